Context: an optimization exercise on an open-source flow, tuned for small area, a short achievable clock period and few clock cycles per item. The choices shown serve that exercise and are no tape-out recipe.
RTL that was checked went through simulation tests only; none was proved equivalent to the original.
The runs stand in the order in which they began. Some may have run side by side, so a run need not build on the results above it, and the first need not be the original design.
Some runs may be left out. An edit can pass the tests and still lose a function that they never use.
Only the layout flow was run in runs 1 to 9; the RTL was not checked for function there.
Power and IR drop assume default switching activity.

==> design/flow/design.v <==
`timescale 1ns / 1ps
module axi_stream_insert_header#(
    parameter DATA_WD = 32,
    parameter DATA_BYTE_WD = DATA_WD / 8,
    parameter BYTE_CNT_WD = $clog2(DATA_BYTE_WD)
    )(
    input                       clk,
    input                       rst_n,
    input                       valid_in,
    input [DATA_WD-1 : 0]       data_in,
    input [DATA_BYTE_WD-1 : 0]  keep_in,
    input                       last_in,
    output                      ready_in,
    output                      valid_out,
    output [DATA_WD-1 : 0]      data_out,
    output [DATA_BYTE_WD-1 : 0] keep_out,
    output                      last_out,
    input                       ready_out,
    input                       valid_insert,
    input [DATA_WD-1 : 0]       header_insert,
    input [DATA_BYTE_WD-1 : 0]  keep_insert,
    input [BYTE_CNT_WD : 0]     byte_insert_cnt,
    output                      ready_insert
);
localparam NB = DATA_BYTE_WD;
localparam BW = BYTE_CNT_WD;
localparam S_HDR  = 2'd0;    
localparam S_DATA = 2'd1;    
localparam S_TAIL = 2'd2;    
reg [1:0]           state;
reg [BW-1:0]        hcnt;    
reg [BW-1:0]        tcnt;    
reg [DATA_WD-9:0]   carry;   
wire in_hdr  = (state == S_HDR);
wire in_data = (state == S_DATA);
wire in_tail = (state == S_TAIL);
wire hdr_full = keep_insert[NB-1];
reg [BW-1:0] kin;
integer i;
always @(*) begin
    kin = 0;
    for (i = 0; i < NB - 1; i = i + 1)
        kin = kin + keep_in[i];
end
wire [BW:0] tot = hcnt + kin;
wire        ovf = tot[BW];
wire [2*DATA_WD-9:0] joined = {carry, data_in} << (8 * (NB - 1 - hcnt));
wire [DATA_WD-1:0]   window = joined[2*DATA_WD-9 -: DATA_WD];
function [NB-1:0] hmask(input [BW-1:0] n);
    hmask = ~({NB{1'b1}} >> (n + 1));
endfunction
wire end_pkt = in_data & valid_in & last_in & ~ovf;    
assign valid_out    = in_tail | (in_data & valid_in) | (in_hdr & valid_insert & hdr_full);
assign ready_in     = in_data & ready_out;
assign ready_insert = in_hdr ? (~hdr_full | ready_out)
                             : (~hdr_full & ready_out & (in_tail | end_pkt));
assign data_out = in_hdr ? header_insert : window;
assign last_out = in_tail | (in_data & last_in & ~ovf);
assign keep_out = in_tail ? hmask(tcnt) :
                  (in_data & last_in & ~ovf) ? hmask(tot[BW-1:0]) : {NB{1'b1}};
wire take_in  = ready_in & valid_in;
wire take_hdr = ready_insert & valid_insert;
always @(posedge clk or negedge rst_n) begin
    if (!rst_n) begin
        state <= S_HDR;
    end else begin
        case (state)
        S_HDR:
            if (take_hdr)
                state <= S_DATA;
        S_DATA:
            if (take_in && last_in)
                state <= ovf ? S_TAIL : take_hdr ? S_DATA : S_HDR;
        S_TAIL:
            if (ready_out)
                state <= take_hdr ? S_DATA : S_HDR;
        default:
            state <= S_HDR;
        endcase
    end
end
always @(posedge clk) begin
    if (take_hdr) begin
        carry <= header_insert[DATA_WD-9:0];
        hcnt  <= byte_insert_cnt[BW-1:0];
    end else if (take_in) begin
        carry <= data_in[DATA_WD-9:0];
        tcnt  <= tot[BW-1:0];
    end
end
endmodule
==> design/flow/constraint.sdc <==
create_clock -name core_clock -period 4.5 [get_ports {clk}]
set_input_delay 0.9000 -clock core_clock [delete_from_list [all_inputs] [get_ports {clk}]]
set_output_delay 0.9000 -clock core_clock [all_outputs]
set_load 0.01 [all_outputs]
==> design/flow/config.mk <==
export PLATFORM = sky130hd
export DESIGN_NAME = axi_stream_insert_header
export DESIGN_NICKNAME = axi_stream_insert_header
export VERILOG_FILES = /design/flow/design.v
export SDC_FILE = /design/flow/constraint.sdc
export NUM_CORES = 4
export LEC_CHECK = 0
export CAP_MARGIN = 20
export CORE_MARGIN = 2
export CORE_UTILIZATION = 40
export PLACE_DENSITY = 0.6
export SLEW_MARGIN = 20
==> design/flow/run.sh <==
#!/bin/bash
# synth_recipe.tcl (not shown) runs the flow's synth.tcl, then flattens the netlist and writes it again
# the make line also repeats each setting of config.mk as NAME=value (left out here)
make -C /OpenROAD-flow-scripts/flow DESIGN_CONFIG=/design/flow/config.mk WORK_HOME=/design/flow/orfs CLKGATE_MAP_FILE= SYNTH_SCRIPT=/design/flow/synth_recipe.tcl finish
==> results of run 1 <==
-- worst register-to-register path: cells and delay by family, from the launching register on --
family	cells	cell delay (ns)
AO/OA/AOI/OAI	1	0.09
adder cells (fa/ha/maj)	3	1.05
buffers and inverters	2	0.37
flip-flops	1	0.41
multiplexers	1	0.31
AND/OR/NAND/NOR	2	0.42
-- layout make-up --
cell class              instances  area (µm²)  share of cell area
clock buffers                   7       86.33             0.02207
clock inverters                 1       5.005            0.001279
repair buffers                125        1226              0.3134
flip-flops and latches         30       890.9              0.2277
well taps                      77       96.34             0.02462
inverters                       2       7.507            0.001919
multi-input cells             195        1600              0.4090
-- cell families (layout without fill, tap and decap cells) --
group / count (synthesis) / in the layout / share of synthesized area
muxes: 96 / 96 / 0.4101
AOI/OAI and AO/OA: 40 / 40 / 0.08580
other: 1 / 1 / 0.001453
buffers and inverters: 20 / 135 / 0.03781
and+or+nand+nor: 55 / 55 / 0.09937
DFF: 30 / 30 / 0.3451
adders and majority gates: 3 / 3 / 0.02036
-- synthesized netlist by cell type, types with 2 or more instances --
master / instances
buf_2: 3
mux2i_1: 48
mux2_4: 10
buf_1: 2
buf_6: 2
mux2_2: 31
dfrtp_1: 2
nor2_1: 12
mux2_1: 7
nand2_1: 33
a21oi_1: 12
edfxtp_1: 28
clkbuf_1: 10
nand3_1: 2
o21ai_0: 25
fa_1: 2
nor3_1: 3
-- final timing paths --
path / endpoint / slack (ns) / cells after the start
min: state[0] / 0.74 / 3
max: keep_out[2] / 0.10 / 9
max in group asynchronous: state[1] / 3.60 / 1
min in group asynchronous: state[0] / 0.77 / 1
max reg2reg: carry[7] / 1.58 / 9
min reg2reg: state[0] / 0.74 / 3
-- timing repair --
| action | in CTS | in global routing |
|---|---|---|
| setup endpoints to repair | 0 | 1 |
| setup buffers | 0 | 0 |
| endpoints found under the hold margin | 0 | 0 |
| hold buffers | 0 | 0 |
| gates resized for setup | 0 | 1 |
-- metrics by stage --
| step | total power [mW] | setup WS (ns) | hold WS, ns | utilization | cells |
|---|---|---|---|---|---|
| final | 1.723 | 0.1045 | 0.7424 | 0.6233 | 437 |
| after global routing | 1.850 | 0.009325 | 0.7675 | 0.6233 | 437 |
| after CTS | 1.750 | 0.06884 | 0.7407 | 0.6229 | 437 |
| after detailed placement | 1.513 | 0.08617 | 0.7371 | 0.6083 | 429 |
| after global placement | 1.508 | 0.09420 | 0.7321 | 0.6083 | 429 |
| after floorplan | 1.015 | 0.8397 | 0.6044 | - | 245 |
-- flip-flops by register name, summed over array words and instances, names as in the netlist --
| name | count |
|---|---|
| state | 2 |
| tcnt | 2 |
| carry | 24 |
| hcnt | 2 |
-- power by group --
part	total, mW	internal (mW)	switching, mW	leakage (nW)
sequential	0.431	0.396	0.0346	0.289
combinational	1.06	0.596	0.467	1.25
clock	0.228	0.123	0.105	0.0482
-- metal layers --
metal,global-route usage,vias up
li1,-,1134
met5,0,-
met3,0.05310,6
met2,0.3283,69
met4,0.04762,0
met1,0.2237,1010
==> results by group, run 1 <==
Floorplanning
  – Initial core utilization: 0.4112
  – Die area: approximately 7000 µm²
  – Die height: 84.33 µm
  – # rows: 29
  – Core Region: roughly 6300 µm²
  – Die Wd: ~84 µm
  – IO Pins: around 120

Flow run
  – Max-cap violations: 0

Synthesis
  – Cells after Synth: roughly 250
  – Synth top area share: 0.3257
  – Post-Syn Area: roughly 2600 µm²
  – Synthesized area per cell: around 11 µm²
  – Synth Net Count: ~330
  – Yosys warns: 1
  – Register area share after synthesis: 0.3451
  – EDFF count, synth: 28
  – Post-synth top area cell: edfxtp_1
  – Yosys cell types: 30
  – Top FF cell, synth: edfxtp_1
  – Flops & latches, synth: 30
  – Async SR Flop Fraction: 0.06667
  – Area contributors post-synth: edfxtp_1, mux2i_1, mux2_2, mux2_4, o21ai_0

Timing
  – Final Setup Violations: 0
  – Post-layout min period: ~4.4 ns
  – Slew HR: 0.5718
  – Skew final: roughly 0.009 ns
  – Final worst path period share: 0.9768
  – Setup TNS: 0 ns
  – Peak Freq: 0.2275 GHz
  – Slew Limit Fails: 0
  – Slew @ Worst Pin: between 0.6 and 0.7 ns
  – Hold Vio Cnt, Final: 0
  – RSZ-0062 raised after global routing: false

Route
  – ANT nets after route: 0
  – Met1 wire length: 2.805 mm
  – Initial drt markers: 124
  – WL final: approximately 6.4 mm
  – Drt pass-1 iters: 4
  – Uppermost layer routed: met4
  – Vias: 2219
  – Post-DR vias/cell: just over 5
  – Routed wl met2: between 3 and 4 mm
  – DRC Markers: 0
  – Wire per inst: around 15 µm
  – WL met3: ~450 µm

Clock tree
  – TritonCTS clock tree: yes
  – Maximum clock path buffer count: 2
  – Clock Latency Late Sink: approximately 0.28 ns
  – Htree depth: 2
  – Clk pin slew, worst setup/hold paths: ~0.07 ns
  – Root buf cell: clkbuf_8
  – Num CTS Buffers: 5
  – Clock sink count: 30

Power and ir drop
  – Lkg Pwr: roughly 1.6 nW
  – Pwr dens: about 440 nW/µm²
  – VDD IR max: 0.2802 mV

Setup path
  – Worst Path Class, Setup: input pin to output port
  – CP Launch Point: keep_in[1]
  – Required time worst endpoint: roughly 3.6 ns
  – CP endpoint kind: output port
  – Largest fanout on the critical path: 4
  – Worst r2r src: hcnt[0]
  – Crit path DAT: ~3.5 ns
  – Crit-path slowest cell: clkdlybuf4s50_1
  – Worst path bufs/invs: 3
  – Cell chain of the critical path: clkdlybuf4s50_1 -> fa_1 -> ha_1 -> fa_1 -> nand4bb_4 -> buf_4 -> nor3_1 -> nor2_1 -> clkdlybuf4s50_1
  – CP peak stage delay: a little under 0.5 ns
  – CP top delay family: buffers and inverters
  – Critical path launch point type: input pin

Worst hold path
  – Min-delay worst type: register to register
  – Hold Startpoint: state[1]

Cells and area
  – Fillcell total: between 500 and 600
  – Fraction of layout cells with a size suffix above 1: 0.1833
  – Final Cell Area: between 3000 and 4000 µm²
  – Syn-to-layout area delta: 51.58%
  – Commonest non-fill, non-tap cell in the layout: clkdlybuf4s50_1
  – N_diodes: 0
  – Final #Nets: 443
  – Most frequent cells in the layout: clkdlybuf4s50_1, mux2i_1, nand2_1

Placement
  – Placement Cell Area: around 3800 µm²
  – RD Place Congestion: just under 0.8
  – Dpl hpwl: roughly 5 mm
  – I/O Buffers: about 110

Global routing
  – Grt total ovfl: 0
  – Initial antenna violation count: 0
  – Largest net degree at the start of global routing: a little under 50
  – GRT Overall Usage: 0.1861
  – First-pass GRT wire length: 10.68 mm
  – Number of global-route vias before repair: ~2.3k

Status
  – Outcome: complete, no violations
==> run 2: changes to the inputs <==
--- a/design/flow/design.v
+++ b/design/flow/design.v
@@ -30,5 +30,5 @@
 reg [1:0]           state;
 reg [BW-1:0]        hcnt;    
-reg [BW-1:0]        tcnt;    
+reg [1:0]           tkeep;   
 reg [DATA_WD-9:0]   carry;   
 wire in_hdr  = (state == S_HDR);
@@ -36,19 +36,19 @@
 wire in_tail = (state == S_TAIL);
 wire hdr_full = keep_insert[NB-1];
-reg [BW-1:0] kin;
-integer i;
-always @(*) begin
-    kin = 0;
-    for (i = 0; i < NB - 1; i = i + 1)
-        kin = kin + keep_in[i];
-end
-wire [BW:0] tot = hcnt + kin;
-wire        ovf = tot[BW];
+wire h1 = (hcnt == 2'd1);
+wire h2 = (hcnt == 2'd2);
+wire h3 = (hcnt == 2'd3);
+wire k2 = keep_in[2];
+wire k1 = keep_in[1];
+wire k0 = keep_in[0];
+wire ovf = (h1 & k0) | (h2 & k1) | (h3 & k2);
+wire [NB-2:0] lkeep = {h1 | h2 | h3 | k2,
+                       h2 | h3 | (h1 & k2) | k1,
+                       h3 | (h2 & k2) | (h1 & k1) | k0};
+wire [1:0] nkeep = {(h3 & k1) | (h2 & k0), h3 & k0};
 wire [2*DATA_WD-9:0] joined = {carry, data_in} << (8 * (NB - 1 - hcnt));
 wire [DATA_WD-1:0]   window = joined[2*DATA_WD-9 -: DATA_WD];
-function [NB-1:0] hmask(input [BW-1:0] n);
-    hmask = ~({NB{1'b1}} >> (n + 1));
-endfunction
-wire end_pkt = in_data & valid_in & last_in & ~ovf;    
+wire last_beat = in_data & last_in & ~ovf;      
+wire end_pkt   = last_beat & valid_in;
 assign valid_out    = in_tail | (in_data & valid_in) | (in_hdr & valid_insert & hdr_full);
 assign ready_in     = in_data & ready_out;
@@ -56,7 +56,7 @@
                              : (~hdr_full & ready_out & (in_tail | end_pkt));
 assign data_out = in_hdr ? header_insert : window;
-assign last_out = in_tail | (in_data & last_in & ~ovf);
-assign keep_out = in_tail ? hmask(tcnt) :
-                  (in_data & last_in & ~ovf) ? hmask(tot[BW-1:0]) : {NB{1'b1}};
+assign last_out = in_tail | last_beat;
+assign keep_out = in_tail   ? {1'b1, tkeep, 1'b0} :
+                  last_beat ? {1'b1, lkeep} : {NB{1'b1}};
 wire take_in  = ready_in & valid_in;
 wire take_hdr = ready_insert & valid_insert;
@@ -86,5 +86,5 @@
     end else if (take_in) begin
         carry <= data_in[DATA_WD-9:0];
-        tcnt  <= tot[BW-1:0];
+        tkeep <= nkeep;
     end
 end
==> run 2 against run 1 <==
Count of clock-buffer cells in the layout unchanged. Combinational power decreased by 6%. Via count is 9.2% higher. Core utilization fell by 2.6 points. Critical path depth is 3 lower. Flip-flop and latch count is the same. Synthesized cell count grew 8.2%. Critical endpoint is now keep_out[1]. Critical path type unchanged. Still clean. Total power decreased by 2.7%. First-iteration DRC count shrank 35%. Global-route usage rose by 1.1 points.
==> results by group, run 2 <==
Status
  – Outcome: complete, no violations

Route
  – Initial drt markers: 81
  – WL final: between 7 and 8 mm
  – Vias: between 2k and 2.5k
  – Wire per inst: between 15 and 20 µm
  – Drt pass-1 iters: 6
  – Post-DR vias/cell: roughly 5.3
  – ANT nets after route: 0
  – DRC Markers: 0

Timing
  – Final Setup Violations: 0
  – RSZ-0062 raised after global routing: false
  – Peak Freq: between 0.2 and 0.3 GHz
  – Skew final: 0.009522 ns
  – Final worst path period share: 0.8292
  – Hold Vio Cnt, Final: 0
  – Setup TNS: 0 ns
  – Post-layout min period: around 3.7 ns
  – Slew Limit Fails: 0

Synthesis
  – Post-synth top area cell: edfxtp_1
  – Area contributors post-synth: edfxtp_1, mux2_2, mux2_4, mux2i_1, o21ai_0
  – Async SR Flop Fraction: 0.06667
  – EDFF count, synth: 28
  – Post-Syn Area: around 2800 µm²
  – Yosys cell types: 43
  – Synth Net Count: between 300 and 400
  – Cells after Synth: approximately 270
  – Synth top area share: 0.3034
  – Synth cell count leaders: nand2_1, mux2_2, edfxtp_1
  – Yosys warns: 1
  – Flops & latches, synth: 30
  – Synthesized area per cell: 10.46 µm²
  – Top FF cell, synth: edfxtp_1
  – Most frequent cell after synthesis: nand2_1
  – Register area share after synthesis: 0.3214

Floorplanning
  – Die area: 7610 µm²
  – IO Pins: roughly 120
  – Die Wd: about 87 µm
  – # rows: 30
  – Initial core utilization: 0.4102
  – Die height: 87.24 µm
  – Core Region: roughly 6800 µm²

Setup path
  – CP Launch Point: keep_in[2]
  – Largest fanout on the critical path: 6
  – FF-to-FF setup slack: 1.95 ns
  – Crit path DAT: about 2.8 ns
  – Critical path launch point type: input pin
  – CP endpoint kind: output port
  – Crit path to: keep_out[1]
  – Reg2Reg Depth: 6
  – Worst r2r src: hcnt[1]
  – Worst Path Class, Setup: input pin to output port
  – RR Endpoint: carry[9]
  – Required time worst endpoint: 3.60 ns

Clock tree
  – Num CTS Buffers: 5
  – Root buf cell: clkbuf_8
  – Clk pin slew, worst setup/hold paths: about 0.070 ns
  – Clock Latency Late Sink: ~0.28 ns
  – Post-CTS Setup Repair Bufs: 0
  – Maximum clock path buffer count: 2
  – Htree depth: 2
  – CTS resizes: 0
  – Clock sink count: 30
  – TritonCTS clock tree: yes
  – CTS Hold Bufs: 0

Cells and area
  – Layout Utilization: 0.5978
  – N_diodes: 0
  – Max reg flops: 24
  – Final Cell Area: approximately 4000 µm²
  – Final #Nets: 454
  – Most frequent cells in the layout: clkdlybuf4s50_1, nand2_1, mux2_2
  – Top reg by flops: carry
  – Syn-to-layout area delta: 45.73%
  – Fillcell total: 600
  – Commonest non-fill, non-tap cell in the layout: clkdlybuf4s50_1
  – Fraction of layout cells with a size suffix above 1: 0.2032

Power and ir drop
  – Lkg Pwr: ~1.6 nW
  – Final Power: roughly 1.7 mW
  – Pwr dens: about 420 nW/µm²
  – VDD IR max: ~0.17 mV

Placement
  – Placement Cell Area: 3933 µm²
  – I/O Buffers: 114
  – Dpl hpwl: 5.633 mm
  – RD Place Congestion: 0.7834

Global routing
  – Grt total ovfl: 0
  – First-pass GRT wire length: approximately 12 mm
  – GRT Overall Usage: 0.1970
  – Initial antenna violation count: 0
  – Number of global-route vias before repair: 2302
  – Largest net degree at the start of global routing: 37

Flow run
  – Max-cap violations: 0

Worst hold path
  – Min-delay worst type: input pin to asynchronous set/reset pin
## run 2: worst max-delay path, stage by stage
cell and delay (ns):
clkdlybuf4s50_1 0.48, mux2i_2 0.29, o2111ai_4 0.19, a2111oi_0 0.41, nor2_1 0.07, clkdlybuf4s50_1 0.49
## run 2: worst min path at each step
stage                  start       end  cells after the start
floorplan              rst_n  state[0]                      0
finish                 rst_n  state[0]                      1
global route           rst_n  state[0]                      1
CTS                    rst_n  state[0]                      1
detailed placement  state[1]  state[1]                      2
global placement    state[1]  state[1]                      2
## run 2: routing by layer
| layer | up-vias | track usage | part of all wire |
|---|---|---|---|
| met2 | 87 | 0.3248 | 0.49 |
| met5 | - | 0 | 0 |
| met1 | 1118 | 0.2588 | 0.44 |
| li1 | 1211 | - | - |
| met4 | 0 | 0.06154 | 0.017 |
| met3 | 8 | 0.04265 | 0.058 |
## run 2: through the flow
step	std cells	setup slack [ns]	hold WS, ns
after floorplan	265	1.617	0.6044
after global placement	446	0.7764	0.8267
after detailed placement	446	0.7910	0.8095
after CTS	454	0.7836	0.7687
after global routing	454	0.6827	0.7753
final	454	0.7685	0.7736
## run 2: layout make-up
class,instances,area [µm²],share of cell area
multi-input combinational,209,1718,0.4253
timing repair buffer,123,1209,0.2993
sequential,30,890.9,0.2206
tap,80,100.1,0.02478
clock buffer,7,76.32,0.01890
clock inverter,1,30.03,0.007435
inverter,4,15.01,0.003717
## run 2: cell families (layout without fill, tap and decap cells)
logic type | count (synthesis) | count (layout) | synth area share
muxes | 74 | 74 | 0.3562
buffers and inverters | 26 | 135 | 0.06185
other | 1 | 1 | 0.001353
AOI/OAI and AO/OA | 65 | 65 | 0.1427
DFF | 30 | 30 | 0.3214
and+or+nand+nor | 69 | 69 | 0.1165
## run 2: where the power goes
part	switching, mW	total, mW	leakage [nW]	internal (mW)
logic	0.439	0.992	1.22	0.553
registers	0.0302	0.414	0.286	0.384
clock network	0.105	0.271	0.0524	0.166
==> run 3: changes to the inputs <==
==> design/flow/flow/run.sh (new file) <==
#!/bin/bash
# Standard layout, with each port buffered by a small buffer instead of
# the delay cell that buffer_ports picks by default.
set -euo pipefail
export BUFFER_PORTS_ARGS="-buffer_cell sky130_fd_sc_hd__buf_1"
bash standard.sh > standard.log 2>&1
==> design/flow/standard.sh (new file) <==
#!/bin/bash
# synth_recipe.tcl (not shown) runs the flow's synth.tcl, then flattens the netlist and writes it again
# the make line also repeats each setting of config.mk as NAME=value (left out here)
make -C /OpenROAD-flow-scripts/flow DESIGN_CONFIG=/design/flow/config.mk WORK_HOME=/design/flow/orfs CLKGATE_MAP_FILE= SYNTH_SCRIPT=/design/flow/synth_recipe.tcl "${@:-finish}"
removed: design/flow/run.sh
==> run 3 against run 2 <==
Clock power fell by 25%. Die area did not move. Sequential power barely moved. Highest routed layer unchanged. First-iteration DRC count rose by 16%. Largest power group unchanged. Count of clock-buffer cells in the layout rose by 1. Combinational power fell by 23%. Still clean. Routed wire length fell by 11%. Register-to-register slack got worse by 0.31 ns.
==> results by group, run 3 <==
Status
  – Outcome: complete, no violations

Synthesis
  – Register area share after synthesis: 0.3214
  – Async SR Flop Fraction: 0.06667
  – Top FF cell, synth: edfxtp_1
  – Synth top area share: 0.3034
  – Yosys warns: 1
  – Most frequent cell after synthesis: nand2_1
  – Synth cell count leaders: nand2_1, mux2_2, edfxtp_1
  – EDFF count, synth: 28
  – Flops & latches, synth: 30
  – Synth Net Count: about 350
  – Yosys cell types: between 40 and 50
  – Synthesized area per cell: between 10 and 15 µm²
  – Cells after Synth: ~270
  – Post-Syn Area: roughly 2800 µm²
  – Area contributors post-synth: edfxtp_1, mux2_2, mux2_4, mux2i_1, o21ai_0
  – Post-synth top area cell: edfxtp_1

Route
  – Post-DR vias/cell: between 5 and 6
  – Drt pass-1 iters: 4
  – Initial drt markers: 94
  – ANT nets after route: 0
  – WL final: ~6.6 mm
  – Wire per inst: ~15 µm
  – Vias: ~2.4k
  – DRC Markers: 0

Clock tree
  – CTS resizes: 0
  – Maximum clock path buffer count: 2
  – TritonCTS clock tree: yes
  – Clock sink count: 30
  – Post-CTS Setup Repair Bufs: 0
  – Clock Latency Late Sink: around 0.27 ns
  – Root buf cell: clkbuf_8
  – CTS Hold Bufs: 0
  – Clk pin slew, worst setup/hold paths: 0.06 ns
  – Htree depth: 2
  – Num CTS Buffers: 5

Timing
  – RSZ-0062 raised after global routing: false
  – Skew final: about 0.0066 ns
  – Peak Freq: 0.3243 GHz
  – Slew Limit Fails: 0
  – Worst setup margin: around 1.4 ns
  – Setup TNS: 0 ns
  – Slew HR: 0.5478
  – Hold Vio Cnt, Final: 0
  – Final worst path period share: 0.6851
  – Final Setup Violations: 0
  – Slew @ Worst Pin: between 0.6 and 0.7 ns
  – Post-layout min period: 3.083 ns

Cells and area
  – Fillcell total: 693
  – Final Cell Area: about 3300 µm²
  – Syn-to-layout area delta: 18.51%
  – Most frequent cells in the layout: buf_1, nand2_1, mux2_2
  – Max reg flops: 24
  – Fraction of layout cells with a size suffix above 1: 0.1941
  – Final #Nets: about 450
  – N_diodes: 0
  – Top reg by flops: carry
  – Commonest non-fill, non-tap cell in the layout: buf_1
  – Finished Layout Cells: 451

Setup path
  – Critical path launch point type: register
  – Worst Path Class, Setup: register to output port
  – CP endpoint kind: output port
  – Crit path DAT: 2.18 ns
  – Required time worst endpoint: 3.60 ns
  – Largest fanout on the critical path: 46

Worst hold path
  – Min-delay worst type: input pin to asynchronous set/reset pin

Placement
  – I/O Buffers: about 110
  – Post-Place Setup Slack: 1.418 ns
  – Placement Cell Area: ~3200 µm²
  – RD Place Congestion: roughly 0.79
  – Dpl hpwl: between 4 and 5 mm
  – Placed cell count: approximately 440

Power and ir drop
  – Net Sw Frac: 0.3997
  – Pwr dens: roughly 420 nW/µm²
  – Final Power: about 1.4 mW
  – Comb power frac: 0.554
  – Sequential share of power: 0.299
  – Lkg Pwr: about 1.2 nW
  – Internal power: 0.8303 mW
  – Clock power share: 0.147
  – VDD IR max: roughly 0.15 mV
  – Net switching power figure: 0.5528 mW

Flow run
  – Max-cap violations: 0

Floorplanning
  – Initial core utilization: 0.4102
  – IO Pins: between 100 and 150
  – Die Wd: ~87 µm
  – # rows: 30
  – Core Region: 6756 µm²
  – Die area: about 7600 µm²
  – Die height: about 87 µm

Global routing
  – GRT Overall Usage: 0.1685
  – First-pass GRT wire length: between 10 and 15 mm
  – Initial antenna violation count: 0
  – Grt total ovfl: 0
  – Largest net degree at the start of global routing: approximately 50
  – Number of global-route vias before repair: 2114
==> run 3: worst paths after layout <==
kind                                    start          end  slack (ns)  cells past startpoint
hold / removal                          rst_n     state[1]        0.41                      1
setup reg to reg                      hcnt[0]    carry[21]        1.64                      5
max in group asynchronous               rst_n     state[0]        3.96                      1
min in group core_clock    byte_insert_cnt[0]      hcnt[0]        0.80                      1
hold reg to reg                      state[1]     state[1]        0.81                      2
setup / recovery                      hcnt[0]  keep_out[1]        1.42                      6
==> run 3: area by class of cell <==
class | instances | area [µm²] | share of cell area
clock buffer | 8 | 80.08 | 0.02438
timing repair buffer | 120 | 480.5 | 0.1463
inverter | 4 | 15.01 | 0.004571
multi-input combinational | 209 | 1718 | 0.5230
tap | 80 | 100.1 | 0.03048
sequential | 30 | 890.9 | 0.2712
==> run 3: per-layer routing <==
metal / track usage / wire length, µm / up-vias / share of wire
met5: 0 / 0 / - / 0
met4: 0.03217 / 50 / 0 / 0.0076
met3: 0.03507 / 329 / 4 / 0.050
met2: 0.2748 / 3123 / 75 / 0.47
met1: 0.2336 / 3102 / 1078 / 0.47
li1: - / - / 1198 / -
==> run 3: power groups by stage <==
stage / Clock (mW) / Sequential (mW) / Combinational [mW]
after floorplan: 0 / 0.407 / 0.581
after global placement: 0 / 0.416 / 0.752
after detailed placement: 0 / 0.419 / 0.760
after CTS: 0.212 / 0.414 / 0.764
after global routing: 0.222 / 0.420 / 0.846
final: 0.204 / 0.414 / 0.766
==> run 3: critical path, cell delays in order (launching register included) <==
cell and delay [ns]:
edfxtp_1 0.34, buf_4 0.44, nand3b_2 0.26, o2111ai_4 0.17, a2111oi_0 0.47, nor2_1 0.07
buf_1 0.14
==> run 3: kinds of logic (layout without fill, tap and decap cells) <==
logic type / Yosys count / after routing / synth area share
AO/OA/AOI/OAI: 65 / 65 / 0.1427
other: 1 / 1 / 0.001353
multiplexers: 74 / 74 / 0.3562
AND/OR/NAND/NOR: 69 / 69 / 0.1165
buffers and inverters: 26 / 132 / 0.06185
flip-flops: 30 / 30 / 0.3214
==> run 3: metrics by stage <==
step	hold slack, ns	utilization
after detailed placement	0.6984	0.4720
after global placement	0.6935	0.4720
after global routing	0.4028	0.4861
final	0.4081	0.4861
after CTS	0.3994	0.4839
after floorplan	0.6044	-
==> run 4: changes to the inputs <==
--- a/design/flow/config.mk
+++ b/design/flow/config.mk
@@ -10,3 +10,4 @@
 export CORE_UTILIZATION = 40
 export PLACE_DENSITY = 0.6
+export SETUP_SLACK_MARGIN = 2.4
 export SLEW_MARGIN = 20
==> run 4 against run 3 <==
Hold slack worse by 0.017 ns. Non-clock buffer count grew 43. Die area unchanged. First-iteration DRC count down 22%. Sequential share of layout area decreased by 7.5 points. Core utilization is 19 points higher. Maximum frequency is 11% higher. Sequential power up 1%. Final area rose by 39%. Critical endpoint is now data_out[31].
==> results by group, run 4 <==
Setup path
  – Cell chain of the critical path: buf_12 -> mux4_2 -> mux2_4 -> buf_6
  – CP Launch Point: hcnt[0]
  – CP peak stage delay: 0.52 ns
  – Required time worst endpoint: roughly 3.6 ns
  – Worst r2r src: hcnt[1]
  – RR Endpoint: carry[15]
  – Largest fanout on the critical path: 12
  – FF-to-FF setup slack: approximately 1.9 ns
  – CP top delay family: multiplexers
  – Crit path DAT: approximately 1.9 ns
  – Worst path bufs/invs: 2
  – Reg2Reg Depth: 11
  – Worst Path Class, Setup: register to output port
  – CP endpoint kind: output port
  – Crit-path slowest cell: mux4_2
  – Critical path launch point type: register

Synthesis
  – Cells after Synth: around 270
  – Register area share after synthesis: 0.3214
  – EDFF count, synth: 28
  – Post-Syn Area: about 2800 µm²
  – Async SR Flop Fraction: 0.06667
  – Post-synth top area cell: edfxtp_1
  – Synth Net Count: between 300 and 400
  – Yosys cell types: 43
  – Yosys warns: 1
  – Top FF cell, synth: edfxtp_1
  – Flops & latches, synth: 30
  – Area contributors post-synth: edfxtp_1, mux2_2, mux2_4, mux2i_1, o21ai_0
  – Synth cell count leaders: nand2_1, mux2_2, edfxtp_1
  – Most frequent cell after synthesis: nand2_1
  – Synth top area share: 0.3034
  – Synthesized area per cell: 10.46 µm²

Placement
  – I/O Buffers: approximately 110
  – RD Place Congestion: approximately 0.76
  – Post-Place Setup Slack: roughly 1.3 ns
  – Dpl hpwl: roughly 4.9 mm

Global routing
  – GRT Overall Usage: 0.2290
  – Initial antenna violation count: 0
  – Largest net degree at the start of global routing: 47
  – Grt total ovfl: 0
  – First-pass GRT wire length: 13.18 mm
  – Number of global-route vias before repair: around 2.7k

Cells and area
  – Syn-to-layout area delta: 64.42%
  – Max reg flops: 24
  – N_diodes: 0
  – Layout Utilization: 0.6744
  – Commonest non-fill, non-tap cell in the layout: buf_1
  – Most frequent cells in the layout: buf_1, mux2_4, buf_6
  – Fillcell total: between 500 and 600
  – Final #Nets: about 500
  – Top reg by flops: carry
  – Fraction of layout cells with a size suffix above 1: 0.5394

Worst hold path
  – Min-delay worst type: input pin to asynchronous set/reset pin

Clock tree
  – Htree depth: 2
  – TritonCTS clock tree: yes
  – CTS Hold Bufs: 0
  – Num CTS Buffers: 5
  – Clk pin slew, worst setup/hold paths: roughly 0.060 ns
  – Clock Latency Late Sink: 0.28 ns
  – Root buf cell: clkbuf_8
  – Maximum clock path buffer count: 2
  – Clock sink count: 30

Power and ir drop
  – Pwr dens: 423.4 nW/µm²
  – Net switching power figure: between 0.7 and 0.8 mW
  – Lkg Pwr: approximately 1.9 nW
  – Net Sw Frac: 0.3860
  – VDD IR max: between 0.15 and 0.2 mV
  – Clock power share: 0.119
  – Internal power: 1.185 mW
  – Comb power frac: 0.664
  – Sequential share of power: 0.218

Timing
  – Final Setup Violations: 0
  – Hold Vio Cnt, Final: 0
  – Worst Hold Slack: roughly 0.39 ns
  – Slew Limit Fails: 0
  – Final worst path period share: 0.6155
  – Worst setup margin: between 1.5 and 2 ns
  – Skew final: around 0.0028 ns
  – Setup TNS: 0 ns
  – RSZ-0062 raised after global routing: true
  – Post-layout min period: between 2 and 3 ns
  – Peak Freq: approximately 0.36 GHz

Route
  – Vias: around 2.7k
  – Post-DR vias/cell: about 5.4
  – WL final: approximately 9.3 mm
  – Wire per inst: between 15 and 20 µm
  – Initial drt markers: 73
  – ANT nets after route: 0
  – DRC Markers: 0
  – Drt pass-1 iters: 4

Floorplanning
  – Die Wd: 87.24 µm
  – Die area: ~7600 µm²
  – IO Pins: between 100 and 150
  – Core Region: a little under 7000 µm²
  – # rows: 30
  – Initial core utilization: 0.4102
  – Die height: between 80 and 90 µm

Status
  – Outcome: complete, no violations

Flow run
  – Max-cap violations: 0
run 4: cell counts after synthesis:
Identical to the previous run, type by type.
run 4: timing repair:
item / in CTS / in global routing
cloned: 10 / 4
buffers inserted: 28 / 7
gates resized for setup: 109 / 47
pin swaps: 9 / 5
setup endpoints to repair: 89 / 91
run 4: cells by family (layout without fill, tap and decap cells):
kind of cell           count (synthesis)  count (layout)  synth area share
AO/OA/AOI/OAI                         65              67            0.1427
AND/OR/NAND/NOR                       69              72            0.1165
flip-flops                            30              30            0.3214
other                                  1               1          0.001353
buffers and inverters                 26             175           0.06185
multiplexers                          74              74            0.3562
run 4: how the worst max path moves through the flow:
stage | depth (start not counted) | endpoint | slack, ns
final | 4 | data_out[31] | 1.73
after global routing | 4 | data_out[27] | 1.68
after CTS | 4 | data_out[29] | 1.74
after detailed placement | 5 | carry[21] | 1.31
after global placement | 5 | carry[19] | 1.35
after floorplan | 3 | keep_out[0] | 1.97
run 4: final cells by class:
type	instances	area, µm²	share of cell area
Multi-Input combinational cell	214	2150	0.4717
Clock buffer	7	86.33	0.01895
Inverter	4	20.02	0.004393
Sequential cell	30	893.4	0.1960
Timing Repair Buffer	163	1303	0.2858
Tap cell	80	100.1	0.02197
Clock inverter	1	5.005	0.001098
run 4: stage by stage:
stage	cell area (µm²)	cells	power (mW)
6_report	4557	499	1.930
3_3_place_gp	3348	442	1.287
5_1_grt	4557	499	2.035
4_1_cts	4258	488	1.835
2_1_floorplan	2978	265	1.109
3_5_place_dp	3348	442	1.297
run 4: layer usage:
layer,vias to the layer above,track usage,part of all wire
met2,87,0.4060,0.52
li1,1312,-,-
met5,-,0,0
met3,13,0.03223,0.046
met1,1293,0.2857,0.41
met4,0,0.07552,0.017
run 4: power groups by stage:
stage	sequential [mW]	clock (mW)	combinational, mW
2_1_floorplan	0.407	0	0.702
3_3_place_gp	0.417	0	0.869
3_5_place_dp	0.421	0	0.876
4_1_cts	0.416	0.232	1.19
5_1_grt	0.425	0.241	1.37
6_report	0.420	0.229	1.28
==> run 5: changes to the inputs <==
--- a/design/flow/config.mk
+++ b/design/flow/config.mk
@@ -8,6 +8,6 @@
 export CAP_MARGIN = 20
 export CORE_MARGIN = 2
-export CORE_UTILIZATION = 40
-export PLACE_DENSITY = 0.6
+export CORE_UTILIZATION = 70
+export PLACE_DENSITY = 0.8
 export SETUP_SLACK_MARGIN = 2.4
 export SLEW_MARGIN = 20
==> run 5 against run 4 <==
The flow now stops in clock tree synthesis. Synthesized area did not move. Synthesized cell count did not move.
==> results by group, run 5 <==
Status
  – Outcome: aborted with a tool error
  – Failed at: clock tree synthesis
  – Stop err: [ERROR DPL-0038] Utilization greater than 100%, impossible to legalize

Synthesis
  – Yosys warns: 1
  – Post-Syn Area: between 2000 and 3000 µm²
  – Most frequent cell after synthesis: nand2_1
  – Flops & latches, synth: 30
  – Yosys cell types: 43
  – Synth cell count leaders: nand2_1, mux2_2, edfxtp_1
  – Post-synth top area cell: edfxtp_1
  – Async SR Flop Fraction: 0.06667
  – Cells after Synth: around 270
  – Synthesized area per cell: approximately 10 µm²
  – Synth Net Count: 346
  – Synth top area share: 0.3034
  – EDFF count, synth: 28
  – Top FF cell, synth: edfxtp_1
  – Register area share after synthesis: 0.3214
  – Area contributors post-synth: edfxtp_1, mux2_2, mux2_4, mux2i_1, o21ai_0

Clock tree
  – Clock sink count: 30
  – Post-CTS Setup Repair Bufs: 23
  – Root buf cell: clkbuf_8
  – Num CTS Buffers: 5
  – CTS Hold Bufs: 0
  – Htree depth: 2
  – CTS resizes: 120
  – Maximum clock path buffer count: 2

Floorplanning
  – IO Pins: ~120
  – Initial core utilization: 0.7403
  – Die Wd: 66.92 µm
  – Die height: between 60 and 70 µm
  – # rows: 22

Placement
  – Dpl hpwl: around 5.4 mm
  – RD Place Congestion: 0.7833
  – I/O Buffers: around 110
  – Placed cell count: ~410
==> run 5: cell counts after synthesis <==
Identical to the previous run, type by type.
==> run 5: how the worst max path moves through the flow <==
stage	endpoint	slack (ns)	cells past startpoint
2_1_floorplan	keep_out[0]	1.97	3
3_5_place_dp	carry[18]	1.30	5
3_3_place_gp	carry[21]	1.40	5
==> run 5: kinds of logic after synthesis <==
| kind of cell | synth area share |
|---|---|
| flip-flops | 0.3214 |
| AO/OA/AOI/OAI | 0.1427 |
| AND/OR/NAND/NOR | 0.1165 |
| multiplexers | 0.3562 |
| buffers and inverters | 0.06185 |
| other | 0.001353 |
==> run 5: power groups by stage <==
stage               registers, mW  clock network [mW]  logic, mW
detailed placement          0.428                   0      0.910
global placement            0.422                   0      0.851
floorplan                   0.407                   0      0.702
==> run 5: stage by stage <==
step / hold slack, ns / area (µm²) / worst slack (ns) / power, mW / util
after detailed placement: 0.6953 / 3336 / 1.300 / 1.337 / 0.8910
after global placement: 0.6834 / 3308 / 1.402 / 1.273 / 0.8837
after floorplan: 0.6044 / 2978 / 1.974 / 1.109 / -
==> run 6: changes to the inputs <==
==> design/flow/design.v (replaced) <==
`timescale 1ns / 1ps
module axi_stream_insert_header#(
    parameter DATA_WD = 32,
    parameter DATA_BYTE_WD = DATA_WD / 8,
    parameter BYTE_CNT_WD = $clog2(DATA_BYTE_WD)
    )(
    input                       clk,
    input                       rst_n,
    input                       valid_in,
    input [DATA_WD-1 : 0]       data_in,
    input [DATA_BYTE_WD-1 : 0]  keep_in,
    input                       last_in,
    output                      ready_in,
    output                      valid_out,
    output [DATA_WD-1 : 0]      data_out,
    output [DATA_BYTE_WD-1 : 0] keep_out,
    output                      last_out,
    input                       ready_out,
    input                       valid_insert,
    input [DATA_WD-1 : 0]       header_insert,
    input [DATA_BYTE_WD-1 : 0]  keep_insert,
    input [BYTE_CNT_WD : 0]     byte_insert_cnt,
    output                      ready_insert
);
localparam NB = DATA_BYTE_WD;
localparam BW = BYTE_CNT_WD;
reg                 in_hdr;
reg                 in_data;
reg                 in_tail;
reg [NB-1:0]        hsel;    
reg [1:0]           tkeep;   
reg [DATA_WD-9:0]   carry;   
wire hdr_full = keep_insert[NB-1];
wire h1 = hsel[1];
wire h2 = hsel[2];
wire h3 = hsel[3];
wire k2 = keep_in[2];
wire k1 = keep_in[1];
wire k0 = keep_in[0];
wire ovf = (h1 & k0) | (h2 & k1) | (h3 & k2);
wire [NB-2:0] lkeep = {h1 | h2 | h3 | k2,
                       h2 | h3 | (h1 & k2) | k1,
                       h3 | (h2 & k2) | (h1 & k1) | k0};
wire [1:0] nkeep = {(h3 & k1) | (h2 & k0), h3 & k0};
reg [DATA_WD-1:0] window;
integer j, k;
always @(*) begin
    window = in_hdr ? header_insert : {DATA_WD{1'b0}};
    for (k = 0; k < NB; k = k + 1)
        if (hsel[k])
            window = window | ({carry, data_in} >> (8 * k));
end
wire last_beat = in_data & last_in & ~ovf;      
wire end_pkt   = last_beat & valid_in;
assign valid_out    = in_tail | (in_data & valid_in) | (in_hdr & valid_insert & hdr_full);
assign ready_in     = in_data & ready_out;
assign ready_insert = (in_hdr & (~hdr_full | ready_out)) |
                      (~hdr_full & ready_out & (in_tail | end_pkt));
assign data_out = window;
assign last_out = in_tail | last_beat;
assign keep_out = in_tail   ? {1'b1, tkeep, 1'b0} :
                  last_beat ? {1'b1, lkeep} : {NB{1'b1}};
wire take_in  = ready_in & valid_in;
wire take_hdr = ready_insert & valid_insert;
wire to_hdr   = ((take_in & last_in & ~ovf) | (in_tail & ready_out)) & ~take_hdr;
wire to_tail  = take_in & last_in & ovf;
always @(posedge clk or negedge rst_n) begin
    if (!rst_n) begin
        in_hdr  <= 1'b1;
        in_data <= 1'b0;
        in_tail <= 1'b0;
    end else begin
        if (take_hdr | to_hdr | to_tail) begin
            in_hdr  <= to_hdr;
            in_data <= take_hdr;
            in_tail <= to_tail;
        end
    end
end
always @(posedge clk or negedge rst_n) begin
    if (!rst_n)
        hsel <= {NB{1'b0}};
    else if (take_hdr)
        hsel <= {NB{1'b0}} | (1 << byte_insert_cnt[BW-1:0]);
    else if (to_hdr)
        hsel <= {NB{1'b0}};
end
always @(posedge clk) begin
    if (take_hdr) begin
        carry <= header_insert[DATA_WD-9:0];
    end else if (take_in) begin
        carry <= data_in[DATA_WD-9:0];
        tkeep <= nkeep;
    end
end
endmodule
--- a/design/flow/config.mk
+++ b/design/flow/config.mk
@@ -8,6 +8,5 @@
 export CAP_MARGIN = 20
 export CORE_MARGIN = 2
-export CORE_UTILIZATION = 70
-export PLACE_DENSITY = 0.8
-export SETUP_SLACK_MARGIN = 2.4
+export CORE_UTILIZATION = 40
+export PLACE_DENSITY = 0.6
 export SLEW_MARGIN = 20
==> run 6 against run 5 <==
The run now finishes clean. Synthesized cell count shrank 12%. Synthesized area shrank 12%.
==> results by group, run 6 <==
Clock tree
  – Root buf cell: clkbuf_8
  – Htree depth: 2
  – CTS Hold Bufs: 0
  – Clock Latency Late Sink: 0.28 ns
  – Clk pin slew, worst setup/hold paths: roughly 0.07 ns
  – Maximum clock path buffer count: 2
  – Post-CTS Setup Repair Bufs: 0
  – CTS resizes: 0
  – Num CTS Buffers: 5
  – Clock sink count: 33
  – TritonCTS clock tree: yes

Setup path
  – Critical path launch point type: input pin
  – Required time worst endpoint: 3.60 ns
  – CP endpoint kind: output port
  – Worst Path Class, Setup: input pin to output port
  – FF-to-FF setup slack: around 1.5 ns
  – Crit path DAT: approximately 2.3 ns
  – Largest fanout on the critical path: 4

Timing
  – Slew Limit Fails: 0
  – Skew final: slightly below 0.006 ns
  – Final worst path period share: 0.7097
  – Peak Freq: 0.3131 GHz
  – Slew @ Worst Pin: roughly 1.0 ns
  – RSZ-0062 raised after global routing: false
  – Post-layout min period: about 3.2 ns
  – Hold Vio Cnt, Final: 0
  – Setup TNS: 0 ns
  – Slew HR: 0.3269
  – Final Setup Violations: 0

Route
  – Drt pass-1 iters: 6
  – Vias: around 2.4k
  – ANT nets after route: 0
  – Initial drt markers: approximately 240
  – WL met3: between 600 and 700 µm
  – WL final: between 6 and 7 mm
  – DRC Markers: 0
  – Uppermost layer routed: met4
  – Wire per inst: around 17 µm
  – Routed wl met2: around 3.1 mm
  – Met1 wire length: a little over 3 mm
  – Post-DR vias/cell: between 5 and 6

Cells and area
  – Final #Nets: between 400 and 500
  – Most frequent cells in the layout: buf_1, nand2_1, a222oi_1
  – Syn-to-layout area delta: 20.94%
  – Finished Layout Cells: 409
  – Largest registers: carry (24), hsel (4), tkeep (2)
  – Fraction of layout cells with a size suffix above 1: 0.1138
  – Top reg by flops: carry
  – Fillcell total: between 600 and 700
  – N_diodes: 0
  – Commonest non-fill, non-tap cell in the layout: buf_1
  – Max reg flops: 24

Synthesis
  – Post-synth top area cell: edfxtp_1
  – Post-Syn Area: about 2400 µm²
  – Synth cell count leaders: nand2_1, a222oi_1, a22oi_1
  – Cells after Synth: 232
  – Most frequent cell after synthesis: nand2_1
  – Area contributors post-synth: edfxtp_1, a222oi_1, mux2_4, a22oi_1, nand2_1
  – Synth top area share: 0.3203
  – Synth Net Count: around 310
  – Register area share after synthesis: 0.3927
  – EDFF count, synth: 26
  – Yosys cell types: 33
  – Synthesized area per cell: roughly 11 µm²
  – Top FF cell, synth: edfxtp_1
  – Yosys warns: 1
  – Async SR Flop Fraction: 0.2121
  – Flops & latches, synth: 33

Global routing
  – Number of global-route vias before repair: 2007
  – First-pass GRT wire length: between 9 and 10 mm
  – Grt total ovfl: 0
  – Largest net degree at the start of global routing: 38
  – Initial antenna violation count: 0
  – GRT Overall Usage: 0.1966

Placement
  – Placed cell count: 401
  – I/O Buffers: between 100 and 150
  – RD Place Congestion: roughly 0.80
  – Dpl hpwl: 4.507 mm

Power and ir drop
  – Lkg Pwr: approximately 1.2 nW
  – VDD IR max: about 0.25 mV
  – Pwr dens: 583.1 nW/µm²

Worst hold path
  – Min-delay worst type: input pin to asynchronous set/reset pin

Floorplanning
  – Core Region: about 6000 µm²
  – Die height: 82.06 µm
  – Die Wd: between 80 and 90 µm
  – # rows: 28
  – Initial core utilization: 0.4117
  – Die area: slightly below 7000 µm²
  – IO Pins: 121

Flow run
  – Max-cap violations: 0

Status
  – Outcome: complete, no violations
run 6: cell count changes after synthesis, moves of 6 or more:
cell,change
a222oi_1,+33
a22oi_1,+32
mux2_2,-28
o21ai_0,-25
a21oi_1,-17
nand2_1,+15
nor2_1,-14
mux2i_1,-13
nor2b_1,-11
a211oi_1,-8
clkbuf_1,+6
run 6: final timing paths:
kind / end / from / depth (start not counted)
worst min-delay path: in_data / rst_n / 1
worst min register to register: in_data / in_data / 2
max in group asynchronous: in_hdr / rst_n / 1
worst max-delay path: keep_out[2] / keep_in[0] / 6
min in group core_clock: in_data / in_data / 2
worst max register to register: carry[4] / hsel[1] / 6
run 6: kinds of logic (layout without fill, tap and decap cells):
kind of cell           after synthesis  in the layout  share of synthesized area
flip-flops                          33             33                     0.3927
buffers and inverters               29            131                    0.06005
AO/OA/AOI/OAI                       79             79                     0.2762
AND/OR/NAND/NOR                     62             62                     0.1083
multiplexers                        28             28                     0.1612
other                                1              1                   0.001539
run 6: report_power, final:
group / switching [mW] / total [mW] / leakage, nW / internal [mW]
combinational: 0.573 / 0.970 / 0.802 / 0.398
clock: 0.108 / 0.216 / 0.0422 / 0.109
sequential: 0.113 / 0.532 / 0.330 / 0.419
total: 0.793 / 1.72 / 1.17 / 0.925
run 6: stage by stage:
step	util	hold slack, ns	worst slack (ns)	power, mW	cell area [µm²]
2_1_floorplan	-	0.5292	1.493	1.190	2437
3_3_place_gp	0.4842	0.5744	1.155	1.506	2867
3_5_place_dp	0.4842	0.5828	1.122	1.507	2867
4_1_cts	0.4979	0.5048	1.326	1.725	2948
5_1_grt	0.4979	0.5221	1.166	1.860	2948
6_report	0.4979	0.4959	1.306	1.719	2948
run 6: cell type report:
class / instances / area [µm²] / area share
multi-input combinational: 170 / 1335 / 0.4529
sequential: 33 / 957.2 / 0.3247
timing repair buffer: 119 / 465.4 / 0.1579
tap: 75 / 93.84 / 0.03183
clock buffer: 7 / 76.32 / 0.02589
inverter: 4 / 15.01 / 0.005093
clock inverter: 1 / 5.005 / 0.001698
run 6: worst max-delay path, stage by stage:
cell	delay, ns
buf_1	0.11
a222oi_1	0.54
nand3_1	0.20
nor4_1	0.27
a2bb2oi_1	0.13
buf_1	0.14
run 6: per-layer routing:
layer	GRT usage	up-vias
li1	-	1155
met1	0.2664	1155
met2	0.3065	131
met3	0.04945	6
met4	0.06333	0
met5	0	-
==> run 7: changes to the inputs <==
--- a/design/flow/config.mk
+++ b/design/flow/config.mk
@@ -6,4 +6,5 @@
 export NUM_CORES = 4
 export LEC_CHECK = 0
+export ABC_CLOCK_PERIOD_IN_PS = 1500
 export CAP_MARGIN = 20
 export CORE_MARGIN = 2
==> run 7 against run 6 <==
Maximum frequency did not move. Clock power barely moved. Final area did not move. First-iteration DRC count did not move. Flip-flop and latch count did not move. Non-clock buffer count did not move. Synthesized cell count did not move. Synthesized area did not move. Combinational power barely moved. Total power did not move. Die area did not move.
==> results by group, run 7 <==
Cells and area
  – Fraction of layout cells with a size suffix above 1: 0.1138
  – N_diodes: 0
  – Finished Layout Cells: roughly 410
  – Final Cell Area: between 2000 and 3000 µm²
  – Layout Utilization: 0.4979
  – Syn-to-layout area delta: 20.94%
  – Max reg flops: 24
  – Final #Nets: between 400 and 500
  – Fillcell total: roughly 600
  – Commonest non-fill, non-tap cell in the layout: buf_1
  – Most frequent cells in the layout: buf_1, nand2_1, a222oi_1
  – Top reg by flops: carry
  – Largest registers: carry (24), hsel (4), tkeep (2)

Floorplanning
  – Die area: 6734 µm²
  – IO Pins: approximately 120
  – Initial core utilization: 0.4117
  – Die height: 82.06 µm
  – Core Region: between 5000 and 6000 µm²
  – # rows: 28
  – Die Wd: 82.06 µm

Synthesis
  – EDFF count, synth: 26
  – Area contributors post-synth: edfxtp_1, a222oi_1, mux2_4, a22oi_1, nand2_1
  – Async SR Flop Fraction: 0.2121
  – Post-synth top area cell: edfxtp_1
  – Post-Syn Area: between 2000 and 2500 µm²
  – Synth top area share: 0.3203
  – Synth cell count leaders: nand2_1, a222oi_1, a22oi_1
  – Synth Net Count: 313
  – Flops & latches, synth: 33
  – Yosys cell types: 33
  – Synthesized area per cell: about 11 µm²
  – Register area share after synthesis: 0.3927
  – Cells after Synth: roughly 230
  – Most frequent cell after synthesis: nand2_1
  – Top FF cell, synth: edfxtp_1
  – Yosys warns: 1

Placement
  – Dpl hpwl: approximately 4.5 mm
  – RD Place Congestion: roughly 0.8
  – Placement Cell Area: around 2900 µm²
  – Placed cell count: between 400 and 500
  – I/O Buffers: 114

Global routing
  – First-pass GRT wire length: 9.991 mm
  – Initial antenna violation count: 0
  – Largest net degree at the start of global routing: 38
  – Number of global-route vias before repair: 2007
  – Grt total ovfl: 0
  – GRT Overall Usage: 0.1966

Power and ir drop
  – Pwr dens: 583.1 nW/µm²
  – Lkg Pwr: 1.174 nW
  – Sequential share of power: 0.310
  – Clock power share: 0.126
  – VDD IR max: 0.2479 mV
  – Internal power: just over 0.9 mW
  – Net switching power figure: between 0.7 and 0.8 mW
  – Net Sw Frac: 0.4616
  – Comb power frac: 0.565

Clock tree
  – CTS Hold Bufs: 0
  – Clk pin slew, worst setup/hold paths: about 0.070 ns
  – CTS resizes: 0
  – Post-CTS Setup Repair Bufs: 0
  – Htree depth: 2
  – Clock Latency Late Sink: approximately 0.28 ns
  – Clock sink count: 33
  – Root buf cell: clkbuf_8
  – Num CTS Buffers: 5
  – TritonCTS clock tree: yes
  – Maximum clock path buffer count: 2

Route
  – Uppermost layer routed: met4
  – DRC Markers: 0
  – Post-DR vias/cell: around 6
  – Vias: about 2.4k
  – Wire per inst: 17.06 µm
  – Routed wl met2: 3.133 mm
  – ANT nets after route: 0
  – WL met3: approximately 660 µm
  – Initial drt markers: 235
  – WL final: approximately 7 mm
  – Drt pass-1 iters: 6
  – Met1 wire length: 3.108 mm

Setup path
  – Worst Path Class, Setup: input pin to output port
  – Crit path DAT: about 2.3 ns
  – Critical path launch point type: input pin
  – CP endpoint kind: output port
  – Largest fanout on the critical path: 4
  – Required time worst endpoint: between 3 and 4 ns

Timing
  – Setup TNS: 0 ns
  – Final Setup Violations: 0
  – Skew final: ~0.006 ns
  – Final worst path period share: 0.7097
  – Hold Vio Cnt, Final: 0
  – Slew @ Worst Pin: 1.010 ns
  – Slew Limit Fails: 0
  – Slew HR: 0.3269
  – Peak Freq: ~0.31 GHz
  – RSZ-0062 raised after global routing: false
  – Post-layout min period: around 3.2 ns

Flow run
  – Max-cap violations: 0

Worst hold path
  – Min-delay worst type: input pin to asynchronous set/reset pin

Status
  – Outcome: complete, no violations
-- run 7: cell counts after synthesis --
No cell type changed its count.
-- run 7: per-layer routing --
metal / vias to the layer above / global-route usage
met5: - / 0
met3: 6 / 0.04945
met4: 0 / 0.06333
li1: 1155 / -
met1: 1155 / 0.2664
met2: 131 / 0.3065
-- run 7: cells by family after synthesis --
kind of cell           synth area share
AO/OA/AOI/OAI                    0.2762
buffers and inverters           0.06005
flip-flops                       0.3927
multiplexers                     0.1612
other                          0.001539
AND/OR/NAND/NOR                  0.1083
-- run 7: through the flow --
stage               hold WS (ns)  total power, mW  setup slack [ns]
finish                    0.4959            1.719             1.306
global route              0.5221            1.860             1.166
detailed placement        0.5828            1.507             1.122
global placement          0.5744            1.506             1.155
CTS                       0.5048            1.725             1.326
floorplan                 0.5292            1.190             1.493
-- run 7: path summary, 6_finish.rpt --
path,slack (ns),from,depth (start not counted),endpoint
setup / recovery,1.31,keep_in[0],6,keep_out[2]
hold / removal,0.50,rst_n,1,in_data
setup reg to reg,1.52,hsel[1],6,carry[4]
hold reg to reg,0.60,in_data,2,in_data
max in group asynchronous,3.69,rst_n,1,in_hdr
min in group core_clock,0.60,in_data,2,in_data
-- run 7: cell type report --
class / instances / area (µm²) / area share
inverter: 4 / 15.01 / 0.005093
clock buffer: 7 / 76.32 / 0.02589
multi-input combinational: 170 / 1335 / 0.4529
timing repair buffer: 119 / 465.4 / 0.1579
tap: 75 / 93.84 / 0.03183
clock inverter: 1 / 5.005 / 0.001698
sequential: 33 / 957.2 / 0.3247
-- run 7: power by group through the flow --
| stage | Clock [mW] | Combinational (mW) | Sequential [mW] |
|---|---|---|---|
| CTS | 0.221 | 0.975 | 0.529 |
| detailed placement | 0 | 0.971 | 0.535 |
| floorplan | 0 | 0.743 | 0.447 |
| finish | 0.216 | 0.970 | 0.532 |
| global route | 0.234 | 1.09 | 0.541 |
| global placement | 0 | 0.971 | 0.534 |
-- run 7: worst max-delay path, stage by stage --
cell	delay [ns]
buf_1	0.11
a222oi_1	0.54
nand3_1	0.20
nor4_1	0.27
a2bb2oi_1	0.13
buf_1	0.14
==> run 8: changes to the inputs <==
--- a/design/flow/config.mk
+++ b/design/flow/config.mk
@@ -6,8 +6,8 @@
 export NUM_CORES = 4
 export LEC_CHECK = 0
-export ABC_CLOCK_PERIOD_IN_PS = 1500
 export CAP_MARGIN = 20
 export CORE_MARGIN = 2
 export CORE_UTILIZATION = 40
 export PLACE_DENSITY = 0.6
+export SETUP_SLACK_MARGIN = 1.8
 export SLEW_MARGIN = 20
==> run 8 against run 7 <==
Hold slack improved by 0.0011 ns. Clock power grew 26%. Count of clock-buffer cells in the layout decreased by 1. Die area unchanged. Core utilization is 1.9 points higher. Still clean on timing, DRC and antenna.
==> results by group, run 8 <==
Timing
  – Peak Freq: about 0.33 GHz
  – Final Setup Violations: 0
  – Worst Hold Slack: around 0.50 ns
  – Setup TNS: 0 ns
  – RSZ-0062 raised after global routing: true
  – Slew @ Worst Pin: 1.028 ns
  – Post-layout min period: ~3.1 ns
  – Slew HR: 0.3150
  – Hold Vio Cnt, Final: 0
  – Slew Limit Fails: 0
  – Skew final: 0.006119 ns
  – Final worst path period share: 0.6799

Synthesis
  – Register area share after synthesis: 0.3927
  – Synth cell count leaders: nand2_1, a222oi_1, a22oi_1
  – Yosys cell types: 33
  – Area contributors post-synth: edfxtp_1, a222oi_1, mux2_4, a22oi_1, nand2_1
  – Most frequent cell after synthesis: nand2_1
  – EDFF count, synth: 26
  – Post-synth top area cell: edfxtp_1
  – Top FF cell, synth: edfxtp_1
  – Cells after Synth: approximately 230
  – Synthesized area per cell: between 10 and 15 µm²
  – Yosys warns: 1
  – Post-Syn Area: approximately 2400 µm²
  – Synth Net Count: around 310
  – Synth top area share: 0.3203
  – Flops & latches, synth: 33
  – Async SR Flop Fraction: 0.2121

Power and ir drop
  – Sequential share of power: 0.297
  – Net switching power figure: between 0.8 and 0.9 mW
  – Clock power share: 0.150
  – Internal power: between 1 and 1.5 mW
  – VDD IR max: between 0.2 and 0.3 mV
  – Net Sw Frac: 0.4436
  – Lkg Pwr: between 1 and 1.5 nW
  – Pwr dens: approximately 590 nW/µm²
  – Comb power frac: 0.553

Route
  – Initial drt markers: 288
  – Post-DR vias/cell: between 5 and 6
  – WL final: slightly below 7 mm
  – Vias: about 2.5k
  – ANT nets after route: 0
  – Wire per inst: 16.89 µm
  – Drt pass-1 iters: 5
  – DRC Markers: 0

Global routing
  – Largest net degree at the start of global routing: 39
  – Initial antenna violation count: 0
  – GRT Overall Usage: 0.2015
  – Grt total ovfl: 0
  – Number of global-route vias before repair: roughly 2.1k
  – First-pass GRT wire length: between 10 and 15 mm

Floorplanning
  – IO Pins: between 100 and 150
  – Die Wd: roughly 80 µm
  – # rows: 28
  – Core Region: about 5900 µm²
  – Die height: a little over 80 µm
  – Die area: 6734 µm²
  – Initial core utilization: 0.4117

Setup path
  – Crit-path slowest cell: a222oi_1
  – CP top delay family: compound AO/OA/AOI/OAI gates
  – CP peak stage delay: between 0.4 and 0.5 ns
  – FF-to-FF setup slack: 1.62 ns
  – Worst Path Class, Setup: input pin to output port
  – Critical path launch point type: input pin
  – Crit path DAT: between 2 and 2.5 ns
  – Worst path bufs/invs: 4
  – Cell chain of the critical path: buf_8 -> a222oi_1 -> buf_4 -> buf_6 -> and3_4 -> nor2_4 -> o21ai_2 -> buf_2
  – CP endpoint kind: output port
  – Largest fanout on the critical path: 2
  – Required time worst endpoint: approximately 3.6 ns

Clock tree
  – Num CTS Buffers: 5
  – Root buf cell: clkbuf_8
  – TritonCTS clock tree: yes
  – Clock sink count: 33
  – CTS Hold Bufs: 0
  – Maximum clock path buffer count: 2
  – Clk pin slew, worst setup/hold paths: 0.07 ns
  – Clock Latency Late Sink: ~0.29 ns
  – Htree depth: 2

Cells and area
  – Fraction of layout cells with a size suffix above 1: 0.1518
  – Commonest non-fill, non-tap cell in the layout: buf_1
  – Max reg flops: 24
  – Largest registers: carry (24), hsel (4), tkeep (2)
  – Most frequent cells in the layout: buf_1, nand2_1, a222oi_1
  – Finished Layout Cells: 411
  – Top reg by flops: carry
  – Final #Nets: 416
  – N_diodes: 0
  – Fillcell total: around 600
  – Syn-to-layout area delta: 25.62%

Placement
  – I/O Buffers: ~110
  – RD Place Congestion: about 0.79
  – Placed cell count: 399
  – Dpl hpwl: about 4.5 mm

Status
  – Outcome: complete, no violations

Worst hold path
  – Min-delay worst type: input pin to asynchronous set/reset pin

Flow run
  – Max-cap violations: 0
-- run 8: changes by cell type in the layout (fill, tap and decap cells not counted), sizes merged --
cell / previous run / this run
buf: 119 / 120
bufinv: 0 / 1
-- run 8: power groups by stage --
stage | combinational, mW | sequential [mW] | clock [mW]
6_report | 1.01 | 0.541 | 0.273
4_1_cts | 0.995 | 0.535 | 0.279
3_5_place_dp | 0.970 | 0.540 | 0
3_3_place_gp | 0.966 | 0.540 | 0
2_1_floorplan | 0.752 | 0.446 | 0
5_1_grt | 1.12 | 0.552 | 0.294
-- run 8: cell type report --
class                      instances  area, µm²  share of cell area
clock buffer                       6      72.57             0.02370
clock inverter                     2      33.78             0.01103
inverter                           4      15.01            0.004904
multi-input combinational        170       1374              0.4487
sequential                        33      962.2              0.3143
tap                               75      93.84             0.03065
timing repair buffer             121      510.5              0.1667
-- run 8: worst reg2reg max path, cell delays in order (launching register included) --
cell and delay [ns]:
dfrtp_1 0.37, buf_6 0.20, a222oi_1 0.48, nand3_1 0.23
a221o_2 0.78, nand2_4 0.47
-- run 8: layer usage --
layer	track usage	wire, µm	share of wire	vias up
met4	0.05667	72	0.010	0
met2	0.3268	3182	0.46	118
li1	-	-	-	1162
met5	0	0	0	-
met3	0.05275	626	0.090	6
met1	0.2647	3058	0.44	1165
-- run 8: kinds of logic after synthesis --
kind of cell,count (synthesis),share of synthesized area
buffers and inverters,29,0.06005
other,1,0.001539
DFF,33,0.3927
and+or+nand+nor,62,0.1083
AOI/OAI and AO/OA,79,0.2762
muxes,28,0.1612
-- run 8: final timing paths --
check,from,endpoint,cells past startpoint
setup reg to reg,hsel[1],carry[0],5
setup / recovery,keep_in[0],ready_insert,8
min in group core_clock,in_data,in_data,2
hold / removal,rst_n,in_data,1
max in group asynchronous,rst_n,in_hdr,1
hold reg to reg,in_data,in_data,2
-- run 8: repair_timing --
action,in CTS,in global routing
buffers inserted,3,1
pin swaps,4,5
endpoints found under the setup margin,87,86
hold endpoints to repair,0,0
resized for setup,10,9
-- run 8: metrics by stage --
| step | util | setup slack (ns) | total power [mW] | area, µm² |
|---|---|---|---|---|
| 2_1_floorplan | - | 1.791 | 1.198 | 2455 |
| 3_3_place_gp | 0.4846 | 1.129 | 1.507 | 2869 |
| 3_5_place_dp | 0.4846 | 1.138 | 1.509 | 2869 |
| 4_1_cts | 0.5110 | 1.551 | 1.809 | 3025 |
| 5_1_grt | 0.5171 | 1.330 | 1.966 | 3062 |
| 6_report | 0.5171 | 1.441 | 1.821 | 3062 |
==> run 9: changes to the inputs <==
--- a/design/flow/config.mk
+++ b/design/flow/config.mk
@@ -10,4 +10,4 @@
 export CORE_UTILIZATION = 40
 export PLACE_DENSITY = 0.6
-export SETUP_SLACK_MARGIN = 1.8
+export SETUP_SLACK_MARGIN = 2.1
 export SLEW_MARGIN = 20
==> run 9 against run 8 <==
First-iteration DRC count grew 53%. Largest power group unchanged. Synthesized cell count is the same. Still clean on timing, DRC and antenna. Non-clock buffer count grew 30. Via count grew 14%. Core utilization grew 12 points. Combinational power grew 42%.
==> results by group, run 9 <==
Status
  – Outcome: complete, no violations

Synthesis
  – Synth Net Count: approximately 310
  – Post-Syn Area: between 2000 and 2500 µm²
  – Area contributors post-synth: edfxtp_1, a222oi_1, mux2_4, a22oi_1, nand2_1
  – Yosys warns: 1
  – Synthesized area per cell: 10.51 µm²
  – Synth cell count leaders: nand2_1, a222oi_1, a22oi_1
  – Register area share after synthesis: 0.3927
  – Yosys cell types: 33
  – Post-synth top area cell: edfxtp_1
  – Top FF cell, synth: edfxtp_1
  – EDFF count, synth: 26
  – Most frequent cell after synthesis: nand2_1
  – Cells after Synth: 232
  – Async SR Flop Fraction: 0.2121
  – Synth top area share: 0.3203
  – Flops & latches, synth: 33

Cells and area
  – Commonest non-fill, non-tap cell in the layout: buf_1
  – Top reg by flops: carry
  – Syn-to-layout area delta: 54.52%
  – Most frequent cells in the layout: buf_1, nand2_1, a222oi_1
  – Max reg flops: 24
  – Layout Utilization: 0.6361
  – Finished Layout Cells: roughly 450
  – Final #Nets: 453
  – Largest registers: carry (24), hsel (4), tkeep (2)
  – Fraction of layout cells with a size suffix above 1: 0.3914
  – N_diodes: 0

Placement
  – Placed cell count: 400
  – I/O Buffers: between 100 and 150
  – RD Place Congestion: 0.8250
  – Dpl hpwl: about 4.6 mm
  – Post-Place Setup Slack: approximately 1.3 ns

Global routing
  – GRT Overall Usage: 0.2310
  – Number of global-route vias before repair: between 2k and 2.5k
  – Initial antenna violation count: 0
  – First-pass GRT wire length: roughly 12 mm
  – Grt total ovfl: 0
  – Largest net degree at the start of global routing: 39

Clock tree
  – Clk pin slew, worst setup/hold paths: 0.08 ns
  – Clock Latency Late Sink: 0.29 ns
  – Htree depth: 2
  – Maximum clock path buffer count: 2
  – CTS Hold Bufs: 0
  – TritonCTS clock tree: yes
  – Clock sink count: 33
  – Num CTS Buffers: 5
  – Root buf cell: clkbuf_8

Timing
  – Peak Freq: roughly 0.34 GHz
  – Final worst path period share: 0.6595
  – Slew Limit Fails: 0
  – Setup TNS: 0 ns
  – Slew @ Worst Pin: 0.7790 ns
  – Worst Hold Slack: 0.4885 ns
  – Skew final: ~0.011 ns
  – Slew HR: 0.4784
  – Final Setup Violations: 0
  – RSZ-0062 raised after global routing: true
  – Worst setup margin: 1.532 ns
  – Hold Vio Cnt, Final: 0
  – Post-layout min period: a little under 3 ns

Power and ir drop
  – Net switching power figure: ~0.95 mW
  – Internal power: between 1 and 1.5 mW
  – Pwr dens: just under 600 nW/µm²
  – Comb power frac: 0.655
  – VDD IR max: between 0.2 and 0.3 mV
  – Sequential share of power: 0.222
  – Clock power share: 0.123
  – Net Sw Frac: 0.4348
  – Lkg Pwr: 1.671 nW

Route
  – Vias: approximately 2.8k
  – Met1 wire length: about 3.6 mm
  – Drt pass-1 iters: 8
  – WL met3: around 900 µm
  – ANT nets after route: 0
  – Wire per inst: roughly 20 µm
  – Post-DR vias/cell: roughly 6.2
  – Initial drt markers: 440
  – Routed wl met2: around 4.2 mm
  – Uppermost layer routed: met4
  – DRC Markers: 0
  – WL final: 8.941 mm

Setup path
  – CP Launch Point: keep_in[0]
  – Required time worst endpoint: 3.60 ns
  – Crit path to: keep_out[2]
  – FF-to-FF setup slack: 2.03 ns
  – Reg2Reg Depth: 5
  – CP endpoint kind: output port
  – RR Endpoint: carry[18]
  – Crit path DAT: 2.07 ns
  – Largest fanout on the critical path: 3
  – Worst r2r src: in_hdr
  – Worst Path Class, Setup: input pin to output port
  – Critical path launch point type: input pin

Floorplanning
  – Die Wd: approximately 82 µm
  – # rows: 28
  – IO Pins: 121
  – Initial core utilization: 0.4117
  – Die area: 6734 µm²
  – Core Region: about 5900 µm²
  – Die height: between 80 and 90 µm

Worst hold path
  – Min-delay worst type: input pin to asynchronous set/reset pin

Flow run
  – Max-cap violations: 0
-- run 9: repair_timing --
action / 4_1_cts / 5_1_grt
setup endpoints to repair: 94 / 90
endpoints found under the hold margin: 0 / 0
pin swaps: 30 / 43
buffers inserted: 13 / 17
gates cloned: 2 / 8
gates resized for setup: 65 / 68
-- run 9: cells by family after synthesis --
logic type | Yosys count | share of synthesized area
AOI/OAI and AO/OA | 79 | 0.2762
buffers and inverters | 29 | 0.06005
DFF | 33 | 0.3927
muxes | 28 | 0.1612
other | 1 | 0.001539
and+or+nand+nor | 62 | 0.1083
-- run 9: final cells by class --
cell class,count,area [µm²]
clock inverter,2,15.01
inverter,4,15.01
timing repair buffer,151,1070
fill,498,2155
multi-input combinational,177,1516
clock buffer,6,93.84
tap,75,93.84
sequential,33,962.2
-- run 9: how the worst min path moves through the flow --
stage | start | endpoint | slack (ns) | depth (start not counted)
finish | rst_n | hsel[3] | 0.49 | 1
global route | rst_n | hsel[3] | 0.51 | 1
CTS | rst_n | hsel[3] | 0.50 | 1
detailed placement | in_data | in_data | 0.58 | 2
global placement | in_data | in_data | 0.58 | 2
floorplan | in_data | in_data | 0.53 | 2
-- run 9: routing by layer --
layer	GRT usage	vias to the layer above
li1	-	1257
met1	0.2935	1329
met2	0.3789	186
met3	0.06264	23
met4	0.07667	0
met5	0	-
-- run 9: critical path, stage by stage --
cell,delay [ns]
buf_8,0.09
a222oi_1,0.36
buf_4,0.20
nand3_4,0.10
nor4_4,0.17
a2bb2oi_1,0.11
buf_1,0.13
-- run 9: power groups by stage --
stage               clock network (mW)  registers, mW  logic, mW
floorplan                            0          0.446      0.757
global placement                     0          0.518      0.998
detailed placement                   0          0.517       1.00
CTS                              0.270          0.470       1.19
global route                     0.283          0.490       1.54
finish                           0.269          0.484       1.43
-- run 9: through the flow --
step                      total power, mW  cell area [µm²]
after floorplan                     1.203             2466
after global placement              1.516             2888
after detailed placement            1.519             2888
after CTS                           1.931             3298
after global routing                2.310             3766
final                               2.181             3766
==> run 10: changes to the inputs <==
==> design/flow/design.v (replaced) <==
`timescale 1ns / 1ps
module axi_stream_insert_header#(
    parameter DATA_WD = 32,
    parameter DATA_BYTE_WD = DATA_WD / 8,
    parameter BYTE_CNT_WD = $clog2(DATA_BYTE_WD)
    )(
    input                       clk,
    input                       rst_n,
    input                       valid_in,
    input [DATA_WD-1 : 0]       data_in,
    input [DATA_BYTE_WD-1 : 0]  keep_in,
    input                       last_in,
    output                      ready_in,
    output                      valid_out,
    output [DATA_WD-1 : 0]      data_out,
    output [DATA_BYTE_WD-1 : 0] keep_out,
    output                      last_out,
    input                       ready_out,
    input                       valid_insert,
    input [DATA_WD-1 : 0]       header_insert,
    input [DATA_BYTE_WD-1 : 0]  keep_insert,
    input [BYTE_CNT_WD : 0]     byte_insert_cnt,
    output                      ready_insert
);
localparam NB = DATA_BYTE_WD;
localparam BW = BYTE_CNT_WD;
reg                 in_hdr;
reg                 in_data;
reg                 in_tail;
reg [NB-1:0]        hsel;
reg [NB-2:0]        kfix;
reg [DATA_WD-9:0]   carry;   
wire hdr_full = keep_insert[NB-1];
wire k2 = keep_in[2];
wire k1 = keep_in[1];
wire k0 = keep_in[0];
wire fits = hsel[0] | (hsel[1] & ~k0) | (hsel[2] & ~k1) | (hsel[3] & ~k2);
reg [DATA_WD-1:0] window;
integer k;
always @(*) begin
    window = {DATA_WD{in_hdr}} & header_insert;
    for (k = 0; k < NB; k = k + 1)
        window = window | ({DATA_WD{hsel[k]}} & ({carry, data_in} >> (8 * k)));
end
wire db = in_data & ~last_in;    
assign data_out  = window;
assign last_out  = in_tail | (last_in & fits);
assign keep_out  = {1'b1,
                    kfix[2] | db | (in_data & k2),
                    kfix[1] | db | (in_data & k1) | (in_data & hsel[1] & k2),
                    kfix[0] | db | (in_data & k0) | (in_data & hsel[1] & k1) |
                                                    (in_data & hsel[2] & k2)};
assign valid_out    = in_tail | (in_data & valid_in) | (in_hdr & valid_insert & hdr_full);
assign ready_in     = in_data & ready_out;
assign ready_insert = (in_hdr & ~hdr_full) | (in_hdr & ready_out) |
                      (~hdr_full & ready_out & in_tail) |
                      (~hdr_full & ready_out & valid_in & last_in & fits);
wire take_in  = ready_in & valid_in;
wire take_hdr = ready_insert & valid_insert;
wire end_pkt  = take_in & last_in & fits;
wire to_tail  = take_in & last_in & ~fits;
wire          n_data = take_hdr | (in_data & ~end_pkt & ~to_tail);
wire          n_tail = to_tail | (in_tail & ~ready_out);
wire          n_hdr  = ~n_data & ~n_tail;
wire [NB-1:0] n_hsel = take_hdr ? ({{(NB-1){1'b0}}, 1'b1} << byte_insert_cnt[BW-1:0]) :
                       n_hdr    ? {NB{1'b0}} : hsel;
wire [1:0]    tkeep  = {(hsel[3] & k1) | (hsel[2] & k0), hsel[3] & k0};
wire [NB-2:0] n_kfix = {n_hdr | (n_tail & (to_tail ? tkeep[1] : kfix[2])) |
                            (n_data & ~n_hsel[0]),
                        n_hdr | (n_tail & (to_tail ? tkeep[0] : kfix[1])) |
                            (n_data & (n_hsel[2] | n_hsel[3])),
                        n_hdr | (n_data & n_hsel[3])};
always @(posedge clk or negedge rst_n) begin
    if (!rst_n) begin
        in_hdr  <= 1'b1;
        in_data <= 1'b0;
        in_tail <= 1'b0;
        hsel    <= {NB{1'b0}};
        kfix    <= {(NB-1){1'b1}};
    end else begin
        in_hdr  <= n_hdr;
        in_data <= n_data;
        in_tail <= n_tail;
        hsel    <= n_hsel;
        kfix    <= n_kfix;
    end
end
wire hold = ~take_hdr & ~take_in;
always @(posedge clk)
    carry <= ({(DATA_WD-8){take_hdr}} & header_insert[DATA_WD-9:0]) |
             ({(DATA_WD-8){~take_hdr & take_in}} & data_in[DATA_WD-9:0]) |
             ({(DATA_WD-8){hold}} & carry);
endmodule
--- a/design/flow/config.mk
+++ b/design/flow/config.mk
@@ -10,4 +10,4 @@
 export CORE_UTILIZATION = 40
 export PLACE_DENSITY = 0.6
-export SETUP_SLACK_MARGIN = 2.1
+export SETUP_SLACK_MARGIN = 2.0
 export SLEW_MARGIN = 20
==> run 10 against run 9 <==
Still clean on timing, DRC and antenna. Critical path depth fell by 1. Non-clock buffer count fell by 21. Clock power decreased by 3%. Hold slack improved by 0.028 ns. Register-to-register slack improved by 0.22 ns. Sequential share of layout area is 2.2 points lower. Core utilization is 8.9 points lower. Cell count is 6.9% higher. Critical endpoint is now ready_insert. Highest routed layer unchanged.
==> results by group, run 10 <==
Status
  – Outcome: complete, no violations

Floorplanning
  – Die Wd: between 80 and 90 µm
  – IO Pins: approximately 120
  – Initial core utilization: 0.4108
  – Core Region: approximately 5900 µm²
  – Die height: between 80 and 90 µm
  – Die area: 6645 µm²
  – # rows: 28

Timing
  – Peak Freq: between 0.3 and 0.4 GHz
  – Post-layout min period: about 2.7 ns
  – Slew @ Worst Pin: 0.5894 ns
  – Slew Limit Fails: 0
  – Final worst path period share: 0.6006
  – Hold Vio Cnt, Final: 0
  – Setup TNS: 0 ns
  – RSZ-0062 raised after global routing: true
  – Slew HR: 0.6057
  – Skew final: 0.006545 ns
  – Worst Hold Slack: between 0.5 and 0.6 ns
  – Final Setup Violations: 0

Cells and area
  – N_diodes: 0
  – Fraction of layout cells with a size suffix above 1: 0.1658
  – Top reg by flops: carry
  – Fillcell total: 569
  – Commonest non-fill, non-tap cell in the layout: buf_1
  – Syn-to-layout area delta: 33.26%
  – Most frequent cells in the layout: buf_1, nand2_1, a222oi_1, a22oi_1
  – Largest registers: carry (24), hsel (4), kfix (3)
  – Final #Nets: a little under 500
  – Max reg flops: 24

Route
  – Drt pass-1 iters: 9
  – WL final: approximately 8.2 mm
  – Wire per inst: about 17 µm
  – ANT nets after route: 0
  – DRC Markers: 0
  – Vias: 2907
  – Post-DR vias/cell: around 6
  – Initial drt markers: 422

Setup path
  – Worst Path Class, Setup: input pin to output port
  – Critical path launch point type: input pin
  – Crit path to: ready_insert
  – FF-to-FF setup slack: approximately 2.3 ns
  – CP endpoint kind: output port
  – Crit path DAT: approximately 1.8 ns
  – CP Launch Point: keep_in[0]
  – Required time worst endpoint: 3.60 ns
  – Reg2Reg Depth: 6
  – RR Endpoint: carry[6]
  – Largest fanout on the critical path: 3
  – Worst r2r src: in_hdr

Synthesis
  – Yosys cell types: 45
  – Register area share after synthesis: 0.3061
  – Post-Syn Area: ~2400 µm²
  – Synth Net Count: 376
  – Top FF cell, synth: dfxtp_1
  – Flops & latches, synth: 34
  – Async SR Flop Fraction: 0.2941
  – Synth cell count leaders: nand2_1, a22oi_1, a222oi_1
  – Most frequent cell after synthesis: nand2_1
  – Post-synth top area cell: dfxtp_1
  – Area contributors post-synth: dfxtp_1, a222oi_1, a22oi_1, mux2i_1, nand2_1
  – Cells after Synth: between 200 and 300
  – Synth top area share: 0.1999
  – Synthesized area per cell: slightly above 8 µm²
  – Yosys warns: 1
  – EDFF count, synth: 0

Clock tree
  – Num CTS Buffers: 5
  – Maximum clock path buffer count: 2
  – Htree depth: 2
  – Clock sink count: 34
  – TritonCTS clock tree: yes
  – Root buf cell: clkbuf_8
  – Clk pin slew, worst setup/hold paths: 0.07 ns
  – Clock Latency Late Sink: around 0.28 ns

Global routing
  – Number of global-route vias before repair: approximately 2.7k
  – First-pass GRT wire length: approximately 12 mm
  – Largest net degree at the start of global routing: 39
  – Initial antenna violation count: 0
  – Grt total ovfl: 0
  – GRT Overall Usage: 0.2272

Power and ir drop
  – VDD IR max: ~0.29 mV
  – Pwr dens: between 500 and 600 nW/µm²
  – Lkg Pwr: 1.403 nW

Placement
  – RD Place Congestion: about 0.81
  – I/O Buffers: 114
  – Dpl hpwl: around 5.1 mm

Flow run
  – Max-cap violations: 0

Worst hold path
  – Min-delay worst type: register to register
-- run 10: cell types whose count changed after synthesis, moves of 3 or more --
cell      delta
a21o_1       +4
buf_2        +5
clkbuf_1     +3
dfstp_2      +3
dfxtp_1     +24
edfxtp_1    -26
mux2_4      -22
mux2i_1     +20
nand2_1     +16
nor2b_1      +4
o21ai_0     +23
o21ai_1      +5
-- run 10: kinds of logic after synthesis --
kind of cell | Yosys count | synth area share
compound gates | 113 | 0.3634
buf+inv | 36 | 0.06663
flops | 34 | 0.3061
mux | 24 | 0.09995
other cells | 1 | 0.001560
simple gates | 87 | 0.1624
-- run 10: per-stage QoR --
stage	cells	area (µm²)	util	power (mW)	setup slack, ns
after floorplan	295	2404	-	1.232	2.003
after global placement	459	2825	0.4829	1.511	1.599
after detailed placement	459	2826	0.4831	1.518	1.576
after CTS	474	3068	0.5244	1.834	1.774
after global routing	479	3203	0.5475	2.059	1.750
final	479	3203	0.5475	1.896	1.797
-- run 10: where the power goes --
group          leakage (nW)  internal, mW  switching (mW)
clock network        0.0575         0.155           0.107
registers             0.320         0.466           0.139
logic                  1.02         0.449           0.581
total                  1.40          1.07           0.827
-- run 10: critical path: stages --
cell and delay, ns:
buf_8 0.08, nor2b_4 0.03, o41a_1 0.43, o21ai_1 0.15
o21ai_1 0.07, buf_2 0.13
-- run 10: final cells by class --
cell class / instances / area, µm² / area share
clock buffers: 8 / 110.1 / 0.03438
inverters: 6 / 22.52 / 0.007031
multi-input cells: 226 / 1545 / 0.4824
flip-flops and latches: 34 / 747.0 / 0.2332
well taps: 75 / 93.84 / 0.02930
repair buffers: 130 / 684.4 / 0.2137
-- run 10: per-layer routing --
metal  track usage  part of all wire  vias to the layer above
met5             0                 0                        -
met4       0.05932            0.0082                        0
met3       0.04396              0.10                        6
met2        0.3746              0.45                      159
met1        0.3036              0.44                     1363
li1              -                 -                     1379
-- run 10: what timing repair did --
action / in CTS / in global routing
gates resized for setup: 28 / 40
hold buffers: 0 / 0
pin swaps: 10 / 19
endpoints found under the setup margin: 56 / 45
cloned: 0 / 1
buffers inserted: 7 / 4
endpoints found under the hold margin: 0 / 0
-- run 10: worst min path at each step --
| stage | startpoint | cells after the start | endpoint | slack, ns |
|---|---|---|---|---|
| 5_1_grt | kfix[2] | 2 | kfix[2] | 0.54 |
| 3_5_place_dp | kfix[2] | 2 | kfix[2] | 0.51 |
| 2_1_floorplan | kfix[2] | 2 | kfix[2] | 0.49 |
| 6_report | kfix[2] | 2 | kfix[2] | 0.52 |
| 4_1_cts | kfix[2] | 2 | kfix[2] | 0.52 |
| 3_3_place_gp | kfix[2] | 2 | kfix[2] | 0.51 |
Testbench counts for the RTL of run 10, summed over its fixed seeds: cycles 8,282, bytes 30,700.
==> run 11: changes to the inputs <==
--- a/design/flow/config.mk
+++ b/design/flow/config.mk
@@ -10,4 +10,3 @@
 export CORE_UTILIZATION = 40
 export PLACE_DENSITY = 0.6
-export SETUP_SLACK_MARGIN = 2.0
 export SLEW_MARGIN = 20
==> run 11 against run 10 <==
Sequential power is 3.6% higher. Flip-flop and latch count unchanged. Final area fell by 8.6%. Largest cell class unchanged. First-iteration DRC count is 35% lower. Still clean on timing, DRC and antenna. Combinational power decreased by 13%. Synthesized area unchanged. Hold slack improved by 0.0024 ns. Count of clock-buffer cells in the layout is 2 lower. Total power is 7.2% lower. Core utilization decreased by 4.7 points. Critical path type unchanged. Register-to-register slack lost 0.37 ns. Critical endpoint unchanged.
==> results by group, run 11 <==
Status
  – Outcome: complete, no violations

Cells and area
  – Final #Nets: around 470
  – Top reg by flops: carry
  – Most frequent cells in the layout: buf_1, nand2_1, a22oi_1
  – Syn-to-layout area delta: 21.81%
  – Largest registers: carry (24), hsel (4), kfix (3)
  – Commonest non-fill, non-tap cell in the layout: buf_1
  – Fillcell total: around 630
  – Fraction of layout cells with a size suffix above 1: 0.06361
  – Max reg flops: 24
  – N_diodes: 0

Global routing
  – Largest net degree at the start of global routing: 38
  – First-pass GRT wire length: between 10 and 15 mm
  – Initial antenna violation count: 0
  – Grt total ovfl: 0
  – Number of global-route vias before repair: about 2.4k
  – GRT Overall Usage: 0.2183

Clock tree
  – Clock sink count: 34
  – Htree depth: 2
  – CTS resizes: 0
  – TritonCTS clock tree: yes
  – Root buf cell: clkbuf_8
  – Maximum clock path buffer count: 2
  – Clock Latency Late Sink: roughly 0.29 ns
  – Clk pin slew, worst setup/hold paths: 0.08 ns
  – CTS Hold Bufs: 0
  – Num CTS Buffers: 5
  – Post-CTS Setup Repair Bufs: 0

Timing
  – Hold Vio Cnt, Final: 0
  – Final worst path period share: 0.6509
  – Skew final: roughly 0.0084 ns
  – Post-layout min period: 2.929 ns
  – Slew HR: 0.5261
  – Worst Hold Slack: slightly above 0.5 ns
  – Setup TNS: 0 ns
  – Final Setup Violations: 0
  – Slew @ Worst Pin: just over 0.7 ns
  – RSZ-0062 raised after global routing: false
  – Peak Freq: 0.3414 GHz
  – Slew Limit Fails: 0

Synthesis
  – Synthesized area per cell: between 8 and 9 µm²
  – Post-Syn Area: between 2000 and 2500 µm²
  – Post-synth top area cell: dfxtp_1
  – Yosys warns: 1
  – Async SR Flop Fraction: 0.2941
  – Most frequent cell after synthesis: nand2_1
  – Area contributors post-synth: dfxtp_1, a222oi_1, a22oi_1, mux2i_1, nand2_1
  – Yosys cell types: 45
  – Top FF cell, synth: dfxtp_1
  – Synth top area share: 0.1999
  – EDFF count, synth: 0
  – Cells after Synth: 295
  – Register area share after synthesis: 0.3061
  – Synth cell count leaders: nand2_1, a22oi_1, a222oi_1
  – Synth Net Count: 376
  – Flops & latches, synth: 34

Setup path
  – Critical path launch point type: input pin
  – Largest fanout on the critical path: 4
  – CP endpoint kind: output port
  – Worst Path Class, Setup: input pin to output port
  – Crit path DAT: 2.03 ns
  – Required time worst endpoint: between 3 and 4 ns

Route
  – Post-DR vias/cell: roughly 6
  – Drt pass-1 iters: 7
  – WL final: about 7.4 mm
  – Vias: approximately 2.8k
  – DRC Markers: 0
  – Wire per inst: between 15 and 20 µm
  – Initial drt markers: 273
  – ANT nets after route: 0

Floorplanning
  – IO Pins: roughly 120
  – Core Region: about 6000 µm²
  – Initial core utilization: 0.4108
  – Die height: about 82 µm
  – Die Wd: ~82 µm
  – Die area: roughly 6600 µm²
  – # rows: 28

Power and ir drop
  – VDD IR max: 0.2795 mV
  – Pwr dens: around 600 nW/µm²
  – Lkg Pwr: between 1 and 1.5 nW

Placement
  – I/O Buffers: roughly 110
  – RD Place Congestion: 0.7989
  – Dpl hpwl: roughly 5.1 mm

Worst hold path
  – Min-delay worst type: register to register

Flow run
  – Max-cap violations: 0
run 11: cell counts after synthesis:
No cell type changed its count.
run 11: where the power goes:
| part | internal (mW) | total, mW | switching (mW) |
|---|---|---|---|
| logic | 0.377 | 0.892 | 0.514 |
| clock network | 0.123 | 0.240 | 0.117 |
| registers | 0.461 | 0.627 | 0.167 |
run 11: logic make-up (layout without fill, tap and decap cells):
family | after synthesis | count (layout) | synth area share
muxes | 24 | 24 | 0.09995
AOI/OAI and AO/OA | 113 | 113 | 0.3634
other | 1 | 1 | 0.001560
and+or+nand+nor | 87 | 87 | 0.1624
buffers and inverters | 36 | 134 | 0.06663
DFF | 34 | 34 | 0.3061
run 11: worst paths after layout:
check | from | to | slack [ns] | cells after the start
min in group asynchronous | rst_n | in_tail | 0.56 | 1
min | kfix[2] | kfix[2] | 0.52 | 2
max in group asynchronous | rst_n | hsel[3] | 3.57 | 1
max | keep_in[1] | ready_insert | 1.57 | 6
min reg2reg | kfix[2] | kfix[2] | 0.52 | 2
max reg2reg | in_hdr | carry[3] | 1.88 | 5
run 11: critical path, stage by stage:
cell and delay [ns]:
buf_1 0.21, nor2b_4 0.06, o41a_1 0.46, o21ai_0 0.16, o21ai_0 0.11, buf_1 0.13
run 11: per-stage QoR:
stage               std cells  setup slack [ns]  instance area (µm²)  power [mW]    util
finish                    468             1.571                 2928       1.759  0.5004
global route              468             1.476                 2928       1.917  0.5004
CTS                       468             1.575                 2928       1.766  0.5004
detailed placement        460             1.583                 2833       1.523  0.4842
global placement          460             1.580                 2833       1.511  0.4842
floorplan                 295             1.974                 2404       1.232       -
run 11: layout make-up:
class	instances	area, µm²	share of cell area
inverters	6	22.52	0.007692
repair buffers	120	473.0	0.1615
well taps	75	93.84	0.03205
multi-input cells	225	1508	0.5150
clock inverters	2	12.51	0.004274
clock buffers	6	82.58	0.02821
flip-flops and latches	34	735.7	0.2513
run 11: layer usage:
| metal | GRT usage | share of wire | vias up |
|---|---|---|---|
| li1 | - | - | 1344 |
| met1 | 0.3076 | 0.46 | 1305 |
| met2 | 0.3385 | 0.45 | 141 |
| met3 | 0.03736 | 0.081 | 7 |
| met4 | 0.06949 | 0.010 | 0 |
| met5 | 0 | 0 | - |
==> run 12: changes to the inputs <==
==> design/flow/flow/run.sh (replaced) <==
#!/bin/bash
# Standard layout, with each port buffered by a small buffer instead of
# the delay cell that buffer_ports picks by default, and a clock tree of
# one sink cluster without dummy loads.
set -euo pipefail
export BUFFER_PORTS_ARGS="-buffer_cell sky130_fd_sc_hd__buf_1"
export CTS_ARGS="-sink_clustering_enable -repair_clock_nets -dont_use_dummy_load -sink_clustering_size 50 -sink_clustering_max_diameter 200 -buf_list sky130_fd_sc_hd__clkbuf_8"
bash standard.sh > standard.log 2>&1
--- a/design/flow/config.mk
+++ b/design/flow/config.mk
@@ -8,5 +8,5 @@
 export CAP_MARGIN = 20
 export CORE_MARGIN = 2
-export CORE_UTILIZATION = 40
-export PLACE_DENSITY = 0.6
+export CORE_UTILIZATION = 70
+export PLACE_DENSITY = 0.8
 export SLEW_MARGIN = 20
==> run 12 against run 11 <==
Setup slack worse by 0.088 ns. Total power shrank 1.3%. Sequential share of layout area increased by 0.72 points. Clock skew is 0.0032 ns higher. Maximum frequency shrank 2.9%. Via count increased by 7.4%. Register-to-register slack lost 0.18 ns. Critical path type unchanged.
==> results by group, run 12 <==
Status
  – Outcome: complete, no violations

Cells and area
  – Fraction of layout cells with a size suffix above 1: 0.05412
  – Syn-to-layout area delta: 18.64%
  – Largest registers: carry (24), hsel (4), kfix (3)
  – N_diodes: 0
  – Area of the multi-input gates: roughly 1500 µm²
  – Top reg by flops: carry
  – Max reg flops: 24
  – Final Cell Area: about 2900 µm²
  – Fillcell total: between 200 and 250
  – Finished Layout Cells: 434
  – Most frequent cells in the layout: buf_1, nand2_1, a22oi_1
  – Reg area: roughly 740 µm²
  – Commonest non-fill, non-tap cell in the layout: buf_1
  – Final #Nets: ~470

Synthesis
  – Synth Area in Simple Gates: 0.1624
  – Post-synth top area cell: dfxtp_1
  – Synth cell count leaders: nand2_1, a22oi_1, a222oi_1
  – Largest family of logic cells by synthesized area: compound AO/OA/AOI/OAI gates
  – Register area share after synthesis: 0.3061
  – Multiplexer share of the synthesized area: 0.09995
  – Yosys warns: 1
  – Cells after Synth: between 200 and 300
  – Most frequent cell after synthesis: nand2_1
  – Synth top area share: 0.1999
  – Synth Net Count: approximately 380
  – Post-Syn Area: about 2400 µm²
  – Area contributors post-synth: dfxtp_1, a222oi_1, a22oi_1, mux2i_1, nand2_1
  – Post-synthesis adder-cell area fraction: 0
  – Yosys cell types: 45
  – Flops & latches, synth: 34
  – EDFF count, synth: 0
  – Synthesized area per cell: 8.148 µm²
  – Async SR Flop Fraction: 0.2941
  – XOR/XNOR Fraction of Synth Area: 0
  – Synth Area in Compound Gates: 0.3634
  – Top FF cell, synth: dfxtp_1

Clock tree
  – Num CTS Buffers: 5
  – Clock Latency Late Sink: approximately 0.29 ns
  – Root buf cell: clkbuf_8
  – Clock sink count: 34
  – TritonCTS clock tree: yes
  – Maximum clock path buffer count: 2
  – Htree depth: 2
  – Clk pin slew, worst setup/hold paths: around 0.070 ns
  – CTS resizes: 0
  – CTS Hold Bufs: 0
  – Post-CTS Setup Repair Bufs: 0

Flow run
  – Max-cap violations: 0

Setup path
  – Required time worst endpoint: roughly 3.6 ns
  – Largest fanout on the critical path: 4
  – CP endpoint kind: output port
  – Crit path DAT: ~2.1 ns
  – Worst Path Class, Setup: input pin to output port
  – Critical path launch point type: input pin
  – FF-to-FF setup slack: 1.70 ns

Placement
  – Post-Place Setup Slack: between 1.5 and 2 ns
  – RD Place Congestion: ~0.88
  – I/O Buffers: about 110
  – Dpl hpwl: 5.042 mm
  – Placed cell count: 429
  – Placement Cell Area: roughly 2800 µm²

Power and ir drop
  – Sequential share of power: 0.378
  – Comb power frac: 0.508
  – Pwr dens: 608.8 nW/µm²
  – Clock power share: 0.114
  – Net Sw Frac: 0.4621
  – Net switching power figure: 0.8022 mW
  – VDD IR max: around 0.42 mV
  – Lkg Pwr: 1.212 nW
  – Internal power: ~0.93 mW

Route
  – DRC Markers: 0
  – Vias: ~3.0k
  – ANT nets after route: 0
  – WL final: between 7 and 8 mm
  – Initial drt markers: 565
  – Post-DR vias/cell: 6.922
  – Drt pass-1 iters: 10
  – Wire per inst: approximately 17 µm

Floorplanning
  – Die area: about 3900 µm²
  – Core Region: about 3300 µm²
  – # rows: 21
  – Die Wd: around 63 µm
  – IO Pins: approximately 120
  – Initial core utilization: 0.7260
  – Die height: ~63 µm

Timing
  – Worst Hold Slack: 0.5201 ns
  – Worst setup margin: about 1.5 ns
  – Slew HR: 0.3271
  – Peak Freq: roughly 0.33 GHz
  – Final worst path period share: 0.6703
  – Slew Limit Fails: 0
  – Post-layout min period: ~3 ns
  – Final Setup Violations: 0
  – RSZ-0062 raised after global routing: false
  – Skew final: ~0.012 ns
  – Hold Vio Cnt, Final: 0
  – Slew @ Worst Pin: 1.009 ns
  – Setup TNS: 0 ns

Global routing
  – Number of global-route vias before repair: roughly 2.8k
  – Largest net degree at the start of global routing: 58
  – GRT Overall Usage: 0.3833
  – Initial antenna violation count: 0
  – First-pass GRT wire length: between 10 and 15 mm
  – Grt total ovfl: 0

Worst hold path
  – Min-delay worst type: register to register
run 12: changes by cell type in the layout (fill, tap and decap cells not counted):
| cell | delta |
|---|---|
| clkinvlp_4 | -1 |
| buf_4 | -2 |
| dfrtp_2 | +1 |
| clkinv_2 | -1 |
| dfrtp_1 | -1 |
| clkbuf_8 | -1 |
run 12: cell type report:
type | count | share of cell area
clock buffers | 5 | 0.02413
well taps | 46 | 0.02018
multi-input cells | 225 | 0.5287
flip-flops and latches | 34 | 0.2584
inverters | 6 | 0.007898
repair buffers | 118 | 0.1606
run 12: kinds of logic after synthesis:
kind of cell,count (synthesis)
buffers and inverters,36
other,1
multiplexers,24
AND/OR/NAND/NOR,87
flip-flops,34
AO/OA/AOI/OAI,113
run 12: stage by stage:
step	power, mW	util
floorplan	1.232	-
global placement	1.479	0.8401
detailed placement	1.520	0.8401
CTS	1.720	0.8609
global route	1.869	0.8613
finish	1.736	0.8613
run 12: power by group through the flow:
stage / Clock (mW) / Combinational, mW / Sequential, mW
6_report: 0.198 / 0.882 / 0.656
3_3_place_gp: 0 / 0.839 / 0.640
2_1_floorplan: 0 / 0.698 / 0.533
5_1_grt: 0.213 / 0.976 / 0.679
4_1_cts: 0.199 / 0.873 / 0.648
3_5_place_dp: 0 / 0.868 / 0.651
run 12: metal layers:
| metal | global-route usage | vias up | routed length [µm] | part of all wire |
|---|---|---|---|---|
| met4 | 0.1639 | 0 | 131 | 0.018 |
| met1 | 0.4674 | 1392 | 2808 | 0.38 |
| met2 | 0.6573 | 254 | 3540 | 0.48 |
| met3 | 0.07568 | 18 | 845 | 0.12 |
| li1 | - | 1340 | - | - |
| met5 | 0 | - | 0 | 0 |
run 12: final timing paths:
| check | cells past startpoint | from | endpoint |
|---|---|---|---|
| worst max-delay path | 6 | keep_in[1] | ready_insert |
| worst min-delay path | 2 | kfix[1] | kfix[1] |
| worst max register to register | 5 | in_hdr | hsel[2] |
| worst min register to register | 2 | kfix[1] | kfix[1] |
| max in group asynchronous | 1 | rst_n | hsel[1] |
| min in group asynchronous | 1 | rst_n | hsel[3] |
run 12: worst max-delay path, stage by stage:
cell and delay [ns]:
buf_1 0.24, nor2b_4 0.07, o41a_1 0.47, o21ai_0 0.18, o21ai_0 0.11, buf_1 0.14
==> run 13: changes to the inputs <==
==> design/flow/flow/run.sh (replaced) <==
#!/bin/bash
# Standard layout, with each port buffered by a small buffer instead of
# the delay cell that buffer_ports picks by default.
set -euo pipefail
export BUFFER_PORTS_ARGS="-buffer_cell sky130_fd_sc_hd__buf_1"
bash standard.sh > standard.log 2>&1
--- a/design/flow/config.mk
+++ b/design/flow/config.mk
@@ -6,7 +6,8 @@
 export NUM_CORES = 4
 export LEC_CHECK = 0
+export ABC_CLOCK_PERIOD_IN_PS = 300
 export CAP_MARGIN = 20
 export CORE_MARGIN = 2
-export CORE_UTILIZATION = 70
-export PLACE_DENSITY = 0.8
+export CORE_UTILIZATION = 40
+export PLACE_DENSITY = 0.6
 export SLEW_MARGIN = 20
==> run 13 against run 12 <==
Still clean. Global-route usage is 16 points lower. Sequential share of layout area is 0.72 points lower. Synthesized area stayed put. Non-clock buffer count increased by 2. Maximum frequency grew 3.0%. Combinational power grew 1%. Die area grew 70%. Critical path type unchanged. Critical endpoint unchanged. Largest power group unchanged.
==> results by group, run 13 <==
Status
  – Outcome: complete, no violations

Route
  – Wire per inst: between 15 and 20 µm
  – Initial drt markers: between 200 and 300
  – DRC Markers: 0
  – ANT nets after route: 0
  – Post-DR vias/cell: around 6
  – Drt pass-1 iters: 7
  – Vias: 2797
  – WL final: ~7.4 mm

Cells and area
  – Top reg by flops: carry
  – Max reg flops: 24
  – Fraction of layout cells with a size suffix above 1: 0.06361
  – Finished Layout Cells: 468
  – Layout Utilization: 0.5004
  – Final #Nets: 473
  – Largest registers: carry (24), hsel (4), kfix (3)
  – Most frequent cells in the layout: buf_1, nand2_1, a22oi_1
  – Syn-to-layout area delta: 21.81%
  – Final Cell Area: 2928 µm²
  – Commonest non-fill, non-tap cell in the layout: buf_1
  – N_diodes: 0

Power and ir drop
  – Lkg Pwr: 1.236 nW
  – Clock power share: 0.137
  – Net switching power figure: ~0.80 mW
  – Internal power: 0.9609 mW
  – Net Sw Frac: 0.4538
  – VDD IR max: approximately 0.28 mV
  – Sequential share of power: 0.357
  – Comb power frac: 0.507
  – Final Power: about 1.8 mW
  – Pwr dens: approximately 600 nW/µm²

Placement
  – I/O Buffers: between 100 and 150
  – Post-Place Setup Slack: between 1.5 and 2 ns
  – Dpl hpwl: 5.090 mm
  – RD Place Congestion: roughly 0.8
  – Placed cell count: 460
  – Placement Cell Area: ~2800 µm²

Clock tree
  – Htree depth: 2
  – CTS Hold Bufs: 0
  – Num CTS Buffers: 5
  – CTS resizes: 0
  – Maximum clock path buffer count: 2
  – Root buf cell: clkbuf_8
  – Post-CTS Setup Repair Bufs: 0
  – Clock sink count: 34
  – Clk pin slew, worst setup/hold paths: approximately 0.08 ns
  – TritonCTS clock tree: yes
  – Clock Latency Late Sink: 0.29 ns

Synthesis
  – EDFF count, synth: 0
  – Yosys warns: 1
  – Cells after Synth: 295
  – Area contributors post-synth: dfxtp_1, a222oi_1, a22oi_1, mux2i_1, nand2_1
  – Synth top area share: 0.1999
  – Yosys cell types: 45
  – Async SR Flop Fraction: 0.2941
  – Register area share after synthesis: 0.3061
  – Flops & latches, synth: 34
  – Most frequent cell after synthesis: nand2_1
  – Synthesized area per cell: 8.148 µm²
  – Post-synth top area cell: dfxtp_1
  – Synth cell count leaders: nand2_1, a22oi_1, a222oi_1
  – Top FF cell, synth: dfxtp_1
  – Post-Syn Area: around 2400 µm²
  – Synth Net Count: 376

Global routing
  – Number of global-route vias before repair: 2447
  – Met1 Resource Use GR: 0.3076
  – Grt total ovfl: 0
  – Initial antenna violation count: 0
  – Met2 GRT Util: 0.3385
  – GRT busiest layer: met2
  – GRT Overall Usage: 0.2183
  – First-pass GRT wire length: about 11 mm
  – Met3 Usage GRT: 0.03736
  – Largest net degree at the start of global routing: 38

Floorplanning
  – # rows: 28
  – Initial core utilization: 0.4108
  – IO Pins: 121
  – Die height: just over 80 µm
  – Die area: about 6600 µm²
  – Core Region: around 5900 µm²
  – Die Wd: 81.52 µm

Timing
  – Slew @ Worst Pin: 0.7108 ns
  – Skew final: between 0.008 and 0.009 ns
  – Setup TNS: 0 ns
  – Worst setup margin: roughly 1.6 ns
  – Slew Limit Fails: 0
  – Final Setup Violations: 0
  – Post-layout min period: approximately 3 ns
  – Hold Vio Cnt, Final: 0
  – RSZ-0062 raised after global routing: false
  – Slew HR: 0.5261
  – Final worst path period share: 0.6509
  – Peak Freq: between 0.3 and 0.4 GHz
  – Worst Hold Slack: between 0.5 and 0.6 ns

Setup path
  – Worst r2r src: in_hdr
  – FF-to-FF setup slack: roughly 1.9 ns
  – CP Launch Point: keep_in[1]
  – Largest fanout on the critical path: 4
  – Required time worst endpoint: around 3.6 ns
  – Worst Path Class, Setup: input pin to output port
  – CP endpoint kind: output port
  – Crit path DAT: around 2 ns
  – Critical path launch point type: input pin
  – RR Endpoint: carry[3]
  – Reg2Reg Depth: 5
  – Crit path to: ready_insert

Worst hold path
  – Min-delay worst type: register to register

Flow run
  – Max-cap violations: 0
-- run 13: cell counts after synthesis --
Identical to the previous run, type by type.
-- run 13: logic make-up after synthesis --
logic type      count (synthesis)  synth area share
other cells                     1          0.001560
compound gates                113            0.3634
mux                            24           0.09995
flops                          34            0.3061
simple gates                   87            0.1624
buf+inv                        36           0.06663
-- run 13: how the worst min path moves through the flow --
| stage | from | end | cells past startpoint |
|---|---|---|---|
| floorplan | kfix[2] | kfix[2] | 2 |
| global placement | kfix[2] | kfix[2] | 2 |
| detailed placement | kfix[2] | kfix[2] | 2 |
| CTS | kfix[2] | kfix[2] | 2 |
| global route | kfix[2] | kfix[2] | 2 |
| finish | kfix[2] | kfix[2] | 2 |
-- run 13: area by class of cell --
cell class	count	area, µm²
clock buffer	6	82.58
multi-input combinational	225	1508
tap	75	93.84
fill	632	2923
inverter	6	22.52
clock inverter	2	12.51
sequential	34	735.7
timing repair buffer	120	473.0
-- run 13: metal layers --
layer  vias to the layer above  share of wire
li1                       1344              -
met1                      1305           0.46
met2                       141           0.45
met3                         7          0.081
met4                         0          0.010
met5                         -              0
-- run 13: power by group through the flow --
stage	Sequential, mW	Combinational, mW	Clock, mW
global placement	0.627	0.884	0
finish	0.627	0.892	0.240
global route	0.650	1.01	0.259
floorplan	0.533	0.698	0
detailed placement	0.629	0.894	0
CTS	0.624	0.895	0.246
-- run 13: worst max-delay path: stages --
cell and delay, ns:
buf_1 0.21, nor2b_4 0.06, o41a_1 0.46, o21ai_0 0.16, o21ai_0 0.11, buf_1 0.13
==> run 14: changes to the inputs <==
==> design/flow/flow/run.sh (replaced) <==
#!/bin/bash
# Standard layout, with each port buffered by a small buffer instead of
# the delay cell that buffer_ports picks by default, and a clock tree
# without dummy loads.
set -euo pipefail
export BUFFER_PORTS_ARGS="-buffer_cell sky130_fd_sc_hd__buf_1"
export CTS_ARGS="-sink_clustering_enable -repair_clock_nets -dont_use_dummy_load"
bash standard.sh > standard.log 2>&1
--- a/design/flow/config.mk
+++ b/design/flow/config.mk
@@ -6,8 +6,8 @@
 export NUM_CORES = 4
 export LEC_CHECK = 0
-export ABC_CLOCK_PERIOD_IN_PS = 300
 export CAP_MARGIN = 20
 export CORE_MARGIN = 2
 export CORE_UTILIZATION = 40
 export PLACE_DENSITY = 0.6
+export SETUP_SLACK_MARGIN = 1.6
 export SLEW_MARGIN = 20
==> run 14 against run 13 <==
First-iteration DRC count rose by 12%. Still clean on timing, DRC and antenna. Highest routed layer unchanged. Register-to-register slack improved by 0.22 ns. Final area fell by 0.47%. Critical path type unchanged. Sequential share of layout area rose by 0.12 points.
==> results by group, run 14 <==
Placement
  – Placement Cell Area: between 2000 and 3000 µm²
  – RD Place Congestion: approximately 0.8
  – I/O Buffers: approximately 110
  – Dpl hpwl: roughly 5.1 mm

Setup path
  – Worst path bufs/invs: 2
  – Cell chain of the critical path: buf_2 -> nor2b_4 -> o41a_1 -> o21ai_1 -> o21ai_0 -> buf_1
  – Worst Path Class, Setup: input pin to output port
  – CP peak stage delay: ~0.46 ns
  – CP endpoint kind: output port
  – CP top delay family: compound AO/OA/AOI/OAI gates
  – Crit-path slowest cell: o41a_1
  – Largest fanout on the critical path: 4
  – Critical path launch point type: input pin
  – Crit path DAT: 1.92 ns
  – Required time worst endpoint: around 3.6 ns

Route
  – WL final: 7.427 mm
  – Vias: approximately 2.8k
  – ANT nets after route: 0
  – Wire per inst: ~16 µm
  – Post-DR vias/cell: 6.019
  – DRC Markers: 0
  – Initial drt markers: about 300
  – Drt pass-1 iters: 9

Global routing
  – First-pass GRT wire length: around 11 mm
  – Number of global-route vias before repair: about 2.4k
  – Initial antenna violation count: 0
  – Grt total ovfl: 0
  – Largest net degree at the start of global routing: 38
  – GRT Overall Usage: 0.2183

Synthesis
  – Synthesized area per cell: just over 8 µm²
  – Most frequent cell after synthesis: nand2_1
  – Synth Net Count: ~380
  – Top FF cell, synth: dfxtp_1
  – Async SR Flop Fraction: 0.2941
  – Synth cell count leaders: nand2_1, a22oi_1, a222oi_1
  – Synth top area share: 0.1999
  – Post-synth top area cell: dfxtp_1
  – Yosys warns: 1
  – Cells after Synth: just under 300
  – Yosys cell types: 45
  – Flops & latches, synth: 34
  – EDFF count, synth: 0
  – Post-Syn Area: about 2400 µm²
  – Register area share after synthesis: 0.3061
  – Area contributors post-synth: dfxtp_1, a222oi_1, a22oi_1, mux2i_1, nand2_1

Cells and area
  – Largest registers: carry (24), hsel (4), kfix (3)
  – Final Cell Area: approximately 3000 µm²
  – Commonest non-fill, non-tap cell in the layout: buf_1
  – Final #Nets: between 400 and 500
  – Top reg by flops: carry
  – N_diodes: 0
  – Max reg flops: 24
  – Syn-to-layout area delta: 21.24%
  – Most frequent cells in the layout: buf_1, nand2_1, a22oi_1
  – Fraction of layout cells with a size suffix above 1: 0.06410

Timing
  – Slew @ Worst Pin: between 0.7 and 0.8 ns
  – Peak Freq: around 0.35 GHz
  – Final worst path period share: 0.6267
  – Setup TNS: 0 ns
  – Slew HR: 0.5326
  – Hold Vio Cnt, Final: 0
  – Post-layout min period: 2.820 ns
  – Slew Limit Fails: 0
  – Final Setup Violations: 0
  – Skew final: 0.02161 ns
  – RSZ-0062 raised after global routing: false

Clock tree
  – Htree depth: 2
  – Root buf cell: clkbuf_8
  – Clk pin slew, worst setup/hold paths: 0.08 ns
  – Post-CTS Setup Repair Bufs: 0
  – CTS Hold Bufs: 0
  – Maximum clock path buffer count: 2
  – Clock Latency Late Sink: about 0.28 ns
  – Clock sink count: 34
  – Num CTS Buffers: 5
  – TritonCTS clock tree: yes

Floorplanning
  – # rows: 28
  – Die area: between 6000 and 7000 µm²
  – Die height: just over 80 µm
  – Die Wd: 81.52 µm
  – Initial core utilization: 0.4108
  – Core Region: a little under 6000 µm²
  – IO Pins: approximately 120

Power and ir drop
  – Internal power: between 0.9 and 1 mW
  – Pwr dens: about 590 nW/µm²
  – Net Sw Frac: 0.4555
  – Clock power share: 0.117
  – VDD IR max: approximately 0.28 mV
  – Lkg Pwr: about 1.2 nW
  – Net switching power figure: 0.7863 mW
  – Sequential share of power: 0.364
  – Comb power frac: 0.519

Status
  – Outcome: complete, no violations

Flow run
  – Max-cap violations: 0

Worst hold path
  – Min-delay worst type: register to register
==> run 14: cell counts after synthesis <==
Identical to the previous run, type by type.
==> run 14: cell families (layout without fill, tap and decap cells) <==
family                 Yosys count  in the layout  share of synthesized area
AO/OA/AOI/OAI                  113            113                     0.3634
buffers and inverters           36            131                    0.06663
flip-flops                      34             34                     0.3061
multiplexers                    24             24                    0.09995
other                            1              1                   0.001560
AND/OR/NAND/NOR                 87             87                     0.1624
==> run 14: tightest hold or removal path, stage by stage, from the launching register on <==
cell and delay [ns]:
dfstp_2 0.37, nand2_1 0.06, o221ai_2 0.08
==> run 14: path summary, 6_finish.rpt <==
kind	start	endpoint	slack (ns)	depth (start not counted)
worst max register to register	in_hdr	carry[8]	2.10	5
min in group asynchronous	rst_n	in_tail	0.56	1
worst max-delay path	keep_in[1]	ready_insert	1.68	6
worst min register to register	kfix[2]	kfix[2]	0.52	2
max in group asynchronous	rst_n	hsel[3]	3.56	1
worst min-delay path	kfix[2]	kfix[2]	0.52	2
==> run 14: repair_timing <==
| action | CTS | global route |
|---|---|---|
| gates resized for setup | 1 | 4 |
| endpoints found under the setup margin | 1 | 2 |
| gates cloned | 0 | 0 |
| pin swaps | 0 | 0 |
==> run 14: metal layers <==
layer  vias to the layer above  global-route usage  part of all wire
met5                         -                   0                 0
met4                         0             0.06949            0.0096
met3                         6             0.03736             0.082
met2                       130              0.3385              0.45
met1                      1321              0.3076              0.46
li1                       1342                   -                 -
==> run 14: per-stage QoR <==
stage	total power, mW	cells	setup slack, ns	utilization	hold slack [ns]
6_report	1.726	465	1.680	0.4981	0.5196
2_1_floorplan	1.232	295	1.974	-	0.4854
5_1_grt	1.882	465	1.606	0.4981	0.5336
4_1_cts	1.728	465	1.629	0.4962	0.5272
3_5_place_dp	1.523	460	1.583	0.4842	0.5159
3_3_place_gp	1.511	460	1.580	0.4842	0.5112
==> run 14: power by group through the flow <==
| stage | sequential, mW | combinational, mW | clock, mW |
|---|---|---|---|
| detailed placement | 0.629 | 0.894 | 0 |
| global route | 0.650 | 1.01 | 0.221 |
| finish | 0.629 | 0.896 | 0.202 |
| floorplan | 0.533 | 0.698 | 0 |
| global placement | 0.627 | 0.884 | 0 |
| CTS | 0.624 | 0.895 | 0.208 |
==> run 14: layout make-up <==
type	count	area [µm²]
flip-flops and latches	34	735.7
well taps	75	93.84
multi-input cells	225	1516
repair buffers	120	476.7
fillers	635	2937
clock buffers	5	68.82
inverters	6	22.52
==> run 15: changes to the inputs <==
--- a/design/flow/config.mk
+++ b/design/flow/config.mk
@@ -6,8 +6,8 @@
 export NUM_CORES = 4
 export LEC_CHECK = 0
+export ABC_AREA = 1
 export CAP_MARGIN = 20
 export CORE_MARGIN = 2
 export CORE_UTILIZATION = 40
 export PLACE_DENSITY = 0.6
-export SETUP_SLACK_MARGIN = 1.6
 export SLEW_MARGIN = 20
==> run 15 against run 14 <==
Core utilization fell by 1.5 points. Combinational power up 3.9%. Maximum frequency increased by 1.9%. Final area grew 4.7%. Routed wire length increased by 14%.
==> results by group, run 15 <==
Timing
  – RSZ-0062 raised after global routing: false
  – Final Setup Violations: 0
  – Slew HR: 0.5239
  – Final worst path period share: 0.6153
  – Post-layout min period: about 2.8 ns
  – Worst setup margin: 1.731 ns
  – Slew @ Worst Pin: a little over 0.7 ns
  – Peak Freq: roughly 0.36 GHz
  – Slew Limit Fails: 0
  – Skew final: between 0.007 and 0.008 ns
  – Setup TNS: 0 ns
  – Worst Hold Slack: between 0.4 and 0.5 ns
  – Hold Vio Cnt, Final: 0

Cells and area
  – Finished Layout Cells: between 600 and 700
  – Fraction of layout cells with a size suffix above 1: 0.04952
  – Syn-to-layout area delta: 17.49%
  – Commonest non-fill, non-tap cell in the layout: nand2_1
  – Most frequent cells in the layout: nand2_1, buf_1, nand3_1
  – Largest registers: carry (24), hsel (4), kfix (3)
  – Top reg by flops: carry
  – Final #Nets: approximately 610
  – Max reg flops: 24
  – Fillcell total: 720
  – N_diodes: 0
  – Area of the multi-input gates: between 1500 and 2000 µm²
  – Reg area: roughly 740 µm²

Floorplanning
  – Die height: roughly 85 µm
  – Core Region: 6314 µm²
  – IO Pins: 121
  – Die area: slightly above 7000 µm²
  – Initial core utilization: 0.4112
  – Die Wd: approximately 85 µm
  – # rows: 29

Route
  – Post-DR vias/cell: ~5.3
  – Wire per inst: between 10 and 15 µm
  – Met1 wire length: roughly 3.9 mm
  – DRC Markers: 0
  – Uppermost layer routed: met4
  – Drt pass-1 iters: 5
  – Routed wl met2: 3.506 mm
  – Initial drt markers: around 190
  – WL met3: ~940 µm
  – Vias: around 3.2k
  – WL final: 8.458 mm
  – ANT nets after route: 0

Setup path
  – Worst Path Class, Setup: register to output port
  – Critical path launch point type: register
  – Largest fanout on the critical path: 34
  – RR Endpoint: carry[9]
  – Reg2Reg Depth: 8
  – Crit path DAT: 1.87 ns
  – Required time worst endpoint: between 3 and 4 ns
  – Worst r2r src: in_hdr
  – FF-to-FF setup slack: approximately 2.2 ns
  – CP endpoint kind: output port

Global routing
  – Largest net degree at the start of global routing: 37
  – GRT Overall Usage: 0.2312
  – Initial antenna violation count: 0
  – Number of global-route vias before repair: around 2.8k
  – First-pass GRT wire length: between 10 and 15 mm
  – Grt total ovfl: 0

Synthesis
  – XOR/XNOR Fraction of Synth Area: 0
  – Yosys warns: 1
  – Flops & latches, synth: 34
  – Yosys cell types: 31
  – Synth Area in Compound Gates: 0.1557
  – Synth Net Count: between 500 and 600
  – Top FF cell, synth: dfxtp_1
  – Multiplexer share of the synthesized area: 0
  – Synth top area share: 0.3629
  – Async SR Flop Fraction: 0.2941
  – Synthesized area per cell: 6.010 µm²
  – Post-synthesis adder-cell area fraction: 0
  – Register area share after synthesis: 0.2834
  – Synth Area in Simple Gates: 0.4699
  – Largest family of logic cells by synthesized area: simple AND/OR/NAND/NOR gates
  – Most frequent cell after synthesis: nand2_1
  – Post-synth top area cell: nand2_1
  – Post-Syn Area: 2596 µm²
  – Cells after Synth: roughly 430
  – EDFF count, synth: 0
  – Area contributors post-synth: nand2_1, dfxtp_1, a221oi_1, nand3_1, dfrtp_1
  – Synth cell count leaders: nand2_1, nand3_1, a221oi_1

Clock tree
  – Post-CTS Setup Repair Bufs: 0
  – Clock sink count: 34
  – Clock Latency Late Sink: ~0.28 ns
  – Maximum clock path buffer count: 2
  – Htree depth: 2
  – Num CTS Buffers: 5
  – CTS resizes: 0
  – TritonCTS clock tree: yes
  – Clk pin slew, worst setup/hold paths: ~0.070 ns
  – CTS Hold Bufs: 0
  – Root buf cell: clkbuf_8

Power and ir drop
  – Final Power: 1.793 mW
  – Clock power share: 0.116
  – Net Sw Frac: 0.4992
  – Comb power frac: 0.519
  – Lkg Pwr: roughly 1.4 nW
  – Net switching power figure: just under 0.9 mW
  – Sequential share of power: 0.365
  – Pwr dens: between 500 and 600 nW/µm²
  – Internal power: ~0.9 mW
  – VDD IR max: 0.2709 mV

Placement
  – Dpl hpwl: between 5 and 6 mm
  – I/O Buffers: ~110
  – Post-Place Setup Slack: 1.785 ns
  – Placed cell count: 597
  – RD Place Congestion: 0.8426

Worst hold path
  – Min-delay worst type: register to register
  – Hold path endpoint: carry[18]
  – Worst Hold Depth: 2
  – Hold Startpoint: carry[18]

Status
  – Outcome: complete, no violations

Flow run
  – Max-cap violations: 0
==> run 15: changes by cell type in the layout (fill, tap and decap cells not counted), sizes merged, moves of 4 or more <==
cell    previous run  this run
a22oi             33         0
o21ai             29         4
a21o               4         0
nand3              3        35
nor2b              5         0
a221oi             0        32
inv                6        19
a222oi            32         0
nand2             62       254
mux2i             24         0
o211ai             0         5
nor2               4        11
==> run 15: worst max-delay path, cell delays in order (launching register included) <==
cell	delay, ns
dfstp_2	0.98
a21boi_0	0.27
a21oi_1	0.07
nand2_2	0.10
buf_1	0.15
==> run 15: power groups by stage <==
stage	combinational, mW	clock, mW	sequential (mW)
floorplan	0.750	0	0.532
global placement	0.923	0	0.653
detailed placement	0.930	0	0.656
CTS	0.933	0.211	0.650
global route	1.05	0.230	0.676
finish	0.931	0.208	0.654
==> run 15: area by class of cell <==
type,count,share of cell area
Multi-Input combinational cell,351,0.5336
Sequential cell,34,0.2420
Timing Repair Buffer,116,0.1452
Tap cell,77,0.03158
Inverter,19,0.02502
Clock buffer,5,0.02256
==> run 15: how the worst max path moves through the flow <==
stage                    start           end  slack, ns  cells after the start
global route            in_hdr  ready_insert       1.59                      4
global placement       hsel[1]      last_out       1.80                      5
CTS                    hsel[2]   keep_out[0]       1.48                      3
floorplan           keep_in[2]   keep_out[0]       2.13                      2
finish                  in_hdr  ready_insert       1.73                      4
detailed placement     hsel[2]   keep_out[0]       1.79                      3
==> run 15: cell families after synthesis <==
kind of cell / after synthesis
flops: 34
buf+inv: 47
other cells: 1
compound gates: 49
simple gates: 301
==> run 15: metrics by stage <==
step / instance area (µm²) / utilization
after floorplan: 2596 / -
after detailed placement: 2980 / 0.4721
after global routing: 3050 / 0.4832
final: 3050 / 0.4832
after CTS: 3049 / 0.4830
after global placement: 2979 / 0.4719
==> run 15: layer usage <==
metal	up-vias	track usage
met5	-	0
met4	0	0.06782
met3	9	0.06981
met2	164	0.3236
met1	1447	0.3410
li1	1599	-
==> run 16: changes to the inputs <==
--- a/design/flow/config.mk
+++ b/design/flow/config.mk
@@ -11,3 +11,4 @@
 export CORE_UTILIZATION = 40
 export PLACE_DENSITY = 0.6
+export SETUP_SLACK_MARGIN = 1.6
 export SLEW_MARGIN = 20
==> run 16 against run 15 <==
Still clean on timing, DRC and antenna. Sequential share of layout area rose by 0.093 points. Synthesized cell count did not move. Cell count did not move. Core utilization rose by 0.060 points. Count of clock-buffer cells in the layout did not move. Routed wire length fell by 0.19%. Critical path depth fell by 1. Combinational power barely moved. Largest power group unchanged.
==> results by group, run 16 <==
Synthesis
  – Most frequent cell after synthesis: nand2_1
  – Post-Syn Area: between 2000 and 3000 µm²
  – Register area share after synthesis: 0.2834
  – Post-synth top area cell: nand2_1
  – Top FF cell, synth: dfxtp_1
  – Flops & latches, synth: 34
  – Cells after Synth: 432
  – Area contributors post-synth: nand2_1, dfxtp_1, a221oi_1, nand3_1, dfrtp_1
  – EDFF count, synth: 0
  – Synth Net Count: between 500 and 600
  – Synthesized area per cell: between 6 and 7 µm²
  – Yosys warns: 1
  – Async SR Flop Fraction: 0.2941
  – Synth cell count leaders: nand2_1, nand3_1, a221oi_1
  – Yosys cell types: 31
  – Synth top area share: 0.3629

Placement
  – RD Place Congestion: roughly 0.84
  – Placed cell count: ~600
  – Post-Place Setup Slack: roughly 1.8 ns
  – Dpl hpwl: between 5 and 6 mm
  – I/O Buffers: around 110

Route
  – Drt pass-1 iters: 5
  – Vias: 3215
  – Wire per inst: around 14 µm
  – Initial drt markers: around 200
  – ANT nets after route: 0
  – DRC Markers: 0
  – Post-DR vias/cell: roughly 5.3
  – WL final: around 8.4 mm

Floorplanning
  – Initial core utilization: 0.4112
  – Core Region: 6314 µm²
  – IO Pins: approximately 120
  – Die height: 84.57 µm
  – Die Wd: about 85 µm
  – Die area: 7151 µm²
  – # rows: 29

Setup path
  – Critical path launch point type: register
  – CP peak stage delay: 0.80 ns
  – Crit-path slowest cell: dfrtp_2
  – CP endpoint kind: output port
  – Worst Path Class, Setup: register to output port
  – Cell chain of the critical path: inv_1 -> o311ai_0 -> buf_1
  – Worst path bufs/invs: 2
  – Required time worst endpoint: 3.60 ns
  – Crit path DAT: 1.75 ns
  – Largest fanout on the critical path: 35
  – CP top delay family: flip-flops

Timing
  – Hold Vio Cnt, Final: 0
  – Setup TNS: 0 ns
  – Final Setup Violations: 0
  – Slew Limit Fails: 0
  – Slew @ Worst Pin: 0.6959 ns
  – Peak Freq: roughly 0.38 GHz
  – Slew HR: 0.5351
  – RSZ-0062 raised after global routing: false
  – Final worst path period share: 0.5883
  – Worst setup margin: around 1.9 ns
  – Skew final: ~0.0059 ns
  – Post-layout min period: around 2.6 ns

Cells and area
  – Max reg flops: 24
  – Top reg by flops: carry
  – Fillcell total: 720
  – Syn-to-layout area delta: 17.64%
  – N_diodes: 0
  – Most frequent cells in the layout: nand2_1, buf_1, nand3_1
  – Layout Utilization: 0.4838
  – Finished Layout Cells: between 600 and 700
  – Largest registers: carry (24), hsel (4), kfix (3)
  – Fraction of layout cells with a size suffix above 1: 0.04952
  – Commonest non-fill, non-tap cell in the layout: nand2_1
  – Final #Nets: 608

Clock tree
  – Clock sink count: 34
  – Root buf cell: clkbuf_8
  – TritonCTS clock tree: yes
  – CTS Hold Bufs: 0
  – Clock Latency Late Sink: about 0.28 ns
  – Maximum clock path buffer count: 2
  – Num CTS Buffers: 5
  – Clk pin slew, worst setup/hold paths: around 0.07 ns
  – Htree depth: 2

Status
  – Outcome: complete, no violations

Global routing
  – Met3 Usage GRT: 0.06981
  – Number of global-route vias before repair: 2777
  – Grt total ovfl: 0
  – GRT busiest layer: met1
  – Initial antenna violation count: 0
  – Met1 Resource Use GR: 0.3410
  – First-pass GRT wire length: around 13 mm
  – Met2 GRT Util: 0.3236
  – GRT Overall Usage: 0.2312
  – Largest net degree at the start of global routing: 37

Worst hold path
  – Min-delay worst type: register to register

Power and ir drop
  – VDD IR max: a little under 0.3 mV
  – Lkg Pwr: approximately 1.4 nW
  – Final Power: 1.791 mW
  – Pwr dens: about 590 nW/µm²

Flow run
  – Max-cap violations: 0
==> run 16: through the flow <==
| stage | hold WS (ns) | cell area, µm² |
|---|---|---|
| after floorplan | 0.4292 | 2596 |
| after global placement | 0.4393 | 2979 |
| after detailed placement | 0.4443 | 2980 |
| after CTS | 0.4617 | 3050 |
| after global routing | 0.4813 | 3054 |
| final | 0.4604 | 3054 |
==> run 16: power breakdown <==
| group | total, mW | internal, mW | switching (mW) |
|---|---|---|---|
| clock network | 0.206 | 0.0998 | 0.106 |
| logic | 0.929 | 0.343 | 0.587 |
| registers | 0.656 | 0.458 | 0.198 |
==> run 16: worst paths after layout <==
check                          start     endpoint  slack [ns]  depth (start not counted)
hold / removal             carry[18]    carry[18]        0.46                          2
max in group asynchronous      rst_n      hsel[2]        3.54                          1
min in group asynchronous      rst_n      hsel[3]        0.57                          1
setup reg to reg             hsel[1]    carry[20]        2.25                         11
setup / recovery             hsel[2]  keep_out[0]        1.85                          3
hold reg to reg            carry[18]    carry[18]        0.46                          2
==> run 16: cells by family after synthesis <==
logic type | Yosys count | share of synthesized area
other | 1 | 0.001444
buffers and inverters | 47 | 0.08963
AND/OR/NAND/NOR | 301 | 0.4699
flip-flops | 34 | 0.2834
AO/OA/AOI/OAI | 49 | 0.1557
==> run 16: routing by layer <==
layer / share of wire / vias up / wire, µm
met2: 0.41 / 151 / 3483
met1: 0.47 / 1455 / 3958
met5: 0 / - / 0
met3: 0.11 / 9 / 906
li1: - / 1600 / -
met4: 0.011 / 0 / 93
==> run 16: cell type report <==
cell class              instances  area (µm²)  area share
well taps                      77       96.34     0.03154
clock buffers                   5       68.82     0.02253
flip-flops and latches         34       742.0      0.2429
inverters                      19       76.32     0.02499
repair buffers                116       442.9      0.1450
multi-input cells             351        1628      0.5330
==> run 16: timing repair <==
action | CTS | global route
pin swaps | 0 | 0
gates resized for setup | 1 | 1
setup endpoints to repair | 3 | 1
cloned | 0 | 0
hold endpoints to repair | 0 | 0
setup buffers | 0 | 0
==> run 16: worst register-to-register path, cell delays in order, from the launching register on <==
cell	delay (ns)
dfrtp_2	0.66
nand2_1	0.16
nand2_1	0.08
inv_2	0.05
nand2_1	0.05
nand2_1	0.07
nand2_2	0.07
nand2_4	0.12
inv_6	0.14
a21oi_4	0.58
nand2_1	0.13
nand3_1	0.09
==> run 17: changes to the inputs <==
--- a/design/flow/design.v
+++ b/design/flow/design.v
@@ -35,5 +35,5 @@
 wire k1 = keep_in[1];
 wire k0 = keep_in[0];
-wire fits = hsel[0] | (hsel[1] & ~k0) | (hsel[2] & ~k1) | (hsel[3] & ~k2);
+wire fits = ~((hsel[1] & k0) | (hsel[2] & k1) | (hsel[3] & k2));
 reg [DATA_WD-1:0] window;
 integer k;
@@ -45,5 +45,5 @@
 wire db = in_data & ~last_in;    
 assign data_out  = window;
-assign last_out  = in_tail | (last_in & fits);
+assign last_out  = in_tail | (in_data & last_in & fits);
 assign keep_out  = {1'b1,
                     kfix[2] | db | (in_data & k2),
@@ -53,7 +53,5 @@
 assign valid_out    = in_tail | (in_data & valid_in) | (in_hdr & valid_insert & hdr_full);
 assign ready_in     = in_data & ready_out;
-assign ready_insert = (in_hdr & ~hdr_full) | (in_hdr & ready_out) |
-                      (~hdr_full & ready_out & in_tail) |
-                      (~hdr_full & ready_out & valid_in & last_in & fits);
+assign ready_insert = ready_out & (in_hdr | (~hdr_full & (in_tail | (valid_in & last_in & fits))));
 wire take_in  = ready_in & valid_in;
 wire take_hdr = ready_insert & valid_insert;
==> run 17 against run 16 <==
Synthesized cell count shrank 0.69%. Cell count fell by 0.66%. Critical path depth is 2 higher. Synthesized area is 2.8% lower. Maximum frequency fell by 2.3%. Combinational power down 15%. Routed wire length rose by 0.69%. First-iteration DRC count down 4.5%. Register-to-register slack better by 0.17 ns. Clock skew up 0.015 ns. Sequential share of layout area rose by 0.31 points. Critical endpoint is now data_out[25]. Largest cell class unchanged. Largest power group unchanged.
==> results by group, run 17 <==
Status
  – Outcome: complete, no violations

Synthesis
  – Post-synth top area cell: nand2_1
  – Most frequent cell after synthesis: nand2_1
  – Synthesized area per cell: 5.880 µm²
  – EDFF count, synth: 0
  – Register area share after synthesis: 0.2917
  – Synth Net Count: 510
  – Top FF cell, synth: dfxtp_1
  – Synth cell count leaders: nand2_1, nand3_1, a221oi_1
  – Async SR Flop Fraction: 0.2941
  – Flops & latches, synth: 34
  – Area contributors post-synth: nand2_1, dfxtp_1, a221oi_1, nand3_1, dfrtp_1
  – Yosys warns: 1
  – Synth top area share: 0.3839
  – Yosys cell types: 28
  – Cells after Synth: ~430
  – Post-Syn Area: 2522 µm²

Cells and area
  – Largest registers: carry (24), hsel (4), kfix (3)
  – Syn-to-layout area delta: 18.75%
  – Max reg flops: 24
  – Most frequent cells in the layout: nand2_1, buf_1, nand3_1
  – Fillcell total: 697
  – Reg area: around 740 µm²
  – Commonest non-fill, non-tap cell in the layout: nand2_1
  – Area of the multi-input gates: ~1600 µm²
  – Fraction of layout cells with a size suffix above 1: 0.04207
  – Layout Utilization: 0.5000
  – Top reg by flops: carry
  – N_diodes: 0
  – Final #Nets: ~600

Setup path
  – Crit path DAT: 1.81 ns
  – Worst path bufs/invs: 1
  – CP Launch Point: in_hdr
  – Worst Path Class, Setup: register to output port
  – CP endpoint kind: output port
  – CP peak stage delay: 0.99 ns
  – Required time worst endpoint: about 3.6 ns
  – Critical path launch point type: register
  – Crit-path slowest cell: dfstp_2
  – Worst r2r src: in_hdr
  – CP top delay family: flip-flops
  – Most used cell along the critical path: nand2_1
  – Cell chain of the critical path: nand2_1 -> nand2_1 -> a221oi_1 -> nand2_1 -> buf_1
  – Largest fanout on the critical path: 34

Clock tree
  – CTS resizes: 0
  – Clk pin slew, worst setup/hold paths: 0.06 ns
  – Num CTS Buffers: 5
  – Htree depth: 2
  – Clock Latency Late Sink: 0.28 ns
  – Clock sink count: 34
  – Root buf cell: clkbuf_8
  – CTS Hold Bufs: 0
  – Maximum clock path buffer count: 2
  – TritonCTS clock tree: yes
  – Post-CTS Setup Repair Bufs: 0

Floorplanning
  – Die height: ~83 µm
  – Core Region: 5991 µm²
  – Die Wd: between 80 and 90 µm
  – # rows: 28
  – IO Pins: between 100 and 150
  – Die area: 6957 µm²
  – Initial core utilization: 0.4211

Timing
  – Slew HR: 0.5303
  – Slew Limit Fails: 0
  – Skew final: roughly 0.021 ns
  – Slew @ Worst Pin: a little over 0.7 ns
  – Final worst path period share: 0.6018
  – RSZ-0062 raised after global routing: false
  – Post-layout min period: approximately 2.7 ns
  – Peak Freq: 0.3692 GHz
  – Hold Vio Cnt, Final: 0
  – Final Setup Violations: 0
  – Worst Hold Slack: 0.4684 ns
  – Setup TNS: 0 ns

Global routing
  – Initial antenna violation count: 0
  – Largest net degree at the start of global routing: 37
  – GRT Overall Usage: 0.2374
  – Grt total ovfl: 0
  – Number of global-route vias before repair: between 2k and 3k
  – First-pass GRT wire length: roughly 14 mm

Route
  – Vias: 3151
  – DRC Markers: 0
  – Wire per inst: ~14 µm
  – ANT nets after route: 0
  – WL final: around 8.5 mm
  – Post-DR vias/cell: 5.269
  – Routed wl met2: a little under 4 mm
  – WL met3: approximately 630 µm
  – Uppermost layer routed: met4
  – Met1 wire length: about 4.0 mm
  – Drt pass-1 iters: 5
  – Initial drt markers: approximately 190

Power and ir drop
  – Net switching power figure: between 0.7 and 0.8 mW
  – Pwr dens: roughly 540 nW/µm²
  – VDD IR max: 0.2377 mV
  – Clock power share: 0.121
  – Sequential share of power: 0.392
  – Final Power: ~1.6 mW
  – Comb power frac: 0.487
  – Net Sw Frac: 0.4746
  – Internal power: ~0.85 mW
  – Lkg Pwr: 1.425 nW

Placement
  – Dpl hpwl: ~6 mm
  – RD Place Congestion: around 0.86
  – I/O Buffers: 114

Worst hold path
  – Min-delay worst type: register to register
  – Hold Startpoint: carry[16]

Flow run
  – Max-cap violations: 0
-- run 17: cell types whose count changed in the layout (fill, tap and decap cells not counted), moves of 2 or more --
cell,change
o211ai_1,-2
inv_1,-4
nand2_1,+7
nor2_1,-3
nand3_1,+6
o21ai_0,-2
nand2_4,-2
-- run 17: worst paths after layout --
check	slack, ns	to	depth (start not counted)
max	1.79	data_out[25]	5
min	0.47	carry[16]	2
max reg2reg	2.42	kfix[1]	8
min reg2reg	0.47	carry[16]	2
max in group asynchronous	3.55	hsel[0]	1
min in group asynchronous	0.57	hsel[3]	1
-- run 17: power groups by stage --
stage / registers (mW) / clock network [mW] / logic [mW]
after detailed placement: 0.636 / 0 / 0.792
after global placement: 0.636 / 0 / 0.782
after CTS: 0.631 / 0.202 / 0.794
final: 0.634 / 0.197 / 0.789
after floorplan: 0.531 / 0 / 0.625
after global routing: 0.659 / 0.220 / 0.900
-- run 17: metrics by stage --
stage / cell area, µm² / cells / setup slack [ns]
after floorplan: 2522 / 429 / 2.239
after global placement: 2925 / 593 / 1.892
after detailed placement: 2927 / 593 / 1.861
after CTS: 2995 / 598 / 1.783
after global routing: 2995 / 598 / 1.609
final: 2995 / 598 / 1.792
-- run 17: area by class of cell --
cell class,count,area share
inverter,15,0.01963
multi-input combinational,352,0.5297
sequential,34,0.2460
timing repair buffer,117,0.1504
tap,75,0.03133
clock buffer,5,0.02297
-- run 17: worst register-to-register path: stages (launching register included) --
cell and delay, ns:
dfstp_2 0.99, inv_1 0.12, nand2_2 0.13, nand3_4 0.14, inv_4 0.29, nand3_1 0.11
nand2_1 0.12, a21oi_2 0.07, nand2_1 0.06
-- run 17: logic make-up after synthesis --
family                 after synthesis  share of synthesized area
DFF                                 34                     0.2917
AOI/OAI and AO/OA                   43                     0.1404
and+or+nand+nor                    308                     0.4871
buffers and inverters               43                    0.07936
other                                1                   0.001487
-- run 17: routing by layer --
layer	up-vias	GRT usage
met5	-	0
met4	0	0.04399
met3	2	0.04871
met2	121	0.3988
met1	1433	0.3181
li1	1595	-
Testbench counts for the RTL of run 17, summed over its fixed seeds: cycles 8,282, bytes 30,700.
==> run 18: changes to the inputs <==
--- a/design/flow/design.v
+++ b/design/flow/design.v
@@ -35,5 +35,5 @@
 wire k1 = keep_in[1];
 wire k0 = keep_in[0];
-wire fits = ~((hsel[1] & k0) | (hsel[2] & k1) | (hsel[3] & k2));
+wire fits = hsel[0] | (hsel[1] & ~k0) | (hsel[2] & ~k1) | (hsel[3] & ~k2);
 reg [DATA_WD-1:0] window;
 integer k;
@@ -45,5 +45,5 @@
 wire db = in_data & ~last_in;    
 assign data_out  = window;
-assign last_out  = in_tail | (in_data & last_in & fits);
+assign last_out  = in_tail | (last_in & fits);
 assign keep_out  = {1'b1,
                     kfix[2] | db | (in_data & k2),
@@ -53,5 +53,7 @@
 assign valid_out    = in_tail | (in_data & valid_in) | (in_hdr & valid_insert & hdr_full);
 assign ready_in     = in_data & ready_out;
-assign ready_insert = ready_out & (in_hdr | (~hdr_full & (in_tail | (valid_in & last_in & fits))));
+assign ready_insert = (in_hdr & ~hdr_full) | (in_hdr & ready_out) |
+                      (~hdr_full & ready_out & in_tail) |
+                      (~hdr_full & ready_out & valid_in & last_in & fits);
 wire take_in  = ready_in & valid_in;
 wire take_hdr = ready_insert & valid_insert;
--- a/design/flow/config.mk
+++ b/design/flow/config.mk
@@ -11,4 +11,4 @@
 export CORE_UTILIZATION = 40
 export PLACE_DENSITY = 0.6
-export SETUP_SLACK_MARGIN = 1.6
+export SETUP_SLACK_MARGIN = 1.9
 export SLEW_MARGIN = 20
==> run 18 against run 17 <==
Clock skew fell by 0.015 ns. Synthesized cell count rose by 0.70%. Die area rose by 2.8%. Count of clock-buffer cells in the layout did not move. Still clean. Sequential share of layout area fell by 0.87 points. Combinational power rose by 29%. Register-to-register slack got worse by 0.20 ns. Via count rose by 3.7%. Total power rose by 15%. Hold slack got worse by 0.0078 ns. Routed wire length rose by 3.0%. Sequential power barely moved.
==> results by group, run 18 <==
Clock tree
  – TritonCTS clock tree: yes
  – Clock sink count: 34
  – Clk pin slew, worst setup/hold paths: 0.07 ns
  – Root buf cell: clkbuf_8
  – Maximum clock path buffer count: 2
  – Htree depth: 2
  – CTS Hold Bufs: 0
  – Clock Latency Late Sink: ~0.29 ns
  – Num CTS Buffers: 5

Cells and area
  – Final #Nets: 612
  – Fraction of layout cells with a size suffix above 1: 0.07372
  – Commonest non-fill, non-tap cell in the layout: nand2_1
  – N_diodes: 0
  – Largest registers: carry (24), hsel (4), kfix (3)
  – Most frequent cells in the layout: nand2_1, buf_1, nand3_1
  – Finished Layout Cells: slightly above 600
  – Fillcell total: approximately 700
  – Top reg by flops: carry
  – Max reg flops: 24
  – Syn-to-layout area delta: 21.20%

Timing
  – Peak Freq: just under 0.4 GHz
  – Skew final: 0.006059 ns
  – Hold Vio Cnt, Final: 0
  – Post-layout min period: around 2.6 ns
  – Slew Limit Fails: 0
  – Worst Hold Slack: about 0.46 ns
  – Slew HR: 0.5198
  – RSZ-0062 raised after global routing: true
  – Final worst path period share: 0.5679
  – Final Setup Violations: 0
  – Slew @ Worst Pin: between 0.7 and 0.8 ns
  – Setup TNS: 0 ns

Synthesis
  – Post-synth top area cell: nand2_1
  – Synth Net Count: 513
  – Area contributors post-synth: nand2_1, dfxtp_1, a221oi_1, nand3_1, dfrtp_1
  – Top FF cell, synth: dfxtp_1
  – Most frequent cell after synthesis: nand2_1
  – Async SR Flop Fraction: 0.2941
  – Yosys cell types: 31
  – Register area share after synthesis: 0.2834
  – Synthesized area per cell: 6.010 µm²
  – Post-Syn Area: around 2600 µm²
  – Yosys warns: 1
  – Cells after Synth: around 430
  – Flops & latches, synth: 34
  – Synth cell count leaders: nand2_1, nand3_1, a221oi_1
  – EDFF count, synth: 0
  – Synth top area share: 0.3629

Setup path
  – Critical path depth in cells: 6
  – CP top delay family: buffers and inverters
  – Crit-path slowest cell: a221oi_1
  – Required time worst endpoint: between 3 and 4 ns
  – Reg2Reg Depth: 11
  – Critical path launch point type: input pin
  – Worst Path Class, Setup: input pin to output port
  – CP peak stage delay: 0.23 ns
  – Cell chain of the critical path: buf_1 -> nand2_1 -> nand2_1 -> a221oi_1 -> nand2_1 -> buf_1
  – Crit path DAT: between 1.5 and 2 ns
  – Worst path bufs/invs: 2
  – CP endpoint kind: output port
  – Most used cell along the critical path: nand2_1
  – Largest fanout on the critical path: 4

Floorplanning
  – Die area: a little over 7000 µm²
  – Die height: between 80 and 90 µm
  – Initial core utilization: 0.4112
  – # rows: 29
  – Die Wd: 84.57 µm
  – IO Pins: roughly 120
  – Core Region: 6314 µm²

Route
  – Drt pass-1 iters: 5
  – Wire per inst: about 14 µm
  – Post-DR vias/cell: approximately 5.4
  – DRC Markers: 0
  – Vias: 3267
  – WL final: between 8 and 9 mm
  – ANT nets after route: 0
  – Initial drt markers: around 240

Placement
  – Dpl hpwl: between 5 and 6 mm
  – Placed cell count: between 500 and 600
  – RD Place Congestion: 0.8426
  – I/O Buffers: approximately 110

Flow run
  – Max-cap violations: 0

Power and ir drop
  – Lkg Pwr: ~1.5 nW
  – VDD IR max: 0.2764 mV
  – Pwr dens: around 600 nW/µm²

Global routing
  – Number of global-route vias before repair: about 2.8k
  – GRT Overall Usage: 0.2359
  – First-pass GRT wire length: roughly 14 mm
  – Largest net degree at the start of global routing: 37
  – Grt total ovfl: 0
  – Initial antenna violation count: 0

Worst hold path
  – Min-delay worst type: register to register
  – Worst Hold Depth: 2

Status
  – Outcome: complete, no violations
## run 18: area by class of cell
| class | instances | area [µm²] | area share |
|---|---|---|---|
| Clock buffer | 5 | 68.82 | 0.02187 |
| Inverter | 19 | 76.32 | 0.02425 |
| Multi-Input combinational cell | 351 | 1662 | 0.5280 |
| Sequential cell | 34 | 747.0 | 0.2374 |
| Tap cell | 77 | 96.34 | 0.03062 |
| Timing Repair Buffer | 120 | 496.7 | 0.1579 |
## run 18: logic make-up (layout without fill, tap and decap cells)
family / count (synthesis) / in the layout / synth area share
AO/OA/AOI/OAI: 49 / 49 / 0.1557
other: 1 / 1 / 0.001444
flip-flops: 34 / 34 / 0.2834
buffers and inverters: 47 / 144 / 0.08963
AND/OR/NAND/NOR: 301 / 301 / 0.4699
## run 18: metrics by stage
stage               total power [mW]  setup slack (ns)  cell area (µm²)    util
floorplan                      1.282             2.128             2596       -
global placement               1.576             1.796             2979  0.4719
detailed placement             1.586             1.785             2980  0.4721
CTS                            1.817             1.919             3074  0.4869
global route                   2.032             1.869             3147  0.4984
finish                         1.868             1.944             3147  0.4984
## run 18: final timing paths
| kind | from | endpoint | slack, ns |
|---|---|---|---|
| worst max-delay path | data_in[27] | data_out[27] | 1.94 |
| worst min-delay path | carry[18] | carry[18] | 0.46 |
| worst max register to register | hsel[1] | carry[23] | 2.22 |
| worst min register to register | carry[18] | carry[18] | 0.46 |
| max in group asynchronous | rst_n | hsel[2] | 3.53 |
| min in group asynchronous | rst_n | hsel[3] | 0.57 |
## run 18: repair_timing
action / in CTS / in global routing
buffers inserted: 1 / 3
setup endpoints to repair: 36 / 23
pin swaps: 0 / 3
gates resized for setup: 4 / 9
## run 18: routing by layer
| layer | vias to the layer above | share of wire | global-route usage | wire (µm) |
|---|---|---|---|---|
| li1 | 1609 | - | - | - |
| met1 | 1495 | 0.47 | 0.3543 | 4081 |
| met2 | 154 | 0.41 | 0.3278 | 3631 |
| met3 | 9 | 0.11 | 0.06785 | 951 |
| met4 | 0 | 0.010 | 0.06349 | 91 |
| met5 | - | 0 | 0 | 0 |
## run 18: tightest hold or removal path, cell delays in order, from the launching register on
cell	delay [ns]
dfxtp_1	0.33
nand2_1	0.05
nand3_1	0.05
## run 18: power by group
part           switching, mW  internal [mW]
Sequential             0.177          0.459
Combinational          0.641          0.383
Clock                  0.108         0.0998
Testbench counts for the RTL of run 18, summed over its fixed seeds: cycles 8,282, bytes 30,700.
==> run 19: changes to the inputs <==
--- a/design/flow/config.mk
+++ b/design/flow/config.mk
@@ -11,4 +11,4 @@
 export CORE_UTILIZATION = 40
 export PLACE_DENSITY = 0.6
-export SETUP_SLACK_MARGIN = 1.9
+export SETUP_SLACK_MARGIN = 2.1
 export SLEW_MARGIN = 20
==> run 19 against run 18 <==
Flip-flop and latch count unchanged. Total power up 23%. Largest cell class unchanged. Critical path type unchanged. Sequential power down 2%. Highest routed layer unchanged.
==> results by group, run 19 <==
Floorplanning
  – Die height: ~85 µm
  – Die Wd: 84.57 µm
  – IO Pins: approximately 120
  – Die area: 7151 µm²
  – Core Region: 6314 µm²
  – # rows: 29
  – Initial core utilization: 0.4112

Route
  – ANT nets after route: 0
  – DRC Markers: 0
  – WL final: approximately 11 mm
  – Initial drt markers: around 240
  – Vias: between 3k and 4k
  – Drt pass-1 iters: 5
  – Wire per inst: ~17 µm
  – Post-DR vias/cell: 5.619

Timing
  – Worst Hold Slack: approximately 0.46 ns
  – Hold Vio Cnt, Final: 0
  – Post-layout min period: approximately 2.5 ns
  – Skew final: slightly below 0.007 ns
  – Final worst path period share: 0.5515
  – Slew HR: 0.6129
  – Final Setup Violations: 0
  – Worst setup margin: about 2 ns
  – Setup TNS: 0 ns
  – Slew Limit Fails: 0
  – RSZ-0062 raised after global routing: true
  – Peak Freq: between 0.4 and 0.5 GHz
  – Slew @ Worst Pin: 0.5785 ns

Setup path
  – Worst Path Class, Setup: input pin to output port
  – CP Launch Point: data_in[14]
  – Reg2Reg Depth: 14
  – CP endpoint kind: output port
  – Most used cell along the critical path: nand2_1
  – Critical path launch point type: input pin
  – Cell chain of the critical path: buf_6 -> nand2_1 -> nand2_1 -> a221oi_2 -> nand2_1 -> buf_2
  – Crit-path slowest cell: a221oi_2
  – RR Endpoint: carry[20]
  – Crit path DAT: 1.58 ns
  – Required time worst endpoint: 3.60 ns
  – FF-to-FF setup slack: approximately 2.2 ns
  – Largest fanout on the critical path: 3
  – Worst r2r src: hsel[2]
  – CP peak stage delay: 0.21 ns

Worst hold path
  – Hold Startpoint: carry[18]
  – Worst Hold Depth: 2
  – Min-delay worst type: register to register
  – Hold path endpoint: carry[18]

Synthesis
  – Async SR Flop Fraction: 0.2941
  – Synth cell count leaders: nand2_1, nand3_1, a221oi_1
  – Post-synth top area cell: nand2_1
  – Post-Syn Area: around 2600 µm²
  – Flops & latches, synth: 34
  – Most frequent cell after synthesis: nand2_1
  – Cells after Synth: around 430
  – Top FF cell, synth: dfxtp_1
  – Yosys cell types: 31
  – Register area share after synthesis: 0.2834
  – Synthesized area per cell: 6.010 µm²
  – EDFF count, synth: 0
  – Yosys warns: 1
  – Area contributors post-synth: nand2_1, dfxtp_1, a221oi_1, nand3_1, dfrtp_1
  – Synth Net Count: slightly above 500
  – Synth top area share: 0.3629

Cells and area
  – Fraction of layout cells with a size suffix above 1: 0.3364
  – Finished Layout Cells: 627
  – Top reg by flops: carry
  – Layout Utilization: 0.6415
  – Final Cell Area: between 4000 and 5000 µm²
  – N_diodes: 0
  – Max reg flops: 24
  – Syn-to-layout area delta: 56.00%
  – Largest registers: carry (24), hsel (4), kfix (3)
  – Final #Nets: ~630
  – Most frequent cells in the layout: nand2_1, buf_1, nand3_1
  – Commonest non-fill, non-tap cell in the layout: nand2_1

Global routing
  – Largest net degree at the start of global routing: 34
  – First-pass GRT wire length: approximately 16 mm
  – Number of global-route vias before repair: 3193
  – Grt total ovfl: 0
  – GRT Overall Usage: 0.2723
  – Initial antenna violation count: 0

Flow run
  – Max-cap violations: 0

Power and ir drop
  – Final Power: 2.302 mW
  – VDD IR max: about 0.36 mV
  – Lkg Pwr: between 2 and 2.5 nW
  – Pwr dens: around 570 nW/µm²

Clock tree
  – Maximum clock path buffer count: 2
  – CTS Hold Bufs: 0
  – Htree depth: 2
  – Num CTS Buffers: 5
  – TritonCTS clock tree: yes
  – Clock Latency Late Sink: 0.29 ns
  – Root buf cell: clkbuf_8
  – Clk pin slew, worst setup/hold paths: around 0.07 ns
  – Clock sink count: 34

Status
  – Outcome: complete, no violations

Placement
  – Placement Cell Area: roughly 3000 µm²
  – I/O Buffers: between 100 and 150
  – RD Place Congestion: around 0.84
  – Dpl hpwl: 5.829 mm
  – Placed cell count: roughly 600
  – Post-Place Setup Slack: 1.785 ns
run 19: worst max-delay path: cells and delay by family:
kind                   cells  cell delay [ns]
AOI/OAI and AO/OA          1             0.21
and+or+nand+nor            3             0.22
buffers and inverters      2             0.24
run 19: power breakdown:
| part | internal [mW] | total (mW) | switching, mW |
|---|---|---|---|
| logic | 0.647 | 1.47 | 0.820 |
| registers | 0.460 | 0.626 | 0.165 |
| clock network | 0.0999 | 0.210 | 0.110 |
run 19: per-layer routing:
layer | routed length, µm | part of all wire | up-vias | track usage
met2 | 4892 | 0.46 | 182 | 0.4188
met5 | 0 | 0 | - | 0
met1 | 4489 | 0.42 | 1658 | 0.3775
li1 | - | - | 1661 | -
met3 | 1052 | 0.099 | 22 | 0.07178
met4 | 207 | 0.019 | 0 | 0.07648
run 19: cell families after synthesis:
family / share of synthesized area
AOI/OAI and AO/OA: 0.1557
buffers and inverters: 0.08963
other: 0.001444
DFF: 0.2834
and+or+nand+nor: 0.4699
run 19: layout make-up:
type	count	area (µm²)
timing repair buffer	139	1090
sequential	34	747.0
multi-input combinational	353	1957
tap	77	96.34
inverter	19	91.34
clock buffer	5	68.82
fill	597	2263
run 19: how the worst max path moves through the flow:
stage,endpoint,slack [ns],depth (start not counted)
after global placement,last_out,1.80,5
after detailed placement,keep_out[0],1.79,3
after CTS,data_out[26],2.07,6
after floorplan,keep_out[0],2.13,2
after global routing,data_out[20],1.99,6
final,data_out[14],2.02,6
run 19: what timing repair did:
action,CTS,global route
setup endpoints to repair,62,65
cloned,0,3
setup buffers,18,4
pin swaps,71,43
resized for setup,172,54
==> run 20: changes to the inputs <==
--- a/design/flow/design.v
+++ b/design/flow/design.v
@@ -35,5 +35,5 @@
 wire k1 = keep_in[1];
 wire k0 = keep_in[0];
-wire fits = hsel[0] | (hsel[1] & ~k0) | (hsel[2] & ~k1) | (hsel[3] & ~k2);
+wire fits = ~((hsel[1] & k0) | (hsel[2] & k1) | (hsel[3] & k2));
 reg [DATA_WD-1:0] window;
 integer k;
@@ -45,5 +45,5 @@
 wire db = in_data & ~last_in;    
 assign data_out  = window;
-assign last_out  = in_tail | (last_in & fits);
+assign last_out  = in_tail | (in_data & last_in & fits);
 assign keep_out  = {1'b1,
                     kfix[2] | db | (in_data & k2),
@@ -53,7 +53,5 @@
 assign valid_out    = in_tail | (in_data & valid_in) | (in_hdr & valid_insert & hdr_full);
 assign ready_in     = in_data & ready_out;
-assign ready_insert = (in_hdr & ~hdr_full) | (in_hdr & ready_out) |
-                      (~hdr_full & ready_out & in_tail) |
-                      (~hdr_full & ready_out & valid_in & last_in & fits);
+assign ready_insert = ready_out & (in_hdr | (~hdr_full & (in_tail | (valid_in & last_in & fits))));
 wire take_in  = ready_in & valid_in;
 wire take_hdr = ready_insert & valid_insert;
--- a/design/flow/config.mk
+++ b/design/flow/config.mk
@@ -11,4 +11,4 @@
 export CORE_UTILIZATION = 40
 export PLACE_DENSITY = 0.6
-export SETUP_SLACK_MARGIN = 2.1
+export SETUP_SLACK_MARGIN = 1.9
 export SLEW_MARGIN = 20
==> run 20 against run 19 <==
Via count fell by 9.1%. Combinational power shrank 38%. Clock skew increased by 0.015 ns. Setup slack worse by 0.040 ns. Still clean on timing, DRC and antenna. Critical path depth is the same. Hold slack improved by 0.0076 ns. Count of clock-buffer cells in the layout unchanged. Sequential share of layout area is 5.2 points higher. Global-route usage is 3.5 points lower. Maximum frequency is 1.6% lower.
==> results by group, run 20 <==
Status
  – Outcome: complete, no violations

Power and ir drop
  – Pwr dens: about 540 nW/µm²
  – VDD IR max: around 0.24 mV
  – Lkg Pwr: roughly 1.5 nW

Synthesis
  – Register area share after synthesis: 0.2917
  – Yosys cell types: 28
  – Synth Net Count: 510
  – Flops & latches, synth: 34
  – Async SR Flop Fraction: 0.2941
  – EDFF count, synth: 0
  – Synth top area share: 0.3839
  – Yosys warns: 1
  – Synthesized area per cell: 5.880 µm²
  – Post-synth top area cell: nand2_1
  – Top FF cell, synth: dfxtp_1
  – Cells after Synth: about 430
  – Post-Syn Area: 2522 µm²
  – Area contributors post-synth: nand2_1, dfxtp_1, a221oi_1, nand3_1, dfrtp_1
  – Most frequent cell after synthesis: nand2_1
  – Synth cell count leaders: nand2_1, nand3_1, a221oi_1

Worst hold path
  – Min-delay worst type: register to register

Timing
  – Hold Vio Cnt, Final: 0
  – Skew final: approximately 0.022 ns
  – Slew Limit Fails: 0
  – Final worst path period share: 0.5605
  – Slew @ Worst Pin: approximately 0.52 ns
  – RSZ-0062 raised after global routing: true
  – Setup TNS: 0 ns
  – Post-layout min period: about 2.5 ns
  – Final Setup Violations: 0
  – Slew HR: 0.6507
  – Peak Freq: 0.3965 GHz
  – Worst setup margin: 1.978 ns

Clock tree
  – Clk pin slew, worst setup/hold paths: about 0.05 ns
  – Htree depth: 2
  – Num CTS Buffers: 5
  – CTS Hold Bufs: 0
  – Clock sink count: 34
  – TritonCTS clock tree: yes
  – Maximum clock path buffer count: 2
  – Root buf cell: clkbuf_8
  – Clock Latency Late Sink: approximately 0.28 ns

Route
  – Wire per inst: ~15 µm
  – ANT nets after route: 0
  – Post-DR vias/cell: ~5.3
  – WL final: 8.843 mm
  – Drt pass-1 iters: 4
  – DRC Markers: 0
  – Initial drt markers: between 150 and 200
  – Vias: 3204

Setup path
  – Crit path DAT: around 1.6 ns
  – RR Endpoint: carry[9]
  – CP peak stage delay: ~0.24 ns
  – Required time worst endpoint: ~3.6 ns
  – Worst r2r src: hsel[2]
  – Worst Path Class, Setup: input pin to output port
  – CP Launch Point: data_in[26]
  – Critical path launch point type: input pin
  – Crit path to: data_out[26]
  – Crit-path slowest cell: a221oi_1
  – Largest fanout on the critical path: 4
  – Cell chain of the critical path: buf_1 -> nand2_1 -> nand2_1 -> a221oi_1 -> nand2_1 -> buf_1
  – CP endpoint kind: output port
  – Most used cell along the critical path: nand2_1
  – Reg2Reg Depth: 12
  – FF-to-FF setup slack: about 2.4 ns

Floorplanning
  – Die area: 6957 µm²
  – Die height: 83.41 µm
  – Core Region: between 5000 and 6000 µm²
  – Die Wd: between 80 and 90 µm
  – IO Pins: between 100 and 150
  – # rows: 28
  – Initial core utilization: 0.4211

Cells and area
  – Largest registers: carry (24), hsel (4), kfix (3)
  – Commonest non-fill, non-tap cell in the layout: nand2_1
  – Most frequent cells in the layout: nand2_1, buf_1, nand3_1
  – Syn-to-layout area delta: 24.50%
  – Fillcell total: 679
  – Fraction of layout cells with a size suffix above 1: 0.07345
  – N_diodes: 0
  – Top reg by flops: carry
  – Max reg flops: 24
  – Final #Nets: approximately 610

Global routing
  – First-pass GRT wire length: 13.72 mm
  – Grt total ovfl: 0
  – GRT Overall Usage: 0.2372
  – Largest net degree at the start of global routing: 37
  – Number of global-route vias before repair: just under 3k
  – Initial antenna violation count: 0

Placement
  – Post-Place Setup Slack: 1.861 ns
  – RD Place Congestion: ~0.86
  – I/O Buffers: between 100 and 150
  – Dpl hpwl: 5.840 mm

Flow run
  – Max-cap violations: 0
run 20: changes by cell type after synthesis, sizes merged, moves of 2 or more:
cell | before | now
nand3 | 35 | 42
inv | 19 | 14
nand2 | 254 | 259
nor2 | 11 | 6
o211ai | 5 | 3
run 20: what timing repair did:
item | 4_1_cts | 5_1_grt
gates resized for setup | 2 | 10
setup buffers | 0 | 8
endpoints found under the setup margin | 33 | 25
endpoints found under the hold margin | 0 | 0
pin swaps | 0 | 1
run 20: how the worst min path moves through the flow:
stage / depth (start not counted) / end / slack (ns) / from
after floorplan: 2 / carry[16] / 0.44 / carry[16]
after global routing: 2 / carry[18] / 0.49 / carry[18]
after CTS: 2 / carry[16] / 0.47 / carry[16]
final: 2 / carry[16] / 0.47 / carry[16]
after global placement: 2 / carry[18] / 0.45 / carry[18]
after detailed placement: 2 / carry[16] / 0.46 / carry[16]
run 20: final cells by class:
type	instances	area, µm²	share of cell area
tap	75	93.84	0.02988
sequential	34	743.2	0.2367
clock buffer	5	68.82	0.02191
timing repair buffer	125	574.3	0.1829
inverter	15	58.81	0.01873
multi-input combinational	352	1602	0.5100
run 20: cell families (layout without fill, tap and decap cells):
group,after synthesis,after routing,share of synthesized area
compound gates,43,43,0.1404
buf+inv,43,145,0.07936
flops,34,34,0.2917
other cells,1,1,0.001487
simple gates,308,308,0.4871
run 20: critical path: cells and delay by family:
kind | cells | cell delay [ns]
simple gates | 3 | 0.21
compound gates | 1 | 0.24
buf+inv | 2 | 0.27
run 20: layer usage:
layer | up-vias | wire length, µm | global-route usage
met1 | 1459 | 4045 | 0.3175
met3 | 2 | 667 | 0.04871
li1 | 1617 | - | -
met2 | 126 | 4096 | 0.3988
met4 | 0 | 34 | 0.04399
met5 | - | 0 | 0
run 20: stage by stage:
step / total power [mW] / hold slack (ns) / instance area [µm²] / utilization / cells
2_1_floorplan: 1.156 / 0.4421 / 2522 / - / 429
3_3_place_gp: 1.418 / 0.4529 / 2925 / 0.4883 / 593
3_5_place_dp: 1.427 / 0.4567 / 2927 / 0.4885 / 593
4_1_cts: 1.629 / 0.4702 / 3000 / 0.5008 / 598
5_1_grt: 1.866 / 0.4916 / 3141 / 0.5242 / 606
6_report: 1.705 / 0.4685 / 3141 / 0.5242 / 606
run 20: power breakdown:
group	internal [mW]	leakage (nW)	switching, mW
clock network	0.0995	0.0359	0.0963
logic	0.348	1.15	0.570
registers	0.461	0.322	0.130
total	0.909	1.51	0.796
Testbench counts for the RTL of run 20, summed over its fixed seeds: cycles 8,282, bytes 30,700.
==> run 21: changes to the inputs <==
--- a/design/flow/config.mk
+++ b/design/flow/config.mk
@@ -11,4 +11,4 @@
 export CORE_UTILIZATION = 40
 export PLACE_DENSITY = 0.6
-export SETUP_SLACK_MARGIN = 1.9
+export SETUP_SLACK_MARGIN = 2.0
 export SLEW_MARGIN = 20
==> run 21 against run 20 <==
Critical endpoint is now data_out[19]. Total power rose by 7.3%. Clock skew fell by 0.0017 ns. Global-route usage rose by 0.19 points. Setup slack improved by 0.032 ns. Cell count rose by 0.17%. Count of clock-buffer cells in the layout did not move. Maximum frequency rose by 1.3%. Sequential power rose by 3%.
==> results by group, run 21 <==
Status
  – Outcome: complete, no violations

Synthesis
  – Async SR Flop Fraction: 0.2941
  – Synthesized area per cell: ~5.9 µm²
  – Synth cell count leaders: nand2_1, nand3_1, a221oi_1
  – Area contributors post-synth: nand2_1, dfxtp_1, a221oi_1, nand3_1, dfrtp_1
  – EDFF count, synth: 0
  – Cells after Synth: ~430
  – Register area share after synthesis: 0.2917
  – Synth Net Count: just over 500
  – Yosys cell types: 28
  – Post-Syn Area: approximately 2500 µm²
  – Yosys warns: 1
  – Most frequent cell after synthesis: nand2_1
  – Post-synth top area cell: nand2_1
  – Synth top area share: 0.3839
  – Top FF cell, synth: dfxtp_1
  – Flops & latches, synth: 34

Setup path
  – CP endpoint kind: output port
  – Worst Path Class, Setup: input pin to output port
  – Crit path DAT: approximately 1.6 ns
  – Critical path launch point type: input pin
  – Required time worst endpoint: about 3.6 ns
  – Reg2Reg Depth: 12
  – Largest fanout on the critical path: 4

Timing
  – Hold Vio Cnt, Final: 0
  – Final Setup Violations: 0
  – Slew HR: 0.6521
  – Slew @ Worst Pin: about 0.52 ns
  – Final worst path period share: 0.5533
  – Slew Limit Fails: 0
  – Post-layout min period: around 2.5 ns
  – Skew final: a little over 0.02 ns
  – Setup TNS: 0 ns
  – Peak Freq: ~0.40 GHz
  – RSZ-0062 raised after global routing: true

Power and ir drop
  – VDD IR max: 0.2466 mV
  – Final Power: ~1.8 mW
  – Pwr dens: 534.0 nW/µm²
  – Lkg Pwr: around 1.7 nW

Cells and area
  – N_diodes: 0
  – Syn-to-layout area delta: 35.86%
  – Max reg flops: 24
  – Most frequent cells in the layout: nand2_1, buf_1, nand3_1
  – Fillcell total: about 660
  – Reg area: about 740 µm²
  – Top reg by flops: carry
  – Largest registers: carry (24), hsel (4), kfix (3)
  – Commonest non-fill, non-tap cell in the layout: nand2_1
  – Area of the multi-input gates: 1762 µm²
  – Fraction of layout cells with a size suffix above 1: 0.1823
  – Final #Nets: 615

Placement
  – Dpl hpwl: between 5 and 6 mm
  – RD Place Congestion: between 0.8 and 0.9
  – I/O Buffers: approximately 110

Clock tree
  – Root buf cell: clkbuf_8
  – Clock Latency Late Sink: 0.29 ns
  – Htree depth: 2
  – Num CTS Buffers: 5
  – Maximum clock path buffer count: 2
  – TritonCTS clock tree: yes
  – Clock sink count: 34
  – Clk pin slew, worst setup/hold paths: around 0.05 ns

Global routing
  – First-pass GRT wire length: around 14 mm
  – Grt total ovfl: 0
  – Number of global-route vias before repair: between 2k and 3k
  – Largest net degree at the start of global routing: 37
  – Initial antenna violation count: 0
  – GRT Overall Usage: 0.2390

Route
  – DRC Markers: 0
  – WL final: slightly above 9 mm
  – Initial drt markers: ~170
  – Wire per inst: 15.01 µm
  – Drt pass-1 iters: 5
  – Post-DR vias/cell: between 5 and 6
  – Vias: between 3k and 4k
  – ANT nets after route: 0

Floorplanning
  – Die area: between 6000 and 7000 µm²
  – Initial core utilization: 0.4211
  – Die Wd: around 83 µm
  – IO Pins: 121
  – Core Region: roughly 6000 µm²
  – # rows: 28
  – Die height: between 80 and 90 µm

Worst hold path
  – Min-delay worst type: register to register
  – Worst Hold Depth: 2

Flow run
  – Max-cap violations: 0
-- run 21: changes by cell type in the layout (fill, tap and decap cells not counted) --
cell,change
a221oi_1,-20
a221oi_2,+20
buf_1,-24
buf_12,+1
buf_2,+5
buf_4,+3
buf_6,+9
buf_8,+1
clkbuf_2,+6
clkinv_1,-1
inv_4,+1
nand2_1,-12
nand2_2,+11
nand2_4,+1
-- run 21: worst paths after layout --
| kind | end | slack (ns) | startpoint |
|---|---|---|---|
| max | data_out[19] | 2.01 | data_in[19] |
| min | carry[16] | 0.47 | carry[16] |
| max reg2reg | carry[1] | 2.47 | hsel[2] |
| min reg2reg | carry[16] | 0.47 | carry[16] |
| max in group asynchronous | hsel[0] | 3.54 | rst_n |
| min in group asynchronous | hsel[3] | 0.57 | rst_n |
-- run 21: cell families after synthesis --
kind of cell | count (synthesis) | share of synthesized area
other | 1 | 0.001487
AO/OA/AOI/OAI | 43 | 0.1404
flip-flops | 34 | 0.2917
buffers and inverters | 43 | 0.07936
AND/OR/NAND/NOR | 308 | 0.4871
-- run 21: layout make-up --
cell class,count,area share
clock buffers,5,0.02008
inverters,15,0.01789
multi-input cells,352,0.5141
flip-flops and latches,34,0.2169
well taps,75,0.02738
repair buffers,126,0.2037
-- run 21: critical path, stage by stage --
cell and delay (ns):
buf_1 0.12, nand2_1 0.07, nand2_1 0.05, a221oi_1 0.21, nand2_1 0.09, clkbuf_2 0.14
-- run 21: report_power, final --
group | total [mW] | switching (mW) | internal [mW] | leakage [nW]
clock | 0.199 | 0.0995 | 0.0995 | 0.0359
sequential | 0.610 | 0.149 | 0.461 | 0.322
combinational | 1.02 | 0.604 | 0.416 | 1.33
-- run 21: what timing repair did --
item / CTS / global route
gates resized for setup: 20 / 89
pin swaps: 4 / 23
endpoints found under the setup margin: 34 / 33
buffers inserted: 2 / 7
endpoints found under the hold margin: 0 / 0
hold buffers: 0 / 0
gates cloned: 0 / 0
-- run 21: routing by layer --
layer / vias up / track usage / share of wire
met4: 0 / 0.04252 / 0.0075
met2: 117 / 0.4018 / 0.46
li1: 1620 / - / -
met5: - / 0 / 0
met1: 1473 / 0.3212 / 0.46
met3: 8 / 0.04871 / 0.072
-- run 21: through the flow --
step                      setup slack (ns)  std cells    util  hold WS (ns)  area [µm²]
after global routing                 1.935        607  0.5721        0.4916        3427
after CTS                            1.971        600  0.5117        0.4702        3065
after floorplan                      2.239        429       -        0.4421        2522
final                                2.010        607  0.5721        0.4695        3427
after detailed placement             1.861        593  0.4885        0.4567        2927
after global placement               1.892        593  0.4883        0.4529        2925

[port drivers added, routing unchanged]
How much do the figures lean on ideal ports? The routed layouts below were timed once more, with nothing changed but the port constraints. Step 1 assumes that a clkbuf_16 drives the clock port and a buf_2 every other input. Step 2 also shifts input and output timing later by t, the mid clock arrival at the registers, as if the neighbouring blocks saw the same clock. Slacks: ideal ports / drivers / drivers and shift; pairs: ideal ports / drivers.
| run | t, ns | setup WS [ns] | worst slew at a driven data input, ns |
|---|---|---|---|
| run 1 | 0.311 | 0.105 / 0.078 / 0.078 | 0.05 |
| run 2 | 0.311 | 0.769 / 0.746 / 0.746 | 0.06 |
| run 3 | 0.296 | 1.417 / 1.391 / 1.406 | 0.05 |
| run 4 | 0.308 | 1.730 / 1.703 / 1.591 | 0.06 |
| run 6 | 0.308 | 1.306 / 1.285 / 1.124 | 0.05 |
| run 7 | 0.308 | 1.306 / 1.285 / 1.124 | 0.05 |
| run 8 | 0.313 | 1.441 / 1.402 / 1.225 | 0.05 |
| run 9 | 0.315 | 1.532 / 1.480 / 1.480 | 0.07 |
| run 10 | 0.300 | 1.797 / 1.743 / 1.743 | 0.05 |
| run 11 | 0.311 | 1.571 / 1.543 / 1.543 | 0.04 |
| run 12 | 0.308 | 1.484 / 1.459 / 1.445 | 0.06 |
| run 13 | 0.311 | 1.571 / 1.543 / 1.543 | 0.04 |
| run 14 | 0.303 | 1.680 / 1.653 / 1.653 | 0.04 |
| run 15 | 0.310 | 1.731 / 1.701 / 1.892 | 0.07 |
| run 16 | 0.309 | 1.853 / 1.825 / 1.906 | 0.06 |
| run 17 | 0.299 | 1.792 / 1.762 / 1.845 | 0.06 |
| run 18 | 0.311 | 1.944 / 1.923 / 1.851 | 0.06 |
| run 19 | 0.311 | 2.018 / 1.976 / 1.836 | 0.06 |
| run 20 | 0.301 | 1.978 / 1.958 / 1.958 | 0.06 |
| run 21 | 0.305 | 2.010 / 1.977 / 1.977 | 0.07 |
After both steps setup and hold are still met in every run listed. The setup slack of run 8, which loses most, moves by -0.039 ns with the drivers and by -0.216 ns with both steps.
